From an optimization exercise on the open Yosys and OpenROAD flow, aimed at small area; shortcuts taken in it are not production practice.
Where RTL was checked, it was by simulation tests only, not by an equivalence proof against the original.
Runs are listed by start time; runs that overlapped did not see each other's results, and the first one shown may already differ from the original design.
Some runs may be left out. An edit can pass the tests and still lose a function that they never use.
The RTL of runs 2 to 4 and 10 was laid out without a check of its function.
The clock cells of runs 8 and 10 to 18 come from the design's own scripts or RTL, not from TritonCTS.
The clock input has no modelled driver; a real chip could not lean on it and would need a root buffer or a full tree.
Power is estimated from default activity; no workload was simulated.

[flow/config.mk]
export PLATFORM = sky130hd
export DESIGN_NAME = top
export DESIGN_NICKNAME = top
export VERILOG_FILES = /design/flow/design.v
export SDC_FILE = /design/flow/constraint.sdc
export NUM_CORES = 4
export LEC_CHECK = 0
export CAP_MARGIN = 20
export CORE_MARGIN = 2
export CORE_UTILIZATION = 45
export PLACE_DENSITY = 0.6
export SLEW_MARGIN = 20
[flow/constraint.sdc]
create_clock -name core_clock -period 10.0 [get_ports {clk}]
set_input_delay 2.0000 -clock core_clock [delete_from_list [all_inputs] [get_ports {clk}]]
set_output_delay 2.0000 -clock core_clock [all_outputs]
set_load 0.01 [all_outputs]
[flow/design.v]
`timescale 1ns / 1ps
module debounce (
    input  wire  clk,    
    input  wire  rst,    
    input  wire  in,     
    output reg  out,    
    output reg onup    
    );
    reg sync_0, sync_1;
    always @(posedge clk) sync_0 <= rst ? 1'b0 : in;
    always @(posedge clk) sync_1 <= rst ? 1'b0 : sync_0;
    reg [19:0] cnt;   
    reg idle, max;
    always @(*) begin
        idle = (out == sync_1);
        max  = &cnt;
        onup = ~idle & max & out;
    end
    always @(posedge clk) begin
        if (rst) begin
            cnt <= 0;
            out <= 0;
        end else if (idle) begin
            cnt <= 0;
        end else begin
            cnt <= cnt + 1;
            if (max) out <= ~out;
        end
    end
endmodule
`timescale 1ns / 1ps
module square_wave(
    input clk,
    input rst,
    input [27:0] half_wave_period,
    output reg wave_val
    );
    reg [26:0] counter;
    always @(posedge clk) begin
        if (rst) begin
            wave_val <= 0;
            counter <= 0;
        end else if (counter >= half_wave_period-1) begin
            wave_val <= ~wave_val;
            counter <= 0;
        end else begin
            counter <= counter + 1;
        end
    end
endmodule
`timescale 1ns / 1ps
module uart_tx_out_mod (
    input wire clk,            
    input wire rst,            
    input wire [7:0] data,     
    input wire start,          
    output reg ready,          
    output reg tx              
);
    parameter BAUD_RATE = 115200;           
    parameter CLOCK_FREQ = 100_000_000;  
    localparam BAUD_COUNT = CLOCK_FREQ / BAUD_RATE;   
    reg [$clog2(BAUD_COUNT)-1:0] baud_cnt;   
    reg [3:0] bit_idx;                       
    reg [9:0] shift_reg;                     
    reg tx_active;                           
    always @(posedge clk) begin
        if (rst) begin
            shift_reg <= 0;
            bit_idx <= 0;
            baud_cnt <= 0;
            tx_active <= 0;
            ready <= 0;
            tx <= 1;
        end else if (!tx_active) begin
            if (start) begin
                shift_reg <= {1'b1, data, 1'b0};   
                bit_idx <= 0;
                baud_cnt <= 0;
                tx_active <= 1;
                ready <= 0;   
            end else begin
                tx <= 1;   
                ready <= 1;   
            end
        end else begin
            if (baud_cnt == BAUD_COUNT - 1) begin
                tx <= shift_reg[0];   
                shift_reg <= shift_reg >> 1;   
                bit_idx <= bit_idx + 1;
                baud_cnt <= 0;
                if (bit_idx == 9) begin
                    tx_active <= 0;
                    ready <= 1;
                end
            end else begin
                baud_cnt <= baud_cnt + 1;   
            end
        end
    end
endmodule
`timescale 1ns / 1ps
module top(
    input clk,
    input rst,
    input [3:0] sw,
    input [3:0] btn,
    output led,
    output wire uart_tx_out
    );
    reg [7:0] wave_data;
    wire uart_ready;
    reg uart_start;
    wire wave_val;
    reg [27:0] half_wave_period;
    wire deb_btn0_up, deb_btn1_up, deb_btn2_up, deb_btn3_up;
    wire deb_btn0, deb_btn1, deb_btn2, deb_btn3;
    debounce deb_inst0 (.clk(clk), .rst(rst), .in(btn[0]), .out(deb_btn0), .onup(deb_btn0_up));
    debounce deb_inst1 (.clk(clk), .rst(rst), .in(btn[1]), .out(deb_btn1), .onup(deb_btn1_up));
    debounce deb_inst2 (.clk(clk), .rst(rst), .in(btn[2]), .out(deb_btn2), .onup(deb_btn2_up));
    debounce deb_inst3 (.clk(clk), .rst(rst), .in(btn[3]), .out(deb_btn3), .onup(deb_btn3_up));
    always @(posedge clk) begin
        if (rst) half_wave_period <= 28'hFFFFFFF;
        else casex ({sw[3:0], deb_btn3, deb_btn2, deb_btn1, deb_btn0})
            8'b00000001: half_wave_period <= 191_110;  
            8'b00000010: half_wave_period <= 180_388;  
            8'b00000100: half_wave_period <= 170_265;  
            8'b00001000: half_wave_period <= 160_705;  
            8'b00010001: half_wave_period <= 151_685;  
            8'b00010010: half_wave_period <= 143_172;  
            8'b00010100: half_wave_period <= 135_139;  
            8'b00011000: half_wave_period <= 127_551;  
            8'b001X0001: half_wave_period <= 120_395;  
            8'b001X0010: half_wave_period <= 113_636;  
            8'b001X0100: half_wave_period <= 107_259;  
            8'b001X1000: half_wave_period <= 101_239;  
            8'b01XX0001: half_wave_period <= 95_557;   
            8'b01XX0010: half_wave_period <= 90_192;   
            8'b01XX0100: half_wave_period <= 85_131;   
            8'b01XX1000: half_wave_period <= 80_354;   
            8'b1XXX0001: half_wave_period <= 75_843;   
            8'b1XXX0010: half_wave_period <= 71_586;   
            8'b1XXX0100: half_wave_period <= 67_568;   
            8'b1XXX1000: half_wave_period <= 63_776;   
            default: half_wave_period <= 28'hFFFFFFF;
        endcase
    end
    square_wave square_wave_inst (.clk(clk), .rst(rst), .half_wave_period(half_wave_period), .wave_val(wave_val));
    assign led = wave_val;
    uart_tx_out_mod uart_tx_out_mod_inst (
        .clk(clk),                
        .rst(rst),
        .data(wave_data),         
        .start(uart_start),       
        .ready(uart_ready),       
        .tx(uart_tx_out)              
    );
    always @(posedge clk) begin
        if (rst) begin
            uart_start <= 0;
            wave_data <= 0;
        end else begin
        if (uart_ready) begin
            uart_start <= 1;   
        end else begin
            uart_start <= 0;   
        end
        wave_data <= {7'b0, wave_val};
        end
    end
endmodule
[flow/run.sh]
#!/bin/bash
# synth_recipe.tcl (not shown) runs the flow's synth.tcl, then flattens the netlist and writes it again
# the make line also repeats each setting of config.mk as NAME=value (left out here)
make -C /OpenROAD-flow-scripts/flow DESIGN_CONFIG=/design/flow/config.mk WORK_HOME=/design/flow/orfs CLKGATE_MAP_FILE= SYNTH_SCRIPT=/design/flow/synth_recipe.tcl finish
==> results of run 1 <==
[routing by layer]
layer  global-route usage, %  wire [um]  vias to the layer above
li1                        -          -                     3295
met1                    21.7       7740                     2851
met2                    28.0       7270                       79
met3                    4.30        446                       22
met4                    5.53        268                        0
met5                       0          0                        -
[per-stage QoR]
stage / setup slack (ps) / hold WS (ps) / std cells / cell area, sq um / power [mW]
after floorplan: 6660 / 414 / 942 / 8090 / 0.747
after CTS: 6070 / 449 / 1188 / 8940 / 1.40
after global placement: 5820 / 420 / 1157 / 8360 / 0.762
final: 6130 / 445 / 1188 / 8940 / 1.38
after detailed placement: 5840 / 431 / 1157 / 8360 / 0.763
after global routing: 5650 / 458 / 1188 / 8940 / 1.44
[worst reg2reg max path, stage by stage (launching register included)]
cell and delay [ps]:
dfxtp_1 340, nor4_1 590, nand2_1 230, or4_1 500, nor3_1 200, xnor2_1 110
ha_1 210, a41o_1 200, a211oi_1 320, o211ai_1 140, o211a_1 280, o31a_1 250
buf_4 270, nor2_1 180
[power groups by stage]
stage | Sequential, mW | Combinational, mW | Clock, mW
2_1_floorplan | 0.705 | 0.0420 | 0
3_3_place_gp | 0.709 | 0.0525 | 0
3_5_place_dp | 0.709 | 0.0537 | 0
4_1_cts | 0.694 | 0.0542 | 0.651
5_1_grt | 0.696 | 0.0608 | 0.681
6_report | 0.694 | 0.0537 | 0.636
[cell usage after synthesis, types with 6 or more instances]
library cell	count	area (sq um)
o22ai_1	6	37.5
o21ai_0	29	145
xnor2_1	31	272
clkbuf_1	22	82.6
nor2_4	8	90.1
and4_1	10	87.6
dfxtp_1	168	3360
ha_1	36	450
nor4_1	7	43.8
a22oi_1	9	67.6
nand2_1	81	304
a21oi_1	38	190
or3_1	15	93.8
nand4_1	22	138
nor2b_1	14	87.6
and3_1	25	156
a31oi_1	6	37.5
and2_1	8	50.1
xor2_1	79	692
nand2b_1	10	62.6
nor2_1	161	604
nor3_1	16	80.1
nand3_1	52	260
inv_1	14	52.6
[how the worst min path moves through the flow]
stage,end,slack (ps)
6_report,deb_inst1.sync_1,440
5_1_grt,deb_inst1.sync_1,460
4_1_cts,deb_inst1.sync_1,450
3_5_place_dp,deb_inst2.sync_1,430
3_3_place_gp,deb_inst2.sync_1,420
2_1_floorplan,deb_inst0.sync_1,410
[cell type report]
class                   count  share of cell area [%]
inverters                  14                   0.588
repair buffers             14                    1.43
clock inverters            13                    1.58
flip-flops and latches    168                    37.6
clock buffers              18                    4.91
well taps                 229                    3.20
multi-input cells         732                    50.7
[logic make-up after synthesis]
family | after synthesis | share of synthesized area (%)
mux | 4 | 0.495
compound gates | 133 | 10.6
xor+xnor | 110 | 11.9
simple gates | 449 | 27.4
fa+ha+maj | 36 | 5.57
buf+inv | 42 | 2.35
flops | 168 | 41.6
==> flow_summary_export.csv, run 1 <==
group,metric,value,unit
yosys,async_reset_ff_share,0,%
clocking,clk_latency,420,ps
power_and_ir_drop,clkPwrFrac,46.0,%
worst_setup_path,max_stage_delay,590,ps
timing,period_share,38.7,%
grt,grt_overflow,0,
die,die_h,138,um
yosys,ys_types,60,
yosys,ys.flop_type,"dfxtp_1",
yosys,syn_area_per_cell,8.58,sq um
cells_and_area,largest-register,"square_wave_inst.counter",
clocking,cts_tree,"done",
placement,hpwl,10.9,mm
worst_setup_path,cp-endpoint,"square_wave_inst.counter[15]",
clocking,path_clk_slew,70,ps
timing,fmax,0.258,GHz
yosys,syn-instance-count,942,
cells_and_area,layout_common_cells,"dfxtp_1, nor2_1, nand2_1",
drt,drtIter0Drc,304,
cells_and_area,multi_input_area,4530,sq um
clocking,cts_buffers,17,
die,fp.dieArea,19100,sq um
placement,gp_congestion,0.903,
clocking,postCtsSetupBuffers,0,
die,fp.dieW,138,um
grt,grt_first_pass_wirelength,27.2,mm
cells_and_area,drive_above_1_share,5.42,%
worst_setup_path,critical_path.top_delay_family,"simple AND/OR/NAND/NOR gates",
drt,routed_wl,15.7,mm
timing,slew_viol_final,0,
power_and_ir_drop,power_density,155,nW/um^2
yosys,syn_area,8090,sq um
timing,hold_violations,0,
worst_hold_path,hp-class,"flip-flop to flip-flop",
worst_hold_path,holdPathStages,1,
clocking,cts_buffer_depth,2,
drt,drtPass1Iterations,4,
worst_setup_path,r2r-end,"square_wave_inst.counter[15]",
die,pin_count,12,
cells_and_area,final_common_cell,"dfxtp_1",
grt,grt_pass1_vias,5883,
grt,grt_max_degree,45,
clocking,cts_htree_levels,4,
timing,relSlewSlack,36.7,%
power_and_ir_drop,swShare,23.6,%
timing,rsz0062_at_grt,"false",
worst_setup_path,crit_path_end_kind,"flip-flop",
run_status,status,"timing/DRC/antenna clean",
die,initial_core_util,45.5,%
timing,fin_setup_tns,0,ps
placement,port_buffers,11,
worst_setup_path,r2r_setup_slack,6130,ps
worst_setup_path,path_buf_inv,1,
drt,drc_errors,0,
worst_setup_path,cp.depth,13,
cells_and_area,diodes,0,
grt,grt_antenna_before_repair,0,
power_and_ir_drop,p_int,1.06,mW
yosys,yosys_register_bits,168,
clocking,cts.repair.resized,0,
yosys,yosysSeqAreaShare,41.6,%
clocking,cts_hold_buf,0,
worst_setup_path,worstPathCellList,"nor4_1, nand2_1, or4_1, nor3_1, xnor2_1, ha_1, a41o_1, a211oi_1, o211ai_1, o211a_1, o31a_1, buf_4, nor2_1",
power_and_ir_drop,p_leak,3.30,nW
timing,setup_viol,0,
drt,ant_nets,0,
flow_run,drv_cap,0,
die,coreArea,17800,sq um
yosys,synth-edff-count,0,
cells_and_area,syn_to_final_growth,10.6,%
drt,vias,6247,
cells_and_area,nFillCells,1730,
worst_setup_path,critPathMaxFanout,27,
cells_and_area,largest_reg_flops,27,
power_and_ir_drop,p_switching,0.327,mW
worst_setup_path,cp-startpoint,"half_wave_period[4]",
power_and_ir_drop,pwr-share-seq,50.1,%
worst_setup_path,worstSetupPathType,"flip-flop to flip-flop",
grt,grt.total_usage,16.9,%
yosys,yosysWarnings,4,
timing,worstMarginPinSlew,940,ps
clocking,cts_sinks,168,
worst_hold_path,min_from,"deb_inst1.sync_0",
worst_setup_path,cp.required,10360,ps
timing,clock_skew,4.47,ps
drt,wl_per_cell,13.2,um
power_and_ir_drop,combPwrFrac,3.9,%
worst_setup_path,r2r_cells,13,
worst_setup_path,critPathSlowestCell,"nor4_1",
clocking,cts-root-buf,"clkbuf_16",
cells_and_area,regArea,3360,sq um
power_and_ir_drop,ir_worst_vdd,0.000134,V
worst_setup_path,crit_path_start_kind,"flip-flop",
cells_and_area,nets,993,
yosys,syn_nets,988,
cells_and_area,fin_util,50.3,%
worst_setup_path,worstPathArrival,4230,ps
die,std_cell_rows,49,
worst_setup_path,r2r-start,"half_wave_period[4]",
drt,vias_per_cell,5.26,
timing,fin_crit,3870,ps
==> inputs of run 2 (changes only) <==
==> flow/design.v (replaced) <==
`timescale 1ns / 1ps
module debounce (
    input  wire clk,
    input  wire rst,
    input  wire in,
    output reg  out
    );
    reg sync_0, sync_1;
    always @(posedge clk) sync_0 <= rst ? 1'b0 : in;
    always @(posedge clk) sync_1 <= rst ? 1'b0 : sync_0;
    localparam [19:0] P = 20'hAAAAA;
    reg  [19:0] cnt;
    wire [19:0] s = cnt ^ P;
    wire low_zero = ~|s[18:0];
    wire idle = (out == sync_1);
    wire max  = s[19] & low_zero;
    wire fb   = s[19] ^ s[16] ^ low_zero;
    always @(posedge clk) begin
        if (rst | idle) cnt <= P;
        else            cnt <= {s[18:0], fb} ^ P;
    end
    always @(posedge clk) begin
        if (rst)                out <= 1'b0;
        else if (~idle & max)   out <= ~out;
    end
endmodule
`timescale 1ns / 1ps
module square_wave(
    input clk,
    input rst,
    input [4:0] note,       
    output reg wave_val
    );
    wire [17:0] lim =
        ({18{note == 5'd0}} & 18'd191109) |
        ({18{note == 5'd1}} & 18'd180387) |
        ({18{note == 5'd2}} & 18'd170264) |
        ({18{note == 5'd3}} & 18'd160704) |
        ({18{note == 5'd4}} & 18'd151684) |
        ({18{note == 5'd5}} & 18'd143171) |
        ({18{note == 5'd6}} & 18'd135138) |
        ({18{note == 5'd7}} & 18'd127550) |
        ({18{note == 5'd8}} & 18'd120394) |
        ({18{note == 5'd9}} & 18'd113635) |
        ({18{note == 5'd10}} & 18'd107258) |
        ({18{note == 5'd11}} & 18'd101238) |
        ({18{note == 5'd12}} & 18'd95556) |
        ({18{note == 5'd13}} & 18'd90191) |
        ({18{note == 5'd14}} & 18'd85130) |
        ({18{note == 5'd15}} & 18'd80353) |
        ({18{note == 5'd16}} & 18'd75842) |
        ({18{note == 5'd17}} & 18'd71585) |
        ({18{note == 5'd18}} & 18'd67567) |
        ({18{note == 5'd19}} & 18'd63775);
    wire silent = note[4] & (note[3] | note[2]);
    reg [26:0] counter;
    wire hit = ~silent & ((|counter[26:18]) | (counter[17:0] >= lim));
    always @(posedge clk) begin
        if (rst) begin
            wave_val <= 0;
            counter <= 0;
        end else if (hit) begin
            wave_val <= ~wave_val;
            counter <= 0;
        end else begin
            counter <= counter + 1;
        end
    end
endmodule
`timescale 1ns / 1ps
module uart_tx_out_mod (
    input  wire clk,
    input  wire rst,
    input  wire data,
    output wire tx
);
    localparam [9:0] P     = 10'b1010101010;
    localparam [9:0] S_867 = 10'b1001110111;
    localparam [9:0] S_869 = 10'b0111011101;
    reg  [9:0] cnt;
    reg  [3:0] slot;
    reg        bit_r;
    wire [9:0] s = cnt ^ P;
    wire s0   = (slot == 4'd0);
    wire sr   = (slot == 4'd15);    
    wire endx = sr | (s0 ? (s == S_869) : (s == S_867));
    always @(posedge clk) begin
        if (rst) begin
            slot <= 4'd15;
            cnt  <= 10'd0;
        end else if (endx) begin
            slot <= (slot == 4'd9 || sr) ? 4'd0 : slot + 4'd1;
            cnt  <= 10'd0;
        end else begin
            cnt  <= {s[8:0], s[9] ^ s[6]} ^ P;
        end
    end
    always @(posedge clk)
        if (s0 & (cnt == 10'd0)) bit_r <= data;
    assign tx = s0 | sr | ((slot == 4'd2) & bit_r);
endmodule
`timescale 1ns / 1ps
module top(
    input clk,
    input rst,
    input [3:0] sw,
    input [3:0] btn,
    output led,
    output wire uart_tx_out
    );
    wire [3:0] deb;
    debounce deb_inst0 (.clk(clk), .rst(rst), .in(btn[0]), .out(deb[0]));
    debounce deb_inst1 (.clk(clk), .rst(rst), .in(btn[1]), .out(deb[1]));
    debounce deb_inst2 (.clk(clk), .rst(rst), .in(btn[2]), .out(deb[2]));
    debounce deb_inst3 (.clk(clk), .rst(rst), .in(btn[3]), .out(deb[3]));
    reg [2:0] oct;
    reg [1:0] bsel;
    reg       one;
    always @(*) begin
        casex (sw)
            4'b1xxx: oct = 3'd4;
            4'b01xx: oct = 3'd3;
            4'b001x: oct = 3'd2;
            4'b0001: oct = 3'd1;
            default: oct = 3'd0;
        endcase
        one = 1'b1;
        case (deb)
            4'b0001: bsel = 2'd0;
            4'b0010: bsel = 2'd1;
            4'b0100: bsel = 2'd2;
            4'b1000: bsel = 2'd3;
            default: begin bsel = 2'd0; one = 1'b0; end
        endcase
    end
    reg [4:0] note;
    always @(posedge clk) begin
        if (rst | ~one) note <= 5'b11100;
        else            note <= {oct, bsel};
    end
    wire wave_val;
    square_wave square_wave_inst (.clk(clk), .rst(rst), .note(note), .wave_val(wave_val));
    assign led = wave_val;
    uart_tx_out_mod uart_tx_out_mod_inst (.clk(clk), .rst(rst), .data(wave_val), .tx(uart_tx_out));
endmodule
==> flow_summary_export.csv, run 2 <==
group,metric,value,unit
drt,drtIter0Drc,379,
cells_and_area,syn_to_final_growth,13.0,%
cells_and_area,final_common_cell,"dfxtp_1",
grt,grt_pass1_vias,4093,
cells_and_area,largest_reg_flops,27,
worst_hold_path,holdPathEnd,"deb_inst1.cnt[11]",
yosys,yosys_register_bits,140,
clocking,cts_buffer_depth,2,
clocking,clk_latency,410,ps
worst_setup_path,r2r_setup_slack,6080,ps
yosys,syn_area,5780,sq um
clocking,cts-root-buf,"clkbuf_16",
die,pin_count,12,
grt,grt_max_degree,50,
cells_and_area,diodes,0,
die,initial_core_util,46.0,%
yosys,synth_common_cells,"dfxtp_1, nor2_1, nand2_1",
grt,grt_antenna_before_repair,0,
placement,port_buffers,11,
yosys,ys_types,60,
yosys,yosysTopAreaCellShare,48.1,%
die,die_h,117,um
yosys,syn-instance-count,644,
worst_setup_path,worstPathArrival,2070,ps
timing,period_share,40.7,%
timing,hold_violations,0,
die,coreArea,12600,sq um
timing,clock_skew,6.91,ps
worst_setup_path,crit_path_end_kind,"primary output",
clocking,cts_htree_levels,4,
worst_setup_path,r2r-end,"square_wave_inst.wave_val",
power_and_ir_drop,ir_worst_vdd,0.000147,V
worst_setup_path,critical_path.top_delay_family,"buffers and inverters",
grt,grt_first_pass_wirelength,19.3,mm
drt,routed_wl,11.1,mm
clocking,cts_buffers,17,
clocking,path_clk_slew,60,ps
clocking,cts_hold_buf,0,
grt,grt_overflow,0,
placement,hpwl,7.55,mm
yosys,synth_top_cells_by_area,"dfxtp_1, ha_1, nor2_1",
flow_run,drv_cap,0,
worst_setup_path,max_stage_delay,580,ps
yosys,syn_nets,677,
cells_and_area,layout_common_cells,"dfxtp_1, nor2_1, nand2_1",
worst_setup_path,critPathMaxFanout,5,
placement,post_dp_cell_area,5950,sq um
die,fp.dieW,117,um
drt,ant_nets,0,
yosys,syn_area_per_cell,8.98,sq um
yosys,synth-edff-count,1,
yosys,yosys.area.top_type,"dfxtp_1",
yosys,ys.flop_type,"dfxtp_1",
timing,fmax,0.246,GHz
drt,vias_per_cell,5.26,
timing,fin_crit,4070,ps
timing,worstMarginPinSlew,1020,ps
timing,relSlewSlack,31.7,%
clocking,cts_tree,"done",
worst_setup_path,critPathSlowestCell,"clkdlybuf4s50_1",
grt,grt.total_usage,17.0,%
worst_hold_path,holdPathStages,1,
worst_setup_path,path_buf_inv,1,
drt,drc_errors,0,
yosys,yosysWarnings,4,
worst_setup_path,cp.depth,5,
worst_setup_path,r2r_cells,10,
cells_and_area,fin_area,6530,sq um
timing,rsz0062_at_grt,"false",
yosys,yosysSeqAreaShare,48.6,%
cells_and_area,final_cells,824,
clocking,postCtsSetupBuffers,0,
drt,drtPass1Iterations,4,
worst_setup_path,r2r-start,"note[1]",
timing,fin_setup_tns,0,ps
worst_hold_path,min_from,"deb_inst1.cnt[10]",
cells_and_area,drive_above_1_share,6.13,%
cells_and_area,largest-register,"square_wave_inst.counter",
worst_setup_path,worstSetupPathType,"flip-flop to primary output",
drt,vias,4336,
timing,slew_viol_final,0,
clocking,cts.repair.resized,0,
power_and_ir_drop,p_leak,2.42,nW
die,std_cell_rows,41,
placement,dp_cells,792,
power_and_ir_drop,power_density,200,nW/um^2
cells_and_area,nets,672,
die,fp.dieArea,13800,sq um
worst_hold_path,hp-class,"flip-flop to flip-flop",
worst_setup_path,worstPathCellList,"ha_1, and2_1, nand2_1, o31ai_1, clkdlybuf4s50_1",
placement,gp_congestion,0.819,
run_status,status,"timing/DRC/antenna clean",
cells_and_area,nFillCells,1184,
worst_setup_path,crit_path_start_kind,"flip-flop",
timing,setup_viol,0,
clocking,cts_sinks,140,
yosys,synth.most_common_cell,"dfxtp_1",
worst_setup_path,cp.required,8000,ps
yosys,async_reset_ff_share,0,%
drt,wl_per_cell,13.5,um
[run 2: cell types whose count changed after synthesis, sizes merged, moves of 22 or more]
cell | previous run | this run
nand3 | 52 | 20
nor3 | 16 | 49
nor2 | 172 | 75
and3 | 25 | 3
xor2 | 79 | 15
dfxtp | 168 | 139
[run 2: through the flow]
step	hold slack, ps	setup WS (ps)	util, %	power [mW]
finish	376	5930	52.0	1.31
global route	396	5610	52.0	1.36
global placement	359	6210	47.3	0.700
floorplan	358	6950	-	0.681
detailed placement	366	6040	47.3	0.704
CTS	377	5900	52.0	1.32
[run 2: how the worst max path moves through the flow]
stage                                       from                           end  slack [ps]
finish              uart_tx_out_mod_inst.slot[1]                   uart_tx_out        5930
global route                             note[1]     square_wave_inst.wave_val        5610
CTS                 uart_tx_out_mod_inst.slot[1]                   uart_tx_out        5900
detailed placement                       note[1]     square_wave_inst.wave_val        6040
global placement                         note[1]     square_wave_inst.wave_val        6210
floorplan                                note[1]  square_wave_inst.counter[10]        6950
[run 2: per-layer routing]
metal / GRT usage [%] / wire [um] / up-vias
li1: - / - / 2227
met1: 23.4 / 5660 / 2050
met2: 25.5 / 5020 / 50
met3: 4.96 / 342 / 9
met4: 6.25 / 111 / 0
met5: 0 / 0 / -
[run 2: layout make-up]
type,instances,area (sq um),area share [%]
Multi-Input combinational cell,454,2760,42.2
Tap cell,172,215,3.29
Inverter,15,56.3,0.862
Sequential cell,140,2810,43.1
Timing Repair Buffer,11,105,1.61
Clock inverter,11,134,2.05
Clock buffer,21,450,6.89
[run 2: power breakdown]
group | total [mW] | switching (mW) | internal [mW]
clock | 0.614 | 0.236 | 0.378
sequential | 0.611 | 0.0275 | 0.583
combinational | 0.0820 | 0.0460 | 0.0360
[run 2: cell families after synthesis]
group,Yosys count,synth area share [%]
and+or+nand+nor,299,25.3
DFF,140,48.6
AOI/OAI and AO/OA,79,9.09
buffers and inverters,50,3.66
xor gates and xnor gates,43,6.51
adders and majority gates,23,4.98
muxes,10,1.80
[run 2: worst reg2reg max path: cells and delay by family, from the launching register on]
kind | cells | cell delay [ps]
compound gates | 4 | 1380
fa+ha+maj | 1 | 280
flops | 1 | 860
mux | 1 | 400
simple gates | 4 | 880
==> inputs of run 3 (changes only) <==
--- a/flow/config.mk
+++ b/flow/config.mk
@@ -8,5 +8,6 @@
 export CAP_MARGIN = 20
 export CORE_MARGIN = 2
 export CORE_UTILIZATION = 45
+export CTS_BUF_LIST = sky130_fd_sc_hd__clkbuf_4
 export PLACE_DENSITY = 0.6
 export SLEW_MARGIN = 20
==> flow_summary_export.csv, run 3 <==
group,metric,value,unit
die,pin_count,12,
run_status,status,"timing/DRC/antenna clean",
yosys,syn-instance-count,644,
timing,fin_crit,4210,ps
cells_and_area,layout_common_cells,"dfxtp_1, nor2_1, nand2_1",
grt,grt.total_usage,16.9,%
yosys,syn_area_per_cell,8.98,sq um
worst_setup_path,r2r-end,"square_wave_inst.wave_val",
power_and_ir_drop,ir_worst_vdd,0.000103,V
cells_and_area,fin_util,49.6,%
power_and_ir_drop,power_density,169,nW/um^2
die,std_cell_rows,41,
yosys,yosysSeqAreaShare,48.6,%
yosys,async_reset_ff_share,0,%
drt,wl_per_cell,13.4,um
timing,rsz0062_at_grt,"false",
clocking,cts_htree_levels,4,
timing,hold_violations,0,
worst_setup_path,r2r-start,"note[1]",
timing,setup_slack,5790,ps
grt,grt_max_degree,50,
worst_setup_path,crit_path_start_kind,"flip-flop",
placement,post_dp_cell_area,5950,sq um
cells_and_area,final_cells,824,
clocking,clk_latency,530,ps
worst_setup_path,crit_path_end_kind,"primary output",
die,die_h,117,um
yosys,synth_common_cells,"dfxtp_1, nor2_1, nand2_1",
worst_hold_path,holdPathStages,1,
drt,drtPass1Iterations,4,
die,fp.dieArea,13800,sq um
yosys,synth_top_cells_by_area,"dfxtp_1, ha_1, nor2_1",
timing,slew_viol_final,0,
drt,drtIter0Drc,365,
timing,setup_viol,0,
timing,fmax,0.237,GHz
yosys,yosys_register_bits,140,
clocking,path_clk_slew,120,ps
worst_setup_path,cp-startpoint,"uart_tx_out_mod_inst.slot[1]",
power_and_ir_drop,p_leak,2.29,nW
clocking,cts_buffer_depth,2,
drt,vias,4374,
worst_setup_path,cp.required,8000,ps
flow_run,drv_cap,0,
grt,grt_first_pass_wirelength,19.2,mm
worst_hold_path,hp-class,"flip-flop to flip-flop",
cells_and_area,diodes,0,
timing,holdWs,381,ps
grt,grt_pass1_vias,4089,
worst_setup_path,r2r_setup_slack,6060,ps
cells_and_area,largest_reg_flops,27,
yosys,yosysWarnings,4,
placement,port_buffers,11,
die,coreArea,12600,sq um
worst_setup_path,critPathMaxFanout,5,
drt,routed_wl,11.1,mm
yosys,syn_nets,677,
yosys,synth.most_common_cell,"dfxtp_1",
die,fp.dieW,117,um
placement,dp_cells,792,
cells_and_area,drive_above_1_share,6.44,%
yosys,yosysTopAreaCellShare,48.1,%
timing,worstMarginPinSlew,1020,ps
cells_and_area,final_common_cell,"dfxtp_1",
grt,grt_overflow,0,
placement,gp_congestion,0.819,
worst_setup_path,worstPathArrival,2210,ps
yosys,syn_area,5780,sq um
timing,clock_skew,12.6,ps
clocking,cts_tree,"done",
cells_and_area,nets,672,
cells_and_area,fin_area,6240,sq um
clocking,cts-root-buf,"clkbuf_4",
worst_setup_path,r2r_cells,11,
worst_hold_path,holdPathEnd,"deb_inst1.cnt[11]",
worst_hold_path,min_from,"deb_inst1.cnt[10]",
worst_setup_path,worstSetupPathType,"flip-flop to primary output",
clocking,postCtsSetupBuffers,0,
cells_and_area,largest-register,"square_wave_inst.counter",
clocking,cts_sinks,140,
grt,grt_antenna_before_repair,0,
placement,place_ws,6040,ps
yosys,synth-edff-count,1,
placement,hpwl,7.55,mm
yosys,yosys.area.top_type,"dfxtp_1",
drt,vias_per_cell,5.31,
clocking,cts_buffers,17,
timing,period_share,42.1,%
clocking,cts.repair.resized,0,
timing,fin_setup_tns,0,ps
clocking,cts_hold_buf,0,
yosys,ys_types,60,
die,initial_core_util,46.0,%
drt,drc_errors,0,
yosys,ys.flop_type,"dfxtp_1",
power_and_ir_drop,fin_total_pwr,1.06,mW
cells_and_area,syn_to_final_growth,7.85,%
drt,ant_nets,0,
timing,relSlewSlack,31.8,%
-- run 3: cell counts after synthesis --
Identical to the previous run, type by type.
-- run 3: cells by family (layout without fill, tap and decap cells) --
kind of cell,count (synthesis),in the layout,share of synthesized area (%)
AOI/OAI and AO/OA,79,79,9.09
adders and majority gates,23,23,4.98
buffers and inverters,50,58,3.66
and+or+nand+nor,299,299,25.3
muxes,10,10,1.80
DFF,140,140,48.6
xor gates and xnor gates,43,43,6.51
-- run 3: critical path, cell delays in order, from the launching register on --
cell             delay, ps
dfxtp_1                430
ha_1                   210
and2_1                 220
nand2_1                120
o31ai_1                110
clkdlybuf4s50_1        580
-- run 3: metal layers --
| layer | track usage (%) | share of wire, % | up-vias |
|---|---|---|---|
| met4 | 6.70 | 1.3 | 0 |
| met2 | 25.3 | 45 | 60 |
| met1 | 23.3 | 50 | 2071 |
| li1 | - | - | 2230 |
| met5 | 0 | 0 | - |
| met3 | 4.52 | 3.2 | 13 |
-- run 3: worst max-delay path by stage --
stage,slack (ps),cells past startpoint,to
global route,5600,10,square_wave_inst.wave_val
global placement,6210,11,square_wave_inst.wave_val
CTS,5720,5,uart_tx_out
finish,5790,5,uart_tx_out
floorplan,6950,13,square_wave_inst.counter[10]
detailed placement,6040,11,square_wave_inst.wave_val
-- run 3: final cells by class --
cell class	count	area (sq um)
Multi-Input combinational cell	454	2760
Sequential cell	140	2810
Inverter	15	56.3
Clock inverter	12	138
Timing Repair Buffer	11	105
Tap cell	172	215
Clock buffer	20	150
Fill cell	1229	6330
-- run 3: report_power, final --
part | internal, mW | switching (mW)
sequential | 0.583 | 0.0273
clock | 0.160 | 0.205
combinational | 0.0359 | 0.0460
==> inputs of run 4 (changes only) <==
--- a/flow/config.mk
+++ b/flow/config.mk
@@ -8,6 +8,6 @@
 export CAP_MARGIN = 20
 export CORE_MARGIN = 2
 export CORE_UTILIZATION = 45
-export CTS_BUF_LIST = sky130_fd_sc_hd__clkbuf_4
+export CTS_BUF_LIST = sky130_fd_sc_hd__clkbuf_8
 export PLACE_DENSITY = 0.6
 export SLEW_MARGIN = 20
==> flow_summary_export.csv, run 4 <==
group,metric,value,unit
run_status,status,"timing/DRC/antenna clean",
power_and_ir_drop,ir_worst_vdd,0.000130,V
timing,relSlewSlack,31.2,%
cells_and_area,regArea,2810,sq um
worst_setup_path,worstSetupPathType,"flip-flop to primary output",
clocking,cts_buffer_depth,2,
timing,worstMarginPinSlew,1030,ps
power_and_ir_drop,p_leak,2.34,nW
placement,port_buffers,11,
worst_setup_path,cp.required,8000,ps
timing,holdWs,381,ps
clocking,cts.repair.resized,0,
grt,grt_pass1_vias,4081,
yosys,yosys_register_bits,140,
die,fp.dieW,117,um
worst_hold_path,hp-class,"flip-flop to flip-flop",
power_and_ir_drop,power_density,179,nW/um^2
clocking,cts_tree,"done",
cells_and_area,nets,672,
yosys,syn_area_per_cell,8.98,sq um
clocking,cts_buffers,17,
die,initial_core_util,46.0,%
worst_setup_path,crit_path_start_kind,"flip-flop",
grt,grt_antenna_before_repair,0,
worst_setup_path,r2r_setup_slack,6070,ps
yosys,ys.flop_type,"dfxtp_1",
yosys,synth_common_cells,"dfxtp_1, nor2_1, nand2_1",
cells_and_area,layout_common_cells,"dfxtp_1, nor2_1, nand2_1",
drt,routed_wl,11.1,mm
grt,grt.total_usage,17.0,%
clocking,path_clk_slew,80,ps
timing,slew_viol_final,0,
yosys,yosys.area.top_type,"dfxtp_1",
clocking,postCtsSetupBuffers,0,
worst_setup_path,worstPathArrival,2100,ps
clocking,cts-root-buf,"clkbuf_8",
yosys,synth.most_common_cell,"dfxtp_1",
flow_run,drv_cap,0,
placement,post_dp_cell_area,5950,sq um
yosys,syn_nets,677,
cells_and_area,nFillCells,1204,
clocking,clk_latency,440,ps
yosys,syn_area,5780,sq um
die,pin_count,12,
drt,wl_per_cell,13.5,um
die,coreArea,12600,sq um
yosys,synth_top_cells_by_area,"dfxtp_1, ha_1, nor2_1",
yosys,synth-edff-count,1,
yosys,yosysTopAreaCellShare,48.1,%
cells_and_area,fin_area,6340,sq um
yosys,syn-instance-count,644,
yosys,yosysWarnings,4,
drt,vias,4343,
grt,grt_max_degree,50,
drt,drtPass1Iterations,4,
yosys,yosysSeqAreaShare,48.6,%
cells_and_area,final_common_cell,"dfxtp_1",
drt,drtIter0Drc,336,
drt,vias_per_cell,5.27,
timing,clock_skew,7.94,ps
cells_and_area,largest-register,"square_wave_inst.counter",
timing,period_share,41.0,%
placement,gp_congestion,0.819,
die,std_cell_rows,41,
timing,fmax,0.244,GHz
clocking,cts_htree_levels,4,
timing,fin_setup_tns,0,ps
die,fp.dieArea,13800,sq um
placement,place_ws,6040,ps
timing,rsz0062_at_grt,"false",
cells_and_area,drive_above_1_share,6.13,%
grt,grt_overflow,0,
worst_setup_path,critPathMaxFanout,5,
worst_setup_path,crit_path_end_kind,"primary output",
grt,grt_first_pass_wirelength,19.2,mm
yosys,ys_types,60,
cells_and_area,largest_reg_flops,27,
cells_and_area,multi_input_area,2760,sq um
cells_and_area,diodes,0,
cells_and_area,syn_to_final_growth,9.67,%
clocking,cts_hold_buf,0,
timing,setup_slack,5900,ps
timing,setup_viol,0,
timing,fin_crit,4100,ps
yosys,async_reset_ff_share,0,%
drt,drc_errors,0,
clocking,cts_sinks,140,
die,die_h,117,um
timing,hold_violations,0,
drt,ant_nets,0,
cells_and_area,fin_util,50.5,%
placement,hpwl,7.55,mm
run 4: worst max-delay path, stage by stage (launching register included):
cell and delay [ps]:
dfxtp_1 420, ha_1 220, and2_1 220, nand2_1 120, o31ai_1 100, clkdlybuf4s50_1 580
run 4: cell families after synthesis:
| kind of cell | count (synthesis) | share of synthesized area (%) |
|---|---|---|
| multiplexers | 10 | 1.80 |
| buffers and inverters | 50 | 3.66 |
| XOR/XNOR | 43 | 6.51 |
| flip-flops | 140 | 48.6 |
| AO/OA/AOI/OAI | 79 | 9.09 |
| AND/OR/NAND/NOR | 299 | 25.3 |
| adder cells (fa/ha/maj) | 23 | 4.98 |
run 4: where the power goes:
group / internal (mW) / total [mW] / switching (mW)
Combinational: 0.0360 / 0.0819 / 0.0459
Sequential: 0.582 / 0.610 / 0.0275
Clock: 0.230 / 0.446 / 0.216
Total: 0.848 / 1.14 / 0.289
run 4: path summary, 6_finish.rpt:
check	from	to	cells past startpoint
setup / recovery	uart_tx_out_mod_inst.slot[1]	uart_tx_out	5
hold / removal	deb_inst3.cnt[2]	deb_inst3.cnt[3]	1
setup reg to reg	note[1]	square_wave_inst.wave_val	10
hold reg to reg	deb_inst3.cnt[2]	deb_inst3.cnt[3]	1
run 4: layout make-up:
cell class | instances | area share [%]
sequential | 140 | 44.4
timing repair buffer | 11 | 1.66
inverter | 15 | 0.888
multi-input combinational | 454 | 43.5
clock buffer | 18 | 3.91
tap | 172 | 3.39
clock inverter | 14 | 2.29
run 4: routing by layer:
metal	track usage [%]	routed length, um	vias to the layer above
met2	25.3	4990	53
met1	23.4	5670	2054
met4	6.70	170	0
met3	4.52	297	14
met5	0	0	-
li1	-	-	2222
run 4: stage by stage:
stage | instances | total power [mW]
5_1_grt | 824 | 1.19
6_report | 824 | 1.14
2_1_floorplan | 644 | 0.681
3_3_place_gp | 792 | 0.700
4_1_cts | 824 | 1.15
3_5_place_dp | 792 | 0.704
==> inputs of run 5 (changes only) <==
--- a/flow/design.v
+++ b/flow/design.v
@@ -16,7 +16,7 @@
     wire max  = s[19] & low_zero;
     wire fb   = s[19] ^ s[16] ^ low_zero;
     always @(posedge clk) begin
-        if (rst | idle) cnt <= P;
+        if (idle)       cnt <= P;
         else            cnt <= {s[18:0], fb} ^ P;
     end
     always @(posedge clk) begin
@@ -135,7 +135,7 @@
     end
     reg [4:0] note;
     always @(posedge clk) begin
-        if (rst | ~one) note <= 5'b11100;
+        if (~one)       note <= 5'b11100;
         else            note <= {oct, bsel};
     end
     wire wave_val;
==> flow/flow/run.sh (new file) <==
#!/bin/bash
# Own layout flow: the standard synthesis, then its combinational logic
# re-mapped for area (registers untouched: same cells, same names), then the
# standard ORFS flow from floorplan on, with CTS told not to add dummy loads.
# Each tool's output goes to a log file of its own in this folder.
set -euo pipefail
W=$PWD
F=$W/flow
R=$W/orfs/results/$FLOW_PLATFORM/top/base
LIB=$FLOW_HOME/platforms/$FLOW_PLATFORM/lib/sky130_fd_sc_hd__tt_025C_1v80.lib

# 1. standard synthesis
bash standard.sh synth > $W/log_1_synth.txt 2>&1
cp $R/1_2_yosys.v $W/std_1_2_yosys.v

# 2. re-map the combinational cells
yosys -q -l $W/log_2_models.txt -p "read_liberty -ignore_miss_func $LIB; write_verilog -noattr $W/models_all.v"
python3 $F/comb_models.py $W/models_all.v $W/models_comb.v > $W/log_2_models_py.txt 2>&1
sed "s#@LIB@#$LIB#g; s#@MODELS@#$W/models_comb.v#g; s#@IN@#$W/std_1_2_yosys.v#g; s#@OUT@#$W/reopt.v#g; s#@ABC@#$F/area.abc#g" \
    $F/reopt.ys > $W/reopt_run.ys
yosys -l $W/log_2_reopt.txt -s $W/reopt_run.ys > /dev/null 2>&1
python3 $F/check_regs.py $W/std_1_2_yosys.v $W/reopt.v > $W/log_2_check_regs.txt 2>&1
cp $W/reopt.v $R/1_2_yosys.v
rm -f $R/1_synth.odb $R/1_synth.sdc

# 3. the rest of the standard flow
bash standard.sh "CTS_ARGS=${CTS_ARGS_OWN:--sink_clustering_enable -repair_clock_nets -dont_use_dummy_load -buf_list sky130_fd_sc_hd__clkbuf_8}" finish \
    > $W/log_3_finish.txt 2>&1
==> flow/flow/area.abc (new file) <==
strash
&get -n
&dch -f
&nf -R 1000
&put
topo
==> flow/flow/check_regs.py (new file) <==
import re, sys
def regs(path):
    s = open(path).read()
    return {m.group(2): m.group(1) for m in re.finditer(r'^\s*(sky130_fd_sc_hd__(?:df|edf|sdf|sedf|dl)\w*)\s+(\S+)\s*\(', s, re.M)}
a, b = regs(sys.argv[1]), regs(sys.argv[2])
print(len(a), 'registers in the standard synthesis,', len(b), 'after re-mapping')
if a != b:
    print('MISMATCH', set(a.items()) ^ set(b.items()))
    sys.exit(1)
==> flow/flow/comb_models.py (new file) <==
# Keep only the combinational cell models (as Yosys writes them from the
# liberty file); sequential and special cells stay black boxes.
import re, sys
s = open(sys.argv[1]).read()
out = []
for body, name in re.findall(r'(module\s+(\S+)\s*\(.*?endmodule)', s, re.S):
    seq = re.search(r'\$_(DFF|DLATCH|SR|ALDFF|DFFSR|DFFE|SDFF)|\breg\b', body)
    special = re.match(r'\\?sky130_fd_sc_hd__(df|edf|sdf|sedf|dl|lpflow|probe|tap|fill|decap|conb|macro|diode)', name)
    if seq or special:
        print('black box:', name)
        continue
    out.append(body)
open(sys.argv[2], 'w').write('\n'.join(out) + '\n')
==> flow/flow/reopt.ys (new file) <==
read_liberty -lib -ignore_miss_func @LIB@
read_verilog -overwrite @MODELS@
read_verilog @IN@
hierarchy -top top
flatten
techmap
opt -fast
opt_clean -purge
abc -liberty @LIB@ -dont_use *lpflow* -dont_use *probe* -dont_use *clkbuf* -dont_use *clkinv* -dont_use *dlygate* -dont_use *dlymetal* -dont_use *clkdly* -script @ABC@
opt_clean -purge
hilomap -singleton -hicell sky130_fd_sc_hd__conb_1 HI -locell sky130_fd_sc_hd__conb_1 LO
splitnets
opt_clean -purge
stat -liberty @LIB@
write_verilog -noattr -noexpr @OUT@
==> flow/standard.sh (new file) <==
#!/bin/bash
# synth_recipe.tcl (not shown) runs the flow's synth.tcl, then flattens the netlist and writes it again
# the make line also repeats each setting of config.mk as NAME=value (left out here)
make -C /OpenROAD-flow-scripts/flow DESIGN_CONFIG=/design/flow/config.mk WORK_HOME=/design/flow/orfs CLKGATE_MAP_FILE= SYNTH_SCRIPT=/design/flow/synth_recipe.tcl "${@:-finish}"
--- a/flow/config.mk
+++ b/flow/config.mk
@@ -8,6 +8,5 @@
 export CAP_MARGIN = 20
 export CORE_MARGIN = 2
 export CORE_UTILIZATION = 45
-export CTS_BUF_LIST = sky130_fd_sc_hd__clkbuf_8
 export PLACE_DENSITY = 0.6
 export SLEW_MARGIN = 20
removed: flow/run.sh
==> flow_summary_export.csv, run 5 <==
group,metric,value,unit
run_status,status,"timing/DRC/antenna clean",
cells_and_area,final_common_cell,"dfxtp_1",
yosys,syn_area,5180,sq um
worst_setup_path,cpMostUsedCell,"nand2_1",
worst_setup_path,r2r_cells,13,
clocking,path_clk_slew,80,ps
cells_and_area,fin_area,5710,sq um
flow_run,drv_cap,0,
cells_and_area,drive_above_1_share,2.95,%
power_and_ir_drop,power_density,178,nW/um^2
worst_setup_path,worstPathCellList,"and2_0, nand2_1, a21oi_1, nor2_1, xnor2_1, o21ai_0, nor4b_1, nand2_1, or4_1, a211oi_1, o31ai_1, nand2b_1, nor3_1",
timing,fmax,0.230,GHz
placement,hpwl,6.91,mm
clocking,clk_latency,430,ps
clocking,postCtsSetupBuffers,0,
worst_setup_path,r2r-start,"note[0]",
grt,grt_overflow,0,
die,fp.dieArea,12400,sq um
drt,routed_wl,9.98,mm
grt,grt_max_degree,31,
worst_setup_path,worstPathArrival,4600,ps
clocking,cts_buffers,17,
cells_and_area,fin_util,50.4,%
drt,drc_errors,0,
timing,clock_skew,29.6,ps
worst_setup_path,critical_path.top_delay_family,"simple AND/OR/NAND/NOR gates",
grt,grt_antenna_before_repair,0,
drt,vias,4133,
power_and_ir_drop,ir_worst_vdd,0.000124,V
yosys,yosysWarnings,4,
timing,setup_viol,0,
drt,wl_per_cell,13.3,um
yosys,syn_area_per_cell,8.90,sq um
worst_setup_path,crit_path_start_kind,"flip-flop",
drt,drtPass1Iterations,5,
cells_and_area,layout_common_cells,"dfxtp_1, nor2_1, nand2_1",
placement,gp_congestion,0.849,
clocking,cts_tree,"done",
timing,fin_setup_tns,0,ps
cells_and_area,syn_to_final_growth,10.2,%
worst_setup_path,max_stage_delay,770,ps
timing,relSlewSlack,32.9,%
timing,rsz0062_at_grt,"false",
worst_setup_path,critPathSlowestCell,"dfxtp_1",
clocking,cts-root-buf,"clkbuf_8",
die,pin_count,12,
placement,port_buffers,11,
clocking,cts.repair.resized,0,
worst_hold_path,min_from,"deb_inst2.cnt[8]",
drt,ant_nets,0,
timing,hold_violations,0,
yosys,syn-instance-count,582,
drt,vias_per_cell,5.49,
die,initial_core_util,45.8,%
die,die_h,111,um
power_and_ir_drop,p_leak,2.14,nW
grt,grt.total_usage,16.9,%
clocking,cts_htree_levels,4,
clocking,cts_buffer_depth,2,
clocking,cts_sinks,140,
die,fp.dieW,111,um
worst_setup_path,critPathMaxFanout,27,
timing,fin_crit,4360,ps
grt,grt_first_pass_wirelength,17.4,mm
worst_setup_path,r2r_setup_slack,5640,ps
worst_setup_path,r2r-end,"square_wave_inst.counter[6]",
worst_hold_path,holdPathStages,1,
timing,slew_viol_final,0,
drt,drtIter0Drc,201,
die,std_cell_rows,39,
timing,period_share,43.6,%
worst_setup_path,crit_path_end_kind,"flip-flop",
worst_setup_path,cp.required,10240,ps
cells_and_area,diodes,0,
worst_setup_path,path_buf_inv,0,
placement,post_dp_cell_area,5470,sq um
worst_hold_path,hp-class,"flip-flop to flip-flop",
grt,grt_pass1_vias,3935,
timing,worstMarginPinSlew,1010,ps
yosys,syn_nets,592,
worst_setup_path,worstSetupPathType,"flip-flop to flip-flop",
die,coreArea,11300,sq um
cells_and_area,nets,622,
worst_hold_path,holdPathEnd,"deb_inst2.cnt[9]",
cells_and_area,largest_reg_flops,27,
clocking,cts_hold_buf,0,
cells_and_area,largest-register,"square_wave_inst.counter",
run 5: cell types whose count changed in the layout (fill, tap and decap cells not counted), moves of 7 or more:
cell,change
nor2_1,+30
ha_1,-23
nor3_1,-18
xnor2_1,-11
inv_1,-9
o21ai_0,+9
a31oi_1,+7
and3_1,+7
run 5: worst register-to-register path, stage by stage, from the launching register on:
cell and delay, ps:
dfxtp_1 770, and2_0 330, nand2_1 80, a21oi_1 280, nor2_1 90, xnor2_1 220
o21ai_0 120, nor4b_1 290, nand2_1 110, or4_1 600, a211oi_1 250, o31ai_1 160
nand2b_1 730, nor3_1 130
run 5: final cells by class:
cell class / count / area (sq um)
Clock buffer: 17 / 234
Fill cell: 1097 / 5610
Inverter: 8 / 30.0
Multi-Input combinational cell: 434 / 2340
Sequential cell: 140 / 2810
Tap cell: 143 / 179
Timing Repair Buffer: 11 / 110
run 5: stage by stage:
step / hold WS (ps) / total power, mW / instances / worst slack (ps)
after floorplan: 353 / 0.678 / 582 / 6450
after global placement: 362 / 0.704 / 736 / 5880
after detailed placement: 366 / 0.707 / 736 / 5730
final: 363 / 1.02 / 753 / 5640
after global routing: 390 / 1.07 / 753 / 5190
after CTS: 364 / 1.03 / 753 / 5680
run 5: power breakdown:
part	switching [mW]	internal, mW	total (mW)
Sequential	0.0288	0.588	0.617
Combinational	0.0411	0.0371	0.0783
Clock	0.171	0.149	0.321
run 5: worst max-delay path by stage:
stage                 start                           end  slack (ps)  cells past startpoint
finish              note[0]   square_wave_inst.counter[6]        5640                     13
global route        note[0]   square_wave_inst.counter[3]        5190                     13
CTS                 note[0]   square_wave_inst.counter[6]        5680                     13
detailed placement  note[0]  square_wave_inst.counter[14]        5730                     13
global placement    note[0]  square_wave_inst.counter[23]        5880                     13
floorplan           note[0]  square_wave_inst.counter[10]        6450                     13
run 5: per-layer routing:
layer	wire length, um	global-route usage [%]	vias to the layer above
li1	-	-	2090
met5	0	0	-
met3	401	5.03	10
met4	112	5.93	0
met2	4430	25.6	70
met1	5040	23.2	1963
==> inputs of run 6 (changes only) <==
--- a/flow/flow/run.sh
+++ b/flow/flow/run.sh
@@ -24,5 +24,5 @@
 rm -f $R/1_synth.odb $R/1_synth.sdc
 
 # 3. the rest of the standard flow
-bash standard.sh "CTS_ARGS=${CTS_ARGS_OWN:--sink_clustering_enable -repair_clock_nets -dont_use_dummy_load -buf_list sky130_fd_sc_hd__clkbuf_8}" finish \
+bash standard.sh "CTS_ARGS=${CTS_ARGS_OWN:--sink_clustering_enable -repair_clock_nets -dont_use_dummy_load -buf_list {sky130_fd_sc_hd__clkbuf_4 sky130_fd_sc_hd__clkbuf_8}}" finish \
     > $W/log_3_finish.txt 2>&1
==> flow_summary_export.csv, run 6 <==
group,metric,value,unit
run_status,status,"timing/DRC/antenna clean",
clocking,postCtsSetupBuffers,0,
cells_and_area,fin_util,50.4,%
die,pin_count,12,
drt,wl_per_cell,13.3,um
timing,period_share,43.6,%
placement,port_buffers,11,
die,die_h,111,um
worst_setup_path,r2r-end,"square_wave_inst.counter[6]",
yosys,syn_area,5180,sq um
cells_and_area,drive_above_1_share,2.95,%
die,fp.dieArea,12400,sq um
clocking,cts-root-buf,"clkbuf_8",
worst_hold_path,hp-class,"flip-flop to flip-flop",
cells_and_area,diodes,0,
clocking,cts_buffer_depth,2,
clocking,cts_htree_levels,4,
yosys,syn-instance-count,582,
timing,rsz0062_at_grt,"false",
worst_setup_path,worstPathArrival,4600,ps
drt,ant_nets,0,
power_and_ir_drop,p_leak,2.14,nW
timing,worstMarginPinSlew,1010,ps
power_and_ir_drop,p_int,0.775,mW
timing,clock_skew,29.6,ps
power_and_ir_drop,ir_worst_vdd,0.000124,V
cells_and_area,largest-register,"square_wave_inst.counter",
drt,vias,4133,
timing,relSlewSlack,32.9,%
worst_setup_path,r2r_cells,13,
worst_setup_path,r2r-start,"note[0]",
power_and_ir_drop,pwr-share-seq,60.7,%
grt,grt_overflow,0,
worst_setup_path,crit_path_start_kind,"flip-flop",
drt,routed_wl,9.98,mm
power_and_ir_drop,combPwrFrac,7.7,%
die,fp.dieW,111,um
worst_setup_path,cp.required,10240,ps
timing,fin_crit,4360,ps
die,initial_core_util,45.8,%
clocking,cts_buffers,17,
clocking,cts_tree,"done",
timing,fmax,0.230,GHz
worst_setup_path,cp-startpoint,"note[0]",
worst_hold_path,min_from,"deb_inst2.cnt[8]",
yosys,syn_area_per_cell,8.90,sq um
worst_setup_path,r2r_setup_slack,5640,ps
die,std_cell_rows,39,
cells_and_area,syn_to_final_growth,10.2,%
clocking,path_clk_slew,80,ps
grt,grt_antenna_before_repair,0,
clocking,cts_hold_buf,0,
die,coreArea,11300,sq um
worst_setup_path,crit_path_end_kind,"flip-flop",
placement,hpwl,6.91,mm
timing,fin_setup_tns,0,ps
power_and_ir_drop,power_density,178,nW/um^2
drt,drc_errors,0,
clocking,cts_sinks,140,
grt,grt_pass1_vias,3935,
grt,grt_first_pass_wirelength,17.4,mm
drt,drtPass1Iterations,5,
drt,drtIter0Drc,201,
cells_and_area,final_common_cell,"dfxtp_1",
clocking,cts.repair.resized,0,
timing,slew_viol_final,0,
yosys,syn_nets,592,
worst_hold_path,holdPathStages,1,
placement,gp_congestion,0.849,
power_and_ir_drop,clkPwrFrac,31.6,%
timing,setup_viol,0,
flow_run,drv_cap,0,
power_and_ir_drop,p_switching,0.241,mW
yosys,yosysWarnings,4,
worst_setup_path,critPathMaxFanout,27,
worst_setup_path,worstSetupPathType,"flip-flop to flip-flop",
power_and_ir_drop,swShare,23.7,%
clocking,clk_latency,430,ps
cells_and_area,largest_reg_flops,27,
cells_and_area,layout_common_cells,"dfxtp_1, nor2_1, nand2_1",
cells_and_area,nets,622,
timing,hold_violations,0,
drt,vias_per_cell,5.49,
grt,grt.total_usage,16.9,%
grt,grt_max_degree,31,
worst_hold_path,holdPathEnd,"deb_inst2.cnt[9]",
==> run 6: worst max path at each step <==
stage               cells past startpoint  slack (ps)                            to
global placement                       13        5880  square_wave_inst.counter[23]
finish                                 13        5640   square_wave_inst.counter[6]
CTS                                    13        5680   square_wave_inst.counter[6]
global route                           13        5190   square_wave_inst.counter[3]
floorplan                              13        6450  square_wave_inst.counter[10]
detailed placement                     13        5730  square_wave_inst.counter[14]
==> run 6: stage by stage <==
stage               cell area [sq um]  power [mW]  hold slack (ps)  instances  setup slack [ps]
floorplan                        5180       0.678              353        582              6450
global placement                 5470       0.704              362        736              5880
detailed placement               5470       0.707              366        736              5730
CTS                              5700        1.03              364        753              5680
global route                     5710        1.07              390        753              5190
finish                           5710        1.02              363        753              5640
==> run 6: layer usage <==
| metal | up-vias | GRT usage, % | wire length (um) |
|---|---|---|---|
| met1 | 1963 | 23.2 | 5040 |
| met5 | - | 0 | 0 |
| met4 | 0 | 5.93 | 112 |
| met3 | 10 | 5.03 | 401 |
| li1 | 2090 | - | - |
| met2 | 70 | 25.6 | 4430 |
==> run 6: layout make-up <==
class,count,area [sq um]
inverter,8,30.0
multi-input combinational,434,2340
sequential,140,2810
clock buffer,17,234
timing repair buffer,11,110
fill,1097,5610
tap,143,179
==> run 6: worst max-delay path, stage by stage (launching register included) <==
cell and delay, ps:
dfxtp_1 770, and2_0 330, nand2_1 80, a21oi_1 280
nor2_1 90, xnor2_1 220, o21ai_0 120, nor4b_1 290
nand2_1 110, or4_1 600, a211oi_1 250, o31ai_1 160
nand2b_1 730, nor3_1 130
==> run 6: power groups by stage <==
stage               Sequential, mW  Combinational (mW)  Clock [mW]
finish                       0.617              0.0783       0.321
global route                 0.622              0.0902       0.355
CTS                          0.617              0.0788       0.333
detailed placement           0.629              0.0784           0
global placement             0.628              0.0760           0
floorplan                    0.621              0.0568           0
==> inputs of run 7 (changes only) <==
--- a/flow/flow/run.sh
+++ b/flow/flow/run.sh
@@ -23,6 +23,8 @@
 cp $W/reopt.v $R/1_2_yosys.v
 rm -f $R/1_synth.odb $R/1_synth.sdc
 
-# 3. the rest of the standard flow
-bash standard.sh "CTS_ARGS=${CTS_ARGS_OWN:--sink_clustering_enable -repair_clock_nets -dont_use_dummy_load -buf_list {sky130_fd_sc_hd__clkbuf_4 sky130_fd_sc_hd__clkbuf_8}}" finish \
-    > $W/log_3_finish.txt 2>&1
+# 3. the rest of the standard flow, with the CTS and port-buffer settings of knobs.sh
+CTS_ARGS="-sink_clustering_enable -repair_clock_nets -dont_use_dummy_load -buf_list sky130_fd_sc_hd__clkbuf_8"
+BUFFER_PORTS_ARGS=""
+source $F/knobs.sh
+bash standard.sh "CTS_ARGS=$CTS_ARGS" "BUFFER_PORTS_ARGS=$BUFFER_PORTS_ARGS" finish > $W/log_3_finish.txt 2>&1
==> flow/flow/knobs.sh (new file) <==
# Settings for run.sh step 3.
CTS_ARGS="-sink_clustering_enable -repair_clock_nets -dont_use_dummy_load -buf_list sky130_fd_sc_hd__clkbuf_16 -sink_clustering_size 50 -sink_clustering_max_diameter 150"
BUFFER_PORTS_ARGS="-buffer_cell sky130_fd_sc_hd__buf_2"
==> flow_summary_export.csv, run 7 <==
group,metric,value,unit
run_status,status,"timing/DRC/antenna clean",
drt,drtIter0Drc,222,
die,coreArea,11300,sq um
cells_and_area,multi_input_area,2340,sq um
timing,worstMarginPinSlew,1040,ps
timing,fmax,0.232,GHz
drt,wl_met1,4.97,mm
worst_setup_path,critPathMaxFanout,27,
yosys,syn_area_per_cell,8.90,sq um
timing,hold_violations,0,
worst_setup_path,crit_path_end_kind,"flip-flop",
clocking,cts_htree_levels,4,
grt,grt_max_degree,31,
drt,drc_errors,0,
worst_hold_path,hp-class,"flip-flop to flip-flop",
timing,fin_crit,4310,ps
grt,grt_pass1_vias,3880,
cells_and_area,syn_to_final_growth,12.8,%
cells_and_area,layout_common_cells,"dfxtp_1, nor2_1, nand2_1",
clocking,cts_tree,"done",
timing,slew_viol_final,0,
cells_and_area,nFillCells,1075,
cells_and_area,largest-register,"square_wave_inst.counter",
placement,gp_congestion,0.847,
worst_setup_path,crit_path_start_kind,"flip-flop",
timing,fin_setup_tns,0,ps
drt,vias_per_cell,5.43,
timing,setup_viol,0,
drt,drtPass1Iterations,4,
worst_setup_path,worstPathArrival,4550,ps
grt,grt.total_usage,17.4,%
yosys,yosysWarnings,4,
clocking,cts_buffers,17,
grt,grt_first_pass_wirelength,17.6,mm
drt,routed_wl,10.1,mm
grt,grt_overflow,0,
cells_and_area,drive_above_1_share,4.75,%
clocking,clk_latency,410,ps
die,pin_count,12,
worst_hold_path,min_from,"deb_inst1.cnt[8]",
die,fp.dieArea,12400,sq um
timing,relSlewSlack,31.0,%
placement,dp_cells,736,
drt,vias,4087,
cells_and_area,largest_reg_flops,27,
placement,port_buffers,11,
clocking,cts_buffer_depth,2,
clocking,cts_hold_buf,0,
drt,ant_nets,0,
drt,topRoutingLayerUsed,"met4",
worst_setup_path,worstSetupPathType,"flip-flop to flip-flop",
grt,grt_antenna_before_repair,0,
drt,wl_met3,275,um
cells_and_area,final_common_cell,"dfxtp_1",
clocking,cts-root-buf,"clkbuf_16",
die,die_h,111,um
cells_and_area,nets,622,
worst_setup_path,r2r-start,"note[0]",
timing,period_share,43.1,%
die,fp.dieW,111,um
clocking,cts.repair.resized,0,
worst_setup_path,cp.required,10240,ps
yosys,syn-instance-count,582,
clocking,cts_sinks,140,
cells_and_area,final_cells,753,
cells_and_area,diodes,0,
die,std_cell_rows,39,
placement,hpwl,6.93,mm
power_and_ir_drop,power_density,201,nW/um^2
power_and_ir_drop,ir_worst_vdd,0.000110,V
clocking,postCtsSetupBuffers,0,
flow_run,drv_cap,0,
yosys,syn_nets,592,
timing,rsz0062_at_grt,"false",
drt,wl_per_cell,13.5,um
die,initial_core_util,45.8,%
drt,wl_met2,4.66,mm
power_and_ir_drop,p_leak,2.23,nW
cells_and_area,regArea,2810,sq um
clocking,path_clk_slew,50,ps
timing,clock_skew,14.4,ps
yosys,syn_area,5180,sq um
worst_setup_path,cp-startpoint,"note[0]",
==> run 7: critical path, cell delays in order (launching register included) <==
cell and delay (ps):
dfxtp_1 770, and2_0 310, nand2_1 80, a21oi_1 310
nor2_1 90, xnor2_1 210, o21ai_0 110, nor4b_1 320
nand2_1 110, or4_1 570, a211oi_1 230, o31ai_1 130
nand2b_1 750, nor3_1 140
==> run 7: power breakdown <==
part | internal (mW) | switching (mW) | leakage, nW | total [mW]
registers | 0.589 | 0.0285 | 1.14 | 0.618
logic | 0.0323 | 0.0416 | 0.879 | 0.0739
clock network | 0.293 | 0.193 | 0.209 | 0.486
==> run 7: area by class of cell <==
class,instances,share of cell area [%]
inverter,8,0.514
sequential,140,48.1
tap,143,3.06
timing repair buffer,11,0.942
clock buffer,17,7.28
multi-input combinational,434,40.1
==> run 7: final timing paths <==
kind                                       to  slack, ps  depth (start not counted)
setup / recovery  square_wave_inst.counter[4]       5690                         13
hold / removal               deb_inst1.cnt[9]        370                          1
setup reg to reg  square_wave_inst.counter[4]       5690                         13
hold reg to reg              deb_inst1.cnt[9]        370                          1
==> run 7: stage by stage <==
step,power [mW],util (%),hold slack [ps],worst slack [ps],area [sq um]
floorplan,0.678,-,353,6450,5180
global placement,0.699,47.8,362,5880,5420
detailed placement,0.703,47.9,361,5750,5420
CTS,1.19,51.6,374,5720,5850
global route,1.23,51.6,385,5250,5850
finish,1.18,51.6,371,5690,5850
==> run 7: per-layer routing <==
metal	vias up	track usage, %
met5	-	0
met4	0	9.38
met3	21	4.16
met2	51	27.0
met1	1912	22.6
li1	2103	-
==> inputs of run 8 (changes only) <==
==> flow/flow/run.sh (replaced) <==
#!/bin/bash
# Own layout flow:
#  1. the standard synthesis (standard.sh synth);
#  2. its combinational cells re-mapped for area with Yosys/ABC, registers
#     untouched (same cells, same instance names);
#  3. the standard ORFS flow up to placement, input/output ports buffered
#     with the smallest buffer;
#  4. a one-level clock tree (clock_tree.tcl) in place of ORFS's CTS step:
#     a root buffer fed by the clock port, driving NCLUST leaf buffers, each
#     driving one cluster of register clock pins;
#  5. the standard ORFS flow from global routing to the end.
# Each tool's output goes to a log file of its own in this folder.
set -euo pipefail
W=$PWD
F=$W/flow
PD=$FLOW_HOME/platforms/$FLOW_PLATFORM
R=$W/orfs/results/$FLOW_PLATFORM/top/base
LIB=$PD/lib/sky130_fd_sc_hd__tt_025C_1v80.lib
NCLUST=10
LEAF_BUF=sky130_fd_sc_hd__clkbuf_8
ROOT_BUF=sky130_fd_sc_hd__clkbuf_8
PORT_BUF=sky130_fd_sc_hd__buf_1

# 1. standard synthesis
bash standard.sh synth > $W/log_1_synth.txt 2>&1
cp $R/1_2_yosys.v $W/std_1_2_yosys.v

# 2. re-map the combinational cells
yosys -q -l $W/log_2_models.txt -p "read_liberty -ignore_miss_func $LIB; write_verilog -noattr $W/models_all.v"
python3 $F/comb_models.py $W/models_all.v $W/models_comb.v > $W/log_2_models_py.txt 2>&1
sed "s#@LIB@#$LIB#g; s#@MODELS@#$W/models_comb.v#g; s#@IN@#$W/std_1_2_yosys.v#g; s#@OUT@#$W/reopt.v#g; s#@ABC@#$F/area.abc#g" \
    $F/reopt.ys > $W/reopt_run.ys
yosys -l $W/log_2_reopt.txt -s $W/reopt_run.ys > /dev/null 2>&1
python3 $F/check_regs.py $W/std_1_2_yosys.v $W/reopt.v > $W/log_2_check_regs.txt 2>&1
cp $W/reopt.v $R/1_2_yosys.v
rm -f $R/1_synth.odb $R/1_synth.sdc

# 3. floorplan and placement
bash standard.sh "BUFFER_PORTS_ARGS=-buffer_cell $PORT_BUF" place > $W/log_3_place.txt 2>&1

# 4. clock tree
MYCTS_IN_ODB=$R/3_place.odb MYCTS_IN_SDC=$R/3_place.sdc \
MYCTS_OUT_ODB=$R/4_1_cts.odb MYCTS_OUT_SDC=$R/4_cts.sdc \
MYCTS_LIB=$LIB MYCTS_RC=$PD/setRC.tcl MYCTS_N=$NCLUST MYCTS_BUF=$LEAF_BUF MYCTS_ROOT=$ROOT_BUF \
    openroad -no_init -exit $F/clock_tree.tcl > $W/log_4_cts.txt 2>&1

# 5. routing and the rest
bash standard.sh "BUFFER_PORTS_ARGS=-buffer_cell $PORT_BUF" finish > $W/log_5_finish.txt 2>&1
==> flow/flow/clock_tree.tcl (new file) <==
# A one-level clock tree: the clock port drives NCLUST clock buffers, each
# driving the register clock pins of one cluster (k-means on the pin positions).
# Inputs (env): MYCTS_IN_ODB MYCTS_IN_SDC MYCTS_OUT_ODB MYCTS_OUT_SDC MYCTS_LIB MYCTS_RC
# MYCTS_N (number of leaf buffers) MYCTS_BUF (leaf buffer) MYCTS_ROOT (root buffer, used when MYCTS_N > 4)
read_liberty $::env(MYCTS_LIB)
read_db $::env(MYCTS_IN_ODB)
read_sdc $::env(MYCTS_IN_SDC)
source $::env(MYCTS_RC)

set block [ord::get_db_block]
set db [ord::get_db]
set clkport [$block findBTerm clk]
set clknet [$clkport getNet]
set sinks {}
foreach it [$clknet getITerms] { lappend sinks $it }
puts "clock sinks: [llength $sinks]"

# pin positions
set pts {}
foreach it $sinks {
  set inst [$it getInst]
  set bb [$inst getBBox]
  lappend pts [list [expr {([$bb xMin] + [$bb xMax]) / 2.0}] [expr {([$bb yMin] + [$bb yMax]) / 2.0}]]
}
set K $::env(MYCTS_N)
set n [llength $pts]
# k-means, seeded by sorting along x then y
set order [lsort -real -index 0 $pts]
set cent {}
for {set k 0} {$k < $K} {incr k} {
  lappend cent [lindex $order [expr {int(($k + 0.5) * $n / $K)}]]
}
set cap [expr {int(ceil(double($n) / $K)) + 1}]
for {set iter 0} {$iter < 30} {incr iter} {
  # capacity-limited assignment: nearest centroid first, over all pin/centroid pairs
  set pairs {}
  for {set i 0} {$i < $n} {incr i} {
    set p [lindex $pts $i]
    for {set k 0} {$k < $K} {incr k} {
      set c [lindex $cent $k]
      lappend pairs [list [expr {abs([lindex $p 0] - [lindex $c 0]) + abs([lindex $p 1] - [lindex $c 1])}] $i $k]
    }
  }
  set pairs [lsort -real -index 0 $pairs]
  set assign [lrepeat $n -1]
  set sc [lrepeat $K 0]
  foreach pr $pairs {
    lassign $pr d i k
    if {[lindex $assign $i] >= 0} continue
    if {[lindex $sc $k] >= $cap} continue
    lset assign $i $k
    lset sc $k [expr {[lindex $sc $k] + 1}]
  }
  set sx [lrepeat $K 0.0]; set sy [lrepeat $K 0.0]
  for {set i 0} {$i < $n} {incr i} {
    set k [lindex $assign $i]; set p [lindex $pts $i]
    lset sx $k [expr {[lindex $sx $k] + [lindex $p 0]}]
    lset sy $k [expr {[lindex $sy $k] + [lindex $p 1]}]
  }
  set newc {}
  for {set k 0} {$k < $K} {incr k} {
    set c [lindex $sc $k]
    if {$c == 0} { lappend newc [lindex $cent $k] } else {
      lappend newc [list [expr {[lindex $sx $k] / $c}] [expr {[lindex $sy $k] / $c}]]
    }
  }
  set cent $newc
}
puts "cluster sizes: $sc"

set master [$db findMaster $::env(MYCTS_BUF)]
set drvnet $clknet
if {$K > 4} {
  set rmaster [$db findMaster $::env(MYCTS_ROOT)]
  set rinst [odb::dbInst_create $block $rmaster "clkbuf_root"]
  set rnet [odb::dbNet_create $block "clk_root"]
  $rnet setSigType CLOCK
  set mx 0.0; set my 0.0
  foreach c $cent { set mx [expr {$mx + [lindex $c 0] / $K}]; set my [expr {$my + [lindex $c 1] / $K}] }
  $rinst setLocation [expr {int($mx)}] [expr {int($my)}]
  $rinst setPlacementStatus PLACED
  [$rinst findITerm A] connect $clknet
  [$rinst findITerm X] connect $rnet
  set drvnet $rnet
}
for {set k 0} {$k < $K} {incr k} {
  set inst [odb::dbInst_create $block $master "clkbuf_leaf_$k"]
  set net [odb::dbNet_create $block "clk_leaf_$k"]
  $net setSigType CLOCK
  set c [lindex $cent $k]
  $inst setLocation [expr {int([lindex $c 0])}] [expr {int([lindex $c 1])}]
  $inst setPlacementStatus PLACED
  [$inst findITerm A] connect $drvnet
  [$inst findITerm X] connect $net
  set leafnet($k) $net
}
set i 0
foreach it $sinks {
  set k [lindex $assign $i]
  $it disconnect
  $it connect $leafnet($k)
  incr i
}
$clknet setSigType CLOCK

detailed_placement
check_placement -verbose
set_propagated_clock [all_clocks]
estimate_parasitics -placement
set worst 0
foreach pin [get_pins -hierarchical */CLK] {
  set s [get_property $pin slew_max]
  if {$s > $worst} {set worst $s}
}
puts "WORST_CLK_SLEW $worst"
report_clock_skew
report_worst_slack -max
report_worst_slack -min
write_db $::env(MYCTS_OUT_ODB)
write_sdc $::env(MYCTS_OUT_SDC)
removed: flow/flow/knobs.sh
==> flow_summary_export.csv, run 8 <==
group,metric,value,unit
grt,grt_overflow,0,
placement,port_buffers,11,
worst_hold_path,hp-class,"flip-flop to flip-flop",
drt,vias,4026,
yosys,syn_area,5180,sq um
drt,drc_errors,0,
drt,vias_per_cell,5.38,
cells_and_area,layout_common_cells,"dfxtp_1, nor2_1, nand2_1",
power_and_ir_drop,ir_worst_vdd,0.000102,V
worst_setup_path,cp.required,10240,ps
die,fp.dieW,111,um
run_status,status,"timing/DRC/antenna clean",
yosys,syn_nets,592,
timing,fmax,0.232,GHz
timing,fin_crit,4310,ps
die,std_cell_rows,39,
cells_and_area,drive_above_1_share,2.15,%
placement,hpwl,6.88,mm
drt,drtIter0Drc,202,
timing,worstMarginPinSlew,1010,ps
yosys,syn-instance-count,582,
die,initial_core_util,45.8,%
drt,ant_nets,0,
timing,setup_viol,0,
placement,gp_congestion,0.845,
yosys,yosysWarnings,4,
worst_setup_path,worstSetupPathType,"flip-flop to flip-flop",
drt,routed_wl,9.91,mm
timing,fin_setup_tns,0,ps
placement,place_ws,5810,ps
timing,clock_skew,19.3,ps
timing,slew_viol_final,0,
die,pin_count,12,
yosys,syn_area_per_cell,8.90,sq um
timing,setup_slack,5690,ps
clocking,path_clk_slew,90,ps
cells_and_area,syn_to_final_growth,7.44,%
power_and_ir_drop,power_density,170,nW/um^2
grt,grt_max_degree,31,
cells_and_area,final_common_cell,"dfxtp_1",
timing,period_share,43.1,%
timing,hold_violations,0,
worst_setup_path,critPathMaxFanout,27,
die,coreArea,11300,sq um
timing,relSlewSlack,32.9,%
worst_setup_path,crit_path_start_kind,"flip-flop",
cells_and_area,largest-register,"square_wave_inst.counter",
timing,rsz0062_at_grt,"false",
worst_setup_path,worstPathArrival,4550,ps
clocking,clk_latency,390,ps
die,die_h,111,um
grt,grt_pass1_vias,3729,
drt,drtPass1Iterations,4,
worst_setup_path,crit_path_end_kind,"flip-flop",
cells_and_area,nets,617,
cells_and_area,diodes,0,
grt,grt_antenna_before_repair,0,
grt,grt.total_usage,15.7,%
die,fp.dieArea,12400,sq um
drt,wl_per_cell,13.2,um
flow_run,drv_cap,0,
grt,grt_first_pass_wirelength,17.2,mm
cells_and_area,largest_reg_flops,27,
power_and_ir_drop,p_leak,2.07,nW
==> run 8: cell count changes in the layout (fill, tap and decap cells not counted), sizes merged <==
cell	change
buf	+1
clkbuf	-6
==> run 8: power by group <==
group	switching, mW	internal [mW]	leakage (nW)
clock network	0.158	0.0987	0.0791
registers	0.0286	0.587	1.14
logic	0.0404	0.0313	0.851
total	0.227	0.717	2.07
==> run 8: routing by layer <==
layer,wire (um),up-vias,global-route usage (%),part of all wire [%]
li1,-,2091,-,-
met1,4970,1868,22.5,50
met2,4430,54,26.6,45
met3,307,13,1.15,3.1
met4,202,0,2.80,2.0
met5,0,-,0,0
==> run 8: critical path, cell delays in order, from the launching register on <==
cell and delay [ps]:
dfxtp_1 790, and2_0 330, nand2_1 80, a21oi_1 310, nor2_1 90, xnor2_1 220
o21ai_0 110, nor4b_1 290, nand2_1 110, or4_1 570, a211oi_1 240, o31ai_1 140
nand2b_1 730, nor3_1 150
==> run 8: area by class of cell <==
type                            count  area, sq um
Buffer                             11          151
Fill cell                        1132         5750
Inverter                            8         30.0
Multi-Input combinational cell    434         2340
Sequential cell                   140         2810
Tap cell                          143          179
Timing Repair Buffer               12         48.8
==> run 8: path summary, 6_finish.rpt <==
path                                         from  depth (start not counted)                          end  slack, ps
worst max register to register            note[0]                         13  square_wave_inst.counter[9]       5690
worst max-delay path                      note[0]                         13  square_wave_inst.counter[9]       5690
worst min register to register  deb_inst0.cnt[12]                          1            deb_inst0.cnt[13]        370
worst min-delay path            deb_inst0.cnt[12]                          1            deb_inst0.cnt[13]        370
==> run 8: through the flow <==
step	hold WS, ps	std cells	util [%]	area (sq um)	total power [mW]
floorplan	353	582	-	5180	0.678
global route	393	748	49.2	5570	0.997
finish	369	748	49.2	5570	0.944
global placement	361	737	47.8	5410	0.698
detailed placement	360	737	47.8	5410	0.701
==> inputs of run 9 (changes only) <==
==> flow/flow/run.sh (replaced) <==
#!/bin/bash
# Own layout flow: the standard synthesis, then its combinational logic
# re-mapped for area (registers untouched: same cells, same names), then the
# standard ORFS flow from floorplan on, with CTS told not to add dummy loads.
# Each tool's output goes to a log file of its own in this folder.
set -euo pipefail
W=$PWD
F=$W/flow
R=$W/orfs/results/$FLOW_PLATFORM/top/base
LIB=$FLOW_HOME/platforms/$FLOW_PLATFORM/lib/sky130_fd_sc_hd__tt_025C_1v80.lib

# 1. standard synthesis
bash standard.sh synth > $W/log_1_synth.txt 2>&1
cp $R/1_2_yosys.v $W/std_1_2_yosys.v

# 2. re-map the combinational cells
yosys -q -l $W/log_2_models.txt -p "read_liberty -ignore_miss_func $LIB; write_verilog -noattr $W/models_all.v"
python3 $F/comb_models.py $W/models_all.v $W/models_comb.v > $W/log_2_models_py.txt 2>&1
sed "s#@LIB@#$LIB#g; s#@MODELS@#$W/models_comb.v#g; s#@IN@#$W/std_1_2_yosys.v#g; s#@OUT@#$W/reopt.v#g; s#@ABC@#$F/area.abc#g" \
    $F/reopt.ys > $W/reopt_run.ys
yosys -l $W/log_2_reopt.txt -s $W/reopt_run.ys > /dev/null 2>&1
python3 $F/check_regs.py $W/std_1_2_yosys.v $W/reopt.v > $W/log_2_check_regs.txt 2>&1
cp $W/reopt.v $R/1_2_yosys.v
rm -f $R/1_synth.odb $R/1_synth.sdc

# 3. the rest of the standard flow, with the CTS and port-buffer settings of knobs.sh
CTS_ARGS="-sink_clustering_enable -repair_clock_nets -dont_use_dummy_load -buf_list sky130_fd_sc_hd__clkbuf_8"
BUFFER_PORTS_ARGS=""
source $F/knobs.sh
bash standard.sh "CTS_ARGS=$CTS_ARGS" "BUFFER_PORTS_ARGS=$BUFFER_PORTS_ARGS" finish > $W/log_3_finish.txt 2>&1
==> flow/flow/knobs.sh (new file) <==
# Settings for run.sh step 3.
CTS_ARGS="-sink_clustering_enable -repair_clock_nets -dont_use_dummy_load -buf_list sky130_fd_sc_hd__clkbuf_8 -sink_clustering_size 30 -sink_clustering_max_diameter 100"
BUFFER_PORTS_ARGS="-buffer_cell sky130_fd_sc_hd__buf_1"
removed: flow/flow/clock_tree.tcl
==> flow_summary_export.csv, run 9 <==
group,metric,value,unit
run_status,status,"timing/DRC/antenna clean",
worst_setup_path,cpMostUsedCell,"nand2_1",
die,pin_count,12,
placement,dp_cells,737,
cells_and_area,fin_area,5650,sq um
clocking,cts_hold_buf,0,
die,initial_core_util,45.8,%
yosys,syn_area,5180,sq um
cells_and_area,nets,623,
worst_setup_path,worstPathCellList,"and2_0, nand2_1, a21oi_1, nor2_1, xnor2_1, o21ai_0, nor4b_1, nand2_1, or4_1, a211oi_1, o31ai_1, nand2b_1, nor3_1",
die,fp.dieW,111,um
clocking,cts_htree_levels,4,
yosys,syn_nets,592,
clocking,cts.repair.resized,0,
power_and_ir_drop,p_int,0.769,mW
drt,drtIter0Drc,251,
worst_setup_path,path_buf_inv,0,
timing,slew_viol_final,0,
die,coreArea,11300,sq um
timing,worstMarginPinSlew,1000,ps
grt,grt_use_met3,4.48,%
drt,ant_nets,0,
worst_setup_path,crit_path_end_kind,"flip-flop",
cells_and_area,syn_to_final_growth,9.03,%
power_and_ir_drop,pwr-share-seq,61.3,%
drt,drtPass1Iterations,4,
timing,fin_crit,4280,ps
grt,grtUsageMet1,22.6,%
placement,post_dp_cell_area,5410,sq um
clocking,cts_tree,"done",
placement,hpwl,6.88,mm
cells_and_area,largest-register,"square_wave_inst.counter",
timing,rsz0062_at_grt,"false",
timing,fmax,0.234,GHz
drt,drc_errors,0,
cells_and_area,drive_above_1_share,3.11,%
yosys,yosysWarnings,4,
timing,fin_setup_tns,0,ps
clocking,path_clk_slew,60,ps
grt,busiest_layer,"met2",
worst_setup_path,cp.required,10270,ps
clocking,cts_sinks,140,
grt,grt.total_usage,17.1,%
power_and_ir_drop,ir_worst_vdd,0.0000973,V
cells_and_area,final_cells,754,
worst_setup_path,crit_path_start_kind,"flip-flop",
worst_setup_path,max_stage_delay,770,ps
clocking,postCtsSetupBuffers,0,
drt,routed_wl,10.0,mm
worst_setup_path,critical_path.top_delay_family,"simple AND/OR/NAND/NOR gates",
placement,port_buffers,11,
power_and_ir_drop,clkPwrFrac,31.6,%
placement,place_ws,5810,ps
power_and_ir_drop,swShare,23.7,%
power_and_ir_drop,power_density,178,nW/um^2
grt,grt_max_degree,31,
drt,wl_per_cell,13.3,um
grt,grt_first_pass_wirelength,17.3,mm
power_and_ir_drop,combPwrFrac,7.1,%
clocking,cts_buffer_depth,2,
timing,clock_skew,19.2,ps
power_and_ir_drop,p_leak,2.11,nW
die,std_cell_rows,39,
clocking,cts-root-buf,"clkbuf_8",
clocking,cts_buffers,17,
grt,grt_pass1_vias,3794,
drt,vias_per_cell,5.42,
timing,period_share,42.8,%
cells_and_area,layout_common_cells,"dfxtp_1, nor2_1, nand2_1",
cells_and_area,final_common_cell,"dfxtp_1",
yosys,syn_area_per_cell,8.90,sq um
worst_setup_path,worstSetupPathType,"flip-flop to flip-flop",
timing,setup_slack,5720,ps
grt,grtUsageMet2,26.5,%
power_and_ir_drop,fin_total_pwr,1.01,mW
cells_and_area,nFillCells,1121,
cells_and_area,diodes,0,
timing,setup_viol,0,
worst_setup_path,critPathMaxFanout,27,
timing,relSlewSlack,33.1,%
worst_hold_path,hp-class,"flip-flop to flip-flop",
clocking,clk_latency,440,ps
drt,vias,4090,
flow_run,drv_cap,0,
worst_setup_path,critPathSlowestCell,"dfxtp_1",
worst_setup_path,worstPathArrival,4550,ps
timing,hold_violations,0,
placement,gp_congestion,0.845,
grt,grt_overflow,0,
die,fp.dieArea,12400,sq um
yosys,syn-instance-count,582,
die,die_h,111,um
cells_and_area,largest_reg_flops,27,
grt,grt_antenna_before_repair,0,
power_and_ir_drop,p_switching,0.238,mW
run 9: power groups by stage:
stage,sequential (mW),clock [mW],combinational (mW)
detailed placement,0.628,0,0.0723
global route,0.622,0.352,0.0831
global placement,0.628,0,0.0700
floorplan,0.621,0,0.0568
finish,0.617,0.318,0.0715
CTS,0.617,0.331,0.0726
run 9: cell type report:
class	instances	area, sq um	area share, %
clock buffer	17	234	4.14
inverter	8	30.0	0.532
multi-input combinational	434	2340	41.5
sequential	140	2810	49.8
tap	143	179	3.17
timing repair buffer	12	48.8	0.864
run 9: worst paths after layout:
path,start,endpoint,slack (ps),depth (start not counted)
worst max-delay path,note[0],square_wave_inst.counter[9],5720,13
worst min register to register,deb_inst3.cnt[4],deb_inst3.cnt[5],370,1
worst max register to register,note[0],square_wave_inst.counter[9],5720,13
worst min-delay path,deb_inst3.cnt[4],deb_inst3.cnt[5],370,1
run 9: through the flow:
step	hold WS, ps	utilization [%]
floorplan	353	-
global placement	361	47.8
detailed placement	360	47.8
CTS	375	49.8
global route	391	49.9
finish	371	49.9
run 9: worst register-to-register path, stage by stage (launching register included):
cell	delay, ps
dfxtp_1	770
and2_0	330
nand2_1	80
a21oi_1	300
nor2_1	90
xnor2_1	210
o21ai_0	110
nor4b_1	290
nand2_1	110
or4_1	570
a211oi_1	240
o31ai_1	140
nand2b_1	730
nor3_1	160
run 9: layer usage:
metal  wire length (um)  vias to the layer above
li1                   -                     2103
met1               4990                     1894
met2               4450                       77
met3                371                       16
met4                194                        0
met5                  0                        -
==> inputs of run 10 (changes only) <==
--- a/flow/design.v
+++ b/flow/design.v
@@ -28,34 +28,52 @@
 module square_wave(
     input clk,
     input rst,
-    input [4:0] note,       
+    input [4:0] code,       
+    input valid,            
     output reg wave_val
     );
-    wire [17:0] lim =
-        ({18{note == 5'd0}} & 18'd191109) |
-        ({18{note == 5'd1}} & 18'd180387) |
-        ({18{note == 5'd2}} & 18'd170264) |
-        ({18{note == 5'd3}} & 18'd160704) |
-        ({18{note == 5'd4}} & 18'd151684) |
-        ({18{note == 5'd5}} & 18'd143171) |
-        ({18{note == 5'd6}} & 18'd135138) |
-        ({18{note == 5'd7}} & 18'd127550) |
-        ({18{note == 5'd8}} & 18'd120394) |
-        ({18{note == 5'd9}} & 18'd113635) |
-        ({18{note == 5'd10}} & 18'd107258) |
-        ({18{note == 5'd11}} & 18'd101238) |
-        ({18{note == 5'd12}} & 18'd95556) |
-        ({18{note == 5'd13}} & 18'd90191) |
-        ({18{note == 5'd14}} & 18'd85130) |
-        ({18{note == 5'd15}} & 18'd80353) |
-        ({18{note == 5'd16}} & 18'd75842) |
-        ({18{note == 5'd17}} & 18'd71585) |
-        ({18{note == 5'd18}} & 18'd67567) |
-        ({18{note == 5'd19}} & 18'd63775);
-    wire silent = note[4] & (note[3] | note[2]);
+    wire [17:0] lim2 =
+        ({18{code == 5'd0}} & 18'd191108) |
+        ({18{code == 5'd1}} & 18'd180386) |
+        ({18{code == 5'd2}} & 18'd170263) |
+        ({18{code == 5'd3}} & 18'd160703) |
+        ({18{code == 5'd4}} & 18'd151683) |
+        ({18{code == 5'd5}} & 18'd143170) |
+        ({18{code == 5'd6}} & 18'd135137) |
+        ({18{code == 5'd7}} & 18'd127549) |
+        ({18{code == 5'd8}} & 18'd120393) |
+        ({18{code == 5'd9}} & 18'd113634) |
+        ({18{code == 5'd10}} & 18'd107257) |
+        ({18{code == 5'd11}} & 18'd101237) |
+        ({18{code == 5'd12}} & 18'd95555) |
+        ({18{code == 5'd13}} & 18'd90190) |
+        ({18{code == 5'd14}} & 18'd85129) |
+        ({18{code == 5'd15}} & 18'd80352) |
+        ({18{code == 5'd16}} & 18'd75841) |
+        ({18{code == 5'd17}} & 18'd71584) |
+        ({18{code == 5'd18}} & 18'd67566) |
+        ({18{code == 5'd19}} & 18'd63774);
     reg [26:0] counter;
-    wire hit = ~silent & ((|counter[26:18]) | (counter[17:0] >= lim));
+    reg hit;
+    wire [18:0] ge;
+    assign ge[0] = 1'b1;
+    genvar i;
+    generate
+        for (i = 0; i < 18; i = i + 1) begin : cmp
+            assign ge[i+1] = lim2[i] ? (counter[i] & ge[i]) : (counter[i] | ge[i]);
+        end
+    endgenerate
+    wire [27:0] cy;
+    assign cy[0] = 1'b1;
+    generate
+        for (i = 0; i < 27; i = i + 1) begin : inc
+            assign cy[i+1] = cy[i] & counter[i];
+        end
+    endgenerate
+    wire clr = rst | hit;
+    wire hit_next = ~clr & valid & ~cy[27] & ((|counter[26:18]) | ge[18]);
     always @(posedge clk) begin
+        hit <= hit_next;
         if (rst) begin
             wave_val <= 0;
             counter <= 0;
@@ -63,7 +81,7 @@
             wave_val <= ~wave_val;
             counter <= 0;
         end else begin
-            counter <= counter + 1;
+            counter <= counter ^ cy[26:0];
         end
     end
 endmodule
@@ -133,13 +151,9 @@
             default: begin bsel = 2'd0; one = 1'b0; end
         endcase
     end
-    reg [4:0] note;
-    always @(posedge clk) begin
-        if (~one)       note <= 5'b11100;
-        else            note <= {oct, bsel};
-    end
     wire wave_val;
-    square_wave square_wave_inst (.clk(clk), .rst(rst), .note(note), .wave_val(wave_val));
+    square_wave square_wave_inst (.clk(clk), .rst(rst), .code({oct, bsel}), .valid(one),
+                                  .wave_val(wave_val));
     assign led = wave_val;
     uart_tx_out_mod uart_tx_out_mod_inst (.clk(clk), .rst(rst), .data(wave_val), .tx(uart_tx_out));
 endmodule
==> flow/flow/run.sh (replaced) <==
#!/bin/bash
# Own layout flow:
#  1. the standard synthesis (standard.sh synth);
#  2. its combinational cells re-mapped for area with Yosys/ABC, registers
#     untouched (same cells, same instance names);
#  3. the standard ORFS flow up to placement, input/output ports buffered
#     with the smallest buffer;
#  4. a one-level clock tree (clock_tree.tcl) in place of ORFS's CTS step:
#     a root buffer fed by the clock port, driving NCLUST leaf buffers, each
#     driving one cluster of register clock pins;
#  5. the standard ORFS flow from global routing to the end.
# Each tool's output goes to a log file of its own in this folder.
set -euo pipefail
W=$PWD
F=$W/flow
PD=$FLOW_HOME/platforms/$FLOW_PLATFORM
R=$W/orfs/results/$FLOW_PLATFORM/top/base
LIB=$PD/lib/sky130_fd_sc_hd__tt_025C_1v80.lib
NCLUST=10
LEAF_BUF=sky130_fd_sc_hd__clkbuf_8
ROOT_BUF=sky130_fd_sc_hd__clkbuf_8
PORT_BUF=sky130_fd_sc_hd__buf_1

# 1. standard synthesis
bash standard.sh synth > $W/log_1_synth.txt 2>&1
cp $R/1_2_yosys.v $W/std_1_2_yosys.v

# 2. re-map the combinational cells
yosys -q -l $W/log_2_models.txt -p "read_liberty -ignore_miss_func $LIB; write_verilog -noattr $W/models_all.v"
python3 $F/comb_models.py $W/models_all.v $W/models_comb.v > $W/log_2_models_py.txt 2>&1
sed "s#@LIB@#$LIB#g; s#@MODELS@#$W/models_comb.v#g; s#@IN@#$W/std_1_2_yosys.v#g; s#@OUT@#$W/reopt.v#g; s#@ABC@#$F/area.abc#g" \
    $F/reopt.ys > $W/reopt_run.ys
yosys -l $W/log_2_reopt.txt -s $W/reopt_run.ys > /dev/null 2>&1
python3 $F/check_regs.py $W/std_1_2_yosys.v $W/reopt.v > $W/log_2_check_regs.txt 2>&1
cp $W/reopt.v $R/1_2_yosys.v
rm -f $R/1_synth.odb $R/1_synth.sdc

# 3. floorplan and placement
bash standard.sh "BUFFER_PORTS_ARGS=-buffer_cell $PORT_BUF" place > $W/log_3_place.txt 2>&1

# 4. clock tree
MYCTS_IN_ODB=$R/3_place.odb MYCTS_IN_SDC=$R/3_place.sdc \
MYCTS_OUT_ODB=$R/4_1_cts.odb MYCTS_OUT_SDC=$R/4_cts.sdc \
MYCTS_LIB=$LIB MYCTS_RC=$PD/setRC.tcl MYCTS_N=$NCLUST MYCTS_BUF=$LEAF_BUF MYCTS_ROOT=$ROOT_BUF \
    openroad -no_init -exit $F/clock_tree.tcl > $W/log_4_cts.txt 2>&1

# 5. routing and the rest
bash standard.sh "BUFFER_PORTS_ARGS=-buffer_cell $PORT_BUF" finish > $W/log_5_finish.txt 2>&1
==> flow/flow/clock_tree.tcl: back to that of run 8 <==
removed: flow/flow/knobs.sh
==> flow_summary_export.csv, run 10 <==
group,metric,value,unit
run_status,status,"timing/DRC/antenna clean",
die,std_cell_rows,38,
worst_setup_path,critical_path.top_delay_family,"compound AO/OA/AOI/OAI gates",
cells_and_area,fin_area,5290,sq um
timing,fin_crit,5130,ps
cells_and_area,drive_above_1_share,2.45,%
timing,setup_viol,0,
grt,grt_max_degree,23,
timing,fmax,0.195,GHz
worst_setup_path,r2r-start,"deb_inst1.out",
yosys,syn_nets,557,
worst_setup_path,worstPathArrival,5400,ps
cells_and_area,nets,584,
timing,slew_viol_final,0,
worst_setup_path,crit_path_end_kind,"flip-flop",
placement,post_dp_cell_area,5130,sq um
cells_and_area,syn_to_final_growth,7.97,%
yosys,syn_area_per_cell,8.96,sq um
timing,hold_violations,0,
worst_setup_path,cpMostUsedCell,"o21ai_0",
cells_and_area,largest-register,"square_wave_inst.counter",
drt,drtPass1Iterations,4,
flow_run,drv_cap,0,
placement,gp_congestion,0.931,
cells_and_area,final_cells,712,
drt,drtIter0Drc,265,
power_and_ir_drop,ir_worst_vdd,0.000124,V
timing,fin_setup_tns,0,ps
grt,grt_pass1_vias,3801,
drt,routed_wl,10.1,mm
placement,hpwl,7.06,mm
cells_and_area,fin_util,49.2,%
die,die_h,108,um
worst_setup_path,cp.required,10270,ps
worst_setup_path,crit_path_start_kind,"primary input",
yosys,yosysWarnings,4,
worst_hold_path,hp-class,"flip-flop to flip-flop",
timing,clock_skew,18.5,ps
grt,grt_first_pass_wirelength,17.3,mm
die,initial_core_util,45.6,%
cells_and_area,largest_reg_flops,27,
clocking,path_clk_slew,90,ps
drt,drc_errors,0,
die,fp.dieW,108,um
timing,worstMarginPinSlew,913,ps
drt,vias,3942,
power_and_ir_drop,p_leak,1.98,nW
timing,relSlewSlack,38.5,%
cells_and_area,layout_common_cells,"dfxtp_1, nor2_1, nand2_1",
worst_setup_path,max_stage_delay,340,ps
worst_hold_path,min_from,"deb_inst1.cnt[14]",
worst_setup_path,cp-startpoint,"sw[2]",
drt,ant_nets,0,
die,pin_count,12,
drt,vias_per_cell,5.54,
yosys,syn_area,4900,sq um
die,coreArea,10700,sq um
placement,port_buffers,11,
timing,holdWs,382,ps
placement,dp_cells,700,
power_and_ir_drop,power_density,182,nW/um^2
cells_and_area,diodes,0,
grt,grt_antenna_before_repair,0,
worst_setup_path,critPathSlowestCell,"a211oi_1",
die,fp.dieArea,11700,sq um
clocking,clk_latency,400,ps
worst_setup_path,critPathMaxFanout,10,
worst_setup_path,worstPathCellList,"buf_1, or2_0, nor3_1, nand3_1, o21ai_0, a211oi_1, o22ai_1, o21ai_0, o21ai_0, a311oi_1, a31oi_1, o21ai_0, o221ai_1, a21oi_1, a211oi_1, o211a_1, nor4_1, nor4_1, a2111oi_0",
cells_and_area,final_common_cell,"dfxtp_1",
worst_setup_path,worstSetupPathType,"primary input to flip-flop",
grt,grt.total_usage,17.6,%
worst_setup_path,path_buf_inv,1,
timing,rsz0062_at_grt,"false",
grt,grt_overflow,0,
timing,period_share,51.3,%
cells_and_area,nFillCells,1061,
yosys,syn-instance-count,547,
drt,wl_per_cell,14.1,um
-- run 10: worst paths after layout --
check / end / slack, ps / cells after the start
max: square_wave_inst.hit / 4870 / 19
min: deb_inst1.cnt[15] / 380 / 1
max reg2reg: square_wave_inst.hit / 5450 / 20
min reg2reg: deb_inst1.cnt[15] / 380 / 1
-- run 10: power breakdown --
part | total (mW) | switching (mW) | internal [mW]
registers | 0.609 | 0.0348 | 0.574
logic | 0.0988 | 0.0574 | 0.0414
clock network | 0.256 | 0.158 | 0.0986
total | 0.964 | 0.250 | 0.714
-- run 10: cell type report --
cell class              count  area, sq um  share of cell area, %
inverters                   5         18.8                  0.355
multi-input cells         406         2150                   40.6
well taps                 140          175                   3.31
flip-flops and latches    136         2730                   51.7
plain buffers              11          151                   2.86
repair buffers             14         63.8                   1.21
-- run 10: routing by layer --
| metal | share of wire (%) | wire length, um | global-route usage, % | vias up |
|---|---|---|---|---|
| met2 | 45 | 4570 | 28.8 | 96 |
| met1 | 46 | 4640 | 24.3 | 1838 |
| met5 | 0 | 0 | 0 | - |
| li1 | - | - | - | 1980 |
| met3 | 5.3 | 533 | 2.11 | 28 |
| met4 | 3.2 | 322 | 5.95 | 0 |
-- run 10: worst reg2reg max path, delay by kind of cell, from the launching register on --
family	cells	cell delay [ps]
AOI/OAI and AO/OA	14	2220
and+or+nand+nor	6	1700
DFF	1	510
-- run 10: stage by stage --
stage / worst slack (ps) / power (mW)
6_report: 4870 / 0.964
5_1_grt: 4300 / 1.02
3_5_place_dp: 4550 / 0.719
3_3_place_gp: 4630 / 0.716
2_1_floorplan: 5390 / 0.687
==> inputs of run 11 (changes only) <==
--- a/flow/design.v
+++ b/flow/design.v
@@ -28,31 +28,36 @@
 module square_wave(
     input clk,
     input rst,
-    input [4:0] code,       
-    input valid,            
+    input [3:0] sw,
+    input [3:0] deb,
     output reg wave_val
     );
-    wire [17:0] lim2 =
-        ({18{code == 5'd0}} & 18'd191108) |
-        ({18{code == 5'd1}} & 18'd180386) |
-        ({18{code == 5'd2}} & 18'd170263) |
-        ({18{code == 5'd3}} & 18'd160703) |
-        ({18{code == 5'd4}} & 18'd151683) |
-        ({18{code == 5'd5}} & 18'd143170) |
-        ({18{code == 5'd6}} & 18'd135137) |
-        ({18{code == 5'd7}} & 18'd127549) |
-        ({18{code == 5'd8}} & 18'd120393) |
-        ({18{code == 5'd9}} & 18'd113634) |
-        ({18{code == 5'd10}} & 18'd107257) |
-        ({18{code == 5'd11}} & 18'd101237) |
-        ({18{code == 5'd12}} & 18'd95555) |
-        ({18{code == 5'd13}} & 18'd90190) |
-        ({18{code == 5'd14}} & 18'd85129) |
-        ({18{code == 5'd15}} & 18'd80352) |
-        ({18{code == 5'd16}} & 18'd75841) |
-        ({18{code == 5'd17}} & 18'd71584) |
-        ({18{code == 5'd18}} & 18'd67566) |
-        ({18{code == 5'd19}} & 18'd63774);
+    wire [4:0] oc;
+    assign oc[4] = sw[3];
+    assign oc[3] = ~sw[3] & sw[2];
+    assign oc[2] = ~sw[3] & ~sw[2] & sw[1];
+    assign oc[1] = ~sw[3] & ~sw[2] & ~sw[1] & sw[0];
+    assign oc[0] = ~sw[3] & ~sw[2] & ~sw[1] & ~sw[0];
+    wire valid = (deb == 4'b0001) | (deb == 4'b0010) | (deb == 4'b0100) | (deb == 4'b1000);
+    wire [17:0] lim2;
+    assign lim2[0] = (oc[0] & (deb[2] | deb[3])) | (oc[1] & (deb[0] | deb[2] | deb[3])) | (oc[2] & (deb[0] | deb[2] | deb[3])) | (oc[3] & (deb[0] | deb[2])) | (oc[4] & (deb[0]));
+    assign lim2[1] = (oc[0] & (deb[1] | deb[2] | deb[3])) | (oc[1] & (deb[0] | deb[1])) | (oc[2] & (deb[1])) | (oc[3] & (deb[0] | deb[1])) | (oc[4] & (deb[2] | deb[3]));
+    assign lim2[2] = (oc[0] & (deb[0] | deb[2] | deb[3])) | (oc[1] & (deb[3])) | (oc[2] & (deb[3])) | (oc[3] & (deb[1])) | (oc[4] & (deb[2] | deb[3]));
+    assign lim2[3] = (oc[0] & (deb[3])) | (oc[1] & (deb[3])) | (oc[2] & (deb[0] | deb[2])) | (oc[3] & (deb[1] | deb[2])) | (oc[4] & (deb[2] | deb[3]));
+    assign lim2[4] = (oc[0] & (deb[2] | deb[3])) | (oc[1] & (deb[3])) | (oc[2] & (deb[2] | deb[3])) | (oc[4] & (deb[3]));
+    assign lim2[5] = (oc[0] & (deb[1] | deb[3])) | (oc[1] & (deb[2] | deb[3])) | (oc[2] & (deb[1] | deb[2] | deb[3])) | (oc[3] & (deb[3])) | (oc[4] & (deb[1] | deb[2]));
+    assign lim2[6] = (oc[1] & (deb[1] | deb[2])) | oc[2] | (oc[3] & (deb[0] | deb[1] | deb[3])) | (oc[4] & (deb[0] | deb[2]));
+    assign lim2[7] = (oc[0] & (deb[0] | deb[1] | deb[3])) | (oc[1] & (deb[0] | deb[2])) | (oc[2] & (deb[1] | deb[2])) | (oc[3] & (deb[2] | deb[3])) | (oc[4] & (deb[1] | deb[2]));
+    assign lim2[8] = (oc[0] & (deb[2] | deb[3])) | (oc[1] & (deb[1] | deb[2])) | (oc[2] & (deb[1] | deb[3])) | (oc[3] & (deb[0] | deb[3])) | (oc[4] & (deb[1] | deb[2] | deb[3]));
+    assign lim2[9] = (oc[0] & (deb[0] | deb[3])) | (oc[1] & (deb[1] | deb[2] | deb[3])) | oc[2] | (oc[4] & (deb[1] | deb[2]));
+    assign lim2[10] = (oc[1] & (deb[1] | deb[2])) | (oc[2] & (deb[0])) | (oc[3] & (deb[0] | deb[2])) | (oc[4] & (deb[1] | deb[2]));
+    assign lim2[11] = (oc[0] & (deb[0] | deb[2])) | (oc[1] & (deb[1] | deb[2])) | (oc[2] & (deb[1] | deb[3])) | (oc[3] & (deb[2] | deb[3])) | (oc[4] & (deb[0] | deb[3]));
+    assign lim2[12] = (oc[0] & (deb[2] | deb[3])) | (oc[1] & (deb[0] | deb[3])) | (oc[2] & (deb[0] | deb[1])) | (oc[3] & (deb[0] | deb[3])) | (oc[4] & (deb[1] | deb[3]));
+    assign lim2[13] = (oc[0] & (deb[0] | deb[3])) | (oc[1] & (deb[1] | deb[3])) | (oc[2] & (deb[1] | deb[2])) | (oc[3] & (deb[0] | deb[1] | deb[3])) | (oc[4] & (deb[0] | deb[3]));
+    assign lim2[14] = (oc[0] & (deb[0] | deb[1] | deb[3])) | (oc[1] & (deb[0] | deb[3])) | (oc[2] & (deb[0])) | (oc[3] & (deb[0] | deb[1] | deb[2])) | (oc[4] & (deb[3]));
+    assign lim2[15] = (oc[0] & (deb[0] | deb[1] | deb[2])) | (oc[1] & (deb[3])) | oc[2] | (oc[4] & (deb[3]));
+    assign lim2[16] = (oc[1] & (deb[3])) | oc[2] | oc[3] | (oc[4] & (deb[0] | deb[1] | deb[2]));
+    assign lim2[17] = oc[0] | (oc[1] & (deb[0] | deb[1] | deb[2]));
     reg [26:0] counter;
     reg hit;
     wire [18:0] ge;
@@ -131,28 +136,8 @@
     debounce deb_inst1 (.clk(clk), .rst(rst), .in(btn[1]), .out(deb[1]));
     debounce deb_inst2 (.clk(clk), .rst(rst), .in(btn[2]), .out(deb[2]));
     debounce deb_inst3 (.clk(clk), .rst(rst), .in(btn[3]), .out(deb[3]));
-    reg [2:0] oct;
-    reg [1:0] bsel;
-    reg       one;
-    always @(*) begin
-        casex (sw)
-            4'b1xxx: oct = 3'd4;
-            4'b01xx: oct = 3'd3;
-            4'b001x: oct = 3'd2;
-            4'b0001: oct = 3'd1;
-            default: oct = 3'd0;
-        endcase
-        one = 1'b1;
-        case (deb)
-            4'b0001: bsel = 2'd0;
-            4'b0010: bsel = 2'd1;
-            4'b0100: bsel = 2'd2;
-            4'b1000: bsel = 2'd3;
-            default: begin bsel = 2'd0; one = 1'b0; end
-        endcase
-    end
     wire wave_val;
-    square_wave square_wave_inst (.clk(clk), .rst(rst), .code({oct, bsel}), .valid(one),
+    square_wave square_wave_inst (.clk(clk), .rst(rst), .sw(sw), .deb(deb),
                                   .wave_val(wave_val));
     assign led = wave_val;
     uart_tx_out_mod uart_tx_out_mod_inst (.clk(clk), .rst(rst), .data(wave_val), .tx(uart_tx_out));
==> flow_summary_export.csv, run 11 <==
group,metric,value,unit
run_status,status,"timing/DRC/antenna clean",
timing,hold_violations,0,
power_and_ir_drop,swShare,25.5,%
grt,grt.total_usage,16.4,%
yosys,syn_area,4840,sq um
die,die_h,108,um
yosys,syn-instance-count,537,
worst_setup_path,critPathMaxFanout,21,
cells_and_area,layout_common_cells,"dfxtp_1, nor2_1, nand2_1",
timing,clock_skew,21.0,ps
die,initial_core_util,46.7,%
power_and_ir_drop,power_density,184,nW/um^2
grt,grt_pass1_vias,3714,
drt,ant_nets,0,
cells_and_area,largest_reg_flops,27,
cells_and_area,diodes,0,
drt,drtIter0Drc,327,
clocking,path_clk_slew,90,ps
worst_setup_path,max_stage_delay,610,ps
timing,setup_viol,0,
worst_setup_path,worstPathArrival,4800,ps
power_and_ir_drop,pwr-share-seq,63.1,%
flow_run,drv_cap,0,
grt,grt_overflow,0,
worst_hold_path,holdPathStages,1,
yosys,yosysWarnings,3,
die,fp.dieArea,11600,sq um
drt,routed_wl,9.32,mm
power_and_ir_drop,ir_worst_vdd,0.000195,V
cells_and_area,largest-register,"square_wave_inst.counter",
worst_setup_path,critical_path.top_delay_family,"compound AO/OA/AOI/OAI gates",
placement,port_buffers,11,
die,std_cell_rows,37,
drt,drtPass1Iterations,8,
power_and_ir_drop,fin_total_pwr,0.957,mW
worst_hold_path,min_from,"deb_inst3.cnt[8]",
worst_setup_path,crit_path_end_kind,"flip-flop",
drt,drc_errors,0,
die,fp.dieW,108,um
timing,fin_crit,4510,ps
worst_hold_path,hp-class,"flip-flop to flip-flop",
timing,fin_setup_tns,0,ps
worst_setup_path,worstPathCellList,"buf_1, nor2_1, nand2_1, a21oi_1, a211o_1, maj3_1, o21ai_0, a21oi_1, a21oi_1, nor2_1, a21oi_1, o21ai_0, o21ai_0, nand3_1, a31oi_1, a311oi_1",
worst_setup_path,r2r_setup_slack,5730,ps
cells_and_area,nets,571,
worst_setup_path,worstSetupPathType,"primary input to flip-flop",
worst_setup_path,r2r-end,"square_wave_inst.counter[26]",
drt,vias_per_cell,5.43,
grt,grt_first_pass_wirelength,16.3,mm
clocking,clk_latency,390,ps
cells_and_area,drive_above_1_share,2.15,%
drt,wl_per_cell,13.4,um
power_and_ir_drop,clkPwrFrac,26.5,%
timing,rsz0062_at_grt,"false",
yosys,syn_nets,547,
die,coreArea,10400,sq um
power_and_ir_drop,p_switching,0.244,mW
worst_setup_path,r2r_cells,17,
placement,gp_congestion,0.926,
grt,grt_antenna_before_repair,0,
timing,period_share,45.1,%
cells_and_area,fin_util,50.2,%
power_and_ir_drop,p_leak,1.99,nW
timing,slew_viol_final,0,
worst_setup_path,path_buf_inv,1,
cells_and_area,syn_to_final_growth,7.54,%
die,pin_count,12,
cells_and_area,final_common_cell,"dfxtp_1",
timing,worstMarginPinSlew,913,ps
worst_setup_path,cpMostUsedCell,"a21oi_1",
placement,hpwl,6.41,mm
timing,fmax,0.222,GHz
worst_setup_path,cp.required,10280,ps
cells_and_area,final_cells,695,
yosys,syn_area_per_cell,9.02,sq um
timing,relSlewSlack,39.1,%
worst_hold_path,holdPathEnd,"deb_inst3.cnt[9]",
power_and_ir_drop,combPwrFrac,10.4,%
placement,dp_cells,684,
worst_setup_path,critPathSlowestCell,"buf_1",
worst_setup_path,r2r-start,"square_wave_inst.counter[1]",
drt,vias,3776,
grt,grt_max_degree,22,
power_and_ir_drop,p_int,0.713,mW
worst_setup_path,crit_path_start_kind,"primary input",
==> run 11: changes by cell type in the layout (fill, tap and decap cells not counted), moves of 3 or more <==
cell | previous run | this run
o31ai_1 | 1 | 4
nand2_1 | 61 | 65
a211oi_1 | 8 | 3
buf_4 | 3 | 0
nor2_1 | 95 | 98
a31oi_1 | 1 | 5
and2_0 | 11 | 8
o21ai_0 | 38 | 32
or2_0 | 5 | 1
nor3_1 | 35 | 26
==> run 11: worst max-delay path by stage <==
| stage | from | cells after the start | to |
|---|---|---|---|
| floorplan | sw[0] | 15 | square_wave_inst.hit |
| global placement | sw[3] | 16 | square_wave_inst.hit |
| detailed placement | sw[3] | 16 | square_wave_inst.hit |
| global route | sw[3] | 16 | square_wave_inst.hit |
| finish | sw[3] | 16 | square_wave_inst.hit |
==> run 11: power groups by stage <==
stage	clock [mW]	combinational (mW)	sequential [mW]
after floorplan	0	0.0763	0.610
after global placement	0	0.0973	0.617
after detailed placement	0	0.100	0.616
after global routing	0.288	0.114	0.609
final	0.254	0.0992	0.604
==> run 11: layout make-up <==
cell class	instances	area, sq um
tap	136	170
fill	991	5160
inverter	7	26.3
timing repair buffer	11	41.3
sequential	136	2730
multi-input combinational	394	2090
buffer	11	151
==> run 11: worst register-to-register path, stage by stage (launching register included) <==
cell and delay, ps:
dfxtp_1 420, and3_1 250, and3_1 210, and2_0 250
and3_1 280, nand2_1 120, nor2_1 210, and3_1 280
and3_1 220, and2_0 240, and3_1 230, and2_0 240
and3_1 220, and2_0 240, and3_1 230, and2_0 280
and3_1 190, nor3_1 40
==> run 11: layer usage <==
metal	track usage, %	wire, um	vias up
met3	2.66	533	23
met5	0	0	-
met4	3.48	211	0
li1	-	-	1935
met1	22.0	4390	1720
met2	27.7	4190	98
==> run 11: per-stage QoR <==
stage               hold slack (ps)  instance area [sq um]  setup slack [ps]
finish                          365                   5210              5490
floorplan                       353                   4840              6120
global placement                360                   5050              5160
detailed placement              362                   5050              5100
global route                    378                   5210              5140
==> inputs of run 12 (changes only) <==
--- a/flow/flow/run.sh
+++ b/flow/flow/run.sh
@@ -1,7 +1,8 @@
 #!/bin/bash
 # Own layout flow:
 #  1. the standard synthesis (standard.sh synth);
-#  2. its combinational cells re-mapped for area with Yosys/ABC, registers
+#  2. its combinational cells re-mapped for area with Yosys/ABC (a few ABC
+#     scripts in parallel, abc_*.abc, the smallest result kept), registers
 #     untouched (same cells, same instance names);
 #  3. the standard ORFS flow up to placement, input/output ports buffered
 #     with the smallest buffer;
@@ -28,9 +29,14 @@
 # 2. re-map the combinational cells
 yosys -q -l $W/log_2_models.txt -p "read_liberty -ignore_miss_func $LIB; write_verilog -noattr $W/models_all.v"
 python3 $F/comb_models.py $W/models_all.v $W/models_comb.v > $W/log_2_models_py.txt 2>&1
-sed "s#@LIB@#$LIB#g; s#@MODELS@#$W/models_comb.v#g; s#@IN@#$W/std_1_2_yosys.v#g; s#@OUT@#$W/reopt.v#g; s#@ABC@#$F/area.abc#g" \
-    $F/reopt.ys > $W/reopt_run.ys
-yosys -l $W/log_2_reopt.txt -s $W/reopt_run.ys > /dev/null 2>&1
+for A in $F/abc_*.abc; do
+  N=$(basename $A .abc)
+  sed "s#@LIB@#$LIB#g; s#@MODELS@#$W/models_comb.v#g; s#@IN@#$W/std_1_2_yosys.v#g; s#@OUT@#$W/reopt_$N.v#g; s#@ABC@#$A#g" \
+      $F/reopt.ys > $W/reopt_$N.ys
+  yosys -l $W/reopt_$N.log -s $W/reopt_$N.ys > /dev/null 2>&1 &
+done
+wait
+python3 $F/pick.py $W/reopt.v $W/reopt_abc_*.log > $W/log_2_pick.txt 2>&1
 python3 $F/check_regs.py $W/std_1_2_yosys.v $W/reopt.v > $W/log_2_check_regs.txt 2>&1
 cp $W/reopt.v $R/1_2_yosys.v
 rm -f $R/1_synth.odb $R/1_synth.sdc
==> flow/flow/abc_0.abc (new file) <==
strash
&get -n
&dch -f
&nf -R 1000
&put
topo
==> flow/flow/abc_1.abc (new file) <==
strash
&get -n
&deepsyn -T 150 -S 1
&dch -f
&nf -R 1000
&put
topo
==> flow/flow/abc_2.abc (new file) <==
strash
&get -n
&deepsyn -T 150 -S 2
&dch -f
&nf -R 1000
&put
topo
==> flow/flow/abc_3.abc (new file) <==
strash
&get -n
&deepsyn -T 150 -S 3
&dch -f
&nf -R 1000
&put
topo
==> flow/flow/pick.py (new file) <==
# Pick the smallest of the re-mapped netlists (cell area from each run's stat).
import re, sys, shutil
best = None
for log in sys.argv[2:]:
    m = re.findall(r'Chip area for module .\\top.: ([\d.]+)', open(log).read())
    if not m:
        print(log, 'no result'); continue
    a = float(m[-1]); print(log, a)
    if best is None or a < best[0]: best = (a, log)
print('picked', best[1])
shutil.copy(best[1][:-len('.log')] + '.v', sys.argv[1])
removed: flow/flow/area.abc
==> flow_summary_export.csv, run 12 <==
group,metric,value,unit
timing,fin_setup_tns,0,ps
timing,period_share,51.3,%
timing,clock_skew,22.9,ps
drt,drtIter0Drc,194,
flow_run,drv_cap,0,
worst_setup_path,r2r_cells,18,
worst_hold_path,holdPathEnd,"deb_inst3.cnt[9]",
worst_setup_path,worstSetupPathType,"primary input to flip-flop",
worst_setup_path,r2r-end,"square_wave_inst.hit",
cells_and_area,diodes,0,
die,fp.dieW,106,um
worst_setup_path,path_buf_inv,1,
yosys,syn_area_per_cell,9.18,sq um
worst_setup_path,r2r_setup_slack,5500,ps
die,initial_core_util,45.6,%
die,coreArea,10200,sq um
cells_and_area,drive_above_1_share,2.27,%
worst_setup_path,critPathMaxFanout,13,
power_and_ir_drop,fin_total_pwr,0.937,mW
die,die_h,106,um
die,pin_count,12,
worst_hold_path,min_from,"deb_inst3.cnt[8]",
grt,grt_antenna_before_repair,0,
placement,gp_congestion,0.890,
cells_and_area,fin_util,49.3,%
drt,drtPass1Iterations,5,
clocking,clk_latency,400,ps
placement,port_buffers,11,
placement,hpwl,6.12,mm
power_and_ir_drop,ir_worst_vdd,0.000130,V
drt,routed_wl,8.71,mm
cells_and_area,final_cells,665,
drt,vias_per_cell,5.32,
yosys,syn-instance-count,506,
yosys,syn_nets,516,
timing,setup_viol,0,
yosys,syn_area,4650,sq um
worst_setup_path,critPathSlowestCell,"buf_1",
run_status,status,"timing/DRC/antenna clean",
worst_setup_path,worstPathArrival,5480,ps
worst_setup_path,crit_path_start_kind,"primary input",
timing,worstMarginPinSlew,1010,ps
worst_hold_path,holdPathStages,1,
worst_setup_path,max_stage_delay,430,ps
cells_and_area,final_common_cell,"dfxtp_1",
timing,hold_violations,0,
timing,fin_crit,5130,ps
timing,fmax,0.195,GHz
placement,dp_cells,654,
yosys,yosysWarnings,3,
drt,drc_errors,0,
drt,ant_nets,0,
grt,grt_max_degree,21,
worst_setup_path,critical_path.top_delay_family,"compound AO/OA/AOI/OAI gates",
die,std_cell_rows,37,
worst_setup_path,cpMostUsedCell,"o21ai_0",
grt,grt_pass1_vias,3359,
timing,relSlewSlack,32.3,%
grt,grt.total_usage,15.7,%
clocking,path_clk_slew,90,ps
worst_setup_path,worstPathCellList,"buf_1, nor2_1, nand2_1, o21ai_0, nor2_1, nor2_1, o211ai_1, o21ai_0, a211oi_1, nor2_1, a31oi_1, a21oi_1, o21ai_0, o221ai_1, a21oi_1, a221oi_1, o21ai_0, o221ai_1, a21oi_1, a221oi_1, o21ai_0, o2111a_1",
die,fp.dieArea,11200,sq um
worst_hold_path,hp-class,"flip-flop to flip-flop",
power_and_ir_drop,power_density,187,nW/um^2
cells_and_area,largest-register,"square_wave_inst.counter",
worst_setup_path,cp.required,10350,ps
drt,wl_per_cell,13.1,um
cells_and_area,nFillCells,984,
grt,grt_first_pass_wirelength,15.1,mm
cells_and_area,layout_common_cells,"dfxtp_1, nor2_1, nand2_1",
drt,vias,3540,
timing,rsz0062_at_grt,"false",
timing,slew_viol_final,0,
worst_setup_path,r2r-start,"square_wave_inst.counter[0]",
cells_and_area,syn_to_final_growth,7.97,%
cells_and_area,nets,541,
power_and_ir_drop,p_leak,1.89,nW
worst_setup_path,crit_path_end_kind,"flip-flop",
grt,grt_overflow,0,
cells_and_area,largest_reg_flops,27,
[run 12: cell type report]
type / count / area (sq um) / share of cell area, %
Tap cell: 136 / 170 / 3.39
Timing Repair Buffer: 12 / 48.8 / 0.973
Inverter: 6 / 22.5 / 0.449
Sequential cell: 136 / 2730 / 54.5
Multi-Input combinational cell: 364 / 1890 / 37.7
Buffer: 11 / 151 / 3.02
[run 12: worst max-delay path by stage]
| stage | startpoint | endpoint | slack (ps) | cells after the start |
|---|---|---|---|---|
| floorplan | sw[3] | square_wave_inst.hit | 5570 | 20 |
| global placement | sw[3] | square_wave_inst.hit | 4760 | 22 |
| detailed placement | sw[3] | square_wave_inst.hit | 4610 | 22 |
| global route | sw[3] | square_wave_inst.hit | 4560 | 22 |
| finish | sw[3] | square_wave_inst.hit | 4870 | 22 |
[run 12: metrics by stage]
stage / instance area, sq um / setup slack, ps / hold slack, ps
floorplan: 4650 / 5570 / 353
global placement: 4870 / 4760 / 362
detailed placement: 4870 / 4610 / 365
global route: 5020 / 4560 / 400
finish: 5020 / 4870 / 380
[run 12: report_power, final]
group / switching (mW) / leakage (nW) / total [mW] / internal (mW)
registers: 0.0272 / 1.10 / 0.597 / 0.570
logic: 0.0506 / 0.703 / 0.0859 / 0.0353
clock network: 0.156 / 0.0791 / 0.255 / 0.0986
total: 0.234 / 1.89 / 0.937 / 0.704
[run 12: per-layer routing]
| layer | up-vias | global-route usage, % | wire [um] |
|---|---|---|---|
| li1 | 1819 | - | - |
| met1 | 1637 | 21.4 | 4250 |
| met2 | 65 | 26.3 | 3910 |
| met3 | 19 | 1.73 | 332 |
| met4 | 0 | 4.51 | 216 |
| met5 | - | 0 | 0 |
==> inputs of run 13 (changes only) <==
--- a/flow/flow/run.sh
+++ b/flow/flow/run.sh
@@ -17,7 +17,7 @@
 PD=$FLOW_HOME/platforms/$FLOW_PLATFORM
 R=$W/orfs/results/$FLOW_PLATFORM/top/base
 LIB=$PD/lib/sky130_fd_sc_hd__tt_025C_1v80.lib
-NCLUST=10
+NCLUST=8
 LEAF_BUF=sky130_fd_sc_hd__clkbuf_8
 ROOT_BUF=sky130_fd_sc_hd__clkbuf_8
 PORT_BUF=sky130_fd_sc_hd__buf_1
--- a/flow/config.mk
+++ b/flow/config.mk
@@ -7,6 +7,6 @@
 export LEC_CHECK = 0
 export CAP_MARGIN = 20
 export CORE_MARGIN = 2
-export CORE_UTILIZATION = 45
-export PLACE_DENSITY = 0.6
+export CORE_UTILIZATION = 65
+export PLACE_DENSITY = 0.8
 export SLEW_MARGIN = 20
==> flow_summary_export.csv, run 13 <==
group,metric,value,unit
worst_setup_path,critical_path.top_delay_family,"compound AO/OA/AOI/OAI gates",
worst_setup_path,path_buf_inv,1,
run_status,status,"timing/DRC/antenna clean",
cells_and_area,nets,539,
die,coreArea,6870,sq um
die,std_cell_rows,30,
drt,routed_wl,8.50,mm
yosys,yosysWarnings,3,
yosys,syn_area,4650,sq um
timing,clock_skew,18.8,ps
timing,worstMarginPinSlew,972,ps
die,initial_core_util,67.7,%
flow_run,drv_cap,0,
die,die_h,88.6,um
worst_setup_path,max_stage_delay,430,ps
cells_and_area,layout_common_cells,"dfxtp_1, nor2_1, nand2_1",
worst_setup_path,worstSetupPathType,"primary input to flip-flop",
clocking,path_clk_slew,110,ps
yosys,syn_nets,516,
yosys,syn_area_per_cell,9.18,sq um
timing,slew_viol_final,0,
cells_and_area,drive_above_1_share,1.90,%
power_and_ir_drop,p_switching,0.227,mW
drt,drtIter0Drc,173,
yosys,syn-instance-count,506,
power_and_ir_drop,swShare,24.9,%
grt,grt_antenna_before_repair,0,
timing,fin_crit,5020,ps
grt,grt_overflow,0,
timing,setup_viol,0,
worst_setup_path,critPathSlowestCell,"buf_1",
worst_setup_path,worstPathCellList,"buf_1, nor2_1, nand2_1, o21ai_0, nor2_1, nor2_1, o211ai_1, o21ai_0, a211oi_1, nor2_1, a31oi_1, a21oi_1, o21ai_0, o221ai_1, a21oi_1, a221oi_1, o21ai_0, o221ai_1, a21oi_1, a221oi_1, o21ai_0, o2111a_1",
grt,grt.total_usage,22.1,%
power_and_ir_drop,p_int,0.687,mW
drt,drc_errors,0,
timing,rsz0062_at_grt,"false",
worst_setup_path,cpMostUsedCell,"o21ai_0",
power_and_ir_drop,pwr-share-seq,65.4,%
placement,hpwl,6.09,mm
timing,holdWs,386,ps
placement,port_buffers,11,
cells_and_area,diodes,0,
power_and_ir_drop,power_density,185,nW/um^2
worst_setup_path,r2r-start,"square_wave_inst.counter[0]",
drt,vias_per_cell,5.68,
power_and_ir_drop,p_leak,1.87,nW
worst_hold_path,hp-class,"flip-flop to flip-flop",
placement,gp_congestion,0.973,
grt,grt_first_pass_wirelength,14.4,mm
worst_setup_path,cp-startpoint,"sw[3]",
cells_and_area,syn_to_final_growth,6.30,%
timing,fin_setup_tns,0,ps
power_and_ir_drop,fin_total_pwr,0.914,mW
power_and_ir_drop,ir_worst_vdd,0.000155,V
timing,hold_violations,0,
cells_and_area,largest_reg_flops,27,
timing,fmax,0.199,GHz
clocking,clk_latency,380,ps
die,fp.dieW,88.6,um
drt,drtPass1Iterations,5,
drt,ant_nets,0,
drt,wl_per_cell,13.6,um
die,pin_count,12,
drt,vias,3539,
cells_and_area,final_common_cell,"dfxtp_1",
worst_hold_path,min_from,"deb_inst1.cnt[18]",
worst_setup_path,worstPathArrival,5360,ps
grt,grt_max_degree,21,
timing,relSlewSlack,35.0,%
grt,grt_pass1_vias,3337,
worst_setup_path,crit_path_end_kind,"flip-flop",
worst_setup_path,cp.required,10340,ps
power_and_ir_drop,clkPwrFrac,25.2,%
die,fp.dieArea,7840,sq um
timing,period_share,50.2,%
worst_setup_path,crit_path_start_kind,"primary input",
cells_and_area,largest-register,"square_wave_inst.counter",
power_and_ir_drop,combPwrFrac,9.4,%
worst_setup_path,critPathMaxFanout,13,
-- run 13: cell count changes in the layout (fill, tap and decap cells not counted) --
cell	change
clkbuf_8	-2
-- run 13: power groups by stage --
stage | clock, mW | combinational (mW) | sequential, mW
detailed placement | 0 | 0.0863 | 0.610
global placement | 0 | 0.0820 | 0.608
floorplan | 0 | 0.0663 | 0.603
finish | 0.230 | 0.0862 | 0.597
global route | 0.252 | 0.0979 | 0.601
-- run 13: layer usage --
| metal | share of wire, % | vias up | wire, um | track usage, % |
|---|---|---|---|---|
| li1 | - | 1817 | - | - |
| met1 | 46 | 1632 | 3880 | 29.8 |
| met2 | 48 | 74 | 4080 | 38.7 |
| met3 | 4.6 | 16 | 388 | 2.52 |
| met4 | 1.8 | 0 | 151 | 4.55 |
| met5 | 0 | - | 0 | 0 |
-- run 13: worst reg2reg max path: stages, from the launching register on --
cell and delay, ps:
dfxtp_1 480, and3_1 260, and3_1 200, and2_0 250, and3_1 230, and2_0 250, and3_1 220, and2_0 240
and3_1 220, and2_0 240, and3_1 220, and2_0 240, and3_1 220, and2_0 230, and3_1 230, and2_0 230
and3_1 230, a21oi_1 100, o2111a_1 160
-- run 13: final cells by class --
cell class                 count  area [sq um]
fill                         560          1930
tap                           96           120
inverter                       6          22.5
buffer                         9           124
sequential                   136          2730
multi-input combinational    364          1890
timing repair buffer          12          48.8
-- run 13: per-stage QoR --
step           instance area (sq um)  setup slack (ps)  cells  util (%)
2_1_floorplan                   4650              5570    506         -
3_5_place_dp                    4820              4630    614      70.1
6_report                        4940              4980    623      71.9
5_1_grt                         4940              4580    623      71.9
3_3_place_gp                    4820              4770    614      70.1
-- run 13: worst paths after layout --
check	end	slack, ps	cells past startpoint
max	square_wave_inst.hit	4980	22
min	deb_inst1.cnt[19]	390	1
max reg2reg	square_wave_inst.hit	5480	18
min reg2reg	deb_inst1.cnt[19]	390	1
==> inputs of run 14 (changes only) <==
--- a/flow/flow/run.sh
+++ b/flow/flow/run.sh
@@ -7,8 +7,9 @@
 #  3. the standard ORFS flow up to placement, input/output ports buffered
 #     with the smallest buffer;
 #  4. a one-level clock tree (clock_tree.tcl) in place of ORFS's CTS step:
-#     a root buffer fed by the clock port, driving NCLUST leaf buffers, each
-#     driving one cluster of register clock pins;
+#     a root buffer fed by the clock port, driving K leaf buffers, each
+#     driving one cluster of register clock pins (the smallest K that keeps
+#     the estimated clock-pin slew under SLEW_MAX);
 #  5. the standard ORFS flow from global routing to the end.
 # Each tool's output goes to a log file of its own in this folder.
 set -euo pipefail
@@ -17,7 +18,7 @@
 PD=$FLOW_HOME/platforms/$FLOW_PLATFORM
 R=$W/orfs/results/$FLOW_PLATFORM/top/base
 LIB=$PD/lib/sky130_fd_sc_hd__tt_025C_1v80.lib
-NCLUST=8
+SLEW_MAX=0.112
 LEAF_BUF=sky130_fd_sc_hd__clkbuf_8
 ROOT_BUF=sky130_fd_sc_hd__clkbuf_8
 PORT_BUF=sky130_fd_sc_hd__buf_1
@@ -44,11 +45,17 @@
 # 3. floorplan and placement
 bash standard.sh "BUFFER_PORTS_ARGS=-buffer_cell $PORT_BUF" place > $W/log_3_place.txt 2>&1
 
-# 4. clock tree
-MYCTS_IN_ODB=$R/3_place.odb MYCTS_IN_SDC=$R/3_place.sdc \
-MYCTS_OUT_ODB=$R/4_1_cts.odb MYCTS_OUT_SDC=$R/4_cts.sdc \
-MYCTS_LIB=$LIB MYCTS_RC=$PD/setRC.tcl MYCTS_N=$NCLUST MYCTS_BUF=$LEAF_BUF MYCTS_ROOT=$ROOT_BUF \
-    openroad -no_init -exit $F/clock_tree.tcl > $W/log_4_cts.txt 2>&1
+for K in 4 5 6 7 8 9 10 11 12 14 16 20; do
+  MYCTS_IN_ODB=$R/3_place.odb MYCTS_IN_SDC=$R/3_place.sdc \
+  MYCTS_OUT_ODB=$W/cts_$K.odb MYCTS_OUT_SDC=$W/cts_$K.sdc \
+  MYCTS_LIB=$LIB MYCTS_RC=$PD/setRC.tcl MYCTS_N=$K MYCTS_BUF=$LEAF_BUF MYCTS_ROOT=$ROOT_BUF \
+      openroad -no_init -exit $F/clock_tree.tcl > $W/log_4_cts_$K.txt 2>&1
+  S=$(awk '/^WORST_CLK_SLEW/ {print $2}' $W/log_4_cts_$K.txt)
+  echo "$K leaf buffers: worst clock-pin slew $S ns" >> $W/log_4_cts_pick.txt
+  if awk -v s="$S" -v m="$SLEW_MAX" 'BEGIN {exit !(s != "" && s < m)}'; then break; fi
+done
+cp $W/cts_$K.odb $R/4_1_cts.odb
+cp $W/cts_$K.sdc $R/4_cts.sdc
 
 # 5. routing and the rest
 bash standard.sh "BUFFER_PORTS_ARGS=-buffer_cell $PORT_BUF" finish > $W/log_5_finish.txt 2>&1
--- a/flow/config.mk
+++ b/flow/config.mk
@@ -7,6 +7,6 @@
 export LEC_CHECK = 0
 export CAP_MARGIN = 20
 export CORE_MARGIN = 2
-export CORE_UTILIZATION = 65
-export PLACE_DENSITY = 0.8
+export CORE_UTILIZATION = 45
+export PLACE_DENSITY = 0.6
 export SLEW_MARGIN = 20
==> flow_summary_export.csv, run 14 <==
group,metric,value,unit
run_status,status,"timing/DRC/antenna clean",
worst_hold_path,holdPathEnd,"deb_inst1.cnt[13]",
power_and_ir_drop,p_leak,1.88,nW
flow_run,drv_cap,0,
yosys,syn_area_per_cell,9.18,sq um
timing,setup_slack,4890,ps
power_and_ir_drop,p_switching,0.232,mW
timing,fin_setup_tns,0,ps
worst_setup_path,worstSetupPathType,"primary input to flip-flop",
timing,slew_viol_final,0,
die,fp.dieW,106,um
clocking,path_clk_slew,90,ps
drt,wl_met1,4.29,mm
power_and_ir_drop,clkPwrFrac,26.4,%
die,die_h,106,um
worst_setup_path,crit_path_end_kind,"flip-flop",
power_and_ir_drop,ir_worst_vdd,0.000130,V
worst_hold_path,min_from,"deb_inst1.cnt[12]",
cells_and_area,nets,540,
grt,grt_first_pass_wirelength,15.2,mm
drt,ant_nets,0,
die,std_cell_rows,37,
die,pin_count,12,
die,coreArea,10200,sq um
timing,worstMarginPinSlew,1020,ps
cells_and_area,drive_above_1_share,2.08,%
drt,drtPass1Iterations,5,
cells_and_area,syn_to_final_growth,7.67,%
cells_and_area,layout_common_cells,"dfxtp_1, nor2_1, nand2_1",
grt,grt.total_usage,15.7,%
die,initial_core_util,45.6,%
grt,grt_max_degree,21,
timing,clock_skew,21.8,ps
drt,vias_per_cell,5.33,
timing,rsz0062_at_grt,"false",
timing,relSlewSlack,31.8,%
worst_setup_path,critPathMaxFanout,13,
grt,grt_overflow,0,
cells_and_area,largest-register,"square_wave_inst.counter",
cells_and_area,final_common_cell,"dfxtp_1",
power_and_ir_drop,p_int,0.695,mW
grt,grt_pass1_vias,3376,
placement,place_ws,4610,ps
timing,period_share,51.1,%
worst_setup_path,r2r-start,"square_wave_inst.counter[0]",
worst_hold_path,holdPathStages,1,
timing,fin_crit,5110,ps
yosys,yosysWarnings,3,
worst_setup_path,worstPathArrival,5440,ps
drt,wl_met3,280,um
drt,drc_errors,0,
grt,grt_antenna_before_repair,0,
drt,drtIter0Drc,200,
drt,topRoutingLayerUsed,"met4",
worst_setup_path,crit_path_start_kind,"primary input",
worst_setup_path,r2r-end,"square_wave_inst.hit",
drt,wl_per_cell,13.0,um
cells_and_area,largest_reg_flops,27,
worst_setup_path,r2r_cells,18,
drt,routed_wl,8.64,mm
drt,wl_met2,3.86,mm
yosys,syn_area,4650,sq um
placement,hpwl,6.12,mm
worst_setup_path,r2r_setup_slack,5480,ps
timing,hold_violations,0,
power_and_ir_drop,power_density,185,nW/um^2
drt,vias,3540,
cells_and_area,diodes,0,
die,fp.dieArea,11200,sq um
timing,fmax,0.196,GHz
clocking,clk_latency,390,ps
worst_hold_path,hp-class,"flip-flop to flip-flop",
placement,port_buffers,11,
worst_setup_path,cp.required,10330,ps
power_and_ir_drop,combPwrFrac,9.2,%
yosys,syn-instance-count,506,
placement,gp_congestion,0.890,
timing,setup_viol,0,
power_and_ir_drop,pwr-share-seq,64.4,%
power_and_ir_drop,swShare,25.0,%
yosys,syn_nets,516,
-- run 14: how the worst max path moves through the flow --
stage,from,end,slack (ps),depth (start not counted)
floorplan,sw[3],square_wave_inst.hit,5570,20
global placement,sw[3],square_wave_inst.hit,4760,22
detailed placement,sw[3],square_wave_inst.hit,4610,22
global route,sw[3],square_wave_inst.hit,4540,22
finish,sw[3],square_wave_inst.hit,4890,22
-- run 14: worst max-delay path, cell delays in order --
cell and delay, ps:
buf_1 420, nor2_1 130, nand2_1 100, o21ai_0 150
nor2_1 220, nor2_1 110, o211ai_1 120, o21ai_0 150
a211oi_1 310, nor2_1 70, a31oi_1 150, a21oi_1 50
o21ai_0 150, o221ai_1 120, a21oi_1 170, a221oi_1 70
o21ai_0 180, o221ai_1 140, a21oi_1 180, a221oi_1 70
o21ai_0 190, o2111a_1 210
-- run 14: area by class of cell --
| class | count | area [sq um] |
|---|---|---|
| fillers | 983 | 5180 |
| flip-flops and latches | 136 | 2730 |
| multi-input cells | 364 | 1890 |
| well taps | 136 | 170 |
| plain buffers | 10 | 138 |
| repair buffers | 12 | 48.8 |
| inverters | 6 | 22.5 |
-- run 14: layer usage --
layer,vias up,global-route usage (%)
li1,1813,-
met3,18,1.42
met5,-,0
met1,1652,21.4
met4,0,4.32
met2,57,26.7
-- run 14: power by group through the flow --
| stage | Clock [mW] | Sequential, mW | Combinational, mW |
|---|---|---|---|
| after floorplan | 0 | 0.603 | 0.0663 |
| after global placement | 0 | 0.609 | 0.0836 |
| after detailed placement | 0 | 0.609 | 0.0862 |
| after global routing | 0.274 | 0.602 | 0.0977 |
| final | 0.245 | 0.597 | 0.0855 |
-- run 14: metrics by stage --
step                instance area [sq um]  cells  hold WS, ps  power, mW  utilization [%]
floorplan                            4650    506          353      0.669                -
global placement                     4870    654          362      0.693             47.8
detailed placement                   4870    654          365      0.696             47.8
global route                         5000    664          401      0.974             49.1
finish                               5000    664          385      0.927             49.1
==> inputs of run 15 (changes only) <==
--- a/flow/design.v
+++ b/flow/design.v
@@ -99,28 +99,29 @@
 );
     localparam [9:0] P     = 10'b1010101010;
     localparam [9:0] S_867 = 10'b1001110111;
-    localparam [9:0] S_869 = 10'b0111011101;
+    localparam [9:0] C_M2  = 10'b0100000000;
+    localparam [9:0] C_M3  = 10'b0101111111;
     reg  [9:0] cnt;
     reg  [3:0] slot;
     reg        bit_r;
     wire [9:0] s = cnt ^ P;
     wire s0   = (slot == 4'd0);
-    wire sr   = (slot == 4'd15);    
-    wire endx = sr | (s0 ? (s == S_869) : (s == S_867));
+    wire last = (slot == 4'd9);
+    wire endx = (s == S_867);
     always @(posedge clk) begin
         if (rst) begin
-            slot <= 4'd15;
-            cnt  <= 10'd0;
+            slot <= 4'd0;
+            cnt  <= C_M3;
         end else if (endx) begin
-            slot <= (slot == 4'd9 || sr) ? 4'd0 : slot + 4'd1;
-            cnt  <= 10'd0;
+            slot <= last ? 4'd0 : slot + 4'd1;
+            cnt  <= last ? C_M2 : 10'd0;
         end else begin
             cnt  <= {s[8:0], s[9] ^ s[6]} ^ P;
         end
     end
     always @(posedge clk)
-        if (s0 & (cnt == 10'd0)) bit_r <= data;
-    assign tx = s0 | sr | ((slot == 4'd2) & bit_r);
+        if (s0 & (cnt == C_M2)) bit_r <= data;
+    assign tx = s0 | ((slot == 4'd2) & bit_r);
 endmodule
 `timescale 1ns / 1ps
 module top(
--- a/flow/flow/run.sh
+++ b/flow/flow/run.sh
@@ -18,7 +18,7 @@
 PD=$FLOW_HOME/platforms/$FLOW_PLATFORM
 R=$W/orfs/results/$FLOW_PLATFORM/top/base
 LIB=$PD/lib/sky130_fd_sc_hd__tt_025C_1v80.lib
-SLEW_MAX=0.112
+SLEW_MAX=0.108
 LEAF_BUF=sky130_fd_sc_hd__clkbuf_8
 ROOT_BUF=sky130_fd_sc_hd__clkbuf_8
 PORT_BUF=sky130_fd_sc_hd__buf_1
--- a/flow/config.mk
+++ b/flow/config.mk
@@ -7,6 +7,6 @@
 export LEC_CHECK = 0
 export CAP_MARGIN = 20
 export CORE_MARGIN = 2
-export CORE_UTILIZATION = 45
-export PLACE_DENSITY = 0.6
+export CORE_UTILIZATION = 65
+export PLACE_DENSITY = 0.8
 export SLEW_MARGIN = 20
==> flow_summary_export.csv, run 15 <==
group,metric,value,unit
drt,topRoutingLayerUsed,"met4",
placement,hpwl,5.73,mm
timing,rsz0062_at_grt,"false",
yosys,syn_area_per_cell,9.26,sq um
yosys,syn_nets,508,
cells_and_area,nFillCells,543,
grt,grt_max_degree,30,
die,initial_core_util,67.5,%
cells_and_area,drive_above_1_share,1.93,%
die,fp.dieW,88.2,um
clocking,path_clk_slew,100,ps
placement,gp_congestion,0.937,
placement,port_buffers,11,
worst_setup_path,crit_path_start_kind,"primary input",
cells_and_area,final_cells,615,
timing,fmax,0.171,GHz
die,coreArea,6830,sq um
drt,vias_per_cell,5.69,
grt,grt.total_usage,20.7,%
timing,period_share,58.5,%
timing,relSlewSlack,34.6,%
drt,wl_per_cell,13.4,um
drt,drtIter0Drc,148,
cells_and_area,layout_common_cells,"dfxtp_1, nor2_1, nand2_1",
drt,vias,3498,
yosys,syn_area,4610,sq um
run_status,status,"timing/DRC/antenna clean",
worst_setup_path,cp.required,10270,ps
flow_run,drv_cap,0,
timing,fin_setup_tns,0,ps
grt,grt_overflow,0,
timing,fin_crit,5850,ps
die,die_h,88.2,um
drt,routed_wl,8.23,mm
clocking,clk_latency,380,ps
yosys,syn-instance-count,498,
timing,clock_skew,18.4,ps
grt,grt_pass1_vias,3165,
grt,grt_first_pass_wirelength,13.6,mm
cells_and_area,diodes,0,
drt,wl_met2,3.81,mm
cells_and_area,final_common_cell,"dfxtp_1",
die,fp.dieArea,7780,sq um
power_and_ir_drop,power_density,166,nW/um^2
cells_and_area,nets,531,
die,std_cell_rows,30,
placement,dp_cells,606,
worst_setup_path,critPathMaxFanout,13,
worst_setup_path,worstPathArrival,6120,ps
cells_and_area,syn_to_final_growth,6.35,%
drt,drc_errors,0,
power_and_ir_drop,fin_total_pwr,0.812,mW
drt,drtPass1Iterations,5,
timing,hold_violations,0,
worst_hold_path,hp-class,"flip-flop to flip-flop",
timing,setup_viol,0,
grt,grt_antenna_before_repair,0,
drt,wl_met3,381,um
power_and_ir_drop,p_leak,1.82,nW
drt,wl_met1,3.90,mm
worst_setup_path,crit_path_end_kind,"flip-flop",
cells_and_area,largest_reg_flops,27,
die,pin_count,12,
worst_setup_path,worstSetupPathType,"primary input to flip-flop",
yosys,yosysWarnings,3,
timing,slew_viol_final,0,
timing,worstMarginPinSlew,977,ps
drt,ant_nets,0,
power_and_ir_drop,ir_worst_vdd,0.000160,V
cells_and_area,largest-register,"square_wave_inst.counter",
[run 15: worst max-delay path, cell delays in order]
cell      delay (ps)
buf_1            390
or2_0            420
nor2_1           100
a221oi_1         360
a21oi_1          170
a211oi_1         430
nor2_1           120
xnor2_1          300
nor2_1           100
xnor2_1          300
xnor2_1          120
maj3_1           320
o21ai_0           80
a21oi_1           80
a221oi_1         220
o21ai_0          140
o221ai_1          80
a21oi_1           90
a211oi_1         220
nor3_1            80
[run 15: area by class of cell]
| cell class | instances | area [sq um] | share of cell area [%] |
|---|---|---|---|
| multi-input cells | 355 | 1850 | 37.8 |
| inverters | 7 | 26.3 | 0.536 |
| well taps | 96 | 120 | 2.45 |
| repair buffers | 12 | 48.8 | 0.995 |
| flip-flops and latches | 136 | 2730 | 55.7 |
| plain buffers | 9 | 124 | 2.53 |
[run 15: final timing paths]
kind	end	startpoint	slack, ps	depth (start not counted)
setup / recovery	square_wave_inst.hit	sw[3]	4150	20
hold / removal	deb_inst1.cnt[15]	deb_inst1.cnt[14]	380	1
setup reg to reg	square_wave_inst.hit	square_wave_inst.counter[0]	5440	19
hold reg to reg	deb_inst1.cnt[15]	deb_inst1.cnt[14]	380	1
[run 15: layer usage]
metal  GRT usage [%]  vias to the layer above
met3            2.52                       19
met4            4.13                        0
met2            36.0                       75
met1            28.2                     1628
met5               0                        -
li1                -                     1776
[run 15: report_power, final]
group	switching [mW]	internal, mW	leakage, nW
Clock	0.146	0.0816	0.0647
Sequential	0.00468	0.548	1.10
Combinational	0.0206	0.0113	0.654
Total	0.171	0.641	1.82
[run 15: per-stage QoR]
step	instance area [sq um]	hold slack, ps	utilization, %	worst slack, ps
2_1_floorplan	4610	353	-	4820
3_3_place_gp	4780	362	70.0	4180
3_5_place_dp	4780	366	70.0	3940
5_1_grt	4900	404	71.8	3690
6_report	4900	381	71.8	4150
==> inputs of run 16 (changes only) <==
--- a/flow/flow/clock_tree.tcl
+++ b/flow/flow/clock_tree.tcl
@@ -1,5 +1,6 @@
-# A one-level clock tree: the clock port drives NCLUST clock buffers, each
-# driving the register clock pins of one cluster (k-means on the pin positions).
+# A one-level clock tree: the clock port drives MYCTS_N clock buffers (through
+# a root buffer when there are more than 4), each driving the register clock
+# pins of one cluster (k-means on the pin positions, best of a few seedings).
 # Inputs (env): MYCTS_IN_ODB MYCTS_IN_SDC MYCTS_OUT_ODB MYCTS_OUT_SDC MYCTS_LIB MYCTS_RC
 # MYCTS_N (number of leaf buffers) MYCTS_BUF (leaf buffer) MYCTS_ROOT (root buffer, used when MYCTS_N > 4)
 read_liberty $::env(MYCTS_LIB)
@@ -24,48 +25,68 @@
 }
 set K $::env(MYCTS_N)
 set n [llength $pts]
-# k-means, seeded by sorting along x then y
-set order [lsort -real -index 0 $pts]
-set cent {}
-for {set k 0} {$k < $K} {incr k} {
-  lappend cent [lindex $order [expr {int(($k + 0.5) * $n / $K)}]]
+set cap [expr {int(ceil(double($n) / $K)) + 1}]
+
+proc cluster {pts K cap ax ay} {
+  set n [llength $pts]
+  set keyed {}
+  foreach p $pts { lappend keyed [list [expr {[lindex $p 0] * $ax + [lindex $p 1] * $ay}] $p] }
+  set order [lsort -real -index 0 $keyed]
+  set cent {}
+  for {set k 0} {$k < $K} {incr k} {
+    lappend cent [lindex [lindex $order [expr {int(($k + 0.5) * $n / $K)}]] 1]
+  }
+  for {set iter 0} {$iter < 30} {incr iter} {
+    set pairs {}
+    for {set i 0} {$i < $n} {incr i} {
+      set p [lindex $pts $i]
+      for {set k 0} {$k < $K} {incr k} {
+        set c [lindex $cent $k]
+        lappend pairs [list [expr {abs([lindex $p 0] - [lindex $c 0]) + abs([lindex $p 1] - [lindex $c 1])}] $i $k]
+      }
+    }
+    set pairs [lsort -real -index 0 $pairs]
+    set assign [lrepeat $n -1]
+    set sc [lrepeat $K 0]
+    foreach pr $pairs {
+      lassign $pr d i k
+      if {[lindex $assign $i] >= 0} continue
+      if {[lindex $sc $k] >= $cap} continue
+      lset assign $i $k
+      lset sc $k [expr {[lindex $sc $k] + 1}]
+    }
+    set sx [lrepeat $K 0.0]; set sy [lrepeat $K 0.0]
+    for {set i 0} {$i < $n} {incr i} {
+      set k [lindex $assign $i]; set p [lindex $pts $i]
+      lset sx $k [expr {[lindex $sx $k] + [lindex $p 0]}]
+      lset sy $k [expr {[lindex $sy $k] + [lindex $p 1]}]
+    }
+    set newc {}
+    for {set k 0} {$k < $K} {incr k} {
+      set c [lindex $sc $k]
+      if {$c == 0} { lappend newc [lindex $cent $k] } else {
+        lappend newc [list [expr {[lindex $sx $k] / $c}] [expr {[lindex $sy $k] / $c}]]
+      }
+    }
+    set cent $newc
+  }
+  set load [lrepeat $K 0.0]
+  for {set i 0} {$i < $n} {incr i} {
+    set k [lindex $assign $i]; set p [lindex $pts $i]; set c [lindex $cent $k]
+    lset load $k [expr {[lindex $load $k] + (abs([lindex $p 0] - [lindex $c 0]) + abs([lindex $p 1] - [lindex $c 1])) / 1000.0 + 10.0}]
+  }
+  set worst 0.0
+  foreach l $load { if {$l > $worst} { set worst $l } }
+  return [list $worst $assign $sc $cent]
 }
-set cap [expr {int(ceil(double($n) / $K)) + 1}]
-for {set iter 0} {$iter < 30} {incr iter} {
-  # capacity-limited assignment: nearest centroid first, over all pin/centroid pairs
-  set pairs {}
-  for {set i 0} {$i < $n} {incr i} {
-    set p [lindex $pts $i]
-    for {set k 0} {$k < $K} {incr k} {
-      set c [lindex $cent $k]
-      lappend pairs [list [expr {abs([lindex $p 0] - [lindex $c 0]) + abs([lindex $p 1] - [lindex $c 1])}] $i $k]
-    }
-  }
-  set pairs [lsort -real -index 0 $pairs]
-  set assign [lrepeat $n -1]
-  set sc [lrepeat $K 0]
-  foreach pr $pairs {
-    lassign $pr d i k
-    if {[lindex $assign $i] >= 0} continue
-    if {[lindex $sc $k] >= $cap} continue
-    lset assign $i $k
-    lset sc $k [expr {[lindex $sc $k] + 1}]
-  }
-  set sx [lrepeat $K 0.0]; set sy [lrepeat $K 0.0]
-  for {set i 0} {$i < $n} {incr i} {
-    set k [lindex $assign $i]; set p [lindex $pts $i]
-    lset sx $k [expr {[lindex $sx $k] + [lindex $p 0]}]
-    lset sy $k [expr {[lindex $sy $k] + [lindex $p 1]}]
-  }
-  set newc {}
-  for {set k 0} {$k < $K} {incr k} {
-    set c [lindex $sc $k]
-    if {$c == 0} { lappend newc [lindex $cent $k] } else {
-      lappend newc [list [expr {[lindex $sx $k] / $c}] [expr {[lindex $sy $k] / $c}]]
-    }
-  }
-  set cent $newc
+
+set best {}
+foreach dir {{1 0} {0 1} {1 1} {1 -1} {2 1} {1 2} {2 -1} {1 -2}} {
+  set r [cluster $pts $K $cap [lindex $dir 0] [lindex $dir 1]]
+  puts "seeding $dir: largest cluster load [format %.1f [lindex $r 0]]"
+  if {$best eq {} || [lindex $r 0] < [lindex $best 0]} { set best $r }
 }
+lassign $best bcost assign sc cent
 puts "cluster sizes: $sc"
 
 set master [$db findMaster $::env(MYCTS_BUF)]
==> flow_summary_export.csv, run 16 <==
group,metric,value,unit
worst_setup_path,worstPathCellList,"buf_1, or2_0, nor2_1, a221oi_1, a21oi_1, a211oi_1, nor2_1, xnor2_1, nor2_1, xnor2_1, xnor2_1, maj3_1, o21ai_0, a21oi_1, a221oi_1, o21ai_0, o221ai_1, a21oi_1, a211oi_1, nor3_1",
die,die_h,88.2,um
worst_hold_path,min_from,"deb_inst1.cnt[14]",
timing,fmax,0.171,GHz
die,initial_core_util,67.5,%
flow_run,drv_cap,0,
worst_setup_path,r2r-end,"square_wave_inst.hit",
die,std_cell_rows,30,
cells_and_area,largest-register,"square_wave_inst.counter",
drt,routed_wl,8.23,mm
cells_and_area,largest_reg_flops,27,
worst_setup_path,critPathSlowestCell,"a211oi_1",
timing,worstMarginPinSlew,977,ps
worst_setup_path,critical_path.top_delay_family,"compound AO/OA/AOI/OAI gates",
cells_and_area,nFillCells,543,
timing,setup_viol,0,
worst_setup_path,worstPathArrival,6120,ps
worst_setup_path,r2r-start,"square_wave_inst.counter[0]",
yosys,syn_area_per_cell,9.26,sq um
clocking,path_clk_slew,100,ps
worst_setup_path,critPathMaxFanout,13,
die,coreArea,6830,sq um
timing,hold_violations,0,
placement,place_ws,3940,ps
grt,grt_overflow,0,
drt,drtIter0Drc,148,
die,fp.dieArea,7780,sq um
die,pin_count,12,
worst_hold_path,holdPathEnd,"deb_inst1.cnt[15]",
cells_and_area,drive_above_1_share,1.93,%
yosys,syn_nets,508,
power_and_ir_drop,p_switching,0.171,mW
timing,setup_slack,4150,ps
yosys,syn-instance-count,498,
worst_setup_path,cp.required,10270,ps
power_and_ir_drop,clkPwrFrac,28.0,%
timing,relSlewSlack,34.6,%
worst_setup_path,r2r_setup_slack,5440,ps
power_and_ir_drop,swShare,21.1,%
cells_and_area,layout_common_cells,"dfxtp_1, nor2_1, nand2_1",
power_and_ir_drop,combPwrFrac,3.9,%
power_and_ir_drop,power_density,166,nW/um^2
die,fp.dieW,88.2,um
cells_and_area,final_common_cell,"dfxtp_1",
yosys,syn_area,4610,sq um
drt,vias,3498,
placement,hpwl,5.73,mm
power_and_ir_drop,p_leak,1.82,nW
power_and_ir_drop,fin_total_pwr,0.812,mW
yosys,yosysWarnings,3,
timing,fin_setup_tns,0,ps
timing,slew_viol_final,0,
worst_hold_path,holdPathStages,1,
grt,grt_first_pass_wirelength,13.6,mm
worst_hold_path,hp-class,"flip-flop to flip-flop",
worst_setup_path,path_buf_inv,1,
timing,clock_skew,18.4,ps
timing,rsz0062_at_grt,"false",
worst_setup_path,max_stage_delay,430,ps
placement,gp_congestion,0.937,
timing,period_share,58.5,%
power_and_ir_drop,pwr-share-seq,68.0,%
drt,drc_errors,0,
drt,drtPass1Iterations,5,
worst_setup_path,worstSetupPathType,"primary input to flip-flop",
grt,grt_max_degree,30,
cells_and_area,nets,531,
drt,ant_nets,0,
run_status,status,"timing/DRC/antenna clean",
cells_and_area,syn_to_final_growth,6.35,%
power_and_ir_drop,ir_worst_vdd,0.000160,V
clocking,clk_latency,380,ps
worst_setup_path,crit_path_start_kind,"primary input",
timing,fin_crit,5850,ps
grt,grt_pass1_vias,3165,
cells_and_area,diodes,0,
worst_setup_path,r2r_cells,19,
power_and_ir_drop,p_int,0.641,mW
grt,grt_antenna_before_repair,0,
placement,port_buffers,11,
drt,vias_per_cell,5.69,
worst_setup_path,crit_path_end_kind,"flip-flop",
grt,grt.total_usage,20.7,%
drt,wl_per_cell,13.4,um
-- run 16: cell counts in the layout (fill, tap and decap cells not counted) --
Identical to the previous run, type by type.
-- run 16: layout make-up --
class                      count  area (sq um)  area share [%]
multi-input combinational    355          1850            37.8
inverter                       7          26.3           0.536
timing repair buffer          12          48.8           0.995
tap                           96           120            2.45
buffer                         9           124            2.53
sequential                   136          2730            55.7
-- run 16: worst max path at each step --
stage	from	to	slack, ps	depth (start not counted)
5_1_grt	sw[3]	square_wave_inst.hit	3690	20
3_5_place_dp	sw[3]	square_wave_inst.hit	3940	20
6_report	sw[3]	square_wave_inst.hit	4150	20
3_3_place_gp	sw[3]	square_wave_inst.hit	4180	20
2_1_floorplan	sw[3]	square_wave_inst.hit	4820	20
-- run 16: per-stage QoR --
stage	instances	util (%)	instance area, sq um	hold slack, ps
after floorplan	498	-	4610	353
after global placement	606	70.0	4780	362
after detailed placement	606	70.0	4780	366
after global routing	615	71.8	4900	404
final	615	71.8	4900	381
-- run 16: power by group through the flow --
stage,Clock (mW),Sequential (mW),Combinational (mW)
finish,0.227,0.552,0.0319
floorplan,0,0.564,0.0217
detailed placement,0,0.565,0.0313
global placement,0,0.565,0.0303
global route,0.252,0.553,0.0359
-- run 16: worst reg2reg max path: stages (launching register included) --
cell	delay [ps]
dfxtp_1	440
and3_1	240
and3_1	200
and2_0	230
and3_1	220
and2_0	230
and3_1	220
and2_0	240
and3_1	230
and2_0	250
and3_1	230
and2_0	250
and3_1	240
and2_0	250
and3_1	230
and2_0	250
and3_1	250
a21oi_1	100
o21ai_0	130
nor3_1	60
-- run 16: per-layer routing --
metal / vias to the layer above / share of wire, % / global-route usage, %
li1: 1776 / - / -
met1: 1628 / 47 / 28.2
met2: 75 / 46 / 36.0
met3: 19 / 4.6 / 2.52
met4: 0 / 1.6 / 4.13
met5: - / 0 / 0
==> inputs of run 17 (changes only) <==
--- a/flow/config.mk
+++ b/flow/config.mk
@@ -7,6 +7,6 @@
 export LEC_CHECK = 0
 export CAP_MARGIN = 20
 export CORE_MARGIN = 2
-export CORE_UTILIZATION = 65
-export PLACE_DENSITY = 0.8
+export CORE_UTILIZATION = 75
+export PLACE_DENSITY = 0.9
 export SLEW_MARGIN = 20
==> flow_summary_export.csv, run 17 <==
group,metric,value,unit
run_status,status,"timing/DRC/antenna clean",
worst_setup_path,worstPathCellList,"buf_1, nor4_1, nor2_1, o32ai_1, xnor2_1, nor2_1, xor2_1, o21ai_0, o21ai_0, o22ai_1, a222oi_1, o21ai_0, o21ai_0, a21oi_1, a21oi_1, nor2_1, a221oi_1, o21ai_0, o211ai_1, and3_1, nor2_1",
timing,clock_skew,11.3,ps
yosys,yosysWarnings,3,
cells_and_area,largest_reg_flops,27,
cells_and_area,nFillCells,372,
worst_setup_path,cp.required,10270,ps
cells_and_area,final_cells,592,
die,fp.dieArea,6760,sq um
cells_and_area,diodes,0,
cells_and_area,final_common_cell,"dfxtp_1",
timing,fin_crit,5970,ps
timing,setup_viol,0,
worst_setup_path,critPathSlowestCell,"nor4_1",
timing,holdWs,390,ps
power_and_ir_drop,ir_worst_vdd,0.000181,V
cells_and_area,multi_input_area,1840,sq um
timing,hold_violations,0,
die,pin_count,12,
grt,grt_overflow,0,
grt,grt_max_degree,28,
timing,relSlewSlack,32.3,%
yosys,syn_area,4590,sq um
worst_setup_path,crit_path_start_kind,"primary input",
worst_setup_path,crit_path_end_kind,"flip-flop",
drt,routed_wl,9.15,mm
placement,hpwl,6.33,mm
worst_setup_path,critPathMaxFanout,11,
placement,port_buffers,11,
timing,worstMarginPinSlew,1010,ps
drt,drtPass1Iterations,5,
worst_hold_path,min_from,"deb_inst2.cnt[4]",
power_and_ir_drop,p_leak,1.84,nW
die,initial_core_util,77.5,%
worst_setup_path,critical_path.top_delay_family,"compound AO/OA/AOI/OAI gates",
yosys,syn_area_per_cell,9.25,sq um
clocking,clk_latency,380,ps
die,fp.dieW,82.2,um
timing,slew_viol_final,0,
worst_setup_path,max_stage_delay,880,ps
placement,post_dp_cell_area,4730,sq um
drt,wl_per_cell,15.4,um
placement,dp_cells,583,
grt,grt_pass1_vias,3335,
grt,grt_first_pass_wirelength,15.1,mm
grt,grt_antenna_before_repair,0,
drt,drtIter0Drc,183,
flow_run,drv_cap,0,
drt,drc_errors,0,
yosys,syn_nets,506,
drt,vias_per_cell,6.00,
worst_setup_path,worstSetupPathType,"primary input to flip-flop",
yosys,syn-instance-count,496,
timing,period_share,59.7,%
grt,grt.total_usage,27.8,%
worst_hold_path,hp-class,"flip-flop to flip-flop",
timing,fin_setup_tns,0,ps
worst_setup_path,path_buf_inv,1,
drt,vias,3554,
die,std_cell_rows,28,
worst_setup_path,cp-startpoint,"sw[3]",
cells_and_area,layout_common_cells,"dfxtp_1, nor2_1, nand2_1",
cells_and_area,fin_area,4850,sq um
worst_setup_path,worstPathArrival,6240,ps
placement,gp_congestion,0.879,
power_and_ir_drop,fin_total_pwr,0.817,mW
timing,fmax,0.168,GHz
cells_and_area,nets,529,
cells_and_area,regArea,2730,sq um
die,coreArea,5920,sq um
worst_setup_path,cpMostUsedCell,"o21ai_0",
cells_and_area,drive_above_1_share,1.93,%
placement,place_ws,3820,ps
power_and_ir_drop,power_density,168,nW/um^2
worst_setup_path,r2r-start,"square_wave_inst.counter[0]",
drt,ant_nets,0,
cells_and_area,largest-register,"square_wave_inst.counter",
die,die_h,82.2,um
clocking,path_clk_slew,100,ps
timing,rsz0062_at_grt,"false",
cells_and_area,fin_util,82.0,%
timing,setup_slack,4030,ps
cells_and_area,syn_to_final_growth,5.81,%
## run 17: changes by cell type in the layout (fill, tap and decap cells not counted), sizes merged, moves of 3 or more
cell | before | now
or2 | 4 | 1
a221oi | 4 | 1
a21oi | 31 | 35
nand2 | 55 | 58
xnor2 | 11 | 8
a311oi | 3 | 0
inv | 7 | 4
## run 17: layer usage
metal  up-vias  track usage (%)  share of wire [%]
met2        90             51.1                 50
met3        14             3.04                3.8
met4         0             5.17                1.5
met1      1659             35.5                 44
met5         -                0                  0
li1       1791                -                  -
## run 17: final timing paths
kind,end,slack (ps),cells after the start
setup / recovery,square_wave_inst.hit,4030,21
hold / removal,deb_inst2.cnt[5],390,1
setup reg to reg,square_wave_inst.hit,5360,19
hold reg to reg,deb_inst2.cnt[5],390,1
## run 17: layout make-up
cell class	instances	area share, %
flip-flops and latches	136	56.3
multi-input cells	356	37.9
plain buffers	9	2.55
well taps	75	1.93
repair buffers	12	1.01
inverters	4	0.309
## run 17: where the power goes
part	switching, mW	internal [mW]	total, mW
sequential	0.00512	0.548	0.553
clock	0.147	0.0816	0.229
combinational	0.0226	0.0125	0.0351
==> inputs of run 18 (changes only) <==
--- a/flow/flow/run.sh
+++ b/flow/flow/run.sh
@@ -34,9 +34,8 @@
   N=$(basename $A .abc)
   sed "s#@LIB@#$LIB#g; s#@MODELS@#$W/models_comb.v#g; s#@IN@#$W/std_1_2_yosys.v#g; s#@OUT@#$W/reopt_$N.v#g; s#@ABC@#$A#g" \
       $F/reopt.ys > $W/reopt_$N.ys
-  yosys -l $W/reopt_$N.log -s $W/reopt_$N.ys > /dev/null 2>&1 &
-done
-wait
+  echo $N
+done | xargs -P ${NUM_CORES:-4} -I{} sh -c "yosys -l $W/reopt_{}.log -s $W/reopt_{}.ys > /dev/null 2>&1 || true"
 python3 $F/pick.py $W/reopt.v $W/reopt_abc_*.log > $W/log_2_pick.txt 2>&1
 python3 $F/check_regs.py $W/std_1_2_yosys.v $W/reopt.v > $W/log_2_check_regs.txt 2>&1
 cp $W/reopt.v $R/1_2_yosys.v
==> flow/flow/abc_4.abc (new file) <==
strash
&get -n
&deepsyn -T 150 -S 4
&dch -f
&nf -R 1000
&put
topo
==> flow/flow/abc_5.abc (new file) <==
strash
&get -n
&deepsyn -T 150 -S 5
&dch -f
&nf -R 1000
&put
topo
==> flow/flow/abc_6.abc (new file) <==
strash
&get -n
&deepsyn -T 150 -S 6
&dch -f
&nf -R 1000
&put
topo
==> flow/flow/abc_7.abc (new file) <==
strash
&get -n
&deepsyn -T 150 -S 7
&dch -f
&nf -R 1000
&put
topo
--- a/flow/config.mk
+++ b/flow/config.mk
@@ -7,6 +7,6 @@
 export LEC_CHECK = 0
 export CAP_MARGIN = 20
 export CORE_MARGIN = 2
-export CORE_UTILIZATION = 75
-export PLACE_DENSITY = 0.9
+export CORE_UTILIZATION = 65
+export PLACE_DENSITY = 0.8
 export SLEW_MARGIN = 20
==> flow_summary_export.csv, run 18 <==
group,metric,value,unit
run_status,status,"timing/DRC/antenna clean",
worst_setup_path,critPathSlowestCell,"a211oi_1",
drt,drtIter0Drc,148,
clocking,clk_latency,380,ps
yosys,syn_area_per_cell,9.26,sq um
placement,hpwl,5.73,mm
die,fp.dieW,88.2,um
cells_and_area,diodes,0,
timing,holdWs,381,ps
yosys,yosysWarnings,3,
placement,port_buffers,11,
cells_and_area,largest-register,"square_wave_inst.counter",
cells_and_area,drive_above_1_share,1.93,%
power_and_ir_drop,fin_total_pwr,0.812,mW
cells_and_area,fin_area,4900,sq um
worst_setup_path,worstPathArrival,6120,ps
yosys,syn-instance-count,498,
die,initial_core_util,67.5,%
power_and_ir_drop,combPwrFrac,3.9,%
drt,wl_per_cell,13.4,um
yosys,syn_area,4610,sq um
drt,drc_errors,0,
drt,vias_per_cell,5.69,
grt,grt.total_usage,20.7,%
worst_setup_path,max_stage_delay,430,ps
power_and_ir_drop,p_switching,0.171,mW
clocking,path_clk_slew,100,ps
grt,grt_max_degree,30,
worst_setup_path,cp.required,10270,ps
power_and_ir_drop,power_density,166,nW/um^2
cells_and_area,final_cells,615,
power_and_ir_drop,p_int,0.641,mW
timing,worstMarginPinSlew,977,ps
cells_and_area,nets,531,
worst_setup_path,worstSetupPathType,"primary input to flip-flop",
timing,period_share,58.5,%
worst_setup_path,critPathMaxFanout,13,
grt,grt_antenna_before_repair,0,
placement,gp_congestion,0.937,
placement,post_dp_cell_area,4780,sq um
worst_setup_path,crit_path_end_kind,"flip-flop",
die,coreArea,6830,sq um
drt,drtPass1Iterations,5,
timing,slew_viol_final,0,
timing,fmax,0.171,GHz
power_and_ir_drop,pwr-share-seq,68.0,%
placement,place_ws,3940,ps
timing,relSlewSlack,34.6,%
yosys,syn_nets,508,
worst_hold_path,hp-class,"flip-flop to flip-flop",
drt,vias,3498,
cells_and_area,largest_reg_flops,27,
timing,fin_crit,5850,ps
cells_and_area,syn_to_final_growth,6.35,%
drt,ant_nets,0,
timing,clock_skew,18.4,ps
cells_and_area,fin_util,71.8,%
grt,grt_overflow,0,
timing,hold_violations,0,
power_and_ir_drop,clkPwrFrac,28.0,%
drt,routed_wl,8.23,mm
cells_and_area,final_common_cell,"dfxtp_1",
grt,grt_first_pass_wirelength,13.6,mm
timing,setup_slack,4150,ps
power_and_ir_drop,ir_worst_vdd,0.000160,V
placement,dp_cells,606,
die,pin_count,12,
worst_setup_path,worstPathCellList,"buf_1, or2_0, nor2_1, a221oi_1, a21oi_1, a211oi_1, nor2_1, xnor2_1, nor2_1, xnor2_1, xnor2_1, maj3_1, o21ai_0, a21oi_1, a221oi_1, o21ai_0, o221ai_1, a21oi_1, a211oi_1, nor3_1",
worst_setup_path,crit_path_start_kind,"primary input",
flow_run,drv_cap,0,
timing,fin_setup_tns,0,ps
cells_and_area,layout_common_cells,"dfxtp_1, nor2_1, nand2_1",
die,std_cell_rows,30,
power_and_ir_drop,swShare,21.1,%
timing,setup_viol,0,
timing,rsz0062_at_grt,"false",
grt,grt_pass1_vias,3165,
die,fp.dieArea,7780,sq um
die,die_h,88.2,um
power_and_ir_drop,p_leak,1.82,nW
==> run 18: cell types whose count changed in the layout (fill, tap and decap cells not counted), sizes merged, moves of 3 or more <==
cell,previous run,this run
a21oi,35,31
a221oi,1,4
a311oi,0,3
inv,4,7
nand2,58,55
or2,1,4
xnor2,8,11
==> run 18: final timing paths <==
path	startpoint	to	slack (ps)	depth (start not counted)
min	deb_inst1.cnt[14]	deb_inst1.cnt[15]	380	1
min reg2reg	deb_inst1.cnt[14]	deb_inst1.cnt[15]	380	1
max	sw[3]	square_wave_inst.hit	4150	20
max reg2reg	square_wave_inst.counter[0]	square_wave_inst.hit	5440	19
==> run 18: metal layers <==
layer  GRT usage [%]  vias up  wire (um)
met1            28.2     1628       3900
met2            36.0       75       3810
met3            2.52       19        381
met4            4.13        0        132
li1                -     1776          -
met5               0        -          0
==> run 18: final cells by class <==
type                    count  area, sq um
flip-flops and latches    136         2730
fillers                   543         1930
multi-input cells         355         1850
plain buffers               9          124
well taps                  96          120
repair buffers             12         48.8
inverters                   7         26.3
==> run 18: critical path, delay by kind of cell <==
kind / cells / cell delay (ps)
compound gates: 10 / 1870
xor+xnor: 3 / 720
fa+ha+maj: 1 / 320
buf+inv: 1 / 390
simple gates: 5 / 820
==> run 18: power by group through the flow <==
stage,Clock [mW],Combinational [mW],Sequential (mW)
after floorplan,0,0.0217,0.564
after global placement,0,0.0303,0.565
after detailed placement,0,0.0313,0.565
after global routing,0.252,0.0359,0.553
final,0.227,0.0319,0.552

[static timing again, ports no longer ideal]
The results above use ideal ports. As a check the final layouts listed here were re-extracted and re-timed, cells and wires unchanged.
Step 1 assumes that a clkbuf_16 drives the clock port and a buf_2 every other input.
Step 2 also shifts input and output timing later by t, the mid clock arrival at the registers, as if the neighbouring blocks saw the same clock.
Slacks: ideal ports / drivers / drivers and shift; pairs: ideal ports / drivers.
run	t (ns)	setup slack, ns	worst hold slack (ns)	worst data-port slew with drivers (ns)	cell pins on the clock port's net
run 1	0.462	6.128 / 6.128 / 5.764	0.445 / 0.445 / 0.445	0.03	1
run 2	0.450	5.929 / 5.888 / 6.079	0.376 / 0.376 / 0.376	0.04	1
run 3	0.560	5.789 / 5.755 / 6.056	0.381 / 0.381 / 0.381	0.04	1
run 4	0.470	5.902 / 5.866 / 6.072	0.381 / 0.381 / 0.381	0.04	1
run 5	0.447	5.644 / 5.644 / 5.644	0.363 / 0.363 / 0.363	0.05	1
run 6	0.447	5.644 / 5.644 / 5.644	0.363 / 0.363 / 0.363	0.05	1
run 7	0.443	5.686 / 5.686 / 5.686	0.371 / 0.371 / 0.371	0.03	1
run 8	0.415	5.694 / 5.694 / 5.694	0.369 / 0.369 / 0.369	0.03	1
run 9	0.465	5.724 / 5.724 / 5.724	0.371 / 0.371 / 0.371	0.03	1
run 10	0.422	4.869 / 4.861 / 4.439	0.382 / 0.382 / 0.382	0.04	1
run 11	0.417	5.488 / 5.491 / 5.074	0.365 / 0.365 / 0.365	0.03	1
run 12	0.420	4.871 / 4.876 / 4.456	0.380 / 0.380 / 0.380	0.05	1
run 13	0.406	4.984 / 4.985 / 4.578	0.386 / 0.386 / 0.386	0.03	1
run 14	0.414	4.890 / 4.895 / 4.481	0.385 / 0.385 / 0.385	0.05	1
run 15	0.395	4.150 / 4.144 / 3.749	0.381 / 0.381 / 0.381	0.03	1
run 16	0.395	4.150 / 4.144 / 3.749	0.381 / 0.381 / 0.381	0.03	1
run 17	0.398	4.033 / 4.034 / 3.636	0.390 / 0.390 / 0.390	0.05	1
run 18	0.395	4.150 / 4.144 / 3.749	0.381 / 0.381 / 0.381	0.03	1
After both steps setup and hold are still met in every run listed. For run 10, which loses most, drivers alone change the setup slack by -0.008 ns; drivers and shift together by -0.430 ns.
